What follows belongs to an exercise in optimizing a design on an open flow for small area; a production flow would make more cautious choices.
At most, simulation tests tie the RTL to the original design; equivalence was not proved.
Order is by start time. A run may have started before the one above it ended, and the first run may already hold edits.
Some runs may be left out. An edit can pass the tests and still lose a function that they never use.
The RTL of runs 6 and 8 to 10 was laid out without a check of its function.
The clock port is modelled as an ideal driver; clocking choices that lean on that would not hold on a real chip.

==> design.v <==
`timescale 1ns / 1ps
module game_clock #(
	 parameter WIDTH = 18
)(
	 input clk,
	 input rst,
	 output gclk
    );
	 reg[WIDTH-1:0] counter;
	 always @(posedge clk)
	 begin
		if (rst) counter <= 0;
		else counter <= counter + 1;
	 end
	 assign gclk = &counter;
endmodule
`timescale 1ns / 1ps
module display_clock(
	input wire clk,		 
	input wire rst,
	output wire dclk		 
   );
	reg [1:0] c;
	always @(posedge clk)
	begin
		if (rst) c <= 0;
		else c <= c+ 1;
	end
	assign dclk = (c == 2'b00);
endmodule
`timescale 1ns / 1ps
module game_reset(
	input game_end,
	input other,
	input hard_reset,
	output reset
 );
 assign reset = (game_end && other) || (hard_reset);
endmodule
`timescale 1ns / 1ps
module nes_controller #(
	parameter DIVIDER_EXPONENT = 13
)(
	input data1,
	input data2,
	input clk,
	input rst,
	output c_clk,
	output latch,
	output[1:0] paddle1,
	output[1:0] paddle2,
	output[1:0] other
    );
	reg [7:0] button_state1;
	reg [7:0] button_state2;
	reg [DIVIDER_EXPONENT:0] sample_count;
	wire sample_clock = sample_count[DIVIDER_EXPONENT];
	wire sample_en = ~sample_count[DIVIDER_EXPONENT] & (&sample_count[DIVIDER_EXPONENT-1:0]);
	always @(posedge clk)
		if (rst) sample_count <= 0;
		else sample_count <= sample_count + 1;
	reg [3:0] cycle_stage;
	reg [7:0] data_1;
	reg [7:0] data_2;
	wire latch_phase = cycle_stage == 0;
	wire data_phase = cycle_stage >= 1 & cycle_stage <= 8;
	wire end_phase = cycle_stage == 9;
	always @(posedge clk) begin
		if (rst) begin
			data_1 <= 8'b11111111;
			button_state1 <= 8'b11111111;
		end
		else if (sample_en) begin
		   if(latch_phase)
			begin
				data_1 <= 8'b11111111;
			end
			else if(data_phase)
			begin
			data_1 <= {data1, data_1[7:1]};
			end
			else if(end_phase) begin
			button_state1[7:0] <= data_1;
			end
		end
	end
	always @(posedge clk) begin
		if (rst) cycle_stage <= 4'h0;
		else if (sample_en) begin
			cycle_stage <= cycle_stage + 1;
			if(end_phase) cycle_stage <= 4'h0;
		end
	end
	always @(posedge clk) begin
		if (rst) begin
			data_2 <= 8'b11111111;
			button_state2 <= 8'b11111111;
		end
		else if (sample_en) begin
		   if(latch_phase)
			begin
				data_2 <= 8'b11111111;
			end
			else if(data_phase)
			begin
			data_2 <= {data2, data_2[7:1]};
			end
			else if(end_phase) begin
			button_state2[7:0] <= data_2;
			end
		end
	end
	assign latch = latch_phase;
	assign c_clk = data_phase & sample_clock;
	assign paddle1[0] = ~(button_state1[6]) | ~(button_state1[4]);
	assign paddle1[1] = ~(button_state1[7]) | ~(button_state1[5]);
	assign paddle2[0] = ~(button_state2[5]) | ~(button_state2[3]);
	assign paddle2[1] = ~(button_state2[6]) | ~(button_state2[4]);
	assign other[0] = ~(&button_state1[3:0]);
	assign other[1] = ~(&button_state2[2:0]) | ~button_state2[7];
endmodule
`timescale 1ns / 1ps
module ball_logic(
    input clk,
    input en,		 
    input hard_reset,	 
    input reset,	 
	 input wire[9:0] paddle1_x1,	 
    input wire[9:0] paddle1_x2,	 
    input wire[9:0] paddle2_x1,	 
    input wire[9:0] paddle2_x2,	 
    output reg[9:0] ball_x,
    output reg[9:0] ball_y,
	 output reg ball_sound,
	 output reg[1:0] paddle_hit,
	 output reg game_end
);
    wire bclk;
	 assign bclk = clk;	
    reg x_increase;
    reg y_increase;
    parameter[9:0] width = 640;
    parameter[9:0] height = 360;
    parameter[9:0] x_default = 20;
    parameter[9:0] y_default = 20;
    reg [9:0] x;
    reg [9:0] y;
    always @(posedge bclk)
    begin
        if(hard_reset || (en && reset)) begin
            x <= x_default ;
            y <= y_default ;
            x_increase <= 1;
            y_increase <= 1;
				ball_sound <= 0;
				game_end <= 0;
				paddle_hit <= 2'b00;
        end 
        else if (en) begin
            if(x <= 2 && x_increase == 0) 
				begin
                x  <= x + 1;
					x_increase <= 1; 
					ball_sound <= 1;
					paddle_hit <= 2'b00;
				end
            else if (x >= width - 4 && x_increase  ==1) 
				begin
                x  <= x - 1;
					x_increase <= 0; 
					ball_sound <= 1; 
					paddle_hit <= 2'b00;
					end
            else begin
                x  <= x_increase == 1? (x + 1): (x - 1 );
					x_increase <= x_increase; 
					ball_sound <= 0;
					paddle_hit <= 2'b00;
					end
            if(y <= 5 && y_increase == 0)
				begin
					if(x < paddle1_x1 || x > paddle1_x2)
					begin
						y  <= y;
						y_increase <= 0; 
						ball_sound <= 0;
						game_end <= 1;
						paddle_hit <= 2'b00;
					end
					else begin
						y  <= y + 1;
						y_increase <= 1; 
						ball_sound <= 1;
						paddle_hit <= 2'b01;
					end
				end
            else if (y >= height - 5 && y_increase  == 1) 
				begin
					if(x < paddle2_x1 || x > paddle2_x2)
					begin
						y  <= y;
						y_increase <= 0; 
						ball_sound <= 0;
						game_end <= 1;
						paddle_hit <= 2'b00;
					end
					else begin
						y  <= y - 1;
						y_increase <= 0; 
						ball_sound <= 1;
						paddle_hit <= 2'b10;
					end
				end
            else begin
            y  <= y_increase == 1? (y + 1): (y - 1 );
            y_increase <= y_increase; 
				ball_sound <= 0; 
				paddle_hit <= 2'b00;
				end
        end
    end
    always @(posedge clk)
    begin
        if(hard_reset || (en && reset))
        begin
            ball_x <= x_default ;
            ball_y <= y_default ;
        end 
        else if (en) begin
				if(game_end) begin
					ball_x <= ball_x ;
					ball_y <= ball_y ;
				end
				else begin
					ball_x <= x ;
					ball_y <= y ;
				end
        end
    end
    endmodule
`timescale 1ns / 1ps
module paddle_logic(
    input[1:0] paddle1,
    input[1:0] paddle2,
    input clk,
    input en,		 
    input hard_reset,	 
    input reset,	 
	 input game_end,
	 input[9:0] paddle1_width,
	 input[9:0] paddle2_width,
    output reg[9:0] paddle1_x1,	 
    output reg[9:0] paddle1_x2,	 
    output reg[9:0] paddle2_x1,	 
    output reg[9:0] paddle2_x2	 
);
parameter[1:0] left = 1;
parameter[1:0] right = 2;
reg[9:0] right_most1;
reg[9:0] right_most2;
parameter[9:0] paddle_default = 260;
parameter[9:0] paddle_width_default = 150;
parameter[9:0] distance = 2;
reg[9:0] paddle_1;
reg[9:0] paddle_2;
always @(posedge clk)
begin
    if(hard_reset || (en && reset)) begin
        paddle_1 <= paddle_default;
    end
    else if (en)
    begin
        if(paddle1 == left) begin
            if(paddle_1 > 1)
                paddle_1 <= paddle_1 - distance;
            else
        paddle_1 <= paddle_1; end
        else if(paddle1 == right) begin
            if(paddle_1 < right_most1)
                paddle_1 <= paddle_1 + distance;
            else
        paddle_1 <= paddle_1; end
        else begin
        paddle_1 <= paddle_1; end
    end
end
always @(posedge clk)
begin
    if(hard_reset || (en && reset)) begin
        paddle_2 <= paddle_default;
    end
    else if (en)
    begin
        if(paddle2 == left) begin
            if(paddle_2 > 1)
                paddle_2 <= paddle_2 - distance;
            else
        paddle_2 <= paddle_2; end
        else if(paddle2 == right) begin
            if(paddle_2 < right_most2)
                paddle_2 <= paddle_2 + distance;
            else
        paddle_2 <= paddle_2; end
        else begin
        paddle_2 <= paddle_2; end
    end
end
always @(posedge clk)
begin
  if (hard_reset) begin
	right_most1 <= 640 - paddle_width_default;
	right_most2 <= 640 - paddle_width_default;
	paddle1_x1 <= paddle_default;
	paddle1_x2 <= paddle_default + paddle_width_default;
	paddle2_x1 <= paddle_default;
	paddle2_x2 <= paddle_default + paddle_width_default;
  end
  else if (en) begin
	right_most1 <= 640 - paddle1_width;
	right_most2 <= 640 - paddle2_width;
        paddle1_x1 <= game_end? paddle1_x1: paddle_1;
        paddle1_x2 <= game_end? paddle1_x2: (paddle_1 + paddle1_width);
        paddle2_x1 <= game_end? paddle2_x1:  paddle_2;
        paddle2_x2 <= game_end? paddle2_x2: (paddle_2 + paddle2_width);
  end
end
endmodule
module paddle_hit_logic(input clk,
								input [1:0] hit,
								input reset,
								output reg [9:0] paddle1_width,
								output reg [9:0] paddle2_width);
	parameter paddle1_hit = 2'b10;
	parameter paddle2_hit = 2'b01;
	parameter paddle_default = 150;
	parameter paddle_min = 50;
	reg [9:0] p1_width;
	reg [9:0] p2_width;
	wire has_hit = ^hit;
	reg has_hit_q;
	wire hit_rise = has_hit & ~has_hit_q;
	always @(posedge clk)
		if (reset) has_hit_q <= 1'b0;
		else has_hit_q <= has_hit;
	always @(posedge clk)
		if (reset) begin p1_width <= 150; p2_width <= 150; end
		else if (hit_rise)
			case (hit)
				paddle1_hit:
					begin
						if (p1_width > paddle_min) p1_width <= p1_width - 11;
						else p1_width <= p1_width;
					end
				paddle2_hit:
					begin
						if (p2_width > paddle_min) p2_width <= p2_width - 11;
						else p2_width <= p2_width;
					end
				default:
					begin
						p1_width <= p1_width;
						p2_width <= p2_width;
					end
			endcase
	always @(posedge clk) begin
		if (reset) begin
			paddle1_width <= 150;
			paddle2_width <= 150;
		end
		else if (hit_rise) begin
			paddle1_width <= p1_width;
			paddle2_width <= p2_width;
		end
	end
endmodule
`timescale 1ns / 1ps
module beep_for_wall #(
  parameter LEN_BITS = 23	 
)(
  input clk, rst, e, game_end,
  output reg speaker
  );
  reg turnOnBeep;
  reg [LEN_BITS-1:0] c;
  reg dclk;
  wire enable = e & ~game_end;
  always @(posedge clk)
    begin
	  if (rst) c <= 0;
	  else if(turnOnBeep)
	   begin
		if (dclk==1)
				c <= c;
			else
				c <= c+ 1;
		end
	 end
  reg [16:0] count;
  always @(posedge clk)
    begin
	  if (rst) count <= 0;
	  else if(turnOnBeep)
	   begin
      if(count==56818/2)
        count<=0;
      else
        count <= count+1;
		end
    end
  always @(posedge clk)
    begin
	 if (rst)
	 begin
		turnOnBeep <= 0;
		dclk <= 0;
		speaker <= 0;
	 end
	 else if (enable)
	 begin
		turnOnBeep <= 1;
		dclk <= 0;
	 end
	 else
		 if(game_end) begin
			speaker <= 0;
			turnOnBeep <= 0; end
		 else begin
		 if(turnOnBeep)
			begin
			if (&c == 1)
				begin
					speaker <= 0;
					turnOnBeep <= 0;
				end
			else
			begin
				dclk <= &c;
				if(count==56818/2)
					speaker <= ~speaker;
				else
					speaker <= speaker;
			end
			end
		end
    end
endmodule
`timescale 1ns / 1ps
module should_display(
    input wire[9:0] paddle1_x1,	 
    input wire[9:0] paddle1_x2,	 
    input wire[9:0] paddle2_x1,	 
    input wire[9:0] paddle2_x2,	 
    input wire[9:0] ball_x,	 
    input wire[9:0] ball_y,	 
    input wire[9:0] hbp, 	 
    input wire[9:0] hfp, 	 
    input wire[9:0] vbp, 		 
    input wire[9:0] vfp, 	 
    input wire[9:0] hc,
    input wire[9:0] vc,
    input wire[9:0] ball_radius, 
    input wire[9:0] paddle_height,
    output reg[1:0] color		 
);
wire[19:0] ball_diff_x = hc >= ball_x + hbp? hc - ball_x - hbp : ball_x + hbp - hc;
wire[19:0] ball_diff_y = vc >= ball_y + vbp? vc - ball_y - vbp : ball_y + vbp - vc;
wire[19:0] ball_square = ball_radius * ball_radius;
always @(*)
begin
    if (hc < hbp || hc > hfp)
    color <= 0;
    else if (vc < vbp || vc > vfp)
    color <= 0;
    else if (((hc >= hbp - 1) && (hc <= hbp + 1))|| ((hc >= hfp -1) && (hc <= hfp + 1)))
    color <= 1;
    else if (vc == vbp || vc == vfp)
    color <= 1;
    else if(( hc >= paddle1_x1+ hbp) && (hc <= paddle1_x2 + hbp) && (vc < (paddle_height + vbp)) || 
    ((hc >= paddle2_x1 + hbp) && (hc <= paddle2_x2 + hbp) && (vc > (vfp - paddle_height))))
    color <= 1;
    else if(ball_diff_x * ball_diff_x  + ball_diff_y * ball_diff_y < ball_square)
    color <= 2'b10;
    else
    color <= 0;
end
endmodule
`timescale 1ns / 1ps
module vga_display(
    input clk,
    input rst,
    input dclk,		 
    input wire[9:0] paddle1_x1,	 
    input wire[9:0] paddle1_x2,	 
    input wire[9:0] paddle2_x1,	 
    input wire[9:0] paddle2_x2,	 
    input wire[9:0] ball_x,	 
    input wire[9:0] ball_y,	 
    output wire hsync,	 
    output wire vsync,	 
    output reg[2:0] red,	 
    output reg[2:0] green,	 
    output reg[2:0] blue	 
);
     parameter hpixels = 800; 
     parameter vlines = 431;  
     parameter hpulse = 96; 	 
     parameter vpulse = 2; 	 
     parameter hbp = 144; 	 
     parameter hfp = 784; 	 
     parameter vbp = 31; 		 
     parameter vfp = 391; 	 
    parameter paddle_height = 7;
    parameter ball_radius = 5;  
    parameter bit_white_3 = 3'b111;	 
    parameter bit_white_2 = 2'b11;	 
    parameter bit_black_3 = 3'b000;	 
    parameter bit_black_2 = 2'b00;	 
    parameter bit_yellow_3 = 3'b110;	 
    reg [9:0] hc;
    reg [9:0] vc;
    always @(posedge clk)
    begin
        if (rst) begin
            hc <= 0;
            vc <= 0;
        end
        else if (dclk) begin
            if (hc < hpixels - 1)
                hc <= hc + 1;
            else
            begin
                hc <= 0;
                if (vc < vlines - 1)
                    vc <= vc + 1;
                else
                    vc <= 0;
            end
        end
    end
    assign hsync = (hc < hpulse) ? 0:1;
    assign vsync = (vc < vpulse) ? 0:1;
    wire[1:0] color;
    should_display SHOULD_DISPLAY(
        .paddle1_x1(paddle1_x1),	 
        .paddle1_x2(paddle1_x2),	 
        .paddle2_x1(paddle2_x1),	 
        .paddle2_x2(paddle2_x2),	 
        .ball_x(ball_x),	 
        .ball_y(ball_y),	 
        .hbp(hbp), 	 
        .hfp(hfp), 	 
        .vbp(vbp), 		 
        .vfp(vfp), 	 
        .hc(hc),
        .vc(vc),
        .ball_radius(ball_radius), 
        .paddle_height(paddle_height),
        .color(color)
    );	
    always @(*)
    begin
        case (color)
            2'b01:
            begin
                red <= bit_white_3;
                green <= bit_white_3;
                blue <= bit_white_2;
            end
            2'b10:
            begin
                red <= bit_white_3;
                green <= bit_yellow_3;
                blue <= bit_black_2;
            end
            default:
            begin
                red <= bit_black_3;
                green <= bit_black_3;
                blue <= bit_black_2;
            end
        endcase
    end
    endmodule
`timescale 1ns / 1ps
module pong_main(
    input clk,
    input hard_reset,
	 input data1,
	 input data2,
	 output c_clk,
	 output latch,
     output wire hsync,	 
     output wire vsync,	 
     output wire[2:0] red,	 
     output wire[2:0] green,	 
     output wire[2:0] blue,	 
	  output wire speaker
 );
     localparam GAME_TICK_BITS = 10;
     localparam NES_DIVIDER_EXPONENT = 6;
     localparam BEEP_LEN_BITS = 20;
 wire[9:0] paddle1_x1;  
 wire[9:0] paddle1_x2;  
 wire[9:0] paddle2_x1;  
 wire[9:0] paddle2_x2;  
     wire[1:0] btn1;
     wire[1:0] btn2;
     wire[9:0] ball_x;
     wire[9:0] ball_y;
	  wire ball_sound;
     wire[9:0] paddle1_width;
	  wire[9:0] paddle2_width;
	  wire[1:0] paddle_hit;
	  wire game_end;
	  wire soft_reset;
	  wire[1:0] other;
	  wire _test_other = &other;
     wire gclk;		 
	  game_reset RESET(
			.game_end(game_end),
			.other(_test_other),
			.hard_reset(hard_reset),
			.reset(soft_reset)
		);
     game_clock #(.WIDTH(GAME_TICK_BITS)) GMAE_CLOCK(
         .clk(clk),
         .rst(hard_reset),
         .gclk(gclk)
     );
     ball_logic BALL_LOGIC(
         .clk(clk),
         .en(gclk),
         .hard_reset(hard_reset),
         .reset(soft_reset),
			.paddle1_x1(paddle1_x1),
         .paddle1_x2(paddle1_x2),
         .paddle2_x1(paddle2_x1),
         .paddle2_x2(paddle2_x2),
         .ball_x(ball_x),
         .ball_y(ball_y),
			.ball_sound(ball_sound),
			.paddle_hit(paddle_hit),
			.game_end(game_end)
     );
	  paddle_hit_logic PADDLE_HIT(
			.hit(paddle_hit),
			.clk(clk),
			.reset(soft_reset),
			.paddle1_width(paddle1_width),
			.paddle2_width(paddle2_width)
			);
	  beep_for_wall #(.LEN_BITS(BEEP_LEN_BITS)) WALL_BEEP(
			.clk(clk),
			.rst(hard_reset),
			.e(ball_sound),
			.game_end(game_end),
			.speaker(speaker)
			);
		 nes_controller #(.DIVIDER_EXPONENT(NES_DIVIDER_EXPONENT)) CONTROLLER(
      .data1(data1),
		.data2(data2),
		.clk(clk),
		.rst(hard_reset),
		.c_clk(c_clk),
		.latch(latch),
		.paddle1(btn1),
		.paddle2(btn2),
		.other(other)
    );
    paddle_logic PADDLE_LOGIC(
        .paddle1(btn1),
        .paddle2(btn2),
        .clk(clk),
        .en(gclk),
        .hard_reset(hard_reset),
		  .game_end(game_end),
		  .paddle1_width(paddle1_width),
		  .paddle2_width(paddle2_width),
        .reset(soft_reset),
        .paddle1_x1(paddle1_x1),
        .paddle1_x2(paddle1_x2),
        .paddle2_x1(paddle2_x1),
        .paddle2_x2(paddle2_x2)
    );
    wire dclk;		 
    display_clock DCLK(
        .clk(clk),
        .rst(hard_reset),
        .dclk(dclk)
    );
    vga_display VGA(
        .clk(clk),
        .rst(hard_reset),
        .dclk(dclk),
        .paddle1_x1(paddle1_x1),
        .paddle1_x2(paddle1_x2),
        .paddle2_x1(paddle2_x1),
        .paddle2_x2(paddle2_x2),
        .ball_x(ball_x),
        .ball_y(ball_y),
        .hsync(hsync),
        .vsync(vsync),
        .red(red),
        .green(green),
        .blue(blue)
    );
    endmodule
==> run.sh <==
#!/bin/bash
# synth_recipe.tcl (not shown) runs the flow's synth.tcl, then flattens the netlist and writes it again
# the make line also repeats each setting of config.mk as NAME=value (left out here)
make -C /OpenROAD-flow-scripts/flow DESIGN_CONFIG=/design/flow/config.mk WORK_HOME=/design/flow/orfs CLKGATE_MAP_FILE= SYNTH_SCRIPT=/design/flow/synth_recipe.tcl finish
==> config.mk <==
export PLATFORM = sky130hd
export DESIGN_NAME = pong_main
export DESIGN_NICKNAME = pong_main
export VERILOG_FILES = /design/flow/design.v
export SDC_FILE = /design/flow/constraint.sdc
export NUM_CORES = 4
export LEC_CHECK = 0
export CAP_MARGIN = 20
export CORE_MARGIN = 2
export CORE_UTILIZATION = 40
export SLEW_MARGIN = 20
==> constraint.sdc <==
create_clock -name core_clock -period 20.0 [get_ports {clk}]
set_input_delay 4.0000 -clock core_clock [delete_from_list [all_inputs] [get_ports {clk}]]
set_output_delay 4.0000 -clock core_clock [all_outputs]
set_load 0.01 [all_outputs]
==> results of run 1 <==
[logic make-up after synthesis]
logic type	Yosys count	synth area share (%)
compound gates	542	12.0
xor+xnor	229	6.95
fa+ha+maj	649	35.3
buf+inv	675	8.90
flops	278	19.2
mux	29	1.02
other cells	1	0.0129
simple gates	1043	16.6
[through the flow]
stage | std cells | setup WS [ps]
2_1_floorplan | 3446 | 5740
3_3_place_gp | 4326 | 4480
3_5_place_dp | 4326 | 4140
4_1_cts | 4376 | 3520
5_1_grt | 4376 | 2630
6_report | 4376 | 3510
[final cells by class]
type,count,area [um^2]
Fill cell,7243,40500
Multi-Input combinational cell,2493,20900
Sequential cell,278,5570
Inverter,558,2090
Tap cell,950,1190
Clock buffer,44,862
Timing Repair Buffer,47,390
Clock inverter,6,83.8
[metal layers]
layer | global-route usage, % | part of all wire, % | vias to the layer above
met5 | 0 | 0 | -
met4 | 5.55 | 3.2 | 0
met3 | 1.22 | 2.6 | 105
met2 | 32.9 | 49 | 334
met1 | 23.0 | 45 | 10444
li1 | - | - | 11136
[critical path: cells and delay by family, from the launching register on]
kind                       cells  cell delay, ps
AOI/OAI and AO/OA             10            2130
adders and majority gates     12            5330
buffers and inverters         11            1630
DFF                            1             380
and+or+nand+nor                7            2430
[path summary, 6_finish.rpt]
kind	to	from	slack [ps]	cells past startpoint
max	red[0]	VGA.hc[0]$_SDFFE_PP0N_	3510	40
min	DCLK.c[0]$_SDFF_PP0_	DCLK.c[0]$_SDFF_PP0_	410	1
max reg2reg	BALL_LOGIC.y[5]$_SDFFE_PP0P_	BALL_LOGIC.x[3]$_SDFFE_PP0P_	16380	13
min reg2reg	DCLK.c[0]$_SDFF_PP0_	DCLK.c[0]$_SDFF_PP0_	410	1
[cells in the mapped netlist (all sizes together) (21+ instances only)]
master	instances
xnor2	160
o21a	21
nand2	318
nand3	65
nand2b	34
a21oi	182
and2	26
a21o	55
xor2	69
nor2b	60
buf	21
or3	36
fa	281
inv	558
o21ai	100
nor3	85
clkbuf	96
o21bai	21
nor2	316
nand4	26
a211o	43
mux2i	24
ha	367
dfxtp	278
[sequential cells by signal (all words and copies together), names as in the netlist, 9 cells and up]
name / cells
BALL_LOGIC.ball_x: 10
BALL_LOGIC.ball_y: 10
BALL_LOGIC.x: 10
BALL_LOGIC.y: 10
GMAE_CLOCK.counter: 10
PADDLE_HIT.p1_width: 10
PADDLE_HIT.p2_width: 10
PADDLE_HIT.paddle1_width: 10
PADDLE_HIT.paddle2_width: 10
PADDLE_LOGIC.paddle1_x1: 9
PADDLE_LOGIC.paddle1_x2: 10
PADDLE_LOGIC.paddle2_x1: 9
PADDLE_LOGIC.paddle2_x2: 10
PADDLE_LOGIC.paddle_1: 9
PADDLE_LOGIC.paddle_2: 9
PADDLE_LOGIC.right_most1: 10
PADDLE_LOGIC.right_most2: 10
VGA.hc: 10
VGA.vc: 10
WALL_BEEP.c: 20
WALL_BEEP.count: 17
==> impl_metrics.env, run 1 <==
export IMPL_insertion_delay_ps=570
export IMPL_crit_fanout=22
export IMPL_worst_path_most_repeated_cell="inv_1"
export IMPL_nets=4058
export IMPL_die_area_mm2=0.0746
export IMPL_syn_avg_cell_area_um2=8.41
export IMPL_critical_path_required_ps=16000
export IMPL_cts_buffer_depth=3
export IMPL_worstHoldPathType="reg2reg"
export IMPL_max_stage_delay_ps=790
export IMPL_drive_gt1_share_pct=3.50
export IMPL_synthCells=3446
export IMPL_clk_pin_slew_ps=70
export IMPL_drc_errors=0
export IMPL_grt_max_degree=59
export IMPL_dp_hpwl_um=53100
export IMPL_yosys_warnings=15
export IMPL_io_pins=18
export IMPL_cts_tree="built"
export IMPL_die_h_um=273
export IMPL_period_needed_ps=16490
export IMPL_arrival_ps=12490
export IMPL_criticalPathCategory="reg2out"
export IMPL_wl_um=66500
export IMPL_rows=98
export IMPL_gp_congestion=0.873
export IMPL_cts_hold_buf=0
export IMPL_hold_viol_final=0
export IMPL_max_cap_violations=0
export IMPL_worst_setup_path_start_kind="register"
export IMPL_cts_resized=0
export IMPL_dr_first_iter_drc_count=992
export IMPL_placed_cell_area_mm2=0.0301
export IMPL_final_common_cell="inv_1"
export IMPL_die_w_um=273
export IMPL_cts_buffers=28
export IMPL_grt_pass1_vias=22301
export IMPL_syn2layout_area_growth_pct=7.24
export IMPL_finClkSkew_ps=11.9
export IMPL_syn_num_nets=4098
export IMPL_fin_util_pct=43.4
export IMPL_slew_viol_final=0
export IMPL_status="no timing/DRC/antenna violations"
export IMPL_synth_edf_count=0
export IMPL_core_area_mm2=0.0716
export IMPL_slowest_stage="nor2_1"
export IMPL_slew_limit_headroom_pct=28.8
export IMPL_grt_total_usage_pct=18.2
export IMPL_ys_async_sr_fraction_pct=0
export IMPL_diodes=0
export IMPL_synth_ff_type="dfxtp_1"
export IMPL_yosysTopAreaCell="fa_1"
export IMPL_synth_area_mm2=0.0290
export IMPL_stdcell_area_mm2=0.0311
export IMPL_synth_top_area_share_pct=19.4
export IMPL_ant_nets=0
export IMPL_layout_common_cells="556 x inv_1, 367 x ha_1, 318 x nand2_1"
export IMPL_finalCritPeriodShare_pct=82.4
export IMPL_synth_seq_area_share_pct=19.2
export IMPL_overflow=0
export IMPL_viasPerCell=5.03
export IMPL_drt_wirelength_per_cell_um=15.2
export IMPL_synth_cell_types=74
export IMPL_grt_pass1_wl_um=112000
export IMPL_tightest_slew_ps=1060
export IMPL_setup_viol=0
export IMPL_max_freq_mhz=60.7
export IMPL_critPathCaptureType="output pin"
export IMPL_clock_sinks=278
export IMPL_htree_levels=1
export IMPL_antenna_found_initial=0
export IMPL_cts_root_buf="clkbuf_16"
export IMPL_hold_slack_ps=413
export IMPL_start_util_pct=40.5
export IMPL_drtPass1Iterations=5
export IMPL_rsz0062_at_grt="no"
export IMPL_ys_ff_latch=278
export IMPL_port_buffers=16
export IMPL_via_count=22019
export IMPL_finalSetupTns_ps=0
export IMPL_synth_area_leaders="fa_1 19%, dfxtp_1 19%, ha_1 16%"
export IMPL_post_cts_buffers=0
Power of run 1 is not shown: the default activity estimate is doubtful for this run.
==> run 2: changes to the inputs <==
==> design.v (replaced) <==
`timescale 1ns / 1ps
module pong_main(
    input clk,
    input hard_reset,
    input data1,
    input data2,
    output c_clk,
    output latch,
    output wire hsync,
    output wire vsync,
    output wire [2:0] red,
    output wire [2:0] green,
    output wire [2:0] blue,
    output wire speaker
);
    reg [9:0] cnt;
    always @(posedge clk)
        if (hard_reset) cnt <= 0;
        else cnt <= cnt + 1'b1;
    wire tick = &cnt;
    wire pix_en = (cnt[1:0] == 2'b00);
    wire sample_en = ~cnt[6] & (&cnt[5:0]);
    reg [3:0] stage;
    always @(posedge clk)
        if (hard_reset) stage <= 0;
        else if (sample_en) stage <= (stage == 4'd9) ? 4'd0 : stage + 1'b1;
    assign latch = (stage == 4'd0);
    wire data_phase = (stage != 4'd0) & (stage != 4'd9);
    assign c_clk = data_phase & cnt[6];
    wire k1 = ~data1;	 
    wire k2 = ~data2;
    reg a_o1, a_o2, a_p10, a_p11, a_p20, a_p21;
    always @(posedge clk)
        if (sample_en) begin
            case (stage)
                4'd1: begin a_o1 <= k1; a_o2 <= k2; end
                4'd2, 4'd3: begin a_o1 <= a_o1 | k1; a_o2 <= a_o2 | k2; end
                4'd4: begin a_o1 <= a_o1 | k1; a_p20 <= k2; end
                4'd5: begin a_p10 <= k1; a_p21 <= k2; end
                4'd6: begin a_p11 <= k1; a_p20 <= a_p20 | k2; end
                4'd7: begin a_p10 <= a_p10 | k1; a_p21 <= a_p21 | k2; end
                4'd8: begin a_p11 <= a_p11 | k1; a_o2 <= a_o2 | k2; end
                default: ;
            endcase
        end
    reg [1:0] btn1, btn2;
    reg other;
    always @(posedge clk)
        if (hard_reset) begin
            btn1 <= 2'b00; btn2 <= 2'b00; other <= 1'b0;
        end else if (sample_en && stage == 4'd9) begin
            btn1 <= {a_p11, a_p10};
            btn2 <= {a_p21, a_p20};
            other <= a_o1 & a_o2;
        end
    reg game_end;
    reg fresh;		 
    reg xinc, yinc;
    reg hit;		 
    reg [9:0] bx;	 
    reg [8:0] by;
    reg [4:0] nhit;	 
    reg [9:0] p1x1, p1x2, p2x1, p2x2;
    reg [1:0] m1, m2;	 
    wire restart = game_end & other;
    wire sreset = hard_reset | (tick & restart);
    wire [9:0] x = fresh ? bx : (xinc ? bx + 10'd1 : bx - 10'd1);
    wire [8:0] y = (fresh | game_end) ? by : (yinc ? by + 9'd1 : by - 9'd1);
    wire top_edge = (y <= 9'd5) & ~yinc;
    wire bot_edge = (y >= 9'd355) & yinc;
    wire miss1 = (x < p1x1) | (x > p1x2);
    wire miss2 = (x < p2x1) | (x > p2x2);
    wire hit_now = (top_edge & ~miss1) | (bot_edge & ~miss2);
    wire miss_now = (top_edge & miss1) | (bot_edge & miss2);
    always @(posedge clk)
        if (sreset) begin
            game_end <= 1'b0;
            fresh <= 1'b1;
            xinc <= 1'b1;
            yinc <= 1'b1;
            hit <= 1'b0;
            bx <= 10'd20;
            by <= 9'd20;
            nhit <= 5'd0;
        end else if (tick & ~game_end) begin
            fresh <= 1'b0;
            if (x <= 10'd2 && !xinc) xinc <= 1'b1;
            else if (x >= 10'd636 && xinc) xinc <= 1'b0;
            if (top_edge & ~miss1) yinc <= 1'b1;
            if (bot_edge & ~miss2) yinc <= 1'b0;
            game_end <= miss_now;
            hit <= hit_now;
            if (hit_now && nhit != 5'd21) nhit <= nhit + 1'b1;
            bx <= x;
            by <= y;
        end
    wire [3:0] d1 = (nhit[4:1] > 4'd10) ? 4'd10 : nhit[4:1];
    wire [4:0] nm1 = (nhit == 5'd0) ? 5'd0 : nhit - 1'b1;
    wire [3:0] d2 = (nm1[4:1] > 4'd10) ? 4'd10 : nm1[4:1];
    wire [7:0] w1 = 8'd150 - 8'd11 * d1;
    wire [7:0] w2 = 8'd150 - 8'd11 * d2;
    wire [9:0] pm1 = {{8{m1[1]}}, m1[0], 1'b0};
    wire [9:0] pm2 = {{8{m2[1]}}, m2[0], 1'b0};
    wire [9:0] pd1 = fresh ? 10'd260 : p1x1 + pm1;
    wire [9:0] pd2 = fresh ? 10'd260 : p2x1 + pm2;
    wire [10:0] r1 = {1'b0, p1x2} + {pm1[9], pm1};
    wire [10:0] r2 = {1'b0, p2x2} + {pm2[9], pm2};
    wire room1 = fresh | (r1 < 11'd640);
    wire room2 = fresh | (r2 < 11'd640);
    always @(posedge clk)
        if (hard_reset) begin
            m1 <= 2'b00; m2 <= 2'b00;
        end else if (tick) begin
            if (btn1 == 2'd1 && pd1 > 10'd1) m1 <= 2'b11;
            else if (btn1 == 2'd2 && room1) m1 <= 2'b01;
            else m1 <= 2'b00;
            if (btn2 == 2'd1 && pd2 > 10'd1) m2 <= 2'b11;
            else if (btn2 == 2'd2 && room2) m2 <= 2'b01;
            else m2 <= 2'b00;
        end
    always @(posedge clk)
        if (hard_reset) begin
            p1x1 <= 10'd260; p1x2 <= 10'd410;
            p2x1 <= 10'd260; p2x2 <= 10'd410;
        end else if (tick & ~game_end) begin
            p1x1 <= pd1; p1x2 <= pd1 + w1;
            p2x1 <= pd2; p2x2 <= pd2 + w2;
        end
    reg [19:0] bc;
    reg [14:0] bcount;
    reg ton, spk;
    wire bwrap = (bcount == 15'd28409);
    wire beep_en = hit & ~game_end;
    always @(posedge clk)
        if (hard_reset) begin
            bc <= 0; bcount <= 0;
        end else if (ton) begin
            bc <= bc + 1'b1;
            bcount <= bwrap ? 15'd0 : bcount + 1'b1;
        end
    always @(posedge clk)
        if (hard_reset) begin
            ton <= 1'b0; spk <= 1'b0;
        end else if (beep_en) ton <= 1'b1;
        else if (game_end) begin
            ton <= 1'b0; spk <= 1'b0;
        end else if (ton) begin
            if (&bc) begin
                ton <= 1'b0; spk <= 1'b0;
            end else if (bwrap) spk <= ~spk;
        end
    assign speaker = spk;
    reg [9:0] h;
    reg [8:0] v;
    always @(posedge clk)
        if (hard_reset) begin
            h <= 10'd880; v <= 9'd481;
        end else if (pix_en) begin
            if (h == 10'd655) begin
                h <= 10'd880;
                v <= (v == 9'd399) ? 9'd481 : v + 1'b1;
            end else h <= h + 1'b1;
        end
    assign hsync = ~((h >= 10'd880) & (h <= 10'd975));
    assign vsync = ~((v == 9'd481) | (v == 9'd482));
    wire vis = (h <= 10'd640) & (v <= 9'd360);
    wire border = (h <= 10'd1) | (h >= 10'd639) | (v == 9'd0) | (v == 9'd360);
    wire pad = ((h >= p1x1) & (h <= p1x2) & (v < 9'd7)) |
               ((h >= p2x1) & (h <= p2x2) & (v > 9'd353));
    wire [9:0] ex = h - bx;
    wire [8:0] ey = v - by;
    wire [2:0] ax = ex[9] ? (~ex[2:0] + 1'b1) : ex[2:0];
    wire [2:0] ay = ey[8] ? (~ey[2:0] + 1'b1) : ey[2:0];
    wire nearx = (ex[9:2] == 8'h00) | (ex[9:2] == 8'hff) | (ex == 10'd4);
    wire neary = (ey[8:2] == 7'h00) | (ey[8:2] == 7'h7f) | (ey == 9'd4);
    wire [5:0] sq = ax * ax + ay * ay;
    wire ball = nearx & neary & (sq < 6'd25);
    wire c1 = vis & (border | pad);
    wire c2 = vis & ~border & ~pad & ball;
    assign red = {3{c1 | c2}};
    assign green = {c1 | c2, c1 | c2, c1};
    assign blue = {1'b0, c1, c1};
endmodule
==> run 2 against run 1 <==
Global-route usage grew 2.6 points. Wire length decreased by 48%. Sequential cell count down 124. Count of clock-buffer cells in the layout down 24. Largest cell class unchanged.
==> impl_metrics.env, run 2 <==
export IMPL_synthCells=1650
export IMPL_rsz0062_at_grt="no"
export IMPL_status="no timing/DRC/antenna violations"
export IMPL_synth_cell_types=73
export IMPL_ys_async_sr_fraction_pct=0
export IMPL_die_h_um=185
export IMPL_drive_gt1_share_pct=3.47
export IMPL_clock_sinks=154
export IMPL_synth_seq_area_share_pct=23.9
export IMPL_post_cts_buffers=0
export IMPL_max_cap_violations=0
export IMPL_htree_levels=4
export IMPL_cts_resized=0
export IMPL_hold_depth=1
export IMPL_critical_path_required_ps=16000
export IMPL_dr_first_iter_drc_count=602
export IMPL_rows=66
export IMPL_port_buffers=16
export IMPL_syn2layout_area_growth_pct=8.00
export IMPL_die_area_mm2=0.0344
export IMPL_yosys_warnings=1
export IMPL_gp_congestion=0.869
export IMPL_critPathBufInv=4
export IMPL_reg2regPathDepth=18
export IMPL_cts_hold_buf=0
export IMPL_cp_num_cells=20
export IMPL_max_stage_delay_ps=610
export IMPL_slew_viol_final=0
export IMPL_cts_buffers=17
export IMPL_max_freq_mhz=100
export IMPL_finalCritPeriodShare_pct=50.0
export IMPL_critPathCaptureType="output pin"
export IMPL_worst_setup_path_start_kind="register"
export IMPL_ant_nets=0
export IMPL_final_setup_worst_slack_ps=10000
export IMPL_hold_viol_final=0
export IMPL_finClkSkew_ps=14.2
export IMPL_synth_top_area_share_pct=22.5
export IMPL_cts_root_buf="clkbuf_16"
export IMPL_placed_cell_area_mm2=0.0137
export IMPL_period_needed_ps=10000
export IMPL_crit_fanout=10
export IMPL_io_pins=18
export IMPL_wl_um=34500
export IMPL_criticalPathCategory="reg2out"
export IMPL_die_w_um=185
export IMPL_grt_max_degree=72
export IMPL_worstHoldPathType="reg2reg"
export IMPL_yosysTopAreaCell="dfxtp_1"
export IMPL_tightest_slew_ps=798
export IMPL_dp_hpwl_um=26500
export IMPL_grt_pass1_vias=11065
export IMPL_drtPass1Iterations=5
export IMPL_synth_ff_type="dfxtp_1"
export IMPL_antenna_found_initial=1
export IMPL_grt_pass1_wl_um=56200
export IMPL_viasPerCell=5.52
export IMPL_cts_tree="built"
export IMPL_via_count=11497
export IMPL_largest_register_ff_count=20
export IMPL_synthTopCellsByCount="199 x ha_1, 177 x nor2_1, 148 x dfxtp_1, 126 x nand2_1, 123 x inv_1"
export IMPL_dp_slack_ps=10460
export IMPL_final_common_cell="ha_1"
export IMPL_syn_num_nets=1865
export IMPL_core_area_mm2=0.0325
export IMPL_layout_common_cells="199 x ha_1, 176 x nor2_1, 148 x dfxtp_1"
export IMPL_clk_pin_slew_ps=70
export IMPL_insertion_delay_ps=450
export IMPL_synth_area_mm2=0.0132
export IMPL_drt_wirelength_per_cell_um=16.6
export IMPL_drc_errors=0
export IMPL_largest_register="bc"
export IMPL_ys_ff_latch=154
export IMPL_path_cells="ha_1 -> nor2b_1 -> o2111a_1 -> or3_1 -> and2_1 -> a211oi_1 -> mux2i_1 -> inv_1 -> ha_1 -> a21oi_1 -> fa_1 -> inv_1 -> ha_1 -> inv_1 -> fa_1 -> xor2_1 -> nor3_1 -> o221ai_1 -> o22ai_1 -> clkdlybuf4s50_1"
export IMPL_slowest_stage="clkdlybuf4s50_1"
export IMPL_grt_total_usage_pct=20.8
export IMPL_start_util_pct=40.5
export IMPL_stdcell_area_mm2=0.0142
export IMPL_yosysMostFrequentCell="ha_1"
export IMPL_finalSetupTns_ps=0
export IMPL_overflow=0
export IMPL_arrival_ps=6000
export IMPL_slew_limit_headroom_pct=45.4
export IMPL_setup_viol=0
export IMPL_syn_avg_cell_area_um2=7.98
export IMPL_nets=1847
export IMPL_synth_edf_count=6
export IMPL_synth_area_leaders="dfxtp_1 23%, ha_1 19%, nor2_1 5.0%"
export IMPL_biggestRegsByFlops="bc (20), bcount (15)"
export IMPL_cts_buffer_depth=2
export IMPL_diodes=0
export IMPL_critical_path_top_delay_family="adder cells"
-- run 2: changes by cell type after synthesis, moves of 71 or more --
cell,change
inv_1,-433
fa_1,-269
nand2_1,-192
ha_1,-168
nor2_1,-138
dfxtp_1,-130
xnor2_1,-109
a21oi_1,-71
-- run 2: per-stage QoR --
stage	hold WS [ps]	cells	util (%)
global route	504	2084	43.8
global placement	452	2055	42.1
CTS	471	2084	43.8
detailed placement	454	2055	42.1
floorplan	430	1650	-
finish	464	2084	43.8
-- run 2: layer usage --
layer | vias up | wire [um] | GRT usage (%)
met4 | 2 | 1040 | 7.75
li1 | 5841 | - | -
met1 | 5400 | 15400 | 25.1
met3 | 54 | 1320 | 3.32
met5 | - | 13 | 0
met2 | 200 | 16700 | 36.9
-- run 2: cells by family (layout without fill, tap and decap cells) --
kind of cell	after synthesis	count (layout)	share of synthesized area [%]
adders and majority gates	211	211	20.7
DFF	154	154	23.9
and+or+nand+nor	578	578	21.5
xor gates and xnor gates	114	114	7.59
muxes	19	19	1.45
other	1	1	0.0285
AOI/OAI and AO/OA	388	388	19.1
buffers and inverters	185	177	5.65
-- run 2: worst register-to-register path, stage by stage, from the launching register on --
cell and delay [ps]:
dfxtp_1 460, inv_1 230, ha_1 400, a21o_1 200, a22oi_1 300, a211oi_1 150
or3_1 360, a21oi_1 180, xnor2_1 230, inv_1 260, ha_1 380, a21oi_1 200
o21ai_0 110, a2111oi_0 650, o22ai_1 190, a21oi_1 220, nand4_1 460, a2111o_1 530
o21ai_1 70
-- run 2: worst paths after layout --
kind	end	slack, ps	from
worst max-delay path	red[1]	10000	h[1]$_SDFFE_PP0N_
worst min-delay path	cnt[0]$_SDFF_PP0_	460	cnt[0]$_SDFF_PP0_
worst max register to register	nhit[4]$_SDFFE_PP0P_	14370	xinc$_SDFFE_PP1P_
worst min register to register	cnt[0]$_SDFF_PP0_	460	cnt[0]$_SDFF_PP0_
-- run 2: area by class of cell --
type | count | area, um^2
fillers | 3298 | 18200
well taps | 442 | 553
inverters | 123 | 462
flip-flops and latches | 154 | 3140
clock inverters | 9 | 88.8
clock buffers | 20 | 457
multi-input cells | 1311 | 9280
repair buffers | 25 | 225
Power of run 2 is not shown: the default activity estimate is doubtful for this run.
==> run 3: changes to the inputs <==
==> design.v (replaced) <==
`timescale 1ns / 1ps
module game_clock(
    input clk,
    input rst,
    output tick,
    output pix_en,
    output sample_en,
    output sample_clock
);
    reg [9:0] cnt;
    always @(posedge clk)
        if (rst) cnt <= 0;
        else cnt <= cnt + 1'b1;
    assign tick = &cnt;
    assign pix_en = (cnt[1:0] == 2'b00);
    assign sample_en = ~cnt[6] & (&cnt[5:0]);
    assign sample_clock = cnt[6];
endmodule
`timescale 1ns / 1ps
module nes_controller(
    input clk,
    input rst,
    input sample_en,
    input sample_clock,
    input data1,
    input data2,
    output c_clk,
    output latch,
    output reg [1:0] btn1,
    output reg [1:0] btn2,
    output reg other
);
    reg [3:0] stage;
    always @(posedge clk)
        if (rst) stage <= 0;
        else if (sample_en) stage <= (stage == 4'd9) ? 4'd0 : stage + 1'b1;
    assign latch = (stage == 4'd0);
    assign c_clk = (stage != 4'd0) & (stage != 4'd9) & sample_clock;
    wire k1 = ~data1;	 
    wire k2 = ~data2;
    reg a_o1, a_o2, a_p10, a_p11, a_p20, a_p21;
    always @(posedge clk)
        if (sample_en) begin
            case (stage)
                4'd1: begin a_o1 <= k1; a_o2 <= k2; end
                4'd2, 4'd3: begin a_o1 <= a_o1 | k1; a_o2 <= a_o2 | k2; end
                4'd4: begin a_o1 <= a_o1 | k1; a_p20 <= k2; end
                4'd5: begin a_p10 <= k1; a_p21 <= k2; end
                4'd6: begin a_p11 <= k1; a_p20 <= a_p20 | k2; end
                4'd7: begin a_p10 <= a_p10 | k1; a_p21 <= a_p21 | k2; end
                4'd8: begin a_p11 <= a_p11 | k1; a_o2 <= a_o2 | k2; end
                default: ;
            endcase
        end
    always @(posedge clk)
        if (rst) begin
            btn1 <= 2'b00; btn2 <= 2'b00; other <= 1'b0;
        end else if (sample_en && stage == 4'd9) begin
            btn1 <= {a_p11, a_p10};
            btn2 <= {a_p21, a_p20};
            other <= a_o1 & a_o2;
        end
endmodule
`timescale 1ns / 1ps
module ball_logic(
    input clk,
    input hard_reset,
    input tick,
    input [1:0] btn1,
    input [1:0] btn2,
    input other,
    output reg [9:0] x,
    output reg [8:0] y,
    output reg xinc,
    output reg yinc,
    output reg fresh,
    output reg [9:1] p1x1,
    output reg [9:0] p1x2,
    output reg [9:1] p2x1,
    output reg [9:0] p2x2,
    output reg game_end,
    output reg hit
);
    reg [4:0] nhit;	 
    reg [1:0] m1, m2;	 
    wire sreset = hard_reset | (tick & game_end & other);
    wire top_edge = (y <= 9'd5) & ~yinc;
    wire bot_edge = (y >= 9'd355) & yinc;
    wire miss1 = (x < {p1x1, 1'b0}) | (x > p1x2);
    wire miss2 = (x < {p2x1, 1'b0}) | (x > p2x2);
    wire hit_now = (top_edge & ~miss1) | (bot_edge & ~miss2);
    wire miss_now = (top_edge & miss1) | (bot_edge & miss2);
    wire xinc_n = (x <= 10'd2 && !xinc) ? 1'b1 : (x >= 10'd636 && xinc) ? 1'b0 : xinc;
    wire yinc_n = top_edge ? 1'b1 : bot_edge ? 1'b0 : yinc;
    always @(posedge clk)
        if (sreset) begin
            game_end <= 1'b0;
            fresh <= 1'b1;
            xinc <= 1'b1;
            yinc <= 1'b1;
            hit <= 1'b0;
            x <= 10'd20;
            y <= 9'd20;
            nhit <= 5'd0;
        end else if (tick & ~game_end) begin
            fresh <= 1'b0;
            xinc <= xinc_n;
            x <= xinc_n ? x + 10'd1 : x - 10'd1;
            if (!miss_now) begin
                yinc <= yinc_n;
                y <= yinc_n ? y + 9'd1 : y - 9'd1;
            end
            game_end <= miss_now;
            hit <= hit_now;
            if (hit_now && nhit != 5'd22) nhit <= nhit + 1'b1;
        end
    wire chg1 = hit & ~nhit[0] & (nhit <= 5'd20);
    wire chg2 = hit & nhit[0] & (nhit >= 5'd3) & (nhit <= 5'd21);
    wire left1 = fresh | (m1 == 2'b11 ? (p1x1[9:2] != 0) : (m1 == 2'b01) ? 1'b1 : (p1x1 != 0));
    wire left2 = fresh | (m2 == 2'b11 ? (p2x1[9:2] != 0) : (m2 == 2'b01) ? 1'b1 : (p2x1 != 0));
    wire room1 = fresh | (m1 == 2'b11 ? (p1x2 < 10'd642) : (m1 == 2'b01) ? (p1x2 < 10'd638) : (p1x2 < 10'd640));
    wire room2 = fresh | (m2 == 2'b11 ? (p2x2 < 10'd642) : (m2 == 2'b01) ? (p2x2 < 10'd638) : (p2x2 < 10'd640));
    always @(posedge clk)
        if (tick) begin
            m1 <= (btn1 == 2'd1 && left1) ? 2'b11 : (btn1 == 2'd2 && room1) ? 2'b01 : 2'b00;
            m2 <= (btn2 == 2'd1 && left2) ? 2'b11 : (btn2 == 2'd2 && room2) ? 2'b01 : 2'b00;
        end
    wire [9:1] mv1 = {{8{m1[1]}}, m1[0]};
    wire [9:1] mv2 = {{8{m2[1]}}, m2[0]};
    wire [9:0] dx1 = {{8{m1[1]}}, m1[0], 1'b0} - (chg1 ? 10'd11 : 10'd0);
    wire [9:0] dx2 = {{8{m2[1]}}, m2[0], 1'b0} - (chg2 ? 10'd11 : 10'd0);
    always @(posedge clk)
        if (hard_reset) begin
            p1x1 <= 9'd130; p1x2 <= 10'd410;
            p2x1 <= 9'd130; p2x2 <= 10'd410;
        end else if (tick & ~game_end) begin
            if (fresh) begin
                p1x1 <= 9'd130; p1x2 <= 10'd410;
                p2x1 <= 9'd130; p2x2 <= 10'd410;
            end else begin
                p1x1 <= p1x1 + mv1; p1x2 <= p1x2 + dx1;
                p2x1 <= p2x1 + mv2; p2x2 <= p2x2 + dx2;
            end
        end
endmodule
`timescale 1ns / 1ps
module beep_for_wall(
    input clk,
    input rst,
    input e,
    input game_end,
    output reg speaker
);
    reg [19:0] bc;
    reg [14:0] bcount;
    reg ton;
    wire bwrap = (bcount == 15'd16484);
    wire bend = (bc == 20'h80000);
    wire enable = e & ~game_end;
    always @(posedge clk)
        if (rst) begin
            bc <= 20'd0; bcount <= 15'd1;
        end else if (ton) begin
            bc <= {bc[18:0], bc[19] ^ bc[16] ^ (bc[18:0] == 19'd0)};
            bcount <= bwrap ? 15'd1 : {bcount[13:0], bcount[14] ^ bcount[13]};
        end
    always @(posedge clk)
        if (rst) begin
            ton <= 1'b0; speaker <= 1'b0;
        end else if (enable) ton <= 1'b1;
        else if (game_end) begin
            ton <= 1'b0; speaker <= 1'b0;
        end else if (ton) begin
            if (bend) begin
                ton <= 1'b0; speaker <= 1'b0;
            end else if (bwrap) speaker <= ~speaker;
        end
endmodule
`timescale 1ns / 1ps
module vga_display(
    input clk,
    input rst,
    input pix_en,
    input [9:1] p1x1,
    input [9:0] p1x2,
    input [9:1] p2x1,
    input [9:0] p2x2,
    input [9:0] x,
    input [8:0] y,
    input xinc,
    input yinc,
    input fresh,
    input game_end,
    output hsync,
    output vsync,
    output [2:0] red,
    output [2:0] green,
    output [2:0] blue
);
    reg [9:0] h;
    reg [8:0] v;
    always @(posedge clk)
        if (rst) begin
            h <= 10'd880; v <= 9'd481;
        end else if (pix_en) begin
            if (h == 10'd655) begin
                h <= 10'd880;
                v <= (v == 9'd399) ? 9'd481 : v + 1'b1;
            end else h <= h + 1'b1;
        end
    assign hsync = ~((h >= 10'd880) & (h <= 10'd975));
    assign vsync = ~((v == 9'd481) | (v == 9'd482));
    wire vis = (h <= 10'd640) & (v <= 9'd360);
    wire border = (h <= 10'd1) | (h >= 10'd639) | (v == 9'd0) | (v == 9'd360);
    wire pad = ((h >= {p1x1, 1'b0}) & (h <= p1x2) & (v < 9'd7)) |
               ((h >= {p2x1, 1'b0}) & (h <= p2x2) & (v > 9'd353));
    wire [9:0] e = h - x;
    wire [8:0] f = v - y;
    wire ex_ok = (e[9:3] == 7'h00) | (e[9:3] == 7'h7f);
    wire ey_ok = (f[8:3] == 6'h00) | (f[8:3] == 6'h3f);
    wire [4:0] sx = fresh ? 5'd0 : (xinc ? 5'd1 : 5'h1f);
    wire [4:0] sy = (fresh | game_end) ? 5'd0 : (yinc ? 5'd1 : 5'h1f);
    wire [4:0] ex = {e[3], e[3:0]} + sx;
    wire [4:0] ey = {f[3], f[3:0]} + sy;
    wire [2:0] ax = ex[4] ? (~ex[2:0] + 1'b1) : ex[2:0];
    wire [2:0] ay = ey[4] ? (~ey[2:0] + 1'b1) : ey[2:0];
    wire nx = (ex[4:2] == 3'b000) | (ex[4:2] == 3'b111) | (ex == 5'd4);
    wire ny = (ey[4:2] == 3'b000) | (ey[4:2] == 3'b111) | (ey == 5'd4);
    wire [5:0] sq = ax * ax + ay * ay;
    wire ball = ex_ok & ey_ok & nx & ny & (sq < 6'd25);
    wire c1 = vis & (border | pad);
    wire c2 = vis & ~border & ~pad & ball;
    assign red = {3{c1 | c2}};
    assign green = {c1 | c2, c1 | c2, c1};
    assign blue = {1'b0, c1, c1};
endmodule
`timescale 1ns / 1ps
module pong_main(
    input clk,
    input hard_reset,
    input data1,
    input data2,
    output c_clk,
    output latch,
    output wire hsync,
    output wire vsync,
    output wire [2:0] red,
    output wire [2:0] green,
    output wire [2:0] blue,
    output wire speaker
);
    wire tick, pix_en, sample_en, sample_clock;
    wire [1:0] btn1, btn2;
    wire other;
    wire [9:0] x, p1x2, p2x2;
    wire [9:1] p1x1, p2x1;
    wire [8:0] y;
    wire xinc, yinc, fresh, game_end, hit;
    game_clock TB(.clk(clk), .rst(hard_reset), .tick(tick), .pix_en(pix_en),
        .sample_en(sample_en), .sample_clock(sample_clock));
    nes_controller NES(.clk(clk), .rst(hard_reset), .sample_en(sample_en),
        .sample_clock(sample_clock), .data1(data1), .data2(data2),
        .c_clk(c_clk), .latch(latch), .btn1(btn1), .btn2(btn2), .other(other));
    ball_logic GAME(.clk(clk), .hard_reset(hard_reset), .tick(tick),
        .btn1(btn1), .btn2(btn2), .other(other), .x(x), .y(y),
        .xinc(xinc), .yinc(yinc), .fresh(fresh),
        .p1x1(p1x1), .p1x2(p1x2), .p2x1(p2x1), .p2x2(p2x2),
        .game_end(game_end), .hit(hit));
    beep_for_wall BEEP(.clk(clk), .rst(hard_reset), .e(hit), .game_end(game_end),
        .speaker(speaker));
    vga_display VGA(.clk(clk), .rst(hard_reset), .pix_en(pix_en),
        .p1x1(p1x1), .p1x2(p1x2), .p2x1(p2x1), .p2x2(p2x2),
        .x(x), .y(y), .xinc(xinc), .yinc(yinc), .fresh(fresh), .game_end(game_end),
        .hsync(hsync), .vsync(vsync), .red(red), .green(green), .blue(blue));
endmodule
--- a/config.mk
+++ b/config.mk
@@ -5,6 +5,7 @@
 export SDC_FILE = /design/flow/constraint.sdc
 export NUM_CORES = 4
 export LEC_CHECK = 0
+export ABC_AREA = 1
 export CAP_MARGIN = 20
 export CORE_MARGIN = 2
 export CORE_UTILIZATION = 40
==> run 3 against run 2 <==
Sequential share of layout area grew 1.5 points. Setup slack gained 160 ps. Synthesized cell count grew 5.0%. Largest cell class unchanged. Highest routed layer is now met4.
==> impl_metrics.env, run 3 <==
export IMPL_yosysMostFrequentCell="nand2_1"
export IMPL_hold_depth=1
export IMPL_setup_viol=0
export IMPL_max_cap_violations=0
export IMPL_critPathCaptureType="output pin"
export IMPL_yosysTopAreaCell="dfxtp_1"
export IMPL_cts_tree="built"
export IMPL_cts_root_buf="clkbuf_16"
export IMPL_slew_viol_final=0
export IMPL_grt_total_usage_pct=20.5
export IMPL_worst_setup_path_start_kind="register"
export IMPL_grt_max_degree=56
export IMPL_fillers=3076
export IMPL_critical_path_required_ps=16000
export IMPL_finalSetupTns_ps=0
export IMPL_grt_pass1_vias=10485
export IMPL_period_needed_ps=9840
export IMPL_r2r_slack_ps=15820
export IMPL_ys_async_sr_fraction_pct=0
export IMPL_viasPerCell=5.16
export IMPL_criticalPathCategory="reg2out"
export IMPL_gp_congestion=0.884
export IMPL_arrival_ps=5840
export IMPL_synth_area_mm2=0.0123
export IMPL_synth_top_area_share_pct=23.2
export IMPL_largest_register_ff_count=20
export IMPL_largest_register="BEEP.bc"
export IMPL_synth_cell_types=56
export IMPL_worst_r2r_endpoint="GAME.p2x2[9]$_SDFFE_PP0P_"
export IMPL_synthTopCellsByCount="316 x nand2_1, 278 x inv_1, 180 x ha_1, 171 x a21oi_1, 142 x dfxtp_1"
export IMPL_clock_sinks=152
export IMPL_drive_gt1_share_pct=3.44
export IMPL_crit_fanout=11
export IMPL_ant_nets=0
export IMPL_hold_viol_final=0
export IMPL_drtPass1Iterations=6
export IMPL_clk_pin_slew_ps=70
export IMPL_max_freq_mhz=102
export IMPL_htree_levels=4
export IMPL_insertion_delay_ps=450
export IMPL_antenna_found_initial=0
export IMPL_post_cts_buffers=0
export IMPL_dr_first_iter_drc_count=826
export IMPL_reg2reg_from="GAME.nhit[4]$_SDFFE_PP0P_"
export IMPL_syn2layout_area_growth_pct=8.80
export IMPL_wl_met1_um=15400
export IMPL_highest_layer="met4"
export IMPL_port_buffers=16
export IMPL_dp_hpwl_um=23400
export IMPL_wl_um=31600
export IMPL_cts_buffer_depth=2
export IMPL_die_h_um=179
export IMPL_die_area_mm2=0.0321
export IMPL_tightest_slew_ps=1020
export IMPL_worstHoldPathType="reg2reg"
export IMPL_syn_num_nets=1933
export IMPL_met3_length_um=1180
export IMPL_nets=1931
export IMPL_yosys_warnings=5
export IMPL_drt_wirelength_per_cell_um=14.8
export IMPL_whs_endpoint="TB.cnt[0]$_SDFF_PP0_"
export IMPL_finClkSkew_ps=18.2
export IMPL_layout_common_cells="316 x nand2_1, 277 x inv_1, 180 x ha_1"
export IMPL_biggestRegsByFlops="BEEP.bc (20), BEEP.bcount (15)"
export IMPL_routed_wl_met2_um=14400
export IMPL_rsz0062_at_grt="no"
export IMPL_via_count=11040
export IMPL_cts_buffers=17
export IMPL_synthCells=1733
export IMPL_io_pins=18
export IMPL_synth_ff_type="dfxtp_1"
export IMPL_rows=64
export IMPL_overflow=0
export IMPL_reg2regPathDepth=19
export IMPL_ys_ff_latch=152
export IMPL_core_area_mm2=0.0303
export IMPL_diodes=0
export IMPL_die_w_um=179
export IMPL_synth_edf_count=10
export IMPL_syn_avg_cell_area_um2=7.07
export IMPL_cts_resized=0
export IMPL_synth_area_leaders="dfxtp_1 23%, ha_1 18%, nand2_1 9.7%"
export IMPL_cts_hold_buf=0
export IMPL_status="no timing/DRC/antenna violations"
export IMPL_synth_seq_area_share_pct=25.6
export IMPL_drc_errors=0
export IMPL_hold_path_startpoint="TB.cnt[0]$_SDFF_PP0_"
export IMPL_start_util_pct=40.4
export IMPL_final_common_cell="nand2_1"
export IMPL_finalCritPeriodShare_pct=49.2
export IMPL_slew_limit_headroom_pct=32.0
export IMPL_grt_pass1_wl_um=52100
==> run 3: cell types whose count changed after synthesis, moves of 24 or more <==
cell / previous run / this run
nand2_1: 126 / 316
nand2b_1: 25 / 1
nor2b_1: 31 / 0
xor2_1: 64 / 33
inv_1: 123 / 278
nand3_1: 42 / 100
a21o_1: 32 / 6
xnor2_1: 50 / 17
clkbuf_1: 46 / 21
a21oi_1: 109 / 171
o21ai_0: 76 / 119
nor2_1: 177 / 129
==> run 3: cell families after synthesis <==
group,share of synthesized area [%]
fa+ha+maj,21.0
buf+inv,10.4
simple gates,22.6
flops,25.6
other cells,0.0306
xor+xnor,3.76
compound gates,16.5
==> run 3: worst max path at each step <==
| stage | from | endpoint | slack [ps] | cells after the start |
|---|---|---|---|---|
| after floorplan | VGA.v[0]$_SDFFE_PP1P_ | green[2] | 11430 | 29 |
| after global placement | GAME.fresh$_SDFFE_PP1P_ | red[1] | 10710 | 25 |
| after detailed placement | GAME.fresh$_SDFFE_PP1P_ | red[0] | 10650 | 25 |
| after CTS | GAME.fresh$_SDFFE_PP1P_ | red[0] | 10170 | 25 |
| after global routing | GAME.fresh$_SDFFE_PP1P_ | red[2] | 9760 | 25 |
| final | GAME.fresh$_SDFFE_PP1P_ | red[0] | 10160 | 25 |
==> run 3: final cells by class <==
class                           instances  area [um^2]  share of cell area [%]
Sequential cell                       152         3140                    23.6
Clock inverter                         15          190                    1.43
Timing Repair Buffer                   19          178                    1.33
Inverter                              285         1070                    8.02
Tap cell                              396          495                    3.72
Multi-Input combinational cell       1256         7840                    58.7
Clock buffer                           17          425                    3.19
==> run 3: metrics by stage <==
stage / cell area, um^2 / setup slack [ps] / hold WS (ps) / std cells / util, %
5_1_grt: 13300 / 9760 / 504 / 2140 / 43.9
2_1_floorplan: 12300 / 11430 / 430 / 1733 / -
3_3_place_gp: 12700 / 10710 / 449 / 2108 / 41.9
3_5_place_dp: 12700 / 10650 / 457 / 2108 / 41.9
4_1_cts: 13300 / 10170 / 476 / 2140 / 43.9
6_report: 13300 / 10160 / 476 / 2140 / 43.9
==> run 3: worst max-delay path, stage by stage (launching register included) <==
cell             delay [ps]
dfxtp_1                 730
inv_1                   470
ha_1                    360
inv_1                    70
fa_1                    420
ha_1                    280
nand2_1                  60
o21ai_0                 110
ha_1                    210
o21bai_1                140
inv_1                    70
fa_1                    410
inv_1                    60
ha_1                    140
inv_1                    40
fa_1                    470
nand3b_1                100
nand2_1                  50
nor3_1                  130
nand2_1                  70
nor2_1                   80
nand2_1                  60
nor2_1                   80
nand4_1                  80
nand2_1                 140
clkdlybuf4s50_1         560
==> run 3: routing by layer <==
metal	up-vias	GRT usage, %
li1	5765	-
met1	5038	27.1
met2	203	34.5
met3	34	3.03
met4	0	5.86
met5	-	0
Power of run 3 is not shown: the default activity estimate is doubtful for this run.
==> run 4: changes to the inputs <==
--- a/design.v
+++ b/design.v
@@ -86,12 +86,21 @@
     wire sreset = hard_reset | (tick & game_end & other);
     wire top_edge = (y <= 9'd5) & ~yinc;
     wire bot_edge = (y >= 9'd355) & yinc;
-    wire miss1 = (x < {p1x1, 1'b0}) | (x > p1x2);
-    wire miss2 = (x < {p2x1, 1'b0}) | (x > p2x2);
-    wire hit_now = (top_edge & ~miss1) | (bot_edge & ~miss2);
-    wire miss_now = (top_edge & miss1) | (bot_edge & miss2);
+    wire [9:1] qx1 = yinc ? p2x1 : p1x1;
+    wire [9:0] qx2 = yinc ? p2x2 : p1x2;
+    wire below, above;
+    lt_ripple #(10) LT1(.a(x), .b({qx1, 1'b0}), .y(below));
+    lt_ripple #(10) LT2(.a(qx2), .b(x), .y(above));
+    wire miss = below | above;
+    wire edge_ = top_edge | bot_edge;
+    wire hit_now = edge_ & ~miss;
+    wire miss_now = edge_ & miss;
     wire xinc_n = (x <= 10'd2 && !xinc) ? 1'b1 : (x >= 10'd636 && xinc) ? 1'b0 : xinc;
     wire yinc_n = top_edge ? 1'b1 : bot_edge ? 1'b0 : yinc;
+    wire [9:0] x_n;
+    wire [8:0] y_n;
+    incdec #(10) XN(.a(x), .en(1'b1), .up(xinc_n), .s(x_n));
+    incdec #(9) YN(.a(y), .en(1'b1), .up(yinc_n), .s(y_n));
     always @(posedge clk)
         if (sreset) begin
             game_end <= 1'b0;
@@ -105,10 +114,10 @@
         end else if (tick & ~game_end) begin
             fresh <= 1'b0;
             xinc <= xinc_n;
-            x <= xinc_n ? x + 10'd1 : x - 10'd1;
+            x <= x_n;
             if (!miss_now) begin
                 yinc <= yinc_n;
-                y <= yinc_n ? y + 9'd1 : y - 9'd1;
+                y <= y_n;
             end
             game_end <= miss_now;
             hit <= hit_now;
@@ -125,10 +134,14 @@
             m1 <= (btn1 == 2'd1 && left1) ? 2'b11 : (btn1 == 2'd2 && room1) ? 2'b01 : 2'b00;
             m2 <= (btn2 == 2'd1 && left2) ? 2'b11 : (btn2 == 2'd2 && room2) ? 2'b01 : 2'b00;
         end
-    wire [9:1] mv1 = {{8{m1[1]}}, m1[0]};
-    wire [9:1] mv2 = {{8{m2[1]}}, m2[0]};
-    wire [9:0] dx1 = {{8{m1[1]}}, m1[0], 1'b0} - (chg1 ? 10'd11 : 10'd0);
-    wire [9:0] dx2 = {{8{m2[1]}}, m2[0], 1'b0} - (chg2 ? 10'd11 : 10'd0);
+    wire [9:1] p1x1_n, p2x1_n;
+    incdec #(9) P1A(.a(p1x1), .en(m1[0]), .up(~m1[1]), .s(p1x1_n));
+    incdec #(9) P2A(.a(p2x1), .en(m2[0]), .up(~m2[1]), .s(p2x1_n));
+    wire [4:0] dx1 = {m1[1], m1[1], m1[1], m1[0], 1'b0} - (chg1 ? 5'd11 : 5'd0);
+    wire [4:0] dx2 = {m2[1], m2[1], m2[1], m2[0], 1'b0} - (chg2 ? 5'd11 : 5'd0);
+    wire [9:0] p1x2_n, p2x2_n;
+    add_ripple #(10) P1B(.a(p1x2), .b({{5{dx1[4]}}, dx1}), .ci(1'b0), .s(p1x2_n));
+    add_ripple #(10) P2B(.a(p2x2), .b({{5{dx2[4]}}, dx2}), .ci(1'b0), .s(p2x2_n));
     always @(posedge clk)
         if (hard_reset) begin
             p1x1 <= 9'd130; p1x2 <= 10'd410;
@@ -138,8 +151,8 @@
                 p1x1 <= 9'd130; p1x2 <= 10'd410;
                 p2x1 <= 9'd130; p2x2 <= 10'd410;
             end else begin
-                p1x1 <= p1x1 + mv1; p1x2 <= p1x2 + dx1;
-                p2x1 <= p2x1 + mv2; p2x2 <= p2x2 + dx2;
+                p1x1 <= p1x1_n; p1x2 <= p1x2_n;
+                p2x1 <= p2x1_n; p2x2 <= p2x2_n;
             end
         end
 endmodule
@@ -177,6 +190,48 @@
         end
 endmodule
 `timescale 1ns / 1ps
+module lt_ripple #(parameter W = 10) (
+    input [W-1:0] a,
+    input [W-1:0] b,
+    output y
+);
+    wire [W:0] c;
+    assign c[0] = 1'b0;
+    genvar i;
+    generate for (i = 0; i < W; i = i + 1) begin : g
+        assign c[i+1] = (~a[i] & b[i]) | (~a[i] & c[i]) | (b[i] & c[i]);
+    end endgenerate
+    assign y = c[W];
+endmodule
+module incdec #(parameter W = 10) (
+    input [W-1:0] a,
+    input en,
+    input up,
+    output [W-1:0] s
+);
+    wire [W:0] c;
+    assign c[0] = en;
+    genvar i;
+    generate for (i = 0; i < W; i = i + 1) begin : g
+        assign s[i] = a[i] ^ c[i];
+        assign c[i+1] = c[i] & (a[i] ^ ~up);
+    end endgenerate
+endmodule
+module add_ripple #(parameter W = 10) (
+    input [W-1:0] a,
+    input [W-1:0] b,
+    input ci,
+    output [W-1:0] s
+);
+    wire [W:0] c;
+    assign c[0] = ci;
+    genvar i;
+    generate for (i = 0; i < W; i = i + 1) begin : g
+        assign s[i] = a[i] ^ b[i] ^ c[i];
+        assign c[i+1] = (a[i] & b[i]) | (a[i] & c[i]) | (b[i] & c[i]);
+    end endgenerate
+endmodule
+`timescale 1ns / 1ps
 module vga_display(
     input clk,
     input rst,
@@ -212,10 +267,16 @@
     assign vsync = ~((v == 9'd481) | (v == 9'd482));
     wire vis = (h <= 10'd640) & (v <= 9'd360);
     wire border = (h <= 10'd1) | (h >= 10'd639) | (v == 9'd0) | (v == 9'd360);
-    wire pad = ((h >= {p1x1, 1'b0}) & (h <= p1x2) & (v < 9'd7)) |
-               ((h >= {p2x1, 1'b0}) & (h <= p2x2) & (v > 9'd353));
-    wire [9:0] e = h - x;
-    wire [8:0] f = v - y;
+    wire [9:1] qx1 = v[8] ? p2x1 : p1x1;
+    wire [9:0] qx2 = v[8] ? p2x2 : p1x2;
+    wire left_of, right_of;
+    lt_ripple #(10) LT1(.a(h), .b({qx1, 1'b0}), .y(left_of));
+    lt_ripple #(10) LT2(.a(qx2), .b(h), .y(right_of));
+    wire pad = ~left_of & ~right_of & (((v != 9'd0) & (v < 9'd7)) | ((v > 9'd353) & (v < 9'd360)));
+    wire [9:0] e;
+    wire [8:0] f;
+    add_ripple #(10) EX(.a(h), .b(~x), .ci(1'b1), .s(e));
+    add_ripple #(9) EY(.a(v), .b(~y), .ci(1'b1), .s(f));
     wire ex_ok = (e[9:3] == 7'h00) | (e[9:3] == 7'h7f);
     wire ey_ok = (f[8:3] == 6'h00) | (f[8:3] == 6'h3f);
     wire [4:0] sx = fresh ? 5'd0 : (xinc ? 5'd1 : 5'h1f);
==> flow/run.sh (new file) <==
#!/bin/bash
# Layout flow: the standard flow (standard.sh), except that the
# combinational logic of the standard synthesis is mapped again by ABC with
# an area-oriented script. The registers of the standard synthesis are kept
# as they are (same instances, names and cells); the re-mapped netlist is
# proven equivalent to the standard one before it is used, else the
# standard netlist is kept. Every tool writes its full output to a log here.
set -euo pipefail
W=$(pwd)
F=$W/flow
R=$W/orfs/results/$FLOW_PLATFORM/pong_main/base
PDIR=$FLOW_HOME/platforms/$FLOW_PLATFORM
LIB=$(ls $PDIR/lib/sky130_fd_sc_hd__tt_025C_1v80.lib)
YOSYS=yosys
if [[ -x $FLOW_HOME/../tools/install/yosys/bin/yosys ]]; then
  YOSYS=$FLOW_HOME/../tools/install/yosys/bin/yosys
fi

# 1. standard synthesis
bash standard.sh synth > $W/log_1_standard_synth.log 2>&1
cp $R/1_2_yosys.v $W/std_synth.v

# 2. re-map the combinational logic
SEQ=$(awk '/^[ \t]*cell[ \t]*\(/{match($0,/"[^"]+"/); c=substr($0,RSTART+1,RLENGTH-2)} /^[ \t]*(ff|latch|ff_bank|statetable)[ \t]*\(/{print c}' $LIB | sort -u | tr '\n' ' ')
DU=$(sed -n '/DONT_USE_CELLS/,/^$/p' $PDIR/config.mk | grep -o "sky130_fd_sc_hd__[a-z0-9_]*" | sed 's/^/-dont_use /' | tr '\n' ' ')
cat > $W/remap.ys <<EOY
read_liberty -ignore_miss_func $LIB
blackbox $SEQ sky130_fd_sc_hd__conb_1
read_verilog $W/std_synth.v
hierarchy -top $FLOW_TOP
flatten
opt -purge
abc -liberty $LIB $DU -script $F/area.abc
opt_clean -purge
select $FLOW_TOP
write_verilog -selected -noattr -noexpr -nohex -nodec $W/remap_raw.v
design -reset
read_liberty -lib -ignore_miss_func $LIB
read_verilog $W/remap_raw.v
hierarchy -top $FLOW_TOP
hilomap -singleton -hicell sky130_fd_sc_hd__conb_1 HI -locell sky130_fd_sc_hd__conb_1 LO
insbuf -buf sky130_fd_sc_hd__buf_4 A X
splitnets
opt_clean -purge
check -assert
stat -liberty $LIB
write_verilog -noattr -noexpr -nohex -nodec $W/remap.v
EOY
ok=1
$YOSYS -s $W/remap.ys > $W/log_2_remap.log 2>&1 || ok=0

regs() { grep -E "^ *sky130_fd_sc_hd__[a-z0-9_]+ " "$1" | awk -v seq=" $SEQ " '{ if (index(seq, " " $1 " ")) print $1, $2 }' | sort; }
if [[ $ok == 1 ]]; then
  regs $W/std_synth.v > $W/regs_std.txt
  regs $W/remap.v > $W/regs_remap.txt
  if ! cmp -s $W/regs_std.txt $W/regs_remap.txt || [[ ! -s $W/regs_std.txt ]]; then ok=0; fi
fi
if [[ $ok == 1 ]]; then
  cat > $W/equiv.ys <<EOY
read_liberty -ignore_miss_func $LIB
read_verilog $W/std_synth.v
rename $FLOW_TOP gold
read_verilog $W/remap.v
rename $FLOW_TOP gate
hierarchy -check
flatten gold gate
opt_clean
equiv_make gold gate equiv
hierarchy -top equiv
equiv_simple -undef
equiv_induct -undef
equiv_status -assert
EOY
  $YOSYS -s $W/equiv.ys > $W/log_3_equiv.log 2>&1 || ok=0
fi
echo "remap used: $ok" > $W/remap_status.txt
if [[ $ok == 1 ]]; then
  cp $W/remap.v $R/1_2_yosys.v
  rm -f $R/1_synth.odb $R/1_synth.sdc
  touch $R/1_2_yosys.v
fi

# 4. the rest of the standard flow
bash standard.sh finish > $W/log_4_standard_finish.log 2>&1
==> flow/area.abc (new file) <==
&get -n
&st
&deepsyn -T 90
&put
dch -f
amap
topo
==> standard.sh (new file) <==
#!/bin/bash
# synth_recipe.tcl (not shown) runs the flow's synth.tcl, then flattens the netlist and writes it again
# the make line also repeats each setting of config.mk as NAME=value (left out here)
make -C /OpenROAD-flow-scripts/flow DESIGN_CONFIG=/design/flow/config.mk WORK_HOME=/design/flow/orfs CLKGATE_MAP_FILE= SYNTH_SCRIPT=/design/flow/synth_recipe.tcl "${@:-finish}"
--- a/config.mk
+++ b/config.mk
@@ -8,5 +8,6 @@
 export ABC_AREA = 1
 export CAP_MARGIN = 20
 export CORE_MARGIN = 2
-export CORE_UTILIZATION = 40
+export CORE_UTILIZATION = 60
+export CTS_BUF_LIST = sky130_fd_sc_hd__clkbuf_8
 export SLEW_MARGIN = 20
removed: run.sh
==> run 4 against run 3 <==
Still clean. Hold slack got worse by 33 ps. Cell count fell by 37%. Sequential cell count is the same. First-iteration DRC count unchanged. Final area shrank 34%. Utilization grew 23 points. Critical path depth fell by 3. Register-to-register slack got worse by 720 ps. Setup slack gained 160 ps. Wire length decreased by 34%. Fmax grew 1.7%. Die area fell by 55%. Critical path type unchanged. Largest cell class unchanged.
==> impl_metrics.env, run 4 <==
export IMPL_via_count=8209
export IMPL_cts_hold_buf=0
export IMPL_die_w_um=120
export IMPL_clk_pin_slew_ps=90
export IMPL_insertion_delay_ps=470
export IMPL_arrival_ps=5680
export IMPL_tightest_slew_ps=1010
export IMPL_io_pins=18
export IMPL_period_needed_ps=9680
export IMPL_syn_num_nets=1131
export IMPL_rows=42
export IMPL_cts_tree="built"
export IMPL_wl_um=20900
export IMPL_slew_limit_headroom_pct=32.3
export IMPL_path_cells="clkinv_1 -> o22ai_1 -> nor2_1 -> a21oi_1 -> a221oi_1 -> o22ai_1 -> o21a_1 -> a221oi_1 -> nor3_1 -> a221o_1 -> o21ai_0 -> a21o_1 -> o221ai_1 -> nand2_1 -> o21bai_1 -> and2_0 -> nor3_1 -> nor3_1 -> o31a_1 -> nor2_1 -> or2_0 -> clkdlybuf4s50_1"
export IMPL_hold_viol_final=0
export IMPL_drive_gt1_share_pct=3.07
export IMPL_hold_depth=1
export IMPL_die_h_um=120
export IMPL_criticalPathCategory="reg2out"
export IMPL_layout_common_cells="218 x nor2_1, 186 x clkinv_1, 142 x dfxtp_1"
export IMPL_overflow=0
export IMPL_synth_area_mm2=0.00805
export IMPL_worst_path_most_repeated_cell="nor3_1"
export IMPL_biggestRegsByFlops="BEEP.bc (20), BEEP.bcount (15)"
export IMPL_reg2regPathDepth=24
export IMPL_ant_nets=0
export IMPL_finClkSkew_ps=11.1
export IMPL_drc_errors=0
export IMPL_port_buffers=16
export IMPL_worstHoldPathType="reg2reg"
export IMPL_gp_congestion=0.925
export IMPL_drt_wirelength_per_cell_um=15.5
export IMPL_clock_sinks=152
export IMPL_nets=1162
export IMPL_cts_buffers=17
export IMPL_finalSetupTns_ps=0
export IMPL_slew_viol_final=0
export IMPL_htree_levels=4
export IMPL_grt_total_usage_pct=30.1
export IMPL_cts_resized=0
export IMPL_cts_buffer_depth=2
export IMPL_syn2layout_area_growth_pct=9.48
export IMPL_dp_hpwl_um=15400
export IMPL_grt_pass1_wl_um=35000
export IMPL_status="no timing/DRC/antenna violations"
export IMPL_r2r_slack_ps=15100
export IMPL_yosys_warnings=5
export IMPL_reg2reg_from="GAME.yinc$_SDFFE_PP1P_"
export IMPL_cts_root_buf="clkbuf_8"
export IMPL_hold_path_startpoint="TB.cnt[0]$_SDFF_PP0_"
export IMPL_final_common_cell="nor2_1"
export IMPL_rsz0062_at_grt="no"
export IMPL_largest_register="BEEP.bc"
export IMPL_crit_fanout=23
export IMPL_critPathCaptureType="output pin"
export IMPL_antenna_found_initial=0
export IMPL_critical_path_required_ps=16000
export IMPL_start_util_pct=61.0
export IMPL_slowest_stage="dfxtp_1"
export IMPL_core_area_mm2=0.0132
export IMPL_die_area_mm2=0.0144
export IMPL_setup_viol=0
export IMPL_worst_r2r_endpoint="GAME.y[8]$_SDFFE_PP0P_"
export IMPL_worst_setup_path_start_kind="register"
export IMPL_viasPerCell=6.09
export IMPL_largest_register_ff_count=20
export IMPL_grt_max_degree=33
export IMPL_finalCritPeriodShare_pct=48.4
export IMPL_grt_pass1_vias=7311
export IMPL_max_stage_delay_ps=870
export IMPL_post_cts_buffers=0
export IMPL_max_cap_violations=0
export IMPL_drtPass1Iterations=7
export IMPL_whs_endpoint="TB.cnt[0]$_SDFF_PP0_"
export IMPL_dr_first_iter_drc_count=826
export IMPL_diodes=0
export IMPL_synthCells=1127
export IMPL_max_freq_mhz=103
export IMPL_syn_avg_cell_area_um2=7.14
-- run 4: through the flow --
| stage | std cells | util, % | hold slack [ps] | worst slack (ps) | area (um^2) |
|---|---|---|---|---|---|
| 3_3_place_gp | 1315 | 63.7 | 423 | 11170 | 8400 |
| 2_1_floorplan | 1127 | - | 403 | 12070 | 8050 |
| 4_1_cts | 1347 | 66.8 | 449 | 10500 | 8810 |
| 3_5_place_dp | 1315 | 63.7 | 425 | 11000 | 8400 |
| 6_report | 1347 | 66.8 | 443 | 10320 | 8810 |
| 5_1_grt | 1347 | 66.8 | 480 | 9910 | 8810 |
-- run 4: worst max-delay path: cells and delay by family, from the launching register on --
kind | cells | cell delay, ps
buf+inv | 2 | 1410
flops | 1 | 870
compound gates | 12 | 1710
simple gates | 8 | 1220
-- run 4: layout make-up --
| class | count | area (um^2) |
|---|---|---|
| Clock buffer | 19 | 262 |
| Clock inverter | 13 | 148 |
| Fill cell | 1198 | 4380 |
| Inverter | 186 | 698 |
| Multi-Input combinational cell | 782 | 4160 |
| Sequential cell | 152 | 3140 |
| Tap cell | 176 | 220 |
| Timing Repair Buffer | 19 | 183 |
-- run 4: how the worst max path moves through the flow --
stage | start | end | slack [ps] | cells past startpoint
final | VGA.v[8]$_SDFFE_PP1P_ | green[1] | 10320 | 22
after CTS | VGA.v[8]$_SDFFE_PP1P_ | green[1] | 10500 | 22
after detailed placement | VGA.v[8]$_SDFFE_PP1P_ | green[1] | 11000 | 22
after global placement | VGA.v[8]$_SDFFE_PP1P_ | green[1] | 11170 | 22
after floorplan | VGA.v[8]$_SDFFE_PP1P_ | green[2] | 12070 | 22
after global routing | VGA.v[8]$_SDFFE_PP1P_ | red[0] | 9910 | 22
-- run 4: per-layer routing --
layer / share of wire (%) / wire [um] / global-route usage, % / up-vias
met2: 44 / 9300 / 47.6 / 301
met4: 2.5 / 518 / 10.1 / 0
met1: 47 / 9760 / 41.9 / 3691
li1: - / - / - / 4174
met5: 0 / 0 / 0 / -
met3: 6.4 / 1350 / 5.09 / 43
Power of run 4 is not shown: the default activity estimate is doubtful for this run.
==> run 5: changes to the inputs <==
--- a/flow/run.sh
+++ b/flow/run.sh
@@ -80,5 +80,7 @@
   touch $R/1_2_yosys.v
 fi
 
-# 4. the rest of the standard flow
+# 4. the rest of the standard flow, with a clock tree of small buffers and
+# no dummy loads
+export CTS_ARGS="-sink_clustering_enable -repair_clock_nets -dont_use_dummy_load -buf_list sky130_fd_sc_hd__clkbuf_8"
 bash standard.sh finish > $W/log_4_standard_finish.log 2>&1
--- a/config.mk
+++ b/config.mk
@@ -9,5 +9,4 @@
 export CAP_MARGIN = 20
 export CORE_MARGIN = 2
 export CORE_UTILIZATION = 60
-export CTS_BUF_LIST = sky130_fd_sc_hd__clkbuf_8
 export SLEW_MARGIN = 20
==> run 5 against run 4 <==
Still clean. First-iteration DRC count shrank 3.8%. Count of clock-buffer cells in the layout is 2 lower. Via count is 1.5% lower. Hold slack got worse by 1.7 ps. Utilization shrank 1.3 points. Global-route usage is 0.22 points lower. Sequential share of layout area rose by 0.72 points. Die area stayed put. Critical path type unchanged.
==> impl_metrics.env, run 5 <==
export IMPL_max_freq_mhz=104
export IMPL_io_pins=18
export IMPL_fin_util_pct=65.5
export IMPL_final_setup_worst_slack_ps=10420
export IMPL_overflow=0
export IMPL_slew_limit_headroom_pct=31.6
export IMPL_grt_pass1_vias=7247
export IMPL_reg2regPathDepth=24
export IMPL_largest_register="BEEP.bc"
export IMPL_finClkSkew_ps=29.7
export IMPL_placed_cell_area_mm2=0.00840
export IMPL_core_area_mm2=0.0132
export IMPL_die_h_um=120
export IMPL_finalSetupTns_ps=0
export IMPL_max_cap_violations=0
export IMPL_critPathCaptureType="output pin"
export IMPL_htree_levels=4
export IMPL_post_cts_buffers=0
export IMPL_dp_hpwl_um=15400
export IMPL_grt_total_usage_pct=29.9
export IMPL_hold_depth=1
export IMPL_cts_tree="built"
export IMPL_worst_setup_path_start_kind="register"
export IMPL_synthCells=1127
export IMPL_syn_avg_cell_area_um2=7.14
export IMPL_setup_viol=0
export IMPL_final_common_cell="nor2_1"
export IMPL_critical_path_required_ps=16000
export IMPL_gp_congestion=0.925
export IMPL_drtPass1Iterations=8
export IMPL_dp_slack_ps=11000
export IMPL_cts_root_buf="clkbuf_8"
export IMPL_via_count=8089
export IMPL_clock_sinks=152
export IMPL_antenna_found_initial=0
export IMPL_cts_resized=0
export IMPL_status="no timing/DRC/antenna violations"
export IMPL_yosys_warnings=5
export IMPL_die_area_mm2=0.0144
export IMPL_worstHoldPathType="reg2reg"
export IMPL_synth_area_mm2=0.00805
export IMPL_finalCritPeriodShare_pct=47.9
export IMPL_syn2layout_area_growth_pct=7.31
export IMPL_criticalPathCategory="reg2out"
export IMPL_cts_hold_buf=0
export IMPL_wl_um=20700
export IMPL_syn_num_nets=1131
export IMPL_tightest_slew_ps=1020
export IMPL_start_util_pct=61.0
export IMPL_ant_nets=0
export IMPL_rsz0062_at_grt="no"
export IMPL_arrival_ps=5580
export IMPL_layout_common_cells="218 x nor2_1, 186 x clkinv_1, 142 x dfxtp_1"
export IMPL_grt_max_degree=33
export IMPL_stdcell_area_mm2=0.00864
export IMPL_slew_viol_final=0
export IMPL_dr_first_iter_drc_count=795
export IMPL_grt_pass1_wl_um=34700
export IMPL_drt_wirelength_per_cell_um=15.5
export IMPL_viasPerCell=6.07
export IMPL_port_buffers=16
export IMPL_clk_pin_slew_ps=90
export IMPL_diodes=0
export IMPL_hold_viol_final=0
export IMPL_biggestRegsByFlops="BEEP.bc (20), BEEP.bcount (15)"
export IMPL_crit_fanout=23
export IMPL_drive_gt1_share_pct=1.82
export IMPL_drc_errors=0
export IMPL_insertion_delay_ps=450
export IMPL_cts_buffer_depth=2
export IMPL_period_needed_ps=9580
export IMPL_nets=1162
export IMPL_largest_register_ff_count=20
export IMPL_die_w_um=120
export IMPL_cts_buffers=17
export IMPL_rows=42
## run 5: critical path, cell delays in order (launching register included)
cell             delay (ps)
dfxtp_1                 850
clkinv_1                800
o22ai_1                 470
nor2_1                   70
a21oi_1                 120
a221oi_1                 60
o22ai_1                 140
o21a_1                  140
a221oi_1                 50
nor3_1                  210
a221o_1                 140
o21ai_0                  80
a21o_1                  160
o221ai_1                 60
nand2_1                  60
o21bai_1                180
and2_0                  170
nor3_1                  130
nor3_1                   70
o31a_1                  100
nor2_1                  190
or2_0                   300
clkdlybuf4s50_1         590
## run 5: per-stage QoR
step / hold slack (ps) / instances
3_5_place_dp: 425 / 1315
2_1_floorplan: 403 / 1127
5_1_grt: 479 / 1332
6_report: 441 / 1332
4_1_cts: 447 / 1332
3_3_place_gp: 423 / 1315
## run 5: routing by layer
layer	share of wire [%]	routed length, um	vias up	track usage, %
li1	-	-	4161	-
met4	2.1	439	0	10.2
met2	44	9170	284	46.5
met1	47	9630	3613	42.2
met5	0	0	-	0
met3	7.0	1440	31	5.09
## run 5: worst paths after layout
| path | startpoint | to | slack, ps |
|---|---|---|---|
| max | VGA.v[8]$_SDFFE_PP1P_ | green[1] | 10420 |
| min | TB.cnt[0]$_SDFF_PP0_ | TB.cnt[0]$_SDFF_PP0_ | 440 |
| max reg2reg | GAME.yinc$_SDFFE_PP1P_ | GAME.y[8]$_SDFFE_PP0P_ | 15100 |
| min reg2reg | TB.cnt[0]$_SDFF_PP0_ | TB.cnt[0]$_SDFF_PP0_ | 440 |
## run 5: area by class of cell
class / count / area [um^2]
clock buffers: 17 / 234
fillers: 1223 / 4550
inverters: 186 / 698
multi-input cells: 782 / 4160
flip-flops and latches: 152 / 3140
well taps: 176 / 220
repair buffers: 19 / 183
Power of run 5 is not shown: the default activity estimate is doubtful for this run.
==> run 6: changes to the inputs <==
--- a/design.v
+++ b/design.v
@@ -31,9 +31,11 @@
     output reg other
 );
     reg [3:0] stage;
+    wire [3:0] stage_inc;
+    incdec #(4) SI(.a(stage), .en(sample_en), .up(1'b1), .s(stage_inc));
     always @(posedge clk)
-        if (rst) stage <= 0;
-        else if (sample_en) stage <= (stage == 4'd9) ? 4'd0 : stage + 1'b1;
+        if (rst | (sample_en & (stage == 4'd9))) stage <= 4'd0;
+        else stage <= stage_inc;
     assign latch = (stage == 4'd0);
     assign c_clk = (stage != 4'd0) & (stage != 4'd9) & sample_clock;
     wire k1 = ~data1;	 
@@ -69,11 +71,8 @@
     input [1:0] btn1,
     input [1:0] btn2,
     input other,
-    output reg [9:0] x,
-    output reg [8:0] y,
-    output reg xinc,
-    output reg yinc,
-    output reg fresh,
+    output reg [9:0] bx,
+    output reg [8:0] by,
     output reg [9:1] p1x1,
     output reg [9:0] p1x2,
     output reg [9:1] p2x1,
@@ -81,9 +80,16 @@
     output reg game_end,
     output reg hit
 );
+    reg fresh;		 
+    reg xinc, yinc;
     reg [4:0] nhit;	 
     reg [1:0] m1, m2;	 
     wire sreset = hard_reset | (tick & game_end & other);
+    wire step = tick & ~game_end;
+    wire [9:0] x;
+    wire [8:0] y;
+    incdec #(10) XN(.a(bx), .en(step & ~fresh), .up(xinc), .s(x));
+    incdec #(9) YN(.a(by), .en(step & ~fresh), .up(yinc), .s(y));
     wire top_edge = (y <= 9'd5) & ~yinc;
     wire bot_edge = (y >= 9'd355) & yinc;
     wire [9:1] qx1 = yinc ? p2x1 : p1x1;
@@ -97,10 +103,13 @@
     wire miss_now = edge_ & miss;
     wire xinc_n = (x <= 10'd2 && !xinc) ? 1'b1 : (x >= 10'd636 && xinc) ? 1'b0 : xinc;
     wire yinc_n = top_edge ? 1'b1 : bot_edge ? 1'b0 : yinc;
-    wire [9:0] x_n;
-    wire [8:0] y_n;
-    incdec #(10) XN(.a(x), .en(1'b1), .up(xinc_n), .s(x_n));
-    incdec #(9) YN(.a(y), .en(1'b1), .up(yinc_n), .s(y_n));
+    wire [4:0] nhit_n;
+    incdec #(5) NH(.a(nhit), .en(step & hit_now & (nhit != 5'd22)), .up(1'b1), .s(nhit_n));
+    always @(posedge clk) begin
+        bx <= sreset ? 10'd20 : x;
+        by <= sreset ? 9'd20 : y;
+        nhit <= sreset ? 5'd0 : nhit_n;
+    end
     always @(posedge clk)
         if (sreset) begin
             game_end <= 1'b0;
@@ -108,20 +117,12 @@
             xinc <= 1'b1;
             yinc <= 1'b1;
             hit <= 1'b0;
-            x <= 10'd20;
-            y <= 9'd20;
-            nhit <= 5'd0;
-        end else if (tick & ~game_end) begin
+        end else if (step) begin
             fresh <= 1'b0;
             xinc <= xinc_n;
-            x <= x_n;
-            if (!miss_now) begin
-                yinc <= yinc_n;
-                y <= y_n;
-            end
+            if (!miss_now) yinc <= yinc_n;
             game_end <= miss_now;
             hit <= hit_now;
-            if (hit_now && nhit != 5'd22) nhit <= nhit + 1'b1;
         end
     wire chg1 = hit & ~nhit[0] & (nhit <= 5'd20);
     wire chg2 = hit & nhit[0] & (nhit >= 5'd3) & (nhit <= 5'd21);
@@ -134,27 +135,24 @@
             m1 <= (btn1 == 2'd1 && left1) ? 2'b11 : (btn1 == 2'd2 && room1) ? 2'b01 : 2'b00;
             m2 <= (btn2 == 2'd1 && left2) ? 2'b11 : (btn2 == 2'd2 && room2) ? 2'b01 : 2'b00;
         end
+    wire pstep = step & ~fresh;
+    wire pload = hard_reset | (step & fresh);
     wire [9:1] p1x1_n, p2x1_n;
-    incdec #(9) P1A(.a(p1x1), .en(m1[0]), .up(~m1[1]), .s(p1x1_n));
-    incdec #(9) P2A(.a(p2x1), .en(m2[0]), .up(~m2[1]), .s(p2x1_n));
+    incdec #(9) P1A(.a(p1x1), .en(pstep & m1[0]), .up(~m1[1]), .s(p1x1_n));
+    incdec #(9) P2A(.a(p2x1), .en(pstep & m2[0]), .up(~m2[1]), .s(p2x1_n));
     wire [4:0] dx1 = {m1[1], m1[1], m1[1], m1[0], 1'b0} - (chg1 ? 5'd11 : 5'd0);
     wire [4:0] dx2 = {m2[1], m2[1], m2[1], m2[0], 1'b0} - (chg2 ? 5'd11 : 5'd0);
     wire [9:0] p1x2_n, p2x2_n;
-    add_ripple #(10) P1B(.a(p1x2), .b({{5{dx1[4]}}, dx1}), .ci(1'b0), .s(p1x2_n));
-    add_ripple #(10) P2B(.a(p2x2), .b({{5{dx2[4]}}, dx2}), .ci(1'b0), .s(p2x2_n));
-    always @(posedge clk)
-        if (hard_reset) begin
-            p1x1 <= 9'd130; p1x2 <= 10'd410;
-            p2x1 <= 9'd130; p2x2 <= 10'd410;
-        end else if (tick & ~game_end) begin
-            if (fresh) begin
-                p1x1 <= 9'd130; p1x2 <= 10'd410;
-                p2x1 <= 9'd130; p2x2 <= 10'd410;
-            end else begin
-                p1x1 <= p1x1_n; p1x2 <= p1x2_n;
-                p2x1 <= p2x1_n; p2x2 <= p2x2_n;
-            end
-        end
+    wire [4:0] ex1 = pstep ? dx1 : 5'd0;
+    wire [4:0] ex2 = pstep ? dx2 : 5'd0;
+    add_ripple #(10) P1B(.a(p1x2), .b({{5{ex1[4]}}, ex1}), .ci(1'b0), .s(p1x2_n));
+    add_ripple #(10) P2B(.a(p2x2), .b({{5{ex2[4]}}, ex2}), .ci(1'b0), .s(p2x2_n));
+    always @(posedge clk) begin
+        p1x1 <= pload ? 9'd130 : p1x1_n;
+        p2x1 <= pload ? 9'd130 : p2x1_n;
+        p1x2 <= pload ? 10'd410 : p1x2_n;
+        p2x2 <= pload ? 10'd410 : p2x2_n;
+    end
 endmodule
 `timescale 1ns / 1ps
 module beep_for_wall(
@@ -240,12 +238,8 @@
     input [9:0] p1x2,
     input [9:1] p2x1,
     input [9:0] p2x2,
-    input [9:0] x,
-    input [8:0] y,
-    input xinc,
-    input yinc,
-    input fresh,
-    input game_end,
+    input [9:0] bx,
+    input [8:0] by,
     output hsync,
     output vsync,
     output [2:0] red,
@@ -254,15 +248,16 @@
 );
     reg [9:0] h;
     reg [8:0] v;
-    always @(posedge clk)
-        if (rst) begin
-            h <= 10'd880; v <= 9'd481;
-        end else if (pix_en) begin
-            if (h == 10'd655) begin
-                h <= 10'd880;
-                v <= (v == 9'd399) ? 9'd481 : v + 1'b1;
-            end else h <= h + 1'b1;
-        end
+    wire hwrap = pix_en & (h == 10'd655);
+    wire vwrap = hwrap & (v == 9'd399);
+    wire [9:0] h_inc;
+    wire [8:0] v_inc;
+    incdec #(10) HI(.a(h), .en(pix_en), .up(1'b1), .s(h_inc));
+    incdec #(9) VI(.a(v), .en(hwrap), .up(1'b1), .s(v_inc));
+    always @(posedge clk) begin
+        h <= (rst | hwrap) ? 10'd880 : h_inc;
+        v <= (rst | vwrap) ? 9'd481 : v_inc;
+    end
     assign hsync = ~((h >= 10'd880) & (h <= 10'd975));
     assign vsync = ~((v == 9'd481) | (v == 9'd482));
     wire vis = (h <= 10'd640) & (v <= 9'd360);
@@ -275,18 +270,14 @@
     wire pad = ~left_of & ~right_of & (((v != 9'd0) & (v < 9'd7)) | ((v > 9'd353) & (v < 9'd360)));
     wire [9:0] e;
     wire [8:0] f;
-    add_ripple #(10) EX(.a(h), .b(~x), .ci(1'b1), .s(e));
-    add_ripple #(9) EY(.a(v), .b(~y), .ci(1'b1), .s(f));
+    add_ripple #(10) EX(.a(h), .b(~bx), .ci(1'b1), .s(e));
+    add_ripple #(9) EY(.a(v), .b(~by), .ci(1'b1), .s(f));
     wire ex_ok = (e[9:3] == 7'h00) | (e[9:3] == 7'h7f);
     wire ey_ok = (f[8:3] == 6'h00) | (f[8:3] == 6'h3f);
-    wire [4:0] sx = fresh ? 5'd0 : (xinc ? 5'd1 : 5'h1f);
-    wire [4:0] sy = (fresh | game_end) ? 5'd0 : (yinc ? 5'd1 : 5'h1f);
-    wire [4:0] ex = {e[3], e[3:0]} + sx;
-    wire [4:0] ey = {f[3], f[3:0]} + sy;
-    wire [2:0] ax = ex[4] ? (~ex[2:0] + 1'b1) : ex[2:0];
-    wire [2:0] ay = ey[4] ? (~ey[2:0] + 1'b1) : ey[2:0];
-    wire nx = (ex[4:2] == 3'b000) | (ex[4:2] == 3'b111) | (ex == 5'd4);
-    wire ny = (ey[4:2] == 3'b000) | (ey[4:2] == 3'b111) | (ey == 5'd4);
+    wire [2:0] ax = e[3] ? (~e[2:0] + 1'b1) : e[2:0];
+    wire [2:0] ay = f[3] ? (~f[2:0] + 1'b1) : f[2:0];
+    wire nx = e[3] ? e[2] : (~e[2] | (e[1:0] == 2'b00));
+    wire ny = f[3] ? f[2] : (~f[2] | (f[1:0] == 2'b00));
     wire [5:0] sq = ax * ax + ay * ay;
     wire ball = ex_ok & ey_ok & nx & ny & (sq < 6'd25);
     wire c1 = vis & (border | pad);
@@ -313,24 +304,23 @@
     wire tick, pix_en, sample_en, sample_clock;
     wire [1:0] btn1, btn2;
     wire other;
-    wire [9:0] x, p1x2, p2x2;
+    wire [9:0] bx, p1x2, p2x2;
     wire [9:1] p1x1, p2x1;
-    wire [8:0] y;
-    wire xinc, yinc, fresh, game_end, hit;
+    wire [8:0] by;
+    wire game_end, hit;
     game_clock TB(.clk(clk), .rst(hard_reset), .tick(tick), .pix_en(pix_en),
         .sample_en(sample_en), .sample_clock(sample_clock));
     nes_controller NES(.clk(clk), .rst(hard_reset), .sample_en(sample_en),
         .sample_clock(sample_clock), .data1(data1), .data2(data2),
         .c_clk(c_clk), .latch(latch), .btn1(btn1), .btn2(btn2), .other(other));
     ball_logic GAME(.clk(clk), .hard_reset(hard_reset), .tick(tick),
-        .btn1(btn1), .btn2(btn2), .other(other), .x(x), .y(y),
-        .xinc(xinc), .yinc(yinc), .fresh(fresh),
+        .btn1(btn1), .btn2(btn2), .other(other), .bx(bx), .by(by),
         .p1x1(p1x1), .p1x2(p1x2), .p2x1(p2x1), .p2x2(p2x2),
         .game_end(game_end), .hit(hit));
     beep_for_wall BEEP(.clk(clk), .rst(hard_reset), .e(hit), .game_end(game_end),
         .speaker(speaker));
     vga_display VGA(.clk(clk), .rst(hard_reset), .pix_en(pix_en),
         .p1x1(p1x1), .p1x2(p1x2), .p2x1(p2x1), .p2x2(p2x2),
-        .x(x), .y(y), .xinc(xinc), .yinc(yinc), .fresh(fresh), .game_end(game_end),
+        .bx(bx), .by(by),
         .hsync(hsync), .vsync(vsync), .red(red), .green(green), .blue(blue));
 endmodule
--- a/flow/run.sh
+++ b/flow/run.sh
@@ -81,6 +81,7 @@
 fi
 
 # 4. the rest of the standard flow, with a clock tree of small buffers and
-# no dummy loads
-export CTS_ARGS="-sink_clustering_enable -repair_clock_nets -dont_use_dummy_load -buf_list sky130_fd_sc_hd__clkbuf_8"
+# no dummy loads, and the smallest buffer on each port
+export BUFFER_PORTS_ARGS="-buffer_cell sky130_fd_sc_hd__buf_1"
+export CTS_ARGS="-sink_clustering_enable -repair_clock_nets -dont_use_dummy_load -buf_list sky130_fd_sc_hd__clkbuf_8 -sink_clustering_size 20"
 bash standard.sh finish > $W/log_4_standard_finish.log 2>&1
==> run 6 against run 5 <==
Non-clock buffer count decreased by 1. Clock skew decreased by 0.54 ps. First-iteration DRC count increased by 22%. Critical endpoint is now red[2]. Count of clock-buffer cells in the layout unchanged. Highest routed layer unchanged.
==> impl_metrics.env, run 6 <==
export IMPL_cts_tree="built"
export IMPL_setup_viol=0
export IMPL_reg2reg_from="TB.cnt[0]$_SDFF_PP0_"
export IMPL_final_common_cell="nor2_1"
export IMPL_dr_first_iter_drc_count=966
export IMPL_cts_resized=0
export IMPL_drive_gt1_share_pct=1.72
export IMPL_overflow=0
export IMPL_drtPass1Iterations=6
export IMPL_syn2layout_area_growth_pct=5.94
export IMPL_syn_avg_cell_area_um2=7.12
export IMPL_reg2regPathDepth=25
export IMPL_hold_depth=1
export IMPL_wl_um=21500
export IMPL_cts_buffer_depth=2
export IMPL_synth_area_mm2=0.00806
export IMPL_post_cts_buffers=0
export IMPL_largest_register_ff_count=20
export IMPL_drc_errors=0
export IMPL_htree_levels=4
export IMPL_crit_fanout=25
export IMPL_grt_total_usage_pct=29.9
export IMPL_diodes=0
export IMPL_start_util_pct=61.1
export IMPL_drt_wirelength_per_cell_um=16.1
export IMPL_die_area_mm2=0.0144
export IMPL_finClkSkew_ps=29.2
export IMPL_period_needed_ps=8780
export IMPL_fillers=1210
export IMPL_arrival_ps=4780
export IMPL_worst_setup_path_start_kind="register"
export IMPL_cts_hold_buf=0
export IMPL_biggestRegsByFlops="BEEP.bc (20), BEEP.bcount (15)"
export IMPL_max_cap_violations=0
export IMPL_port_buffers=16
export IMPL_hold_viol_final=0
export IMPL_gp_congestion=0.979
export IMPL_rows=42
export IMPL_worstHoldPathType="reg2reg"
export IMPL_whs_endpoint="TB.cnt[0]$_SDFF_PP0_"
export IMPL_ant_nets=0
export IMPL_multi_input_area_mm2=0.00414
export IMPL_slew_viol_final=0
export IMPL_grt_max_degree=33
export IMPL_tightest_slew_ps=1020
export IMPL_viasPerCell=6.17
export IMPL_cts_root_buf="clkbuf_8"
export IMPL_layout_common_cells="230 x nor2_1, 195 x clkinv_1, 142 x dfxtp_1"
export IMPL_clock_sinks=152
export IMPL_clk_pin_slew_ps=80
export IMPL_criticalPathCategory="reg2out"
export IMPL_synthCells=1133
export IMPL_nets=1167
export IMPL_antenna_found_initial=0
export IMPL_status="no timing/DRC/antenna violations"
export IMPL_insertion_delay_ps=450
export IMPL_syn_num_nets=1137
export IMPL_largest_register="BEEP.bc"
export IMPL_rsz0062_at_grt="no"
export IMPL_finalCritPeriodShare_pct=43.9
export IMPL_die_w_um=120
export IMPL_r2r_slack_ps=13400
export IMPL_cts_buffers=17
export IMPL_core_area_mm2=0.0132
export IMPL_grt_pass1_vias=7124
export IMPL_via_count=8243
export IMPL_yosys_warnings=5
export IMPL_worst_r2r_endpoint="GAME.nhit[4]$_SDFF_PP0_"
export IMPL_critical_path_required_ps=16000
export IMPL_finalSetupTns_ps=0
export IMPL_grt_pass1_wl_um=34700
export IMPL_dp_hpwl_um=15900
export IMPL_max_freq_mhz=114
export IMPL_slew_limit_headroom_pct=31.8
export IMPL_critPathCaptureType="output pin"
export IMPL_io_pins=18
export IMPL_hold_path_startpoint="TB.cnt[0]$_SDFF_PP0_"
export IMPL_die_h_um=120
export IMPL_final_seq_area_mm2=0.00314
==> run 6: changes by cell type in the layout (fill, tap and decap cells not counted), sizes merged, moves of 6 or more <==
cell	before	now
a21oi	66	50
clkdlybuf4s50	16	0
buf	3	18
nor2	218	231
nor4	5	15
clkinv	186	195
nand2	70	61
a221oi	18	11
o211ai	9	2
o22ai	93	100
a31oi	13	7
==> run 6: area by class of cell <==
cell class / count / share of cell area [%]
Clock buffer: 17 / 2.74
Inverter: 195 / 8.57
Multi-Input combinational cell: 779 / 48.4
Sequential cell: 152 / 36.8
Tap cell: 176 / 2.58
Timing Repair Buffer: 18 / 0.879
==> run 6: worst max path at each step <==
stage / start / to / slack, ps / cells after the start
global route: VGA.v[8]$_SDFF_PP1_ / green[2] / 10800 / 18
floorplan: VGA.v[8]$_SDFF_PP1_ / green[2] / 12530 / 18
finish: VGA.v[8]$_SDFF_PP1_ / red[2] / 11220 / 19
CTS: VGA.v[8]$_SDFF_PP1_ / red[1] / 11380 / 18
detailed placement: VGA.v[8]$_SDFF_PP1_ / red[1] / 11870 / 18
global placement: VGA.v[8]$_SDFF_PP1_ / green[2] / 11990 / 18
==> run 6: critical path, stage by stage, from the launching register on <==
cell and delay [ps]:
dfxtp_1 930, clkinv_1 840, o22ai_1 450, nor2_1 70, a21oi_1 130, a222oi_1 80, o22ai_1 150, nand2_1 80
a31oi_1 180, nor2_1 60, a21oi_1 120, nor2_1 60, a21oi_1 110, nor2_1 60, nand2b_1 100, o221ai_1 110
or2_0 200, nor2b_1 160, o21bai_1 250, buf_1 170
==> run 6: per-stage QoR <==
stage | util [%] | hold WS (ps) | cells | setup WS (ps) | cell area (um^2)
after floorplan | - | 403 | 1133 | 12530 | 8060
after global placement | 63.0 | 420 | 1320 | 11990 | 8310
after detailed placement | 63.0 | 429 | 1320 | 11870 | 8310
after CTS | 64.8 | 443 | 1337 | 11380 | 8540
after global routing | 64.8 | 456 | 1337 | 10800 | 8540
final | 64.8 | 441 | 1337 | 11220 | 8540
==> run 6: routing by layer <==
metal,vias up,wire length [um],track usage (%)
met5,-,0,0
met4,0,599,11.6
met3,49,1640,5.75
met2,347,9600,46.3
met1,3723,9640,41.3
li1,4124,-,-
Power of run 6 is not shown: the default activity estimate is doubtful for this run.
==> run 7: changes to the inputs <==
--- a/design.v
+++ b/design.v
@@ -71,8 +71,11 @@
     input [1:0] btn1,
     input [1:0] btn2,
     input other,
-    output reg [9:0] bx,
-    output reg [8:0] by,
+    output reg [9:0] x,
+    output reg [8:0] y,
+    output reg xinc,
+    output reg yinc,
+    output reg fresh,
     output reg [9:1] p1x1,
     output reg [9:0] p1x2,
     output reg [9:1] p2x1,
@@ -80,16 +83,9 @@
     output reg game_end,
     output reg hit
 );
-    reg fresh;		 
-    reg xinc, yinc;
     reg [4:0] nhit;	 
     reg [1:0] m1, m2;	 
     wire sreset = hard_reset | (tick & game_end & other);
-    wire step = tick & ~game_end;
-    wire [9:0] x;
-    wire [8:0] y;
-    incdec #(10) XN(.a(bx), .en(step & ~fresh), .up(xinc), .s(x));
-    incdec #(9) YN(.a(by), .en(step & ~fresh), .up(yinc), .s(y));
     wire top_edge = (y <= 9'd5) & ~yinc;
     wire bot_edge = (y >= 9'd355) & yinc;
     wire [9:1] qx1 = yinc ? p2x1 : p1x1;
@@ -103,11 +99,16 @@
     wire miss_now = edge_ & miss;
     wire xinc_n = (x <= 10'd2 && !xinc) ? 1'b1 : (x >= 10'd636 && xinc) ? 1'b0 : xinc;
     wire yinc_n = top_edge ? 1'b1 : bot_edge ? 1'b0 : yinc;
+    wire step = tick & ~game_end;
+    wire [9:0] x_n;
+    wire [8:0] y_n;
     wire [4:0] nhit_n;
+    incdec #(10) XN(.a(x), .en(step), .up(xinc_n), .s(x_n));
+    incdec #(9) YN(.a(y), .en(step & ~miss_now), .up(yinc_n), .s(y_n));
     incdec #(5) NH(.a(nhit), .en(step & hit_now & (nhit != 5'd22)), .up(1'b1), .s(nhit_n));
     always @(posedge clk) begin
-        bx <= sreset ? 10'd20 : x;
-        by <= sreset ? 9'd20 : y;
+        x <= sreset ? 10'd20 : x_n;
+        y <= sreset ? 9'd20 : y_n;
         nhit <= sreset ? 5'd0 : nhit_n;
     end
     always @(posedge clk)
@@ -238,8 +239,12 @@
     input [9:0] p1x2,
     input [9:1] p2x1,
     input [9:0] p2x2,
-    input [9:0] bx,
-    input [8:0] by,
+    input [9:0] x,
+    input [8:0] y,
+    input xinc,
+    input yinc,
+    input fresh,
+    input game_end,
     output hsync,
     output vsync,
     output [2:0] red,
@@ -270,14 +275,18 @@
     wire pad = ~left_of & ~right_of & (((v != 9'd0) & (v < 9'd7)) | ((v > 9'd353) & (v < 9'd360)));
     wire [9:0] e;
     wire [8:0] f;
-    add_ripple #(10) EX(.a(h), .b(~bx), .ci(1'b1), .s(e));
-    add_ripple #(9) EY(.a(v), .b(~by), .ci(1'b1), .s(f));
+    add_ripple #(10) EX(.a(h), .b(~x), .ci(1'b1), .s(e));
+    add_ripple #(9) EY(.a(v), .b(~y), .ci(1'b1), .s(f));
     wire ex_ok = (e[9:3] == 7'h00) | (e[9:3] == 7'h7f);
     wire ey_ok = (f[8:3] == 6'h00) | (f[8:3] == 6'h3f);
-    wire [2:0] ax = e[3] ? (~e[2:0] + 1'b1) : e[2:0];
-    wire [2:0] ay = f[3] ? (~f[2:0] + 1'b1) : f[2:0];
-    wire nx = e[3] ? e[2] : (~e[2] | (e[1:0] == 2'b00));
-    wire ny = f[3] ? f[2] : (~f[2] | (f[1:0] == 2'b00));
+    wire [4:0] sx = fresh ? 5'd0 : (xinc ? 5'd1 : 5'h1f);
+    wire [4:0] sy = (fresh | game_end) ? 5'd0 : (yinc ? 5'd1 : 5'h1f);
+    wire [4:0] ex = {e[3], e[3:0]} + sx;
+    wire [4:0] ey = {f[3], f[3:0]} + sy;
+    wire [2:0] ax = ex[4] ? (~ex[2:0] + 1'b1) : ex[2:0];
+    wire [2:0] ay = ey[4] ? (~ey[2:0] + 1'b1) : ey[2:0];
+    wire nx = (ex[4:2] == 3'b000) | (ex[4:2] == 3'b111) | (ex == 5'd4);
+    wire ny = (ey[4:2] == 3'b000) | (ey[4:2] == 3'b111) | (ey == 5'd4);
     wire [5:0] sq = ax * ax + ay * ay;
     wire ball = ex_ok & ey_ok & nx & ny & (sq < 6'd25);
     wire c1 = vis & (border | pad);
@@ -304,23 +313,24 @@
     wire tick, pix_en, sample_en, sample_clock;
     wire [1:0] btn1, btn2;
     wire other;
-    wire [9:0] bx, p1x2, p2x2;
+    wire [9:0] x, p1x2, p2x2;
     wire [9:1] p1x1, p2x1;
-    wire [8:0] by;
-    wire game_end, hit;
+    wire [8:0] y;
+    wire xinc, yinc, fresh, game_end, hit;
     game_clock TB(.clk(clk), .rst(hard_reset), .tick(tick), .pix_en(pix_en),
         .sample_en(sample_en), .sample_clock(sample_clock));
     nes_controller NES(.clk(clk), .rst(hard_reset), .sample_en(sample_en),
         .sample_clock(sample_clock), .data1(data1), .data2(data2),
         .c_clk(c_clk), .latch(latch), .btn1(btn1), .btn2(btn2), .other(other));
     ball_logic GAME(.clk(clk), .hard_reset(hard_reset), .tick(tick),
-        .btn1(btn1), .btn2(btn2), .other(other), .bx(bx), .by(by),
+        .btn1(btn1), .btn2(btn2), .other(other), .x(x), .y(y),
+        .xinc(xinc), .yinc(yinc), .fresh(fresh),
         .p1x1(p1x1), .p1x2(p1x2), .p2x1(p2x1), .p2x2(p2x2),
         .game_end(game_end), .hit(hit));
     beep_for_wall BEEP(.clk(clk), .rst(hard_reset), .e(hit), .game_end(game_end),
         .speaker(speaker));
     vga_display VGA(.clk(clk), .rst(hard_reset), .pix_en(pix_en),
         .p1x1(p1x1), .p1x2(p1x2), .p2x1(p2x1), .p2x2(p2x2),
-        .bx(bx), .by(by),
+        .x(x), .y(y), .xinc(xinc), .yinc(yinc), .fresh(fresh), .game_end(game_end),
         .hsync(hsync), .vsync(vsync), .red(red), .green(green), .blue(blue));
 endmodule
--- a/flow/run.sh
+++ b/flow/run.sh
@@ -83,5 +83,5 @@
 # 4. the rest of the standard flow, with a clock tree of small buffers and
 # no dummy loads, and the smallest buffer on each port
 export BUFFER_PORTS_ARGS="-buffer_cell sky130_fd_sc_hd__buf_1"
-export CTS_ARGS="-sink_clustering_enable -repair_clock_nets -dont_use_dummy_load -buf_list sky130_fd_sc_hd__clkbuf_8 -sink_clustering_size 20"
+export CTS_ARGS="-sink_clustering_enable -repair_clock_nets -dont_use_dummy_load -buf_list sky130_fd_sc_hd__clkbuf_8"
 bash standard.sh finish > $W/log_4_standard_finish.log 2>&1
==> run 7 against run 6 <==
Critical path depth down 1. Wire length down 1.7%. Via count decreased by 0.76%. Critical path type unchanged.
==> impl_metrics.env, run 7 <==
export IMPL_setup_viol=0
export IMPL_max_cap_violations=0
export IMPL_cts_resized=0
export IMPL_worst_setup_path_start_kind="register"
export IMPL_syn2layout_area_growth_pct=6.21
export IMPL_viasPerCell=6.26
export IMPL_cts_hold_buf=0
export IMPL_critPathCaptureType="output pin"
export IMPL_hold_viol_final=0
export IMPL_status="no timing/DRC/antenna violations"
export IMPL_cts_root_buf="clkbuf_8"
export IMPL_clock_sinks=152
export IMPL_max_freq_mhz=114
export IMPL_yosys_warnings=5
export IMPL_synth_area_mm2=0.00798
export IMPL_multi_input_area_mm2=0.00406
export IMPL_port_buffers=16
export IMPL_via_count=8180
export IMPL_grt_total_usage_pct=30.0
export IMPL_cts_buffer_depth=2
export IMPL_synthCells=1101
export IMPL_slowest_stage="dfxtp_1"
export IMPL_rsz0062_at_grt="no"
export IMPL_max_stage_delay_ps=890
export IMPL_overflow=0
export IMPL_rows=42
export IMPL_final_seq_area_mm2=0.00314
export IMPL_slew_limit_headroom_pct=28.8
export IMPL_arrival_ps=4790
export IMPL_nets=1136
export IMPL_critical_path_required_ps=16000
export IMPL_layout_common_cells="215 x nor2_1, 193 x clkinv_1, 142 x dfxtp_1"
export IMPL_wl_um=21100
export IMPL_io_pins=18
export IMPL_worstHoldPathType="reg2reg"
export IMPL_worst_path_most_repeated_cell="o21ai_0"
export IMPL_syn_num_nets=1105
export IMPL_slew_viol_final=0
export IMPL_finalCritPeriodShare_pct=43.9
export IMPL_fillers=1259
export IMPL_drt_wirelength_per_cell_um=16.2
export IMPL_drtPass1Iterations=6
export IMPL_largest_register_ff_count=20
export IMPL_die_h_um=119
export IMPL_syn_avg_cell_area_um2=7.25
export IMPL_finalSetupTns_ps=0
export IMPL_fin_util_pct=64.5
export IMPL_grt_pass1_vias=7102
export IMPL_final_common_cell="nor2_1"
export IMPL_dr_first_iter_drc_count=952
export IMPL_core_area_mm2=0.0131
export IMPL_tightest_slew_ps=1060
export IMPL_path_cells="clkinv_1 -> o22ai_1 -> nor2_1 -> o221a_1 -> o22ai_1 -> o21ai_0 -> nand3_1 -> o221ai_1 -> o21ai_0 -> o21ai_0 -> o21ai_0 -> a21oi_1 -> a221oi_1 -> nor2b_1 -> nor3_1 -> o31a_1 -> a21oi_1 -> buf_1"
export IMPL_htree_levels=4
export IMPL_period_needed_ps=8790
export IMPL_post_cts_buffers=0
export IMPL_drive_gt1_share_pct=1.86
export IMPL_clk_pin_slew_ps=80
export IMPL_crit_fanout=24
export IMPL_ant_nets=0
export IMPL_antenna_found_initial=0
export IMPL_largest_register="BEEP.bc"
export IMPL_hold_depth=1
export IMPL_reg2regPathDepth=26
export IMPL_cts_buffers=17
export IMPL_die_area_mm2=0.0142
export IMPL_criticalPathCategory="reg2out"
export IMPL_dp_hpwl_um=15300
export IMPL_die_w_um=119
export IMPL_drc_errors=0
export IMPL_gp_congestion=0.971
export IMPL_insertion_delay_ps=470
export IMPL_finClkSkew_ps=34.6
export IMPL_biggestRegsByFlops="BEEP.bc (20), BEEP.bcount (15)"
export IMPL_start_util_pct=60.7
export IMPL_diodes=0
export IMPL_cts_tree="built"
export IMPL_grt_pass1_wl_um=34600
export IMPL_grt_max_degree=34
run 7: area by class of cell:
type | count | share of cell area [%]
well taps | 176 | 2.60
repair buffers | 19 | 1.06
inverters | 193 | 8.55
clock buffers | 17 | 2.76
flip-flops and latches | 152 | 37.1
multi-input cells | 749 | 47.9
run 7: final timing paths:
| kind | start | end | slack (ps) |
|---|---|---|---|
| min reg2reg | TB.cnt[0]$_SDFF_PP0_ | TB.cnt[0]$_SDFF_PP0_ | 440 |
| max reg2reg | GAME.yinc$_SDFFE_PP1P_ | GAME.y[8]$_SDFF_PP0_ | 14250 |
| min | TB.cnt[0]$_SDFF_PP0_ | TB.cnt[0]$_SDFF_PP0_ | 440 |
| max | VGA.v[8]$_SDFF_PP1_ | red[1] | 11210 |
run 7: critical path: cells and delay by family (launching register included):
kind / cells / cell delay, ps
flops: 1 / 890
simple gates: 4 / 460
compound gates: 12 / 1990
buf+inv: 2 / 990
run 7: per-stage QoR:
stage / area (um^2) / worst slack [ps] / hold slack (ps) / instances
after detailed placement: 8230 / 11940 / 428 / 1288
after floorplan: 7980 / 12720 / 402 / 1101
after global routing: 8470 / 10960 / 464 / 1306
after CTS: 8460 / 11420 / 445 / 1305
final: 8470 / 11210 / 439 / 1306
after global placement: 8230 / 12040 / 419 / 1288
run 7: layer usage:
metal	track usage, %	vias to the layer above	routed length, um
li1	-	4075	-
met1	41.8	3733	9830
met2	45.5	336	9150
met5	0	-	0
met4	11.6	0	464
met3	6.75	36	1670
Power of run 7 is not shown: the default activity estimate is doubtful for this run.
==> run 8: changes to the inputs <==
==> design.v: back to that of run 6 <==
--- a/flow/run.sh
+++ b/flow/run.sh
@@ -81,7 +81,9 @@
 fi
 
 # 4. the rest of the standard flow, with a clock tree of small buffers and
-# no dummy loads, and the smallest buffer on each port
+# no dummy loads, clock buffers then downsized where the clock slew allows,
+# and the smallest buffer on each port
 export BUFFER_PORTS_ARGS="-buffer_cell sky130_fd_sc_hd__buf_1"
+export POST_CTS_TCL=$F/downsize.tcl
 export CTS_ARGS="-sink_clustering_enable -repair_clock_nets -dont_use_dummy_load -buf_list sky130_fd_sc_hd__clkbuf_8"
 bash standard.sh finish > $W/log_4_standard_finish.log 2>&1
==> flow/downsize.tcl (new file) <==
set ds_slew_limit 0.110
set ds_sizes {sky130_fd_sc_hd__clkbuf_1 sky130_fd_sc_hd__clkbuf_2 sky130_fd_sc_hd__clkbuf_4}
proc ds_max_clk_slew {} {
  set mx 0
  foreach pin [get_pins -hierarchical */CLK] {
    set s [get_property $pin slew_max]
    if {$s > $mx} { set mx $s }
  }
  return $mx
}
estimate_parasitics -placement
set ds_bufs {}
foreach inst [get_cells *] {
  set m [get_property $inst ref_name]
  if {[string match "sky130_fd_sc_hd__clkbuf_*" $m] && [string match "clkbuf_*" [get_property $inst name]]} {
    lappend ds_bufs $inst
  }
}
puts "downsize: [llength $ds_bufs] clock buffers, max clock slew [ds_max_clk_slew]"
foreach inst $ds_bufs {
  set orig [get_property $inst ref_name]
  foreach size $ds_sizes {
    if {$size == $orig} { break }
    if {[catch { replace_cell $inst $size } err]} { continue }
    estimate_parasitics -placement
    if {[ds_max_clk_slew] <= $ds_slew_limit} {
      puts "downsize: [get_property $inst name] $orig -> $size"
      break
    }
    replace_cell $inst $orig
    estimate_parasitics -placement
  }
}
puts "downsize: max clock slew now [ds_max_clk_slew]"
==> run 8 against run 7 <==
Still clean on timing, DRC and antenna. Critical path depth stayed put. Setup slack worse by 300 ps. Global-route usage is 0.073 points lower. Fmax is 3.3% lower. Non-clock buffer count is 1 lower. Hold slack better by 3.1 ps. Final area hardly changed. Clock skew is 5.7 ps higher. Sequential cell count stayed put.
==> impl_metrics.env, run 8 <==
export IMPL_highest_layer="met4"
export IMPL_wl_um=21500
export IMPL_core_area_mm2=0.0132
export IMPL_layout_common_cells="230 x nor2_1, 195 x clkinv_1, 142 x dfxtp_1"
export IMPL_worst_r2r_endpoint="GAME.nhit[4]$_SDFF_PP0_"
export IMPL_biggestRegsByFlops="BEEP.bc (20), BEEP.bcount (15)"
export IMPL_crit_fanout=25
export IMPL_slew_limit_headroom_pct=31.8
export IMPL_drc_errors=0
export IMPL_drt_wirelength_per_cell_um=16.0
export IMPL_arrival_ps=5080
export IMPL_cp_startpoint="VGA.v[8]$_SDFF_PP1_"
export IMPL_tightest_slew_ps=1020
export IMPL_worstHoldPathType="reg2reg"
export IMPL_dr_first_iter_drc_count=870
export IMPL_drtPass1Iterations=8
export IMPL_setup_worst_path_end="red[2]"
export IMPL_period_needed_ps=9080
export IMPL_ant_nets=0
export IMPL_setup_viol=0
export IMPL_hold_slack_ps=443
export IMPL_final_common_cell="nor2_1"
export IMPL_grt_pass1_wl_um=34700
export IMPL_port_buffers=16
export IMPL_final_setup_worst_slack_ps=10920
export IMPL_critical_path_required_ps=16000
export IMPL_routed_wl_met2_um=9560
export IMPL_largest_register_ff_count=20
export IMPL_grt_pass1_vias=7117
export IMPL_critPathCaptureType="output pin"
export IMPL_status="no timing/DRC/antenna violations"
export IMPL_die_w_um=120
export IMPL_rsz0062_at_grt="no"
export IMPL_max_cap_violations=0
export IMPL_largest_register="BEEP.bc"
export IMPL_synthCells=1133
export IMPL_syn_num_nets=1137
export IMPL_worst_setup_path_start_kind="register"
export IMPL_finalCritPeriodShare_pct=45.4
export IMPL_finalSetupTns_ps=0
export IMPL_hold_depth=1
export IMPL_rows=42
export IMPL_criticalPathCategory="reg2out"
export IMPL_grt_max_degree=33
export IMPL_via_count=8265
export IMPL_met3_length_um=1550
export IMPL_hold_viol_final=0
export IMPL_dp_slack_ps=11870
export IMPL_die_area_mm2=0.0144
export IMPL_syn2layout_area_growth_pct=5.17
export IMPL_r2r_slack_ps=13390
export IMPL_max_freq_mhz=110
export IMPL_dp_hpwl_um=15900
export IMPL_viasPerCell=6.18
export IMPL_reg2regPathDepth=25
export IMPL_antenna_found_initial=1
export IMPL_io_pins=18
export IMPL_synth_area_mm2=0.00806
export IMPL_clk_pin_slew_ps=90
export IMPL_slew_viol_final=0
export IMPL_overflow=0
export IMPL_nets=1167
export IMPL_yosys_warnings=5
export IMPL_gp_congestion=0.979
export IMPL_insertion_delay_ps=740
export IMPL_finClkSkew_ps=40.4
export IMPL_clock_sinks=152
export IMPL_reg2reg_from="TB.cnt[0]$_SDFF_PP0_"
export IMPL_die_h_um=120
export IMPL_drive_gt1_share_pct=1.72
export IMPL_grt_total_usage_pct=30.0
export IMPL_start_util_pct=61.1
export IMPL_cts_tree="built"
export IMPL_wl_met1_um=9730
export IMPL_syn_avg_cell_area_um2=7.12
==> run 8: worst min-delay path by stage <==
stage | start | to | slack (ps)
after global placement | TB.cnt[0]$_SDFF_PP0_ | TB.cnt[0]$_SDFF_PP0_ | 420
after floorplan | TB.cnt[0]$_SDFF_PP0_ | TB.cnt[0]$_SDFF_PP0_ | 400
final | TB.cnt[0]$_SDFF_PP0_ | TB.cnt[0]$_SDFF_PP0_ | 440
after global routing | TB.cnt[0]$_SDFF_PP0_ | TB.cnt[0]$_SDFF_PP0_ | 460
after detailed placement | TB.cnt[0]$_SDFF_PP0_ | TB.cnt[0]$_SDFF_PP0_ | 430
==> run 8: per-layer routing <==
metal | up-vias | track usage, %
li1 | 4138 | -
met1 | 3716 | 41.3
met2 | 363 | 46.0
met3 | 48 | 6.04
met4 | 0 | 12.2
met5 | - | 0
==> run 8: worst max-delay path, stage by stage (launching register included) <==
cell and delay (ps):
dfxtp_1 940, clkinv_1 830, o22ai_1 480, o22ai_1 130, nor2_1 100, a221oi_1 50
nor2_1 110, o21ai_0 90, a31oi_1 200, o22ai_1 100, a21boi_0 130, nor2_1 100
a2111o_1 90, nand2b_1 120, o221ai_1 110, or2_0 200, nor2b_1 160, o21bai_1 260
buf_1 170
==> run 8: final cells by class <==
| cell class | count | area (um^2) |
|---|---|---|
| Fill cell | 1218 | 4710 |
| Clock buffer | 17 | 169 |
| Timing Repair Buffer | 18 | 75.1 |
| Multi-Input combinational cell | 779 | 4140 |
| Inverter | 195 | 732 |
| Antenna cell | 1 | 2.50 |
| Sequential cell | 152 | 3140 |
| Tap cell | 176 | 220 |
==> run 8: through the flow <==
step / instances / area [um^2] / utilization (%)
floorplan: 1133 / 8060 / -
global placement: 1320 / 8310 / 63.0
detailed placement: 1320 / 8310 / 63.0
global route: 1338 / 8480 / 64.3
finish: 1338 / 8480 / 64.3
Power of run 8 is not shown: the default activity estimate is doubtful for this run.
==> run 9: changes to the inputs <==
--- a/flow/run.sh
+++ b/flow/run.sh
@@ -20,34 +20,50 @@
 bash standard.sh synth > $W/log_1_standard_synth.log 2>&1
 cp $R/1_2_yosys.v $W/std_synth.v
 
-# 2. re-map the combinational logic
+# 2. re-map the combinational logic: ABC's deepsyn with a few random seeds
+# in parallel, keeping the smallest result
 SEQ=$(awk '/^[ \t]*cell[ \t]*\(/{match($0,/"[^"]+"/); c=substr($0,RSTART+1,RLENGTH-2)} /^[ \t]*(ff|latch|ff_bank|statetable)[ \t]*\(/{print c}' $LIB | sort -u | tr '\n' ' ')
 DU=$(sed -n '/DONT_USE_CELLS/,/^$/p' $PDIR/config.mk | grep -o "sky130_fd_sc_hd__[a-z0-9_]*" | sed 's/^/-dont_use /' | tr '\n' ' ')
-cat > $W/remap.ys <<EOY
+remap() {
+  local k=$1
+  printf '&get -n\n&st\n&deepsyn -T 150 -S %s\n&put\ndch -f\namap\ntopo\n' $k > $W/area_$k.abc
+  cat > $W/remap_$k.ys <<EOY
 read_liberty -ignore_miss_func $LIB
 blackbox $SEQ sky130_fd_sc_hd__conb_1
 read_verilog $W/std_synth.v
 hierarchy -top $FLOW_TOP
 flatten
 opt -purge
-abc -liberty $LIB $DU -script $F/area.abc
+abc -liberty $LIB $DU -script $W/area_$k.abc
 opt_clean -purge
 select $FLOW_TOP
-write_verilog -selected -noattr -noexpr -nohex -nodec $W/remap_raw.v
+write_verilog -selected -noattr -noexpr -nohex -nodec $W/remap_raw_$k.v
 design -reset
 read_liberty -lib -ignore_miss_func $LIB
-read_verilog $W/remap_raw.v
+read_verilog $W/remap_raw_$k.v
 hierarchy -top $FLOW_TOP
 hilomap -singleton -hicell sky130_fd_sc_hd__conb_1 HI -locell sky130_fd_sc_hd__conb_1 LO
 insbuf -buf sky130_fd_sc_hd__buf_4 A X
 splitnets
 opt_clean -purge
 check -assert
-stat -liberty $LIB
-write_verilog -noattr -noexpr -nohex -nodec $W/remap.v
+tee -o $W/remap_area_$k.txt stat -liberty $LIB
+write_verilog -noattr -noexpr -nohex -nodec $W/remap_$k.v
 EOY
-ok=1
-$YOSYS -s $W/remap.ys > $W/log_2_remap.log 2>&1 || ok=0
+  $YOSYS -s $W/remap_$k.ys > $W/log_2_remap_$k.log 2>&1 || rm -f $W/remap_$k.v
+}
+for k in 1 2 3 4; do remap $k & done
+wait
+ok=0
+best=""
+for k in 1 2 3 4; do
+  if [[ -s $W/remap_$k.v ]]; then
+    a=$(grep "Chip area" $W/remap_area_$k.txt | awk "{print \$NF}" || true)
+    echo "seed $k: $a" >> $W/remap_areas.txt
+    if [[ -z "$best" ]] || awk -v a=$a -v b=$barea 'BEGIN{exit !(a < b)}'; then best=$k; barea=$a; fi
+  fi
+done
+if [[ -n "$best" ]]; then cp $W/remap_$best.v $W/remap.v; ok=1; echo "chosen: seed $best" >> $W/remap_areas.txt; fi
 
 regs() { grep -E "^ *sky130_fd_sc_hd__[a-z0-9_]+ " "$1" | awk -v seq=" $SEQ " '{ if (index(seq, " " $1 " ")) print $1, $2 }' | sort; }
 if [[ $ok == 1 ]]; then
removed: flow/area.abc
==> run 9 against run 8 <==
Final area down 1.3%. Cell count is 2.7% lower. Die area down 1.5%. Sequential cell count unchanged. Register-to-register slack worse by 550 ps. First-iteration DRC count decreased by 21%. Setup slack improved by 87 ps. Critical path depth up 1. Largest cell class unchanged.
==> impl_metrics.env, run 9 <==
export IMPL_rsz0062_at_grt="no"
export IMPL_hold_viol_final=0
export IMPL_dp_hpwl_um=15400
export IMPL_final_common_cell="nor2_1"
export IMPL_synthCells=1096
export IMPL_grt_max_degree=34
export IMPL_finalSetupTns_ps=0
export IMPL_path_cells="clkinv_1 -> a221oi_1 -> o21ai_0 -> a222oi_1 -> o21ai_0 -> o221a_1 -> a21oi_1 -> nor2_1 -> a221oi_1 -> nor2_1 -> o21a_1 -> a21oi_1 -> a21boi_0 -> nor2b_1 -> nor2_1 -> nor2b_1 -> nor2_1 -> a41o_1 -> buf_1"
export IMPL_syn_num_nets=1100
export IMPL_drtPass1Iterations=26
export IMPL_biggestRegsByFlops="BEEP.bc (20), BEEP.bcount (15)"
export IMPL_syn_avg_cell_area_um2=7.24
export IMPL_finClkSkew_ps=41.6
export IMPL_wl_um=20200
export IMPL_die_h_um=119
export IMPL_fillers=1229
export IMPL_setup_viol=0
export IMPL_slowest_stage="dfxtp_1"
export IMPL_io_pins=18
export IMPL_ant_nets=0
export IMPL_criticalPathCategory="reg2out"
export IMPL_layout_common_cells="196 x nor2_1, 182 x clkinv_1, 142 x dfxtp_1"
export IMPL_max_stage_delay_ps=840
export IMPL_cts_tree="built"
export IMPL_reg2regPathDepth=32
export IMPL_core_area_mm2=0.0131
export IMPL_whs_endpoint="TB.cnt[0]$_SDFF_PP0_"
export IMPL_rows=42
export IMPL_clock_sinks=152
export IMPL_worst_setup_path_start_kind="register"
export IMPL_slew_limit_headroom_pct=30.0
export IMPL_crit_fanout=25
export IMPL_max_freq_mhz=111
export IMPL_grt_total_usage_pct=29.6
export IMPL_overflow=0
export IMPL_period_needed_ps=9000
export IMPL_dr_first_iter_drc_count=685
export IMPL_tightest_slew_ps=1050
export IMPL_max_cap_violations=0
export IMPL_drc_errors=0
export IMPL_via_count=7883
export IMPL_worst_r2r_endpoint="GAME.nhit[4]$_SDFF_PP0_"
export IMPL_critical_path_required_ps=16000
export IMPL_yosys_warnings=5
export IMPL_gp_congestion=0.975
export IMPL_finalCritPeriodShare_pct=45.0
export IMPL_multi_input_area_mm2=0.00406
export IMPL_slew_viol_final=0
export IMPL_status="no timing/DRC/antenna violations"
export IMPL_synth_area_mm2=0.00794
export IMPL_antenna_found_initial=1
export IMPL_cp_startpoint="VGA.v[8]$_SDFF_PP1_"
export IMPL_drive_gt1_share_pct=1.87
export IMPL_final_seq_area_mm2=0.00314
export IMPL_critPathCaptureType="output pin"
export IMPL_port_buffers=16
export IMPL_worstHoldPathType="reg2reg"
export IMPL_largest_register_ff_count=20
export IMPL_largest_register="BEEP.bc"
export IMPL_nets=1131
export IMPL_grt_pass1_wl_um=33800
export IMPL_insertion_delay_ps=770
export IMPL_start_util_pct=60.7
export IMPL_hold_depth=1
export IMPL_critPathBufInv=2
export IMPL_drt_wirelength_per_cell_um=15.5
export IMPL_die_area_mm2=0.0142
export IMPL_viasPerCell=6.05
export IMPL_die_w_um=119
export IMPL_clk_pin_slew_ps=80
export IMPL_worst_path_most_repeated_cell="nor2_1"
export IMPL_arrival_ps=5000
export IMPL_reg2reg_from="TB.cnt[0]$_SDFF_PP0_"
export IMPL_grt_pass1_vias=7054
export IMPL_r2r_slack_ps=12840
export IMPL_syn2layout_area_growth_pct=5.44
export IMPL_critical_path_top_delay_family="compound AO/OA/AOI/OAI gates"
export IMPL_hold_path_startpoint="TB.cnt[0]$_SDFF_PP0_"
## run 9: worst max path at each step
stage / endpoint / cells past startpoint
after floorplan: green[2] / 18
after detailed placement: green[1] / 18
final: green[1] / 19
after global placement: green[2] / 19
after global routing: red[2] / 19
## run 9: layout make-up
| class | instances | area share, % |
|---|---|---|
| Multi-Input combinational cell | 755 | 48.6 |
| Sequential cell | 152 | 37.5 |
| Inverter | 182 | 8.16 |
| Tap cell | 176 | 2.63 |
| Clock buffer | 17 | 2.09 |
| Timing Repair Buffer | 19 | 0.987 |
| Antenna cell | 1 | 0.0299 |
## run 9: metrics by stage
step | hold WS [ps] | area, um^2 | utilization [%] | cells | setup WS [ps]
2_1_floorplan | 403 | 7940 | - | 1096 | 12320
3_3_place_gp | 417 | 8190 | 62.6 | 1284 | 11840
3_5_place_dp | 424 | 8190 | 62.6 | 1284 | 11830
5_1_grt | 493 | 8370 | 64.0 | 1302 | 10450
6_report | 442 | 8370 | 64.0 | 1302 | 11000
## run 9: routing by layer
layer | share of wire (%) | up-vias | GRT usage [%]
met3 | 5.6 | 48 | 6.47
met1 | 47 | 3560 | 39.4
met5 | 0 | - | 0
met2 | 45 | 231 | 46.6
met4 | 3.0 | 0 | 12.1
li1 | - | 4044 | -
Power of run 9 is not shown: the default activity estimate is doubtful for this run.
==> run 10: changes to the inputs <==
--- a/flow/run.sh
+++ b/flow/run.sh
@@ -20,50 +20,34 @@
 bash standard.sh synth > $W/log_1_standard_synth.log 2>&1
 cp $R/1_2_yosys.v $W/std_synth.v
 
-# 2. re-map the combinational logic: ABC's deepsyn with a few random seeds
-# in parallel, keeping the smallest result
+# 2. re-map the combinational logic
 SEQ=$(awk '/^[ \t]*cell[ \t]*\(/{match($0,/"[^"]+"/); c=substr($0,RSTART+1,RLENGTH-2)} /^[ \t]*(ff|latch|ff_bank|statetable)[ \t]*\(/{print c}' $LIB | sort -u | tr '\n' ' ')
 DU=$(sed -n '/DONT_USE_CELLS/,/^$/p' $PDIR/config.mk | grep -o "sky130_fd_sc_hd__[a-z0-9_]*" | sed 's/^/-dont_use /' | tr '\n' ' ')
-remap() {
-  local k=$1
-  printf '&get -n\n&st\n&deepsyn -T 150 -S %s\n&put\ndch -f\namap\ntopo\n' $k > $W/area_$k.abc
-  cat > $W/remap_$k.ys <<EOY
+cat > $W/remap.ys <<EOY
 read_liberty -ignore_miss_func $LIB
 blackbox $SEQ sky130_fd_sc_hd__conb_1
 read_verilog $W/std_synth.v
 hierarchy -top $FLOW_TOP
 flatten
 opt -purge
-abc -liberty $LIB $DU -script $W/area_$k.abc
+abc -liberty $LIB $DU -script $F/area.abc
 opt_clean -purge
 select $FLOW_TOP
-write_verilog -selected -noattr -noexpr -nohex -nodec $W/remap_raw_$k.v
+write_verilog -selected -noattr -noexpr -nohex -nodec $W/remap_raw.v
 design -reset
 read_liberty -lib -ignore_miss_func $LIB
-read_verilog $W/remap_raw_$k.v
+read_verilog $W/remap_raw.v
 hierarchy -top $FLOW_TOP
 hilomap -singleton -hicell sky130_fd_sc_hd__conb_1 HI -locell sky130_fd_sc_hd__conb_1 LO
 insbuf -buf sky130_fd_sc_hd__buf_4 A X
 splitnets
 opt_clean -purge
 check -assert
-tee -o $W/remap_area_$k.txt stat -liberty $LIB
-write_verilog -noattr -noexpr -nohex -nodec $W/remap_$k.v
+stat -liberty $LIB
+write_verilog -noattr -noexpr -nohex -nodec $W/remap.v
 EOY
-  $YOSYS -s $W/remap_$k.ys > $W/log_2_remap_$k.log 2>&1 || rm -f $W/remap_$k.v
-}
-for k in 1 2 3 4; do remap $k & done
-wait
-ok=0
-best=""
-for k in 1 2 3 4; do
-  if [[ -s $W/remap_$k.v ]]; then
-    a=$(grep "Chip area" $W/remap_area_$k.txt | awk "{print \$NF}" || true)
-    echo "seed $k: $a" >> $W/remap_areas.txt
-    if [[ -z "$best" ]] || awk -v a=$a -v b=$barea 'BEGIN{exit !(a < b)}'; then best=$k; barea=$a; fi
-  fi
-done
-if [[ -n "$best" ]]; then cp $W/remap_$best.v $W/remap.v; ok=1; echo "chosen: seed $best" >> $W/remap_areas.txt; fi
+ok=1
+$YOSYS -s $W/remap.ys > $W/log_2_remap.log 2>&1 || ok=0
 
 regs() { grep -E "^ *sky130_fd_sc_hd__[a-z0-9_]+ " "$1" | awk -v seq=" $SEQ " '{ if (index(seq, " " $1 " ")) print $1, $2 }' | sort; }
 if [[ $ok == 1 ]]; then
==> flow/area.abc (new file) <==
&get -n
&st
&deepsyn -T 90
&put
dch -f
amap
topo
--- a/config.mk
+++ b/config.mk
@@ -8,5 +8,5 @@
 export ABC_AREA = 1
 export CAP_MARGIN = 20
 export CORE_MARGIN = 2
-export CORE_UTILIZATION = 60
+export CORE_UTILIZATION = 75
 export SLEW_MARGIN = 20
==> run 10 against run 9 <==
Synthesized cell count grew 3.4%. Utilization is 17 points higher. Count of clock-buffer cells in the layout stayed put. Largest cell class unchanged. Highest routed layer unchanged.
==> impl_metrics.env, run 10 <==
export IMPL_start_util_pct=77.8
export IMPL_criticalPathCategory="reg2out"
export IMPL_critical_path_required_ps=16000
export IMPL_critPathBufInv=2
export IMPL_core_area_mm2=0.0104
export IMPL_worstHoldPathType="reg2reg"
export IMPL_yosys_warnings=5
export IMPL_biggestRegsByFlops="BEEP.bc (20), BEEP.bcount (15)"
export IMPL_finalCritPeriodShare_pct=45.5
export IMPL_viasPerCell=6.84
export IMPL_period_needed_ps=9100
export IMPL_fillers=740
export IMPL_layout_common_cells="230 x nor2_1, 195 x clkinv_1, 142 x dfxtp_1"
export IMPL_syn2layout_area_growth_pct=4.56
export IMPL_slew_limit_headroom_pct=32.9
export IMPL_port_buffers=16
export IMPL_met3_length_um=2570
export IMPL_drc_errors=0
export IMPL_hold_viol_final=0
export IMPL_grt_pass1_vias=8146
export IMPL_largest_register_ff_count=20
export IMPL_placed_cell_area_mm2=0.00826
export IMPL_status="no timing/DRC/antenna violations"
export IMPL_syn_num_nets=1137
export IMPL_highest_layer="met4"
export IMPL_dr_first_iter_drc_count=1127
export IMPL_finalSetupTns_ps=0
export IMPL_insertion_delay_ps=820
export IMPL_worst_setup_path_start_kind="register"
export IMPL_dp_hpwl_um=16400
export IMPL_syn_avg_cell_area_um2=7.12
export IMPL_synth_area_mm2=0.00806
export IMPL_overflow=0
export IMPL_die_h_um=108
export IMPL_io_pins=18
export IMPL_slowest_stage="dfxtp_1"
export IMPL_finClkSkew_ps=53.7
export IMPL_max_cap_violations=0
export IMPL_die_w_um=108
export IMPL_worst_r2r_endpoint="GAME.nhit[4]$_SDFF_PP0_"
export IMPL_die_area_mm2=0.0116
export IMPL_reg2regPathDepth=25
export IMPL_max_freq_mhz=110
export IMPL_hold_slack_ps=462
export IMPL_tightest_slew_ps=1000
export IMPL_hold_path_startpoint="BEEP.bcount[4]$_SDFFE_PP0P_"
export IMPL_via_count=8877
export IMPL_rsz0062_at_grt="no"
export IMPL_final_common_cell="nor2_1"
export IMPL_gp_congestion=1.03
export IMPL_slew_viol_final=0
export IMPL_antenna_found_initial=0
export IMPL_whs_endpoint="BEEP.bcount[5]$_SDFFE_PP0P_"
export IMPL_cts_tree="built"
export IMPL_stdcell_area_mm2=0.00843
export IMPL_r2r_slack_ps=13320
export IMPL_diodes=0
export IMPL_clk_pin_slew_ps=110
export IMPL_drt_wirelength_per_cell_um=18.2
export IMPL_setup_viol=0
export IMPL_hold_depth=2
export IMPL_grt_total_usage_pct=41.2
export IMPL_rows=37
export IMPL_grt_max_degree=33
export IMPL_critical_path_top_delay_family="compound AO/OA/AOI/OAI gates"
export IMPL_path_cells="clkinv_1 -> o22ai_1 -> o22ai_1 -> nor2_1 -> a221oi_1 -> nor2_1 -> o21ai_0 -> a31oi_1 -> o22ai_1 -> a21boi_0 -> nor2_1 -> a2111o_1 -> nand2b_1 -> o221ai_1 -> or2_0 -> nor2b_1 -> o21bai_1 -> buf_1"
export IMPL_max_stage_delay_ps=910
export IMPL_clock_sinks=152
export IMPL_nets=1167
export IMPL_drtPass1Iterations=13
export IMPL_crit_fanout=25
export IMPL_largest_register="BEEP.bc"
export IMPL_grt_pass1_wl_um=37900
export IMPL_wl_um=23600
export IMPL_reg2reg_from="TB.cnt[1]$_SDFF_PP0_"
export IMPL_drive_gt1_share_pct=1.72
export IMPL_arrival_ps=5100
export IMPL_synthCells=1133
export IMPL_routed_wl_met2_um=10900
export IMPL_wl_met1_um=9150
export IMPL_critPathCaptureType="output pin"
export IMPL_ant_nets=0
## run 10: cell types whose count changed in the layout (fill, tap and decap cells not counted), sizes merged, moves of 6 or more
cell / delta
nor2: +35
o22ai: +17
nand2: -14
a22oi: -13
clkinv: +13
nor3: +11
o21ai: -9
o221ai: -8
o22a: +6
## run 10: worst reg2reg max path: cells and delay by family, from the launching register on
kind                   cells  cell delay, ps
buffers and inverters      3             950
AO/OA/AOI/OAI              9            2310
flip-flops                 1             380
AND/OR/NAND/NOR           13            2970
## run 10: how the worst max path moves through the flow
stage / cells after the start / slack [ps] / from / end
finish: 18 / 10900 / VGA.v[8]$_SDFF_PP1_ / red[1]
global route: 18 / 10620 / VGA.v[8]$_SDFF_PP1_ / green[2]
detailed placement: 18 / 11920 / VGA.v[8]$_SDFF_PP1_ / red[1]
global placement: 18 / 12090 / VGA.v[8]$_SDFF_PP1_ / green[2]
floorplan: 18 / 12530 / VGA.v[8]$_SDFF_PP1_ / green[2]
## run 10: cell type report
| type | count | area [um^2] | area share [%] |
|---|---|---|---|
| multi-input combinational | 779 | 4140 | 49.1 |
| sequential | 152 | 3140 | 37.3 |
| inverter | 195 | 732 | 8.68 |
| clock buffer | 17 | 173 | 2.05 |
| tap | 136 | 170 | 2.02 |
| timing repair buffer | 18 | 75.1 | 0.890 |
## run 10: stage by stage
stage          cells  utilization [%]  setup slack [ps]
2_1_floorplan   1133                -             12530
3_3_place_gp    1280             79.6             12090
3_5_place_dp    1280             79.6             11920
5_1_grt         1297             81.3             10620
6_report        1297             81.3             10900
## run 10: layer usage
| layer | track usage [%] | vias up |
|---|---|---|
| met5 | 0 | - |
| met3 | 9.26 | 119 |
| met4 | 19.0 | 0 |
| li1 | - | 4138 |
| met1 | 50.9 | 3981 |
| met2 | 68.4 | 639 |
Power of run 10 is not shown: the default activity estimate is doubtful for this run.
==> run 11: changes to the inputs <==
--- a/design.v
+++ b/design.v
@@ -74,9 +74,9 @@
     output reg [9:0] bx,
     output reg [8:0] by,
     output reg [9:1] p1x1,
-    output reg [9:0] p1x2,
     output reg [9:1] p2x1,
-    output reg [9:0] p2x2,
+    output [7:0] w1,
+    output [7:0] w2,
     output reg game_end,
     output reg hit
 );
@@ -90,14 +90,45 @@
     wire [8:0] y;
     incdec #(10) XN(.a(bx), .en(step & ~fresh), .up(xinc), .s(x));
     incdec #(9) YN(.a(by), .en(step & ~fresh), .up(yinc), .s(y));
+    wire [4:0] q = nhit - {4'd0, hit};
+    reg [7:0] w1r, w2r;
+    reg [8:0] r1, r2;
+    always @(*)
+        case (q)
+            5'd0: begin w1r = 8'd150; r1 = 9'd245; w2r = 8'd150; r2 = 9'd245; end
+            5'd1: begin w1r = 8'd150; r1 = 9'd245; w2r = 8'd150; r2 = 9'd245; end
+            5'd2: begin w1r = 8'd139; r1 = 9'd251; w2r = 8'd150; r2 = 9'd245; end
+            5'd3: begin w1r = 8'd139; r1 = 9'd251; w2r = 8'd139; r2 = 9'd251; end
+            5'd4: begin w1r = 8'd128; r1 = 9'd256; w2r = 8'd139; r2 = 9'd251; end
+            5'd5: begin w1r = 8'd128; r1 = 9'd256; w2r = 8'd128; r2 = 9'd256; end
+            5'd6: begin w1r = 8'd117; r1 = 9'd262; w2r = 8'd128; r2 = 9'd256; end
+            5'd7: begin w1r = 8'd117; r1 = 9'd262; w2r = 8'd117; r2 = 9'd262; end
+            5'd8: begin w1r = 8'd106; r1 = 9'd267; w2r = 8'd117; r2 = 9'd262; end
+            5'd9: begin w1r = 8'd106; r1 = 9'd267; w2r = 8'd106; r2 = 9'd267; end
+            5'd10: begin w1r = 8'd95; r1 = 9'd273; w2r = 8'd106; r2 = 9'd267; end
+            5'd11: begin w1r = 8'd95; r1 = 9'd273; w2r = 8'd95; r2 = 9'd273; end
+            5'd12: begin w1r = 8'd84; r1 = 9'd278; w2r = 8'd95; r2 = 9'd273; end
+            5'd13: begin w1r = 8'd84; r1 = 9'd278; w2r = 8'd84; r2 = 9'd278; end
+            5'd14: begin w1r = 8'd73; r1 = 9'd284; w2r = 8'd84; r2 = 9'd278; end
+            5'd15: begin w1r = 8'd73; r1 = 9'd284; w2r = 8'd73; r2 = 9'd284; end
+            5'd16: begin w1r = 8'd62; r1 = 9'd289; w2r = 8'd73; r2 = 9'd284; end
+            5'd17: begin w1r = 8'd62; r1 = 9'd289; w2r = 8'd62; r2 = 9'd289; end
+            5'd18: begin w1r = 8'd51; r1 = 9'd295; w2r = 8'd62; r2 = 9'd289; end
+            5'd19: begin w1r = 8'd51; r1 = 9'd295; w2r = 8'd51; r2 = 9'd295; end
+            5'd20: begin w1r = 8'd40; r1 = 9'd300; w2r = 8'd51; r2 = 9'd295; end
+            default: begin w1r = 8'd40; r1 = 9'd300; w2r = 8'd40; r2 = 9'd300; end
+        endcase
+    assign w1 = w1r;
+    assign w2 = w2r;
     wire top_edge = (y <= 9'd5) & ~yinc;
     wire bot_edge = (y >= 9'd355) & yinc;
     wire [9:1] qx1 = yinc ? p2x1 : p1x1;
-    wire [9:0] qx2 = yinc ? p2x2 : p1x2;
-    wire below, above;
-    lt_ripple #(10) LT1(.a(x), .b({qx1, 1'b0}), .y(below));
-    lt_ripple #(10) LT2(.a(qx2), .b(x), .y(above));
-    wire miss = below | above;
+    wire [7:0] qw = yinc ? w2 : w1;
+    wire [10:0] dq;
+    add_ripple #(11) DQ(.a({1'b0, x}), .b(~{2'b00, qx1, 1'b0}), .ci(1'b1), .s(dq));
+    wire past;
+    lt_ripple #(8) LTW(.a(qw), .b(dq[7:0]), .y(past));
+    wire miss = dq[10] | (dq[9:8] != 2'b00) | past;
     wire edge_ = top_edge | bot_edge;
     wire hit_now = edge_ & ~miss;
     wire miss_now = edge_ & miss;
@@ -108,7 +139,7 @@
     always @(posedge clk) begin
         bx <= sreset ? 10'd20 : x;
         by <= sreset ? 9'd20 : y;
-        nhit <= sreset ? 5'd0 : nhit_n;
+        nhit <= (hard_reset | (step & fresh)) ? 5'd0 : nhit_n;
     end
     always @(posedge clk)
         if (sreset) begin
@@ -124,34 +155,26 @@
             game_end <= miss_now;
             hit <= hit_now;
         end
-    wire chg1 = hit & ~nhit[0] & (nhit <= 5'd20);
-    wire chg2 = hit & nhit[0] & (nhit >= 5'd3) & (nhit <= 5'd21);
-    wire left1 = fresh | (m1 == 2'b11 ? (p1x1[9:2] != 0) : (m1 == 2'b01) ? 1'b1 : (p1x1 != 0));
-    wire left2 = fresh | (m2 == 2'b11 ? (p2x1[9:2] != 0) : (m2 == 2'b01) ? 1'b1 : (p2x1 != 0));
-    wire room1 = fresh | (m1 == 2'b11 ? (p1x2 < 10'd642) : (m1 == 2'b01) ? (p1x2 < 10'd638) : (p1x2 < 10'd640));
-    wire room2 = fresh | (m2 == 2'b11 ? (p2x2 < 10'd642) : (m2 == 2'b01) ? (p2x2 < 10'd638) : (p2x2 < 10'd640));
-    always @(posedge clk)
-        if (tick) begin
-            m1 <= (btn1 == 2'd1 && left1) ? 2'b11 : (btn1 == 2'd2 && room1) ? 2'b01 : 2'b00;
-            m2 <= (btn2 == 2'd1 && left2) ? 2'b11 : (btn2 == 2'd2 && room2) ? 2'b01 : 2'b00;
-        end
     wire pstep = step & ~fresh;
     wire pload = hard_reset | (step & fresh);
     wire [9:1] p1x1_n, p2x1_n;
     incdec #(9) P1A(.a(p1x1), .en(pstep & m1[0]), .up(~m1[1]), .s(p1x1_n));
     incdec #(9) P2A(.a(p2x1), .en(pstep & m2[0]), .up(~m2[1]), .s(p2x1_n));
-    wire [4:0] dx1 = {m1[1], m1[1], m1[1], m1[0], 1'b0} - (chg1 ? 5'd11 : 5'd0);
-    wire [4:0] dx2 = {m2[1], m2[1], m2[1], m2[0], 1'b0} - (chg2 ? 5'd11 : 5'd0);
-    wire [9:0] p1x2_n, p2x2_n;
-    wire [4:0] ex1 = pstep ? dx1 : 5'd0;
-    wire [4:0] ex2 = pstep ? dx2 : 5'd0;
-    add_ripple #(10) P1B(.a(p1x2), .b({{5{ex1[4]}}, ex1}), .ci(1'b0), .s(p1x2_n));
-    add_ripple #(10) P2B(.a(p2x2), .b({{5{ex2[4]}}, ex2}), .ci(1'b0), .s(p2x2_n));
+    wire room1_lt, room2_lt;
+    lt_ripple #(9) RM1(.a(p1x1_n), .b(r1), .y(room1_lt));
+    lt_ripple #(9) RM2(.a(p2x1_n), .b(r2), .y(room2_lt));
+    wire left1 = fresh | (p1x1_n != 9'd0);
+    wire left2 = fresh | (p2x1_n != 9'd0);
+    wire room1 = fresh | room1_lt;
+    wire room2 = fresh | room2_lt;
+    always @(posedge clk)
+        if (tick) begin
+            m1 <= (btn1 == 2'd1 && left1) ? 2'b11 : (btn1 == 2'd2 && room1) ? 2'b01 : 2'b00;
+            m2 <= (btn2 == 2'd1 && left2) ? 2'b11 : (btn2 == 2'd2 && room2) ? 2'b01 : 2'b00;
+        end
     always @(posedge clk) begin
         p1x1 <= pload ? 9'd130 : p1x1_n;
         p2x1 <= pload ? 9'd130 : p2x1_n;
-        p1x2 <= pload ? 10'd410 : p1x2_n;
-        p2x2 <= pload ? 10'd410 : p2x2_n;
     end
 endmodule
 `timescale 1ns / 1ps
@@ -235,9 +258,9 @@
     input rst,
     input pix_en,
     input [9:1] p1x1,
-    input [9:0] p1x2,
     input [9:1] p2x1,
-    input [9:0] p2x2,
+    input [7:0] w1,
+    input [7:0] w2,
     input [9:0] bx,
     input [8:0] by,
     output hsync,
@@ -263,11 +286,12 @@
     wire vis = (h <= 10'd640) & (v <= 9'd360);
     wire border = (h <= 10'd1) | (h >= 10'd639) | (v == 9'd0) | (v == 9'd360);
     wire [9:1] qx1 = v[8] ? p2x1 : p1x1;
-    wire [9:0] qx2 = v[8] ? p2x2 : p1x2;
-    wire left_of, right_of;
-    lt_ripple #(10) LT1(.a(h), .b({qx1, 1'b0}), .y(left_of));
-    lt_ripple #(10) LT2(.a(qx2), .b(h), .y(right_of));
-    wire pad = ~left_of & ~right_of & (((v != 9'd0) & (v < 9'd7)) | ((v > 9'd353) & (v < 9'd360)));
+    wire [7:0] qw = v[8] ? w2 : w1;
+    wire [10:0] dp;
+    add_ripple #(11) DP(.a({1'b0, h}), .b(~{2'b00, qx1, 1'b0}), .ci(1'b1), .s(dp));
+    wire past;
+    lt_ripple #(8) LTW(.a(qw), .b(dp[7:0]), .y(past));
+    wire pad = ~dp[10] & (dp[9:8] == 2'b00) & ~past & ((v < 9'd7) | (v > 9'd353));
     wire [9:0] e;
     wire [8:0] f;
     add_ripple #(10) EX(.a(h), .b(~bx), .ci(1'b1), .s(e));
@@ -304,8 +328,9 @@
     wire tick, pix_en, sample_en, sample_clock;
     wire [1:0] btn1, btn2;
     wire other;
-    wire [9:0] bx, p1x2, p2x2;
+    wire [9:0] bx;
     wire [9:1] p1x1, p2x1;
+    wire [7:0] w1, w2;
     wire [8:0] by;
     wire game_end, hit;
     game_clock TB(.clk(clk), .rst(hard_reset), .tick(tick), .pix_en(pix_en),
@@ -315,12 +340,12 @@
         .c_clk(c_clk), .latch(latch), .btn1(btn1), .btn2(btn2), .other(other));
     ball_logic GAME(.clk(clk), .hard_reset(hard_reset), .tick(tick),
         .btn1(btn1), .btn2(btn2), .other(other), .bx(bx), .by(by),
-        .p1x1(p1x1), .p1x2(p1x2), .p2x1(p2x1), .p2x2(p2x2),
+        .p1x1(p1x1), .p2x1(p2x1), .w1(w1), .w2(w2),
         .game_end(game_end), .hit(hit));
     beep_for_wall BEEP(.clk(clk), .rst(hard_reset), .e(hit), .game_end(game_end),
         .speaker(speaker));
     vga_display VGA(.clk(clk), .rst(hard_reset), .pix_en(pix_en),
-        .p1x1(p1x1), .p1x2(p1x2), .p2x1(p2x1), .p2x2(p2x2),
+        .p1x1(p1x1), .p2x1(p2x1), .w1(w1), .w2(w2),
         .bx(bx), .by(by),
         .hsync(hsync), .vsync(vsync), .red(red), .green(green), .blue(blue));
 endmodule
--- a/flow/run.sh
+++ b/flow/run.sh
@@ -20,34 +20,50 @@
 bash standard.sh synth > $W/log_1_standard_synth.log 2>&1
 cp $R/1_2_yosys.v $W/std_synth.v
 
-# 2. re-map the combinational logic
+# 2. re-map the combinational logic: ABC's deepsyn with a few random seeds
+# in parallel, keeping the smallest result
 SEQ=$(awk '/^[ \t]*cell[ \t]*\(/{match($0,/"[^"]+"/); c=substr($0,RSTART+1,RLENGTH-2)} /^[ \t]*(ff|latch|ff_bank|statetable)[ \t]*\(/{print c}' $LIB | sort -u | tr '\n' ' ')
 DU=$(sed -n '/DONT_USE_CELLS/,/^$/p' $PDIR/config.mk | grep -o "sky130_fd_sc_hd__[a-z0-9_]*" | sed 's/^/-dont_use /' | tr '\n' ' ')
-cat > $W/remap.ys <<EOY
+remap() {
+  local k=$1
+  printf '&get -n\n&st\n&deepsyn -T 150 -S %s\n&put\ndch -f\namap\ntopo\n' $k > $W/area_$k.abc
+  cat > $W/remap_$k.ys <<EOY
 read_liberty -ignore_miss_func $LIB
 blackbox $SEQ sky130_fd_sc_hd__conb_1
 read_verilog $W/std_synth.v
 hierarchy -top $FLOW_TOP
 flatten
 opt -purge
-abc -liberty $LIB $DU -script $F/area.abc
+abc -liberty $LIB $DU -script $W/area_$k.abc
 opt_clean -purge
 select $FLOW_TOP
-write_verilog -selected -noattr -noexpr -nohex -nodec $W/remap_raw.v
+write_verilog -selected -noattr -noexpr -nohex -nodec $W/remap_raw_$k.v
 design -reset
 read_liberty -lib -ignore_miss_func $LIB
-read_verilog $W/remap_raw.v
+read_verilog $W/remap_raw_$k.v
 hierarchy -top $FLOW_TOP
 hilomap -singleton -hicell sky130_fd_sc_hd__conb_1 HI -locell sky130_fd_sc_hd__conb_1 LO
 insbuf -buf sky130_fd_sc_hd__buf_4 A X
 splitnets
 opt_clean -purge
 check -assert
-stat -liberty $LIB
-write_verilog -noattr -noexpr -nohex -nodec $W/remap.v
+tee -o $W/remap_area_$k.txt stat -liberty $LIB
+write_verilog -noattr -noexpr -nohex -nodec $W/remap_$k.v
 EOY
-ok=1
-$YOSYS -s $W/remap.ys > $W/log_2_remap.log 2>&1 || ok=0
+  $YOSYS -s $W/remap_$k.ys > $W/log_2_remap_$k.log 2>&1 || rm -f $W/remap_$k.v
+}
+for k in 1 2 3 4; do remap $k & done
+wait
+ok=0
+best=""
+for k in 1 2 3 4; do
+  if [[ -s $W/remap_$k.v ]]; then
+    a=$(grep "Chip area" $W/remap_area_$k.txt | awk "{print \$NF}" || true)
+    echo "seed $k: $a" >> $W/remap_areas.txt
+    if [[ -z "$best" ]] || awk -v a=$a -v b=$barea 'BEGIN{exit !(a < b)}'; then best=$k; barea=$a; fi
+  fi
+done
+if [[ -n "$best" ]]; then cp $W/remap_$best.v $W/remap.v; ok=1; echo "chosen: seed $best" >> $W/remap_areas.txt; fi
 
 regs() { grep -E "^ *sky130_fd_sc_hd__[a-z0-9_]+ " "$1" | awk -v seq=" $SEQ " '{ if (index(seq, " " $1 " ")) print $1, $2 }' | sort; }
 if [[ $ok == 1 ]]; then
--- a/config.mk
+++ b/config.mk
@@ -8,5 +8,5 @@
 export ABC_AREA = 1
 export CAP_MARGIN = 20
 export CORE_MARGIN = 2
-export CORE_UTILIZATION = 75
+export CORE_UTILIZATION = 60
 export SLEW_MARGIN = 20
removed: flow/area.abc
==> run 11 against run 10 <==
Non-clock buffer count up 3. Clock skew down 10 ps. Cell count up 0.85%. Setup slack worse by 870 ps. Count of clock-buffer cells in the layout unchanged. Register-to-register slack worse by 950 ps. Utilization down 17 points. Hold slack worse by 9.0 ps. Wire length down 16%. First-iteration DRC count down 39%. Sequential cell count down 20. Via count down 13%. Largest cell class unchanged. Highest routed layer unchanged.
==> impl_metrics.env, run 11 <==
export IMPL_critical_path_top_delay_family="compound AO/OA/AOI/OAI gates"
export IMPL_syn2layout_area_growth_pct=5.54
export IMPL_overflow=0
export IMPL_reg2regPathDepth=35
export IMPL_via_count=7748
export IMPL_biggestRegsByFlops="BEEP.bc (20), BEEP.bcount (15)"
export IMPL_stdcell_area_mm2=0.00801
export IMPL_critPathBufInv=5
export IMPL_worstHoldPathType="reg2reg"
export IMPL_drt_wirelength_per_cell_um=15.2
export IMPL_clk_pin_slew_ps=90
export IMPL_rows=41
export IMPL_dp_hpwl_um=15200
export IMPL_drive_gt1_share_pct=1.94
export IMPL_grt_pass1_vias=6909
export IMPL_port_buffers=16
export IMPL_fillers=1226
export IMPL_slew_viol_final=0
export IMPL_criticalPathCategory="reg2out"
export IMPL_syn_num_nets=1109
export IMPL_max_cap_violations=0
export IMPL_antenna_found_initial=0
export IMPL_period_needed_ps=9970
export IMPL_worst_path_most_repeated_cell="nor2_1"
export IMPL_grt_total_usage_pct=30.6
export IMPL_die_h_um=116
export IMPL_syn_avg_cell_area_um2=6.87
export IMPL_synth_area_mm2=0.00759
export IMPL_slowest_stage="dfxtp_1"
export IMPL_die_w_um=116
export IMPL_yosys_warnings=7
export IMPL_clock_sinks=132
export IMPL_placed_cell_area_mm2=0.00785
export IMPL_ant_nets=0
export IMPL_grt_pass1_wl_um=32500
export IMPL_gp_congestion=0.991
export IMPL_synthCells=1105
export IMPL_drtPass1Iterations=5
export IMPL_insertion_delay_ps=750
export IMPL_core_area_mm2=0.0125
export IMPL_crit_fanout=10
export IMPL_diodes=0
export IMPL_finClkSkew_ps=43.5
export IMPL_use_met1_pct=39.2
export IMPL_drc_errors=0
export IMPL_max_freq_mhz=100
export IMPL_max_stage_delay_ps=400
export IMPL_critical_path_required_ps=16000
export IMPL_groute_layer_met2_usage_pct=51.1
export IMPL_final_common_cell="nor2_1"
export IMPL_largest_register_ff_count=20
export IMPL_nets=1142
export IMPL_busiest_layer="met2"
export IMPL_viasPerCell=5.92
export IMPL_hold_depth=1
export IMPL_die_area_mm2=0.0136
export IMPL_largest_register="BEEP.bc"
export IMPL_arrival_ps=5970
export IMPL_cp_num_cells=29
export IMPL_status="no timing/DRC/antenna violations"
export IMPL_slew_limit_headroom_pct=30.0
export IMPL_dr_first_iter_drc_count=693
export IMPL_io_pins=18
export IMPL_cts_tree="built"
export IMPL_finalSetupTns_ps=0
export IMPL_tightest_slew_ps=1050
export IMPL_gr_usage_met3_pct=5.60
export IMPL_rsz0062_at_grt="no"
export IMPL_worst_setup_path_start_kind="register"
export IMPL_critPathCaptureType="output pin"
export IMPL_start_util_pct=60.9
export IMPL_wl_um=19800
export IMPL_layout_common_cells="206 x nor2_1, 187 x clkinv_1, 122 x dfxtp_1"
export IMPL_setup_viol=0
export IMPL_finalCritPeriodShare_pct=49.8
export IMPL_hold_viol_final=0
export IMPL_grt_max_degree=34
run 11: path summary, 6_finish.rpt:
path / from / end / slack (ps)
setup / recovery: GAME.hit$_SDFFE_PP0N_ / red[1] / 10030
hold / removal: TB.cnt[0]$_SDFF_PP0_ / TB.cnt[0]$_SDFF_PP0_ / 450
setup reg to reg: TB.cnt[0]$_SDFF_PP0_ / GAME.nhit[4]$_SDFF_PP0_ / 12370
hold reg to reg: TB.cnt[0]$_SDFF_PP0_ / TB.cnt[0]$_SDFF_PP0_ / 450
run 11: final cells by class:
cell class	instances	area, um^2	share of cell area, %
multi-input combinational	779	4090	51.1
timing repair buffer	21	97.6	1.22
clock buffer	17	160	2.00
tap	172	215	2.69
sequential	132	2740	34.2
inverter	187	702	8.76
run 11: metal layers:
metal  up-vias  part of all wire, %
li1       4030                    -
met3        39                  5.6
met2       233                   46
met1      3446                   46
met4         0                  2.6
met5         -                    0
run 11: per-stage QoR:
| step | instances | hold slack (ps) | setup slack [ps] | utilization, % |
|---|---|---|---|---|
| final | 1308 | 453 | 10030 | 64.3 |
| after global routing | 1308 | 482 | 9090 | 64.3 |
| after detailed placement | 1291 | 447 | 10880 | 63.0 |
| after global placement | 1291 | 417 | 11060 | 63.0 |
| after floorplan | 1105 | 402 | 11470 | - |
Power of run 11 is not shown: the default activity estimate is doubtful for this run.
==> run 12: changes to the inputs <==
==> flow/downsize.tcl (replaced) <==
set ds_slew_limit 0.105
set ds_sizes {sky130_fd_sc_hd__clkbuf_1 sky130_fd_sc_hd__clkbuf_2 sky130_fd_sc_hd__clkbuf_4}
proc ds_max_clk_slew {} {
  set mx 0
  foreach pin [get_pins -hierarchical */CLK] {
    set s [get_property $pin slew_max]
    if {$s > $mx} { set mx $s }
  }
  return $mx
}
proc ds_run {} {
  global ds_slew_limit ds_sizes
  estimate_parasitics -placement
  set bufs {}
  foreach inst [get_cells *] {
    set m [get_property $inst ref_name]
    if {[string match "sky130_fd_sc_hd__clkbuf_*" $m] && [string match "clkbuf_*" [get_property $inst name]]} {
      lappend bufs $inst
    }
  }
  puts "downsize: [llength $bufs] clock buffers, max clock slew [ds_max_clk_slew]"
  foreach inst $bufs {
    set orig [get_property $inst ref_name]
    foreach size $ds_sizes {
      if {$size == $orig} { break }
      if {[catch { replace_cell $inst $size }]} { continue }
      estimate_parasitics -placement
      if {[ds_max_clk_slew] <= $ds_slew_limit} {
        puts "downsize: [get_property $inst name] $orig -> $size"
        break
      }
      replace_cell $inst $orig
      estimate_parasitics -placement
    }
  }
  puts "downsize: max clock slew now [ds_max_clk_slew]"
}
if {[catch { ds_run } err]} {
  puts "downsize: stopped: $err"
}
==> run 12 against run 11 <==
Sequential share of layout area down 0.31 points. Hold slack got worse by 0.96 ps. Utilization grew 0.59 points. Die area stayed put. Clock skew decreased by 15 ps. Wire length is essentially flat. Critical path type unchanged. Critical endpoint unchanged. Highest routed layer unchanged.
==> impl_metrics.env, run 12 <==
export IMPL_viasPerCell=5.92
export IMPL_port_buffers=16
export IMPL_period_needed_ps=9700
export IMPL_dr_first_iter_drc_count=757
export IMPL_die_w_um=116
export IMPL_crit_fanout=10
export IMPL_cts_tree="built"
export IMPL_drive_gt1_share_pct=1.94
export IMPL_reg2reg_from="TB.cnt[0]$_SDFF_PP0_"
export IMPL_diodes=0
export IMPL_setup_viol=0
export IMPL_syn2layout_area_growth_pct=6.51
export IMPL_slowest_stage="dfxtp_1"
export IMPL_drc_errors=0
export IMPL_largest_register="BEEP.bc"
export IMPL_status="no timing/DRC/antenna violations"
export IMPL_syn_avg_cell_area_um2=6.87
export IMPL_die_area_mm2=0.0136
export IMPL_tightest_slew_ps=1030
export IMPL_drtPass1Iterations=6
export IMPL_arrival_ps=5700
export IMPL_ant_nets=0
export IMPL_rsz0062_at_grt="no"
export IMPL_grt_total_usage_pct=30.7
export IMPL_io_pins=18
export IMPL_drt_wirelength_per_cell_um=15.2
export IMPL_grt_pass1_vias=6898
export IMPL_layout_common_cells="206 x nor2_1, 187 x clkinv_1, 122 x dfxtp_1"
export IMPL_finalCritPeriodShare_pct=48.5
export IMPL_core_area_mm2=0.0125
export IMPL_synth_area_mm2=0.00759
export IMPL_via_count=7744
export IMPL_insertion_delay_ps=460
export IMPL_grt_pass1_wl_um=32500
export IMPL_clock_sinks=132
export IMPL_start_util_pct=60.9
export IMPL_grt_max_degree=34
export IMPL_yosys_warnings=7
export IMPL_wl_um=19900
export IMPL_clk_pin_slew_ps=80
export IMPL_cp_startpoint="GAME.hit$_SDFFE_PP0N_"
export IMPL_worst_path_most_repeated_cell="nor2_1"
export IMPL_syn_num_nets=1109
export IMPL_worst_setup_path_start_kind="register"
export IMPL_max_cap_violations=0
export IMPL_finClkSkew_ps=28.8
export IMPL_slew_viol_final=0
export IMPL_biggestRegsByFlops="BEEP.bc (20), BEEP.bcount (15)"
export IMPL_worstHoldPathType="reg2reg"
export IMPL_final_common_cell="nor2_1"
export IMPL_overflow=0
export IMPL_rows=41
export IMPL_critical_path_required_ps=16000
export IMPL_antenna_found_initial=0
export IMPL_criticalPathCategory="reg2out"
export IMPL_hold_path_startpoint="TB.cnt[0]$_SDFF_PP0_"
export IMPL_largest_register_ff_count=20
export IMPL_synthCells=1105
export IMPL_nets=1142
export IMPL_die_h_um=116
export IMPL_max_freq_mhz=103
export IMPL_dp_hpwl_um=15200
export IMPL_critPathCaptureType="output pin"
export IMPL_hold_viol_final=0
export IMPL_slew_limit_headroom_pct=30.8
export IMPL_gp_congestion=0.991
export IMPL_finalSetupTns_ps=0
export IMPL_max_stage_delay_ps=400
## run 12: changes by cell type in the layout (fill, tap and decap cells not counted)
cell / previous run / this run
clkbuf_8: 6 / 17
clkbuf_4: 9 / 0
clkbuf_2: 2 / 0
## run 12: critical path: cells and delay by family, from the launching register on
kind / cells / cell delay [ps]
AO/OA/AOI/OAI: 15 / 2720
AND/OR/NAND/NOR: 9 / 1330
buffers and inverters: 5 / 790
flip-flops: 1 / 400
## run 12: final cells by class
| type | count | area, um^2 |
|---|---|---|
| Fill cell | 1210 | 4380 |
| Multi-Input combinational cell | 779 | 4090 |
| Sequential cell | 132 | 2740 |
| Inverter | 187 | 702 |
| Clock buffer | 17 | 234 |
| Tap cell | 172 | 215 |
| Timing Repair Buffer | 21 | 97.6 |
## run 12: stage by stage
| step | utilization, % | setup WS [ps] | hold slack [ps] | std cells | area (um^2) |
|---|---|---|---|---|---|
| after global placement | 63.0 | 11060 | 417 | 1291 | 7850 |
| after global routing | 64.8 | 9410 | 480 | 1308 | 8080 |
| after detailed placement | 63.0 | 10880 | 447 | 1291 | 7850 |
| after floorplan | - | 11470 | 402 | 1105 | 7590 |
| final | 64.8 | 10300 | 452 | 1308 | 8080 |
## run 12: final timing paths
kind,endpoint,slack [ps],depth (start not counted)
worst min-delay path,TB.cnt[0]$_SDFF_PP0_,450,1
worst min register to register,TB.cnt[0]$_SDFF_PP0_,450,1
worst max register to register,GAME.nhit[4]$_SDFF_PP0_,12360,35
worst max-delay path,red[1],10300,29
## run 12: per-layer routing
layer | vias up | global-route usage, % | part of all wire (%)
met5 | - | 0 | 0
met2 | 225 | 51.0 | 46
li1 | 4022 | - | -
met3 | 44 | 5.60 | 4.7
met1 | 3453 | 39.3 | 46
met4 | 0 | 12.8 | 2.5
Power of run 12 is not shown: the default activity estimate is doubtful for this run.
==> run 13: changes to the inputs <==
--- a/flow/run.sh
+++ b/flow/run.sh
@@ -20,13 +20,13 @@
 bash standard.sh synth > $W/log_1_standard_synth.log 2>&1
 cp $R/1_2_yosys.v $W/std_synth.v
 
-# 2. re-map the combinational logic: ABC's deepsyn with a few random seeds
-# in parallel, keeping the smallest result
+# 2. re-map the combinational logic: ABC's deepsyn with twelve random seeds,
+# four at a time, keeping the smallest result
 SEQ=$(awk '/^[ \t]*cell[ \t]*\(/{match($0,/"[^"]+"/); c=substr($0,RSTART+1,RLENGTH-2)} /^[ \t]*(ff|latch|ff_bank|statetable)[ \t]*\(/{print c}' $LIB | sort -u | tr '\n' ' ')
 DU=$(sed -n '/DONT_USE_CELLS/,/^$/p' $PDIR/config.mk | grep -o "sky130_fd_sc_hd__[a-z0-9_]*" | sed 's/^/-dont_use /' | tr '\n' ' ')
 remap() {
   local k=$1
-  printf '&get -n\n&st\n&deepsyn -T 150 -S %s\n&put\ndch -f\namap\ntopo\n' $k > $W/area_$k.abc
+  printf '&get -n\n&st\n&deepsyn -T 60 -S %s\n&put\ndch -f\namap\ntopo\n' $k > $W/area_$k.abc
   cat > $W/remap_$k.ys <<EOY
 read_liberty -ignore_miss_func $LIB
 blackbox $SEQ sky130_fd_sc_hd__conb_1
@@ -52,11 +52,13 @@
 EOY
   $YOSYS -s $W/remap_$k.ys > $W/log_2_remap_$k.log 2>&1 || rm -f $W/remap_$k.v
 }
-for k in 1 2 3 4; do remap $k & done
-wait
+for b in 0 4 8; do
+  for i in 1 2 3 4; do remap $((b + i)) & done
+  wait
+done
 ok=0
 best=""
-for k in 1 2 3 4; do
+for k in $(seq 1 12); do
   if [[ -s $W/remap_$k.v ]]; then
     a=$(grep "Chip area" $W/remap_area_$k.txt | awk "{print \$NF}" || true)
     echo "seed $k: $a" >> $W/remap_areas.txt
==> run 13 against run 12 <==
Die area shrank 0.41%. Synthesized cell count shrank 0.18%. Cell count shrank 0.54%. Highest routed layer unchanged. Via count down 1.8%. Non-clock buffer count fell by 1.
==> impl_metrics.env, run 13 <==
export IMPL_status="no timing/DRC/antenna violations"
export IMPL_drc_errors=0
export IMPL_hold_viol_final=0
export IMPL_antenna_found_initial=0
export IMPL_finClkSkew_ps=28.1
export IMPL_grt_total_usage_pct=29.4
export IMPL_yosys_warnings=7
export IMPL_start_util_pct=62.1
export IMPL_final_common_cell="nor2_1"
export IMPL_clk_pin_slew_ps=70
export IMPL_fillers=1089
export IMPL_whs_endpoint="TB.cnt[0]$_SDFF_PP0_"
export IMPL_rsz0062_at_grt="no"
export IMPL_largest_register="BEEP.bc"
export IMPL_die_area_mm2=0.0135
export IMPL_viasPerCell=5.84
export IMPL_slew_viol_final=0
export IMPL_dpl_cell_count=1284
export IMPL_die_h_um=116
export IMPL_nets=1139
export IMPL_core_area_mm2=0.0122
export IMPL_syn_num_nets=1107
export IMPL_ant_nets=0
export IMPL_overflow=0
export IMPL_max_cap_violations=0
export IMPL_slew_limit_headroom_pct=32.0
export IMPL_drive_gt1_share_pct=1.85
export IMPL_reg2reg_from="TB.cnt[0]$_SDFF_PP0_"
export IMPL_period_needed_ps=9550
export IMPL_critical_path_top_delay_family="compound AO/OA/AOI/OAI gates"
export IMPL_r2r_slack_ps=12490
export IMPL_wl_um=19100
export IMPL_fin_util_pct=66.1
export IMPL_cts_tree="built"
export IMPL_insertion_delay_ps=440
export IMPL_largest_register_ff_count=20
export IMPL_syn_avg_cell_area_um2=6.85
export IMPL_hold_depth=1
export IMPL_critical_path_required_ps=16000
export IMPL_syn2layout_area_growth_pct=6.37
export IMPL_worst_path_most_repeated_cell="clkinv_1"
export IMPL_hold_path_startpoint="TB.cnt[0]$_SDFF_PP0_"
export IMPL_grt_max_degree=34
export IMPL_gp_congestion=0.945
export IMPL_die_w_um=116
export IMPL_slowest_stage="o22ai_1"
export IMPL_drt_wirelength_per_cell_um=14.7
export IMPL_crit_fanout=8
export IMPL_grt_pass1_vias=6647
export IMPL_critPathBufInv=6
export IMPL_grt_pass1_wl_um=31200
export IMPL_synthCells=1103
export IMPL_max_stage_delay_ps=450
export IMPL_hold_slack_ps=455
export IMPL_port_buffers=16
export IMPL_finalCritPeriodShare_pct=47.8
export IMPL_io_pins=18
export IMPL_dr_first_iter_drc_count=471
export IMPL_via_count=7602
export IMPL_biggestRegsByFlops="BEEP.bc (20), BEEP.bcount (15)"
export IMPL_critPathCaptureType="output pin"
export IMPL_finalSetupTns_ps=0
export IMPL_tightest_slew_ps=1020
export IMPL_max_freq_mhz=105
export IMPL_worst_setup_path_start_kind="register"
export IMPL_diodes=0
export IMPL_setup_viol=0
export IMPL_clock_sinks=132
export IMPL_worstHoldPathType="reg2reg"
export IMPL_arrival_ps=5550
export IMPL_drtPass1Iterations=5
export IMPL_rows=40
export IMPL_reg2regPathDepth=35
export IMPL_layout_common_cells="208 x nor2_1, 188 x clkinv_1, 122 x dfxtp_1"
export IMPL_final_cell_count_no_fill=1301
export IMPL_criticalPathCategory="reg2out"
export IMPL_dp_hpwl_um=14600
export IMPL_synth_area_mm2=0.00756
export IMPL_worst_r2r_endpoint="GAME.nhit[4]$_SDFF_PP0_"
## run 13: cell type report
| class | instances | area (um^2) | share of cell area [%] |
|---|---|---|---|
| clock buffers | 17 | 234 | 2.91 |
| well taps | 168 | 210 | 2.61 |
| flip-flops and latches | 132 | 2740 | 34.1 |
| multi-input cells | 776 | 4060 | 50.5 |
| repair buffers | 20 | 90.1 | 1.12 |
| inverters | 188 | 706 | 8.78 |
## run 13: worst max-delay path by stage
stage                            startpoint        to  slack (ps)  cells past startpoint
global route          GAME.hit$_SDFFE_PP0N_  green[2]        9630                     28
finish                GAME.hit$_SDFFE_PP0N_    red[1]       10450                     28
global placement      GAME.hit$_SDFFE_PP0N_    red[0]       11110                     26
floorplan           GAME.nhit[1]$_SDFF_PP0_  green[2]       11620                     24
detailed placement    GAME.hit$_SDFFE_PP0N_    red[1]       11030                     28
## run 13: metrics by stage
stage | area (um^2) | setup WS [ps]
6_report | 8040 | 10450
5_1_grt | 8040 | 9630
3_5_place_dp | 7800 | 11030
3_3_place_gp | 7800 | 11110
2_1_floorplan | 7560 | 11620
## run 13: per-layer routing
metal  global-route usage, %  wire length (um)  vias to the layer above
met5                       0                 0                        -
met1                    36.7              8620                     3348
met2                    49.3              8820                      215
li1                        -                 -                     3997
met4                    11.7               620                        0
met3                    6.64              1020                       42
Power of run 13 is not shown: the default activity estimate is doubtful for this run.
==> run 14: changes to the inputs <==
--- a/flow/run.sh
+++ b/flow/run.sh
@@ -20,13 +20,13 @@
 bash standard.sh synth > $W/log_1_standard_synth.log 2>&1
 cp $R/1_2_yosys.v $W/std_synth.v
 
-# 2. re-map the combinational logic: ABC's deepsyn with twelve random seeds,
+# 2. re-map the combinational logic: ABC's deepsyn with sixteen random seeds,
 # four at a time, keeping the smallest result
 SEQ=$(awk '/^[ \t]*cell[ \t]*\(/{match($0,/"[^"]+"/); c=substr($0,RSTART+1,RLENGTH-2)} /^[ \t]*(ff|latch|ff_bank|statetable)[ \t]*\(/{print c}' $LIB | sort -u | tr '\n' ' ')
 DU=$(sed -n '/DONT_USE_CELLS/,/^$/p' $PDIR/config.mk | grep -o "sky130_fd_sc_hd__[a-z0-9_]*" | sed 's/^/-dont_use /' | tr '\n' ' ')
 remap() {
   local k=$1
-  printf '&get -n\n&st\n&deepsyn -T 60 -S %s\n&put\ndch -f\namap\ntopo\n' $k > $W/area_$k.abc
+  printf '&get -n\n&st\n&deepsyn -T 25 -S %s\n&put\ndch -f\namap\ntopo\n' $k > $W/area_$k.abc
   cat > $W/remap_$k.ys <<EOY
 read_liberty -ignore_miss_func $LIB
 blackbox $SEQ sky130_fd_sc_hd__conb_1
@@ -43,7 +43,7 @@
 read_verilog $W/remap_raw_$k.v
 hierarchy -top $FLOW_TOP
 hilomap -singleton -hicell sky130_fd_sc_hd__conb_1 HI -locell sky130_fd_sc_hd__conb_1 LO
-insbuf -buf sky130_fd_sc_hd__buf_4 A X
+insbuf -buf sky130_fd_sc_hd__buf_1 A X
 splitnets
 opt_clean -purge
 check -assert
@@ -52,13 +52,13 @@
 EOY
   $YOSYS -s $W/remap_$k.ys > $W/log_2_remap_$k.log 2>&1 || rm -f $W/remap_$k.v
 }
-for b in 0 4 8; do
-  for i in 1 2 3 4; do remap $((b + i)) & done
+for b in 0 4 8 12; do
+  for i in 0 1 2 3; do remap $((b + i)) & done
   wait
 done
 ok=0
 best=""
-for k in $(seq 1 12); do
+for k in $(seq 0 15); do
   if [[ -s $W/remap_$k.v ]]; then
     a=$(grep "Chip area" $W/remap_area_$k.txt | awk "{print \$NF}" || true)
     echo "seed $k: $a" >> $W/remap_areas.txt
--- a/flow/downsize.tcl
+++ b/flow/downsize.tcl
@@ -1,5 +1,3 @@
-set ds_slew_limit 0.105
-set ds_sizes {sky130_fd_sc_hd__clkbuf_1 sky130_fd_sc_hd__clkbuf_2 sky130_fd_sc_hd__clkbuf_4}
 proc ds_max_clk_slew {} {
   set mx 0
   foreach pin [get_pins -hierarchical */CLK] {
@@ -9,7 +7,8 @@
   return $mx
 }
 proc ds_run {} {
-  global ds_slew_limit ds_sizes
+  set ds_slew_limit 0.105
+  set ds_sizes {sky130_fd_sc_hd__clkbuf_1 sky130_fd_sc_hd__clkbuf_2 sky130_fd_sc_hd__clkbuf_4}
   estimate_parasitics -placement
   set bufs {}
   foreach inst [get_cells *] {
==> run 14 against run 13 <==
Hold slack lost 9.1 ps. Final area shrank 0.58%. Synthesized cell count is the same. Via count grew 2.4%. Setup slack lost 280 ps. Critical endpoint is now red[0]. Highest routed layer unchanged. Critical path type unchanged. Utilization shrank 0.11 points. Die area shrank 0.34%. Critical path depth shrank 2. Non-clock buffer count grew 1. Clock skew grew 26 ps. Register-to-register slack is essentially flat.
==> impl_metrics.env, run 14 <==
export IMPL_via_count=7787
export IMPL_wl_um=19300
export IMPL_tightest_slew_ps=978
export IMPL_rows=40
export IMPL_grt_pass1_vias=6992
export IMPL_grt_total_usage_pct=30.6
export IMPL_viasPerCell=5.98
export IMPL_insertion_delay_ps=780
export IMPL_ant_nets=0
export IMPL_syn2layout_area_growth_pct=6.13
export IMPL_antenna_found_initial=0
export IMPL_gp_congestion=0.968
export IMPL_critPathCaptureType="output pin"
export IMPL_yosys_warnings=7
export IMPL_overflow=0
export IMPL_criticalPathCategory="reg2out"
export IMPL_port_buffers=16
export IMPL_clk_pin_slew_ps=100
export IMPL_core_area_mm2=0.0121
export IMPL_critical_path_required_ps=16000
export IMPL_max_freq_mhz=102
export IMPL_finalSetupTns_ps=0
export IMPL_synth_area_mm2=0.00753
export IMPL_cts_tree="built"
export IMPL_slowest_stage="dfxtp_1"
export IMPL_period_needed_ps=9830
export IMPL_final_common_cell="nor2_1"
export IMPL_status="no timing/DRC/antenna violations"
export IMPL_die_w_um=116
export IMPL_largest_register="BEEP.bc"
export IMPL_drc_errors=0
export IMPL_worst_path_most_repeated_cell="clkinv_1"
export IMPL_crit_fanout=8
export IMPL_synthCells=1103
export IMPL_grt_pass1_wl_um=32400
export IMPL_slew_limit_headroom_pct=34.1
export IMPL_die_area_mm2=0.0135
export IMPL_biggestRegsByFlops="BEEP.bc (20), BEEP.bcount (15)"
export IMPL_worstHoldPathType="reg2reg"
export IMPL_slew_viol_final=0
export IMPL_final_setup_worst_slack_ps=10170
export IMPL_dp_hpwl_um=14800
export IMPL_start_util_pct=62.2
export IMPL_syn_avg_cell_area_um2=6.83
export IMPL_dp_slack_ps=11090
export IMPL_clock_sinks=132
export IMPL_critical_path_top_delay_family="compound AO/OA/AOI/OAI gates"
export IMPL_finClkSkew_ps=54.3
export IMPL_arrival_ps=5830
export IMPL_die_h_um=116
export IMPL_io_pins=18
export IMPL_grt_max_degree=34
export IMPL_hold_viol_final=0
export IMPL_nets=1140
export IMPL_layout_common_cells="208 x nor2_1, 188 x clkinv_1, 122 x dfxtp_1"
export IMPL_finalCritPeriodShare_pct=49.2
export IMPL_largest_register_ff_count=20
export IMPL_syn_num_nets=1107
export IMPL_worst_setup_path_start_kind="register"
export IMPL_max_cap_violations=0
export IMPL_critPathBufInv=6
export IMPL_dr_first_iter_drc_count=633
export IMPL_drt_wirelength_per_cell_um=14.8
export IMPL_drive_gt1_share_pct=1.94
export IMPL_setup_viol=0
export IMPL_drtPass1Iterations=5
export IMPL_diodes=0
export IMPL_max_stage_delay_ps=420
export IMPL_rsz0062_at_grt="no"
-- run 14: worst paths after layout --
kind                              start                 endpoint  slack, ps  cells past startpoint
setup / recovery  GAME.hit$_SDFFE_PP0N_                   red[0]      10170                     26
hold / removal     TB.cnt[0]$_SDFF_PP0_     TB.cnt[0]$_SDFF_PP0_        450                      1
setup reg to reg   TB.cnt[0]$_SDFF_PP0_  GAME.nhit[4]$_SDFF_PP0_      12500                     35
hold reg to reg    TB.cnt[0]$_SDFF_PP0_     TB.cnt[0]$_SDFF_PP0_        450                      1
-- run 14: worst reg2reg max path, delay by kind of cell, from the launching register on --
family                 cells  cell delay, ps
AO/OA/AOI/OAI             11            2320
flip-flops                 1             370
AND/OR/NAND/NOR           22            4100
buffers and inverters      2             620
-- run 14: metrics by stage --
step | hold WS, ps | util, % | cells | instance area (um^2)
3_3_place_gp | 418 | 64.4 | 1284 | 7800
6_report | 446 | 66.0 | 1302 | 7990
5_1_grt | 472 | 66.0 | 1302 | 7990
2_1_floorplan | 402 | - | 1103 | 7530
3_5_place_dp | 430 | 64.4 | 1284 | 7800
-- run 14: metal layers --
metal | vias to the layer above | share of wire, % | track usage (%)
met5 | - | 0 | 0
met4 | 0 | 3.2 | 12.5
met3 | 41 | 5.4 | 6.69
met2 | 220 | 47 | 50.8
met1 | 3509 | 45 | 38.8
li1 | 4017 | - | -
-- run 14: layout make-up --
cell class	instances	area [um^2]
Inverter	188	706
Multi-Input combinational cell	776	4060
Fill cell	1100	4120
Timing Repair Buffer	21	105
Sequential cell	132	2740
Clock buffer	17	173
Tap cell	168	210
Power of run 14 is not shown: the default activity estimate is doubtful for this run.
==> run 15: changes to the inputs <==
--- a/flow/run.sh
+++ b/flow/run.sh
@@ -20,7 +20,7 @@
 bash standard.sh synth > $W/log_1_standard_synth.log 2>&1
 cp $R/1_2_yosys.v $W/std_synth.v
 
-# 2. re-map the combinational logic: ABC's deepsyn with sixteen random seeds,
+# 2. re-map the combinational logic: ABC's deepsyn with 32 random seeds,
 # four at a time, keeping the smallest result
 SEQ=$(awk '/^[ \t]*cell[ \t]*\(/{match($0,/"[^"]+"/); c=substr($0,RSTART+1,RLENGTH-2)} /^[ \t]*(ff|latch|ff_bank|statetable)[ \t]*\(/{print c}' $LIB | sort -u | tr '\n' ' ')
 DU=$(sed -n '/DONT_USE_CELLS/,/^$/p' $PDIR/config.mk | grep -o "sky130_fd_sc_hd__[a-z0-9_]*" | sed 's/^/-dont_use /' | tr '\n' ' ')
@@ -52,13 +52,13 @@
 EOY
   $YOSYS -s $W/remap_$k.ys > $W/log_2_remap_$k.log 2>&1 || rm -f $W/remap_$k.v
 }
-for b in 0 4 8 12; do
+for b in 0 4 8 12 16 20 24 28; do
   for i in 0 1 2 3; do remap $((b + i)) & done
   wait
 done
 ok=0
 best=""
-for k in $(seq 0 15); do
+for k in $(seq 0 31); do
   if [[ -s $W/remap_$k.v ]]; then
     a=$(grep "Chip area" $W/remap_area_$k.txt | awk "{print \$NF}" || true)
     echo "seed $k: $a" >> $W/remap_areas.txt
==> run 15 against run 14 <==
Global-route usage barely moved. Count of clock-buffer cells in the layout stayed put. Hold slack got worse by 2.9 ps. Critical path depth shrank 2. Final area down 0.27%. Sequential share of layout area rose by 0.092 points. Highest routed layer unchanged. Sequential cell count unchanged. Fmax increased by 1.9%. Die area about the same.
==> impl_metrics.env, run 15 <==
export IMPL_dp_hpwl_um=14900
export IMPL_max_cap_violations=0
export IMPL_nets=1128
export IMPL_path_cells="nand2_1 -> nor2_1 -> clkinv_1 -> nor2_1 -> clkinv_1 -> nor2_1 -> clkinv_1 -> o22ai_1 -> clkinv_1 -> nor2_1 -> or2_0 -> nor2_1 -> nor2_1 -> nand2_1 -> or2_0 -> o32ai_1 -> nor2_1 -> a222oi_1 -> nor4_1 -> nand2b_1 -> a31oi_1 -> nor2_1 -> or2_0 -> buf_1"
export IMPL_syn_avg_cell_area_um2=6.90
export IMPL_hold_depth=1
export IMPL_viasPerCell=5.99
export IMPL_via_count=7730
export IMPL_drt_wirelength_per_cell_um=15.2
export IMPL_slew_limit_headroom_pct=36.7
export IMPL_finalCritPeriodShare_pct=48.2
export IMPL_finalSetupTns_ps=0
export IMPL_drive_gt1_share_pct=1.96
export IMPL_overflow=0
export IMPL_fin_util_pct=65.8
export IMPL_slew_viol_final=0
export IMPL_clock_sinks=132
export IMPL_die_w_um=116
export IMPL_grt_total_usage_pct=30.6
export IMPL_tightest_slew_ps=946
export IMPL_largest_register="BEEP.bc"
export IMPL_largest_register_ff_count=20
export IMPL_hold_path_startpoint="TB.cnt[0]$_SDFF_PP0_"
export IMPL_status="no timing/DRC/antenna violations"
export IMPL_criticalPathCategory="reg2out"
export IMPL_worst_path_most_repeated_cell="nor2_1"
export IMPL_cts_tree="built"
export IMPL_syn_num_nets=1096
export IMPL_grt_pass1_vias=6875
export IMPL_io_pins=18
export IMPL_period_needed_ps=9650
export IMPL_drtPass1Iterations=6
export IMPL_grt_max_degree=34
export IMPL_dpl_cell_count=1273
export IMPL_die_h_um=116
export IMPL_grt_pass1_wl_um=32300
export IMPL_arrival_ps=5650
export IMPL_final_common_cell="nor2_1"
export IMPL_drc_errors=0
export IMPL_synthCells=1092
export IMPL_final_cell_count_no_fill=1291
export IMPL_whs_endpoint="TB.cnt[0]$_SDFF_PP0_"
export IMPL_max_freq_mhz=104
export IMPL_rsz0062_at_grt="no"
export IMPL_max_stage_delay_ps=470
export IMPL_worst_r2r_endpoint="GAME.nhit[4]$_SDFF_PP0_"
export IMPL_worst_setup_path_start_kind="register"
export IMPL_critical_path_required_ps=16000
export IMPL_yosys_warnings=7
export IMPL_insertion_delay_ps=760
export IMPL_biggestRegsByFlops="BEEP.bc (20), BEEP.bcount (15)"
export IMPL_reg2regPathDepth=32
export IMPL_crit_fanout=9
export IMPL_gp_congestion=0.939
export IMPL_setup_viol=0
export IMPL_core_area_mm2=0.0121
export IMPL_antenna_found_initial=1
export IMPL_port_buffers=16
export IMPL_slowest_stage="o22ai_1"
export IMPL_worstHoldPathType="reg2reg"
export IMPL_rows=40
export IMPL_layout_common_cells="196 x nor2_1, 181 x clkinv_1, 122 x dfxtp_1"
export IMPL_clk_pin_slew_ps=90
export IMPL_finClkSkew_ps=42.7
export IMPL_start_util_pct=62.2
export IMPL_reg2reg_from="TB.cnt[0]$_SDFF_PP0_"
export IMPL_dr_first_iter_drc_count=645
export IMPL_hold_slack_ps=443
export IMPL_syn2layout_area_growth_pct=5.87
export IMPL_ant_nets=0
export IMPL_die_area_mm2=0.0135
export IMPL_r2r_slack_ps=11910
export IMPL_wl_um=19700
export IMPL_hold_viol_final=0
export IMPL_synth_area_mm2=0.00753
export IMPL_critPathCaptureType="output pin"
run 15: how the worst max path moves through the flow:
stage                          startpoint  depth (start not counted)        to  slack [ps]
floorplan           GAME.hit$_SDFFE_PP0N_                         24  green[2]       11930
global placement    GAME.hit$_SDFFE_PP0N_                         24    red[2]       11450
global route          VGA.v[8]$_SDFF_PP1_                         23    red[2]        9800
finish              GAME.hit$_SDFFE_PP0N_                         24    red[0]       10350
detailed placement  GAME.hit$_SDFFE_PP0N_                         24    red[0]       11270
run 15: per-layer routing:
metal  global-route usage (%)  routed length [um]  up-vias
met5                        0                   0        -
met4                     12.6                 580        0
met3                     5.02                1050       52
met2                     52.2                9130      216
met1                     38.7                8900     3472
li1                         -                   -     3990
run 15: cell type report:
class / instances / area (um^2)
fillers: 1183 / 4140
multi-input cells: 772 / 4080
flip-flops and latches: 132 / 2740
inverters: 181 / 679
well taps: 168 / 210
clock buffers: 17 / 163
repair buffers: 20 / 90.1
diodes: 1 / 2.50
run 15: worst max-delay path, delay by kind of cell, from the launching register on:
family                 cells  cell delay [ps]
AND/OR/NAND/NOR           15             2200
buffers and inverters      5              850
flip-flops                 1              400
AO/OA/AOI/OAI              4             1440
run 15: through the flow:
stage | area, um^2 | worst slack (ps)
floorplan | 7530 | 11930
global placement | 7800 | 11450
detailed placement | 7800 | 11270
global route | 7970 | 9800
finish | 7970 | 10350
Power of run 15 is not shown: the default activity estimate is doubtful for this run.
==> run 16: changes to the inputs <==
--- a/design.v
+++ b/design.v
@@ -40,26 +40,27 @@
     assign c_clk = (stage != 4'd0) & (stage != 4'd9) & sample_clock;
     wire k1 = ~data1;	 
     wire k2 = ~data2;
-    reg a_o1, a_o2, a_p10, a_p11, a_p20, a_p21;
+    reg a_o1, a_o2, a_p1x, a_p1y, a_p2x, a_p2y;
+    wire s1 = (stage == 4'd1);
     always @(posedge clk)
         if (sample_en) begin
-            case (stage)
-                4'd1: begin a_o1 <= k1; a_o2 <= k2; end
-                4'd2, 4'd3: begin a_o1 <= a_o1 | k1; a_o2 <= a_o2 | k2; end
-                4'd4: begin a_o1 <= a_o1 | k1; a_p20 <= k2; end
-                4'd5: begin a_p10 <= k1; a_p21 <= k2; end
-                4'd6: begin a_p11 <= k1; a_p20 <= a_p20 | k2; end
-                4'd7: begin a_p10 <= a_p10 | k1; a_p21 <= a_p21 | k2; end
-                4'd8: begin a_p11 <= a_p11 | k1; a_o2 <= a_o2 | k2; end
-                default: ;
-            endcase
+            if (stage >= 4'd1 && stage <= 4'd4) a_o1 <= k1 | (a_o1 & ~s1);
+            if (stage <= 4'd3 && stage >= 4'd1 || stage == 4'd8) a_o2 <= k2 | (a_o2 & ~s1);
+            if (stage >= 4'd5 && stage <= 4'd8) begin
+                a_p1x <= k1 | (a_p1y & (stage == 4'd7 || stage == 4'd8));
+                a_p1y <= a_p1x;
+            end
+            if (stage >= 4'd4 && stage <= 4'd7) begin
+                a_p2x <= k2 | (a_p2y & (stage == 4'd6 || stage == 4'd7));
+                a_p2y <= a_p2x;
+            end
         end
     always @(posedge clk)
         if (rst) begin
             btn1 <= 2'b00; btn2 <= 2'b00; other <= 1'b0;
         end else if (sample_en && stage == 4'd9) begin
-            btn1 <= {a_p11, a_p10};
-            btn2 <= {a_p21, a_p20};
+            btn1 <= {a_p1x, a_p1y};
+            btn2 <= {a_p2x, a_p2y};
             other <= a_o1 & a_o2;
         end
 endmodule
==> run 16 against run 15 <==
Still clean. Critical path type unchanged. Cell count shrank 0.23%. Setup slack lost 660 ps. Hold slack gained 11 ps. Sequential cell count is the same.
==> impl_metrics.env, run 16 <==
export IMPL_status="no timing/DRC/antenna violations"
export IMPL_die_h_um=116
export IMPL_grt_pass1_wl_um=32000
export IMPL_clk_pin_slew_ps=90
export IMPL_start_util_pct=61.8
export IMPL_grt_total_usage_pct=30.3
export IMPL_max_cap_violations=0
export IMPL_syn_avg_cell_area_um2=6.87
export IMPL_antenna_found_initial=0
export IMPL_largest_register="BEEP.bc"
export IMPL_grt_max_degree=35
export IMPL_core_area_mm2=0.0121
export IMPL_synthCells=1090
export IMPL_grt_pass1_vias=6852
export IMPL_rows=40
export IMPL_overflow=0
export IMPL_drtPass1Iterations=6
export IMPL_slew_viol_final=0
export IMPL_dp_hpwl_um=15000
export IMPL_hold_slack_ps=454
export IMPL_finalCritPeriodShare_pct=51.6
export IMPL_arrival_ps=6310
export IMPL_hold_viol_final=0
export IMPL_max_freq_mhz=97.0
export IMPL_syn_num_nets=1094
export IMPL_critical_path_required_ps=16000
export IMPL_clock_sinks=132
export IMPL_dr_first_iter_drc_count=537
export IMPL_rsz0062_at_grt="no"
export IMPL_worst_setup_path_start_kind="register"
export IMPL_period_needed_ps=10310
export IMPL_syn2layout_area_growth_pct=6.35
export IMPL_drt_wirelength_per_cell_um=15.1
export IMPL_die_w_um=116
export IMPL_tightest_slew_ps=1260
export IMPL_layout_common_cells="188 x nor2_1, 187 x clkinv_1, 122 x dfxtp_1"
export IMPL_ant_nets=0
export IMPL_nets=1126
export IMPL_finalSetupTns_ps=0
export IMPL_io_pins=18
export IMPL_critPathCaptureType="output pin"
export IMPL_cts_tree="built"
export IMPL_synth_area_mm2=0.00748
export IMPL_yosys_warnings=7
export IMPL_crit_fanout=10
export IMPL_finClkSkew_ps=51.8
export IMPL_die_area_mm2=0.0134
export IMPL_viasPerCell=5.91
export IMPL_worstHoldPathType="reg2reg"
export IMPL_insertion_delay_ps=1300
export IMPL_slew_limit_headroom_pct=16.0
export IMPL_diodes=0
export IMPL_port_buffers=16
export IMPL_drc_errors=0
export IMPL_wl_um=19500
export IMPL_via_count=7610
export IMPL_final_common_cell="nor2_1"
export IMPL_drive_gt1_share_pct=1.88
export IMPL_setup_viol=0
export IMPL_biggestRegsByFlops="BEEP.bc (20), BEEP.bcount (15)"
export IMPL_largest_register_ff_count=20
export IMPL_criticalPathCategory="reg2out"
export IMPL_gp_congestion=0.962
run 16: through the flow:
stage	cell area (um^2)	setup slack [ps]	utilization, %	instances
2_1_floorplan	7480	11870	-	1090
3_3_place_gp	7760	11250	64.0	1271
3_5_place_dp	7760	11170	64.0	1271
5_1_grt	7960	8860	65.7	1288
6_report	7960	9690	65.7	1288
run 16: final timing paths:
path / cells after the start / slack [ps] / to / from
worst max register to register: 30 / 13220 / GAME.nhit[4]$_SDFF_PP0_ / TB.cnt[0]$_SDFF_PP0_
worst min register to register: 1 / 450 / TB.cnt[0]$_SDFF_PP0_ / TB.cnt[0]$_SDFF_PP0_
worst max-delay path: 27 / 9690 / red[2] / GAME.hit$_SDFFE_PP0N_
worst min-delay path: 1 / 450 / TB.cnt[0]$_SDFF_PP0_ / TB.cnt[0]$_SDFF_PP0_
run 16: layout make-up:
class | instances | area (um^2)
Tap cell | 168 | 210
Multi-Input combinational cell | 764 | 4020
Timing Repair Buffer | 20 | 90.1
Inverter | 187 | 702
Sequential cell | 132 | 2740
Clock buffer | 17 | 199
Fill cell | 1131 | 4150
run 16: worst max-delay path: stages (launching register included):
cell       delay, ps
dfxtp_1          420
nand2_1          110
nor2_1           160
nand2_1          100
nor2_1           170
nor2_1            60
a21oi_1          530
clkinv_1         460
nand3_1          210
o21ai_0          160
nor2_1           230
clkinv_1         150
o21ai_0          220
o21ai_0          160
o22ai_1          230
a211o_1          130
a31oi_1           80
o22ai_1          120
nand2_1           70
a222oi_1         300
o21ai_0          140
o31ai_1           90
o2111ai_1        140
nand3_1          100
or4b_1           110
nand2_1           70
o31ai_1          130
buf_1            200
run 16: per-layer routing:
layer  part of all wire, %  wire length, um  vias to the layer above  track usage, %
met5                     0                0                        -               0
met4                   2.8              554                        0            10.1
met3                   5.8             1130                       45            6.22
met2                    47             9090                      224            51.6
met1                    45             8680                     3392            38.4
li1                      -                -                     3949               -
Power of run 16 is not shown: the default activity estimate is doubtful for this run.
==> run 17: changes to the inputs <==
--- a/flow/downsize.tcl
+++ b/flow/downsize.tcl
@@ -17,7 +17,20 @@
       lappend bufs $inst
     }
   }
-  puts "downsize: [llength $bufs] clock buffers, max clock slew [ds_max_clk_slew]"
+  # leaf buffers first, then the buffers that drive other clock buffers
+  set leaves {}
+  set inner {}
+  foreach inst $bufs {
+    set opin [get_pins -of_objects $inst -filter "direction == output"]
+    set loads [get_pins -of_objects [get_nets -of_objects $opin] -filter "direction == input"]
+    set drives_buf 0
+    foreach pin $loads {
+      if {[string match "clkbuf_*" [get_full_name $pin]]} { set drives_buf 1 }
+    }
+    if {$drives_buf} { lappend inner $inst } else { lappend leaves $inst }
+  }
+  set bufs [concat $leaves $inner]
+  puts "downsize: [llength $bufs] clock buffers ([llength $leaves] leaves), max clock slew [ds_max_clk_slew]"
   foreach inst $bufs {
     set orig [get_property $inst ref_name]
     foreach size $ds_sizes {
==> run 17 against run 16 <==
Area after synthesis stayed put. Utilization shrank 0.30 points. Still clean on timing, DRC and antenna. Count of clock-buffer cells in the layout unchanged. Synthesized cell count did not move. Critical path type unchanged. Die area unchanged.
==> impl_metrics.env, run 17 <==
export IMPL_reg2reg_from="TB.cnt[0]$_SDFF_PP0_"
export IMPL_nets=1126
export IMPL_max_cap_violations=0
export IMPL_drive_gt1_share_pct=1.96
export IMPL_syn_num_nets=1094
export IMPL_biggestRegsByFlops="BEEP.bc (20), BEEP.bcount (15)"
export IMPL_placed_cell_area_mm2=0.00776
export IMPL_via_count=7629
export IMPL_slowest_stage="a21oi_1"
export IMPL_critPathBufInv=3
export IMPL_cts_tree="built"
export IMPL_crit_fanout=10
export IMPL_clk_pin_slew_ps=70
export IMPL_layout_common_cells="188 x nor2_1, 187 x clkinv_1, 122 x dfxtp_1"
export IMPL_die_area_mm2=0.0134
export IMPL_finClkSkew_ps=42.8
export IMPL_viasPerCell=5.92
export IMPL_synthCells=1090
export IMPL_drc_errors=0
export IMPL_rsz0062_at_grt="no"
export IMPL_insertion_delay_ps=550
export IMPL_hold_path_startpoint="TB.cnt[0]$_SDFF_PP0_"
export IMPL_tightest_slew_ps=765
export IMPL_syn2layout_area_growth_pct=5.87
export IMPL_grt_pass1_wl_um=32000
export IMPL_max_stage_delay_ps=530
export IMPL_grt_total_usage_pct=30.3
export IMPL_yosys_warnings=7
export IMPL_antenna_found_initial=0
export IMPL_stdcell_area_mm2=0.00792
export IMPL_criticalPathCategory="reg2out"
export IMPL_rows=40
export IMPL_overflow=0
export IMPL_largest_register="BEEP.bc"
export IMPL_drt_wirelength_per_cell_um=15.1
export IMPL_syn_avg_cell_area_um2=6.87
export IMPL_dr_first_iter_drc_count=569
export IMPL_cp_startpoint="GAME.hit$_SDFFE_PP0N_"
export IMPL_port_buffers=16
export IMPL_period_needed_ps=9520
export IMPL_status="no timing/DRC/antenna violations"
export IMPL_fillers=1141
export IMPL_max_freq_mhz=105
export IMPL_drtPass1Iterations=6
export IMPL_critPathCaptureType="output pin"
export IMPL_slew_viol_final=0
export IMPL_ant_nets=0
export IMPL_start_util_pct=61.8
export IMPL_worst_setup_path_start_kind="register"
export IMPL_grt_max_degree=35
export IMPL_die_w_um=116
export IMPL_slew_limit_headroom_pct=48.7
export IMPL_hold_viol_final=0
export IMPL_core_area_mm2=0.0121
export IMPL_die_h_um=116
export IMPL_gp_congestion=0.962
export IMPL_diodes=0
export IMPL_finalCritPeriodShare_pct=47.6
export IMPL_setup_viol=0
export IMPL_dp_hpwl_um=15000
export IMPL_grt_pass1_vias=6852
export IMPL_synth_area_mm2=0.00748
export IMPL_worstHoldPathType="reg2reg"
export IMPL_clock_sinks=132
export IMPL_finalSetupTns_ps=0
export IMPL_critical_path_required_ps=16000
export IMPL_wl_um=19400
export IMPL_largest_register_ff_count=20
export IMPL_arrival_ps=5520
export IMPL_critical_path_top_delay_family="compound AO/OA/AOI/OAI gates"
export IMPL_io_pins=18
export IMPL_final_common_cell="nor2_1"
[run 17: cell count changes in the layout (fill, tap and decap cells not counted)]
cell and delta:
clkbuf_1 -1, clkbuf_2 +1, clkbuf_8 -6, clkbuf_4 +6
[run 17: worst paths after layout]
path | slack, ps | to | depth (start not counted)
max | 10480 | red[2] | 27
min | 450 | TB.cnt[0]$_SDFF_PP0_ | 1
max reg2reg | 13230 | GAME.nhit[4]$_SDFF_PP0_ | 30
min reg2reg | 450 | TB.cnt[0]$_SDFF_PP0_ | 1
[run 17: area by class of cell]
class / instances / area, um^2 / share of cell area [%]
inverters: 187 / 702 / 8.86
clock buffers: 17 / 163 / 2.05
well taps: 168 / 210 / 2.65
repair buffers: 20 / 90.1 / 1.14
flip-flops and latches: 132 / 2740 / 34.6
multi-input cells: 764 / 4020 / 50.7
[run 17: worst register-to-register path: cells and delay by family, from the launching register on]
family / cells / cell delay (ps)
AOI/OAI and AO/OA: 8 / 1270
buffers and inverters: 5 / 960
DFF: 1 / 380
and+or+nand+nor: 17 / 4090
[run 17: stage by stage]
| stage | hold WS (ps) | instances | worst slack (ps) | utilization, % |
|---|---|---|---|---|
| floorplan | 402 | 1090 | 11870 | - |
| global placement | 419 | 1271 | 11250 | 64.0 |
| detailed placement | 430 | 1271 | 11170 | 64.0 |
| global route | 464 | 1288 | 9660 | 65.4 |
| finish | 451 | 1288 | 10480 | 65.4 |
[run 17: routing by layer]
metal  up-vias  GRT usage [%]  routed length (um)  part of all wire, %
met5         -              0                   0                    0
met4         0           10.1                 585                  3.0
met3        43           6.38                1140                  5.9
met2       224           51.6                9010                   46
met1      3420           38.4                8680                   45
li1       3942              -                   -                    -
Power of run 17 is not shown: the default activity estimate is doubtful for this run.
==> run 18: changes to the inputs <==
--- a/flow/run.sh
+++ b/flow/run.sh
@@ -20,7 +20,7 @@
 bash standard.sh synth > $W/log_1_standard_synth.log 2>&1
 cp $R/1_2_yosys.v $W/std_synth.v
 
-# 2. re-map the combinational logic: ABC's deepsyn with 32 random seeds,
+# 2. re-map the combinational logic: ABC's deepsyn with 48 random seeds,
 # four at a time, keeping the smallest result
 SEQ=$(awk '/^[ \t]*cell[ \t]*\(/{match($0,/"[^"]+"/); c=substr($0,RSTART+1,RLENGTH-2)} /^[ \t]*(ff|latch|ff_bank|statetable)[ \t]*\(/{print c}' $LIB | sort -u | tr '\n' ' ')
 DU=$(sed -n '/DONT_USE_CELLS/,/^$/p' $PDIR/config.mk | grep -o "sky130_fd_sc_hd__[a-z0-9_]*" | sed 's/^/-dont_use /' | tr '\n' ' ')
@@ -52,13 +52,13 @@
 EOY
   $YOSYS -s $W/remap_$k.ys > $W/log_2_remap_$k.log 2>&1 || rm -f $W/remap_$k.v
 }
-for b in 0 4 8 12 16 20 24 28; do
+for b in $(seq 0 4 44); do
   for i in 0 1 2 3; do remap $((b + i)) & done
   wait
 done
 ok=0
 best=""
-for k in $(seq 0 31); do
+for k in $(seq 0 47); do
   if [[ -s $W/remap_$k.v ]]; then
     a=$(grep "Chip area" $W/remap_area_$k.txt | awk "{print \$NF}" || true)
     echo "seed $k: $a" >> $W/remap_areas.txt
==> run 18 against run 17 <==
Still clean. Area after synthesis fell by 0.18%. First-iteration DRC count is 1.9% lower. Non-clock buffer count is 1 lower. Register-to-register slack worse by 190 ps. Clock skew up 4.3 ps. Fmax increased by 0.36%. Global-route usage down 1.6 points. Sequential share of layout area grew 0.13 points. Sequential cell count unchanged. Cell count decreased by 0.47%. Count of clock-buffer cells in the layout is the same. Via count is 0.20% lower. Largest cell class unchanged.
==> impl_metrics.env, run 18 <==
export IMPL_multi_input_area_mm2=0.00402
export IMPL_criticalPathCategory="reg2out"
export IMPL_yosys_warnings=7
export IMPL_rows=40
export IMPL_cts_tree="built"
export IMPL_status="no timing/DRC/antenna violations"
export IMPL_drive_gt1_share_pct=1.89
export IMPL_fin_util_pct=65.4
export IMPL_overflow=0
export IMPL_viasPerCell=5.94
export IMPL_hold_viol_final=0
export IMPL_finalCritPeriodShare_pct=47.4
export IMPL_crit_fanout=6
export IMPL_reg2regPathDepth=36
export IMPL_diodes=0
export IMPL_synth_area_mm2=0.00747
export IMPL_die_h_um=116
export IMPL_largest_register_ff_count=20
export IMPL_via_count=7614
export IMPL_max_cap_violations=0
export IMPL_die_w_um=116
export IMPL_nets=1120
export IMPL_period_needed_ps=9490
export IMPL_max_freq_mhz=105
export IMPL_grt_pass1_wl_um=30500
export IMPL_worst_path_most_repeated_cell="nor2_1"
export IMPL_critical_path_required_ps=16000
export IMPL_syn_num_nets=1089
export IMPL_final_common_cell="nor2_1"
export IMPL_critPathCaptureType="output pin"
export IMPL_dr_first_iter_drc_count=558
export IMPL_largest_register="BEEP.bc"
export IMPL_arrival_ps=5490
export IMPL_grt_total_usage_pct=28.7
export IMPL_synthCells=1085
export IMPL_rsz0062_at_grt="no"
export IMPL_finalSetupTns_ps=0
export IMPL_layout_common_cells="196 x nor2_1, 183 x clkinv_1, 122 x dfxtp_1"
export IMPL_io_pins=18
export IMPL_slew_viol_final=0
export IMPL_drtPass1Iterations=5
export IMPL_die_area_mm2=0.0134
export IMPL_slew_limit_headroom_pct=44.9
export IMPL_max_stage_delay_ps=480
export IMPL_worstHoldPathType="reg2reg"
export IMPL_gp_congestion=0.959
export IMPL_clk_pin_slew_ps=90
export IMPL_placed_cell_area_mm2=0.00774
export IMPL_wl_um=18500
export IMPL_syn_avg_cell_area_um2=6.88
export IMPL_slowest_stage="nor3_1"
export IMPL_tightest_slew_ps=821
export IMPL_stdcell_area_mm2=0.00789
export IMPL_port_buffers=16
export IMPL_drc_errors=0
export IMPL_grt_pass1_vias=6655
export IMPL_final_seq_area_mm2=0.00274
export IMPL_start_util_pct=61.9
export IMPL_finClkSkew_ps=47.1
export IMPL_biggestRegsByFlops="BEEP.bc (20), BEEP.bcount (15)"
export IMPL_core_area_mm2=0.0121
export IMPL_grt_max_degree=35
export IMPL_insertion_delay_ps=430
export IMPL_drt_wirelength_per_cell_um=14.4
export IMPL_syn2layout_area_growth_pct=5.66
export IMPL_fillers=1109
export IMPL_dp_hpwl_um=14200
export IMPL_worst_setup_path_start_kind="register"
export IMPL_ant_nets=0
export IMPL_setup_viol=0
export IMPL_clock_sinks=132
export IMPL_antenna_found_initial=0
export IMPL_hold_depth=1
run 18: cell count changes in the layout (fill, tap and decap cells not counted), moves of 3 or more:
| cell | previous run | this run |
|---|---|---|
| clkinv_1 | 187 | 183 |
| nor2_1 | 188 | 196 |
| nand3_1 | 17 | 11 |
| nor3_1 | 40 | 52 |
| nand4_1 | 9 | 12 |
| o221ai_1 | 23 | 17 |
| nor2b_1 | 10 | 7 |
| o22ai_1 | 90 | 99 |
| o311ai_0 | 3 | 0 |
| a21oi_1 | 43 | 50 |
| a32oi_1 | 3 | 0 |
| nand2_1 | 106 | 83 |
run 18: final cells by class:
cell class / instances / area share, %
tap: 168 / 2.66
clock buffer: 17 / 1.95
multi-input combinational: 763 / 50.9
timing repair buffer: 19 / 1.05
sequential: 132 / 34.7
inverter: 183 / 8.70
run 18: worst paths after layout:
check,start,to,slack [ps]
hold reg to reg,TB.cnt[0]$_SDFF_PP0_,TB.cnt[0]$_SDFF_PP0_,430
hold / removal,TB.cnt[0]$_SDFF_PP0_,TB.cnt[0]$_SDFF_PP0_,430
setup reg to reg,TB.cnt[0]$_SDFF_PP0_,GAME.nhit[4]$_SDFF_PP0_,13040
setup / recovery,GAME.hit$_SDFFE_PP0N_,green[1],10510
run 18: through the flow:
| stage | std cells | hold slack, ps | worst slack (ps) |
|---|---|---|---|
| 5_1_grt | 1282 | 466 | 9730 |
| 6_report | 1282 | 432 | 10510 |
| 2_1_floorplan | 1085 | 402 | 11580 |
| 3_5_place_dp | 1265 | 426 | 11080 |
| 3_3_place_gp | 1265 | 417 | 11300 |
run 18: worst max-delay path, delay by kind of cell (launching register included):
kind,cells,cell delay (ps)
and+or+nand+nor,15,2380
buffers and inverters,4,640
AOI/OAI and AO/OA,11,1640
DFF,1,410
run 18: per-layer routing:
metal / vias up / global-route usage, % / share of wire [%]
li1: 3957 / - / -
met1: 3436 / 37.4 / 47
met2: 190 / 47.4 / 45
met3: 31 / 5.39 / 5.1
met4: 0 / 10.8 / 2.8
met5: - / 0 / 0
Power of run 18 is not shown: the default activity estimate is doubtful for this run.
==> run 19: changes to the inputs <==
--- a/design.v
+++ b/design.v
@@ -121,25 +121,29 @@
         endcase
     assign w1 = w1r;
     assign w2 = w2r;
-    wire top_edge = (y <= 9'd5) & ~yinc;
-    wire bot_edge = (y >= 9'd355) & yinc;
+    wire top_edge = (y <= 9'd1) & ~yinc;
+    wire bot_edge = (y >= 9'd351) & yinc;
     wire [9:1] qx1 = yinc ? p2x1 : p1x1;
-    wire [7:0] qw = yinc ? w2 : w1;
+    wire [7:0] qw4 = (yinc ? w2 : w1) - 8'd4;
+    wire xneg = (x[9:1] == 9'h1ff);	 
     wire [10:0] dq;
-    add_ripple #(11) DQ(.a({1'b0, x}), .b(~{2'b00, qx1, 1'b0}), .ci(1'b1), .s(dq));
+    add_ripple #(11) DQ(.a({xneg, x}), .b(~{2'b00, qx1, 1'b0}), .ci(1'b1), .s(dq));
     wire past;
-    lt_ripple #(8) LTW(.a(qw), .b(dq[7:0]), .y(past));
-    wire miss = dq[10] | (dq[9:8] != 2'b00) | past;
+    lt_ripple #(8) LTW(.a(qw4), .b(dq[7:0]), .y(past));
+    wire near_left = (dq[10:2] == 9'h1ff);	 
+    wire miss = dq[10] ? ~near_left : ((dq[9:8] != 2'b00) | past);
     wire edge_ = top_edge | bot_edge;
     wire hit_now = edge_ & ~miss;
     wire miss_now = edge_ & miss;
-    wire xinc_n = (x <= 10'd2 && !xinc) ? 1'b1 : (x >= 10'd636 && xinc) ? 1'b0 : xinc;
+    wire xlow = (x >= 10'd1020) & (x <= 10'd1022);	 
+    wire xhigh = (x >= 10'd632) & (x < 10'd1020);	 
+    wire xinc_n = (xlow && !xinc) ? 1'b1 : (xhigh && xinc) ? 1'b0 : xinc;
     wire yinc_n = top_edge ? 1'b1 : bot_edge ? 1'b0 : yinc;
     wire [4:0] nhit_n;
     incdec #(5) NH(.a(nhit), .en(step & hit_now & (nhit != 5'd22)), .up(1'b1), .s(nhit_n));
     always @(posedge clk) begin
-        bx <= sreset ? 10'd20 : x;
-        by <= sreset ? 9'd20 : y;
+        bx <= sreset ? 10'd16 : x;
+        by <= sreset ? 9'd16 : y;
         nhit <= (hard_reset | (step & fresh)) ? 5'd0 : nhit_n;
     end
     always @(posedge clk)
@@ -293,18 +297,16 @@
     wire past;
     lt_ripple #(8) LTW(.a(qw), .b(dp[7:0]), .y(past));
     wire pad = ~dp[10] & (dp[9:8] == 2'b00) & ~past & ((v < 9'd7) | (v > 9'd353));
-    wire [9:0] e;
-    wire [8:0] f;
-    add_ripple #(10) EX(.a(h), .b(~bx), .ci(1'b1), .s(e));
-    add_ripple #(9) EY(.a(v), .b(~by), .ci(1'b1), .s(f));
-    wire ex_ok = (e[9:3] == 7'h00) | (e[9:3] == 7'h7f);
-    wire ey_ok = (f[8:3] == 6'h00) | (f[8:3] == 6'h3f);
-    wire [2:0] ax = e[3] ? (~e[2:0] + 1'b1) : e[2:0];
-    wire [2:0] ay = f[3] ? (~f[2:0] + 1'b1) : f[2:0];
-    wire nx = e[3] ? e[2] : (~e[2] | (e[1:0] == 2'b00));
-    wire ny = f[3] ? f[2] : (~f[2] | (f[1:0] == 2'b00));
+    wire [9:0] ge;
+    wire [8:0] gf;
+    add_ripple #(10) EX(.a(h), .b(~bx), .ci(1'b1), .s(ge));
+    add_ripple #(9) EY(.a(v), .b(~by), .ci(1'b1), .s(gf));
+    wire gx_ok = (ge[9:4] == 6'd0) & (~ge[3] | (ge[2:0] == 3'd0));
+    wire gy_ok = (gf[8:4] == 5'd0) & (~gf[3] | (gf[2:0] == 3'd0));
+    wire [2:0] ax = ge[3] ? 3'd4 : (ge[2] ? {1'b0, ge[1:0]} : 3'd4 - {1'b0, ge[1:0]});
+    wire [2:0] ay = gf[3] ? 3'd4 : (gf[2] ? {1'b0, gf[1:0]} : 3'd4 - {1'b0, gf[1:0]});
     wire [5:0] sq = ax * ax + ay * ay;
-    wire ball = ex_ok & ey_ok & nx & ny & (sq < 6'd25);
+    wire ball = gx_ok & gy_ok & (sq < 6'd25);
     wire c1 = vis & (border | pad);
     wire c2 = vis & ~border & ~pad & ball;
     assign red = {3{c1 | c2}};
==> run 19 against run 18 <==
Synthesized cell count decreased by 2.5%. Global-route usage increased by 0.64 points. Register-to-register slack got worse by 60 ps. Sequential share of layout area increased by 0.46 points. Non-clock buffer count increased by 1. Setup slack got worse by 110 ps. Via count decreased by 2.5%. First-iteration DRC count increased by 15%. Final area decreased by 1.3%. Hold slack improved by 28 ps. Wire length increased by 1.5%. Critical path type unchanged. Critical endpoint is now red[0].
==> impl_metrics.env, run 19 <==
export IMPL_grt_pass1_wl_um=30900
export IMPL_rows=40
export IMPL_placed_cell_area_mm2=0.00763
export IMPL_via_count=7424
export IMPL_syn_avg_cell_area_um2=6.98
export IMPL_final_common_cell="nor2_1"
export IMPL_period_needed_ps=9590
export IMPL_drtPass1Iterations=5
export IMPL_dp_slack_ps=10980
export IMPL_worstHoldPathType="reg2reg"
export IMPL_synthCells=1058
export IMPL_crit_fanout=7
export IMPL_wl_um=18700
export IMPL_cts_tree="built"
export IMPL_ant_nets=0
export IMPL_die_area_mm2=0.0132
export IMPL_arrival_ps=5590
export IMPL_insertion_delay_ps=450
export IMPL_biggestRegsByFlops="BEEP.bc (20), BEEP.bcount (15)"
export IMPL_status="no timing/DRC/antenna violations"
export IMPL_fin_util_pct=64.9
export IMPL_clock_sinks=132
export IMPL_clk_pin_slew_ps=90
export IMPL_largest_register="BEEP.bc"
export IMPL_critPathCaptureType="output pin"
export IMPL_slew_viol_final=0
export IMPL_gp_congestion=1.04
export IMPL_nets=1094
export IMPL_worst_setup_path_start_kind="register"
export IMPL_fillers=1140
export IMPL_max_freq_mhz=104
export IMPL_max_cap_violations=0
export IMPL_viasPerCell=6.01
export IMPL_syn2layout_area_growth_pct=5.54
export IMPL_layout_common_cells="212 x nor2_1, 173 x clkinv_1, 122 x dfxtp_1"
export IMPL_drive_gt1_share_pct=2.02
export IMPL_finClkSkew_ps=31.8
export IMPL_antenna_found_initial=0
export IMPL_port_buffers=16
export IMPL_final_setup_worst_slack_ps=10410
export IMPL_grt_total_usage_pct=29.3
export IMPL_stdcell_area_mm2=0.00779
export IMPL_diodes=0
export IMPL_yosys_warnings=7
export IMPL_drc_errors=0
export IMPL_synth_area_mm2=0.00738
export IMPL_r2r_slack_ps=12980
export IMPL_die_h_um=115
export IMPL_criticalPathCategory="reg2out"
export IMPL_slew_limit_headroom_pct=28.0
export IMPL_start_util_pct=61.4
export IMPL_critical_path_required_ps=16000
export IMPL_overflow=0
export IMPL_dr_first_iter_drc_count=639
export IMPL_drt_wirelength_per_cell_um=15.2
export IMPL_finalCritPeriodShare_pct=48.0
export IMPL_die_w_um=115
export IMPL_core_area_mm2=0.0120
export IMPL_grt_max_degree=35
export IMPL_tightest_slew_ps=1070
export IMPL_rsz0062_at_grt="no"
export IMPL_setup_viol=0
export IMPL_dp_hpwl_um=14500
export IMPL_largest_register_ff_count=20
export IMPL_hold_viol_final=0
export IMPL_io_pins=18
export IMPL_finalSetupTns_ps=0
export IMPL_grt_pass1_vias=6521
export IMPL_syn_num_nets=1062
## run 19: worst max-delay path, cell delays in order (launching register included)
cell and delay, ps:
dfxtp_1 380, clkinv_1 120, nor2_1 250, nand3_1 190, a21oi_1 450, clkinv_1 260, nor2_1 190, clkinv_1 100
nor3_1 240, a21oi_1 80, or3_1 340, o221ai_1 290, or2_0 190, a32o_1 230, o21ai_0 130, a211oi_1 260
o22a_1 160, o21ai_0 80, a221oi_1 260, a221o_1 150, o2111a_1 180, nor3_1 50, nor2b_1 140, o32ai_1 250
buf_1 210
## run 19: layout make-up
type                    instances  area, um^2  area share, %
well taps                     147         184           2.36
clock buffers                  17         159           2.04
multi-input cells             746        3970           50.9
repair buffers                 20        90.1           1.16
inverters                     173         649           8.34
flip-flops and latches        132        2740           35.2
## run 19: worst paths after layout
kind	from	depth (start not counted)	end
hold reg to reg	BEEP.bc[10]$_SDFFE_PP0P_	2	BEEP.bc[11]$_SDFFE_PP0P_
hold / removal	BEEP.bc[10]$_SDFFE_PP0P_	2	BEEP.bc[11]$_SDFFE_PP0P_
setup reg to reg	TB.cnt[0]$_SDFF_PP0_	38	GAME.nhit[4]$_SDFF_PP0_
setup / recovery	GAME.hit$_SDFFE_PP0N_	24	red[0]
## run 19: per-stage QoR
step	cells	hold WS, ps
2_1_floorplan	1058	403
3_3_place_gp	1218	422
3_5_place_dp	1218	443
5_1_grt	1235	476
6_report	1235	460
## run 19: routing by layer
| metal | routed length, um | global-route usage [%] |
|---|---|---|
| met1 | 9010 | 40.3 |
| met2 | 8200 | 45.6 |
| met3 | 964 | 5.69 |
| met4 | 569 | 12.0 |
| met5 | 0 | 0 |
Power of run 19 is not shown: the default activity estimate is doubtful for this run.

afterwards: timing with drivers on the ports:
No port has a modelled driver above. Below, the same layouts with a new extraction and two added sets of constraints.
Step 1 sets driving cells, clkbuf_16 on the clock port and buf_2 on the other inputs (assumed; they add their load-dependent delay and slew).
Step 2, shift: input delay + t, output delay - t, t = (earliest + latest rising clock arrival at the registers) / 2. This alone moves slack from input paths to output paths.
Three values: ideal ports, drivers, drivers and shift; two values: the first two.
run	t (ns)	setup WS [ns]	worst hold slack (ns)	worst register clock-pin slew, ns	cell pins on the clock port's net
run 1	0.614	3.513 / 3.460 / 4.074	0.413 / 0.413 / 0.413	0.07 / 0.07	1
run 2	0.493	10.002 / 9.949 / 10.442	0.464 / 0.464 / 0.464	0.07 / 0.07	1
run 3	0.486	10.163 / 10.117 / 10.603	0.476 / 0.476 / 0.476	0.09 / 0.09	1
run 4	0.500	10.325 / 10.286 / 10.786	0.443 / 0.443 / 0.443	0.10 / 0.10	1
run 5	0.473	10.422 / 10.385 / 10.857	0.441 / 0.441 / 0.441	0.09 / 0.09	1
run 6	0.473	11.222 / 11.183 / 11.656	0.441 / 0.441 / 0.441	0.09 / 0.09	1
run 7	0.494	11.211 / 11.173 / 11.668	0.439 / 0.439 / 0.439	0.10 / 0.10	1
run 8	0.749	10.915 / 10.881 / 11.630	0.443 / 0.442 / 0.442	0.11 / 0.11	1
run 9	0.789	11.003 / 10.967 / 11.756	0.442 / 0.442 / 0.442	0.11 / 0.11	1
run 10	0.830	10.903 / 10.871 / 11.700	0.462 / 0.462 / 0.462	0.11 / 0.11	1
run 11	0.762	10.031 / 9.995 / 10.757	0.453 / 0.453 / 0.453	0.11 / 0.11	1
run 12	0.482	10.300 / 10.261 / 10.743	0.452 / 0.452 / 0.452	0.08 / 0.08	1
run 13	0.465	10.445 / 10.409 / 10.874	0.455 / 0.455 / 0.455	0.08 / 0.08	1
run 14	0.786	10.165 / 10.131 / 10.917	0.446 / 0.446 / 0.446	0.11 / 0.11	1
run 15	0.778	10.350 / 10.315 / 11.093	0.443 / 0.443 / 0.443	0.11 / 0.11	1
run 16	1.315	9.689 / 9.646 / 10.961	0.454 / 0.454 / 0.454	0.11 / 0.11	1
run 17	0.567	10.480 / 10.445 / 11.012	0.451 / 0.451 / 0.451	0.10 / 0.10	1
run 18	0.443	10.514 / 10.479 / 10.921	0.432 / 0.432 / 0.432	0.10 / 0.10	1
run 19	0.467	10.407 / 10.369 / 10.836	0.460 / 0.460 / 0.460	0.10 / 0.10	1
After both steps setup and hold are still met in every run listed.
